Context: an optimization exercise on an open-source flow, tuned for small area, a short achievable clock period and few clock cycles. The choices shown serve that exercise and are no tape-out recipe.
RTL that was checked went through simulation tests only; none was proved equivalent to the original.
Runs are listed by start time; runs that overlapped did not see each other's results, and the first one shown may already differ from the original design.
The series may have gaps, and a smaller design here may also do less where the tests do not look.
The RTL of runs 2, 3 and 7 to 13 was laid out without a check of its function.
Power figures rest on the tool's default switching activity, not on a simulated workload.

File: flow/config.mk
export PLATFORM = sky130hd
export DESIGN_NAME = RNN
export DESIGN_NICKNAME = RNN
export VERILOG_FILES = /design/flow/design.v
export SDC_FILE = /design/flow/constraint.sdc
export NUM_CORES = 4
export LEC_CHECK = 0
export CAP_MARGIN = 20
export CORE_MARGIN = 2
export CORE_UTILIZATION = 40
export SLEW_MARGIN = 20
File: flow/run.sh
#!/bin/bash
# synth_recipe.tcl (not shown) runs the flow's synth.tcl, then flattens the netlist and writes it again
# the make line also repeats each setting of config.mk as NAME=value (left out here)
make -C /OpenROAD-flow-scripts/flow DESIGN_CONFIG=/design/flow/config.mk WORK_HOME=/design/flow/orfs CLKGATE_MAP_FILE= SYNTH_SCRIPT=/design/flow/synth_recipe.tcl finish
File: flow/constraint.sdc
create_clock -name core_clock -period 5.0 [get_ports {clk}]
set_input_delay 1.0000 -clock core_clock [delete_from_list [all_inputs] [get_ports {clk}]]
set_output_delay 1.0000 -clock core_clock [all_outputs]
set_load 0.01 [all_outputs]
File: flow/design.v
module RNN(clk,reset,busy,ready,i_en,idata,mdata_w,mce,mdata_r,maddr,msel);
input           clk, reset;
input           ready;
input    [31:0] idata;
input    [19:0] mdata_r;
output          busy;
output          i_en;
output          mce;
output   [16:0] maddr;
output   [19:0] mdata_w;
output    [2:0] msel;
integer i;
reg signed [18-1:0] h_old[0:63];
reg signed [18-1:0] h_tmp[0:62];
reg signed [43-1:0] h_new;
reg signed [20:0] adder_d[0:8];
reg signed [23:0] adder_00, adder_01, adder_02, adder_03;
reg signed [20:0] adder_04;
reg signed [28:0] adder_10;
reg signed [28:0] adder_11;
reg signed [20:0] adder_12;
reg signed [37:0] adder_20;
reg signed [20:0] adder_21;
reg signed [38:0] adder_30;
reg signed [39:0] adder_40;
reg signed [19:0] add_data;
reg signed [43-1-16:0] h_round;
reg signed [37-1:0] mul_tmp, mul_tmp1, mul_tmp2, mul_tmp3;
reg mul_on;
reg [8:0] single;
reg [8:0] double;
reg [8:0] neg;
reg signed [19:0] mul_data0,mul_data2;
reg signed [17:0] mul_data1;
reg [31:0] x_data;
reg busy_sig;
reg reset_sig;
reg i_en_sig;
reg [19:0] mdata_w_sig;
reg [2:0] msel_sig;
reg [16:0] maddr_sig;
reg [5:0] address, last_address;
reg [10:0] t_offset;
reg [5:0] h_offset;
reg inited;
reg [2:0] last_stage;
reg [2:0] stage;
reg [10:0] t_count;
reg has_t_count;
reg can_mul;
reg carry_bit;
assign busy = busy_sig;
assign i_en = i_en_sig;
assign mce = busy_sig;
assign mdata_w = mdata_w_sig;
assign msel = msel_sig;
assign maddr = maddr_sig;
always @(posedge clk ) begin
    if (busy_sig&&!has_t_count) begin
        has_t_count <= 1;
        t_count <= mdata_r;
    end
    reset_sig <= reset;
    busy_sig <= inited & !reset_sig & (ready | busy_sig);
    h_new <= h_new + adder_40;
    if ((|h_round[43-2-16:16])&!h_round[43-1-16]) begin
        mdata_w_sig <= 20'h10000;
    end else if ((|(~h_round[43-2-16:16]))&h_round[43-1-16]) begin
        mdata_w_sig <= 20'hf0000;
    end else begin
        mdata_w_sig <= h_round[19:0];
    end
    h_round <= $signed(h_new[43-1:16]) + $signed(adder_40[39:16]) + $signed(add_data) + $signed({1'd0,carry_bit});
    adder_40 <= adder_30 + $signed({add_data,16'd0});
    if (can_mul) begin
        adder_30 <= adder_20 + $signed({adder_21,16'd0});
    end else begin
        adder_30 <=0;
    end
    adder_20 <= adder_10 + $signed({adder_11,8'd0});
    adder_21 <= adder_12;
    adder_10 <= adder_00 + $signed({adder_01,4'd0});
    adder_11 <= adder_02 + $signed({adder_03,4'd0});
    adder_12 <= adder_04;
    adder_00 <= adder_d[0] + $signed({adder_d[1],2'd0});
    adder_01 <= adder_d[2] + $signed({adder_d[3],2'd0});
    adder_02 <= adder_d[4] + $signed({adder_d[5],2'd0});
    adder_03 <= adder_d[6] + $signed({adder_d[7],2'd0});
    adder_04 <= adder_d[8];
    for (i = 0; i < 9; i = i + 1) begin
        adder_d[i] <= (single[i] ? $signed({(neg[i]?-mul_data2:mul_data2)     }) : double[i] ? $signed({(neg[i]?-mul_data2:mul_data2),1'd0}) : $signed(0) );
    end
    neg[0] <= mul_data1[1];
    neg[1] <= mul_data1[3];
    neg[2] <= mul_data1[5];
    neg[3] <= mul_data1[7];
    neg[4] <= mul_data1[9];
    neg[5] <= mul_data1[11];
    neg[6] <= mul_data1[13];
    neg[7] <= mul_data1[15];
    neg[8] <= mul_data1[17];
    single[0] <= 0 ^ mul_data1[0];
    single[1] <= mul_data1[1] ^ mul_data1[2];
    single[2] <= mul_data1[3] ^ mul_data1[4];
    single[3] <= mul_data1[5] ^ mul_data1[6];
    single[4] <= mul_data1[7] ^ mul_data1[8];
    single[5] <= mul_data1[9] ^ mul_data1[10];
    single[6] <= mul_data1[11] ^ mul_data1[12];
    single[7] <= mul_data1[13] ^ mul_data1[14];
    single[8] <= mul_data1[15] ^ mul_data1[16];
    double[0] <= (0 == mul_data1[0]) & (mul_data1[0] ^ mul_data1[1]);
    double[1] <= (mul_data1[1] == mul_data1[2]) & (mul_data1[2] ^ mul_data1[3]);
    double[2] <= (mul_data1[3] == mul_data1[4]) & (mul_data1[4] ^ mul_data1[5]);
    double[3] <= (mul_data1[5] == mul_data1[6]) & (mul_data1[6] ^ mul_data1[7]);
    double[4] <= (mul_data1[7] == mul_data1[8]) & (mul_data1[8] ^ mul_data1[9]);
    double[5] <= (mul_data1[9] == mul_data1[10]) & (mul_data1[10] ^ mul_data1[11]);
    double[6] <= (mul_data1[11] == mul_data1[12]) & (mul_data1[12] ^ mul_data1[13]);
    double[7] <= (mul_data1[13] == mul_data1[14]) & (mul_data1[14] ^ mul_data1[15]);
    double[8] <= (mul_data1[15] == mul_data1[16]) & (mul_data1[16] ^ mul_data1[17]);
    mul_data2 <= mul_data0;
    if (mul_on) begin
        mul_data1 <= h_old[last_address];
    end else begin
        mul_data1 <= 0;
    end
    mul_data0 <= mdata_r;
    add_data <= 0;
    carry_bit <= h_new[15];
    x_data <= idata;
    if(t_count==t_offset) begin
        inited <= 0;
    end
    last_address <= address;
    if (stage == 0) begin
        address <= address + 1;
    end else if(stage == 2) begin
        address <= 32 | (address + 1);
    end else begin
        address <= 0;
    end
    case (last_stage)
        0 : begin
        end
        1 : begin
            add_data <= $signed(mdata_r);
        end
        2 : begin
            if (x_data[last_address[4:0]]) begin
                add_data <= $signed(mdata_r);
            end
        end
        3 : begin
            add_data <= $signed(mdata_r);
        end
        4,5,6 : begin
        end
        7 : begin
            if(h_offset==0) begin
                for (i = 0; i < 63; i = i + 1) begin
                    h_old[i] <= h_tmp[i];
                end
            end
            h_new <= 0;
        end
    endcase
    i_en_sig <= 0;
    case (stage)
        0 : begin
            can_mul <= 1;
            mul_on <= 1;
            msel_sig <= 3'b010;
            maddr_sig <= {h_offset,address};
        end
        1 : begin
            mul_on <= 0;
            if (busy_sig) begin
                msel_sig <= 3'b001;
                maddr_sig <= h_offset;
                if(h_offset == 0) begin
                    i_en_sig <= 1;
                end
            end
        end
        2 : begin
            msel_sig <= 3'b000;
            maddr_sig <= {h_offset,address[4:0]};
        end
        3 : begin
            msel_sig <= 3'b011;
            maddr_sig <= h_offset;
        end
        4,5,6 : begin
        end
        7 : begin
            msel_sig <= 3'b101;
            maddr_sig <= {t_offset,h_offset};
            if((&h_offset)) begin
                t_offset <= t_offset + 1;
                h_old[63] <= mdata_w_sig;
            end else begin
                h_tmp[h_offset] <= mdata_w_sig;
            end
            h_offset <= h_offset + 1;
        end
    endcase
    if (busy_sig) begin
        last_stage <= stage;
        if (stage == 7 && t_offset == 0 && !(&h_offset) ) begin
            stage <= 1;
        end else if (stage[0] || stage[2] || &address[5:0]) begin
            stage <= stage + 1;
        end
    end
    if (reset_sig) begin
        inited <= 1;
        has_t_count <= 0;
        t_count <= -1;
        last_stage <= 0;
        stage <= 1;
        address <= 0;
        msel_sig <= 3'b100;
        maddr_sig <= 0;
        t_offset <= 0;
        h_offset <= 0;
        h_new <= 0;
        mul_on <= 0;
        can_mul <= 0;
        adder_40 <= 0;
    end
end
endmodule
==> results.ini, run 1 <==
[status]
outcome=finished clean

[clocking]
cts-buffers-inserted=318
hold_buffers=0
cts_tree=done
clock_latency_ns=0.92
post-cts-setup-buffers=0
cts.clk_slew.worst_paths_ns=0.06
cts-root-buf=clkbuf_16
cts_max_level=5
clk_path_buf_depth=4
cts_resized=0
cts_sinks=3110

[critical_path]
required_ns=5.62
crit_arrival_ns=5.00
cp_cell_sequence=or2_2 -> nor2_2 -> buf_4 -> a22o_1 -> a221oi_1 -> nand4_1 -> nor3_1 -> a21oi_1
cp_slowest_stage_delay_ns=0.93
critPathKind=reg -> reg
endpoint_kind=flip-flop
worst_path_max_delay_cell=nor3_1
crit_path_max_fanout=17
cp-start-kind=flip-flop

[drt]
via_per_inst=5.83
ant_nets=0
maxUsedRoutingLayer=met5
route.met3.wl_mm=46.1
drt_wl_total_mm=369
drc_errors=0
wl_per_cell_um=32.2
via_count=66900
drt_iter0_markers=9970
wl_met1_mm=142
routed-wl-met2_mm=165
drt-pass1-iter-count=9

[global_route]
grt_usage_pct=25.4
grt_pass1_vias=63000
grt_max_degree=66
overflow=0
antenna_found_initial=43
grt_pass1_wl_mm=503

[floorplanning]
num_io_pins=98
die_x_um=532
start_util_pct=40.3
rows=193
die_h_um=532
core_area_mm2=0.277
dieArea_mm2=0.283

[synth]
synth-edff-count=2286
ys.flop_type=edfxtp_1
post-synth-top-count-cell=edfxtp_1
synthCells=7005
ys_types=73
synth_largest_area_cell=edfxtp_1
yosys.area.top_type_share_pct=61.5
synth_common_cells=2286 x edfxtp_1, 824 x dfxtp_1, 417 x nor2_1, 333 x a22oi_1, 295 x nand2_1
yosysSeqAreaShare_pct=76.3
ys_warn_count=3
synthTopCellsByArea=edfxtp_1 62%, dfxtp_1 15%, ha_1 3.2%
async_flop_share_pct=0
syn_area_per_cell_um2=15.9
syn-num-nets=7383
syn-cell-area_mm2=0.112
ys_ff_latch=3110

[run]
cap_violations=0

[final_layout]
drive_above_1_share_pct=12.4
nNetsFinal=7879
syn_to_final_growth_pct=16.5

[timing]
setup_slack_ns=0.628
skew_ns=0.0994
worst_pin_slew_ns=1.28
clock.fmax_ghz=0.229
relSlewSlack_pct=14.3
drv_slew=0
setup_tns_ns=0
min_period_over_period_pct=87.4
hold_violations=0
setup_viol=0
rsz0062_at_grt=no
min_period_ns=4.37

[placed_design]
gp_congestion=0.926
dp_hpwl_mm=245
pre_cts_ws_ns=0.670
port_buffers=97

[power]
irDropWorstVdd_mv=0.295
power_density_mw_per_mm2=480
leakagePower_nw=45.1

[hold_path]
hp-class=reg -> reg

## kinds of logic (layout without fill, tap and decap cells)
| kind of cell | count (synthesis) | in the layout | share of synthesized area, % |
|---|---|---|---|
| mux | 41 | 41 | 0.485 |
| flops | 3110 | 3110 | 76.3 |
| simple gates | 1373 | 1373 | 5.95 |
| xor+xnor | 409 | 409 | 3.22 |
| fa+ha+maj | 323 | 323 | 3.87 |
| buf+inv | 300 | 1045 | 1.03 |
| other cells | 0 | 10 | 0 |
| compound gates | 1449 | 1449 | 9.11 |
## registers in the layout, indices dropped and copies added, names as in the netlist, 29 cells and up
| name | cells |
|---|---|
| adder_10 | 29 |
| adder_11 | 29 |
| adder_20 | 38 |
| adder_30 | 39 |
| adder_40 | 40 |
| adder_d | 189 |
| h_new | 43 |
| h_old | 1152 |
| h_tmp | 1134 |
| x_data | 32 |
## path summary, 6_finish.rpt
path / startpoint / endpoint / slack, ns / cells past startpoint
max reg2reg: last_address[4] / mul_data1[16] / 0.63 / 8
max: last_address[4] / mul_data1[16] / 0.63 / 8
min reg2reg: adder_12[3] / adder_21[3] / 0.30 / 0
min: adder_12[3] / adder_21[3] / 0.30 / 0
## cells in the final DEF, fill, tap and decap left out, types with 28 or more instances in the layout
cell type        instances
a21o_1                  94
a21oi_1                244
a221oi_1               123
a22o_1                 120
a22oi_1                333
and2_1                  62
buf_12                  35
buf_4                  271
clkbuf_1                61
clkbuf_16              331
clkbuf_8                28
clkdlybuf4s50_1         97
clkinv_1                45
clkinv_2                52
dfxtp_1                805
edfxtp_1              2286
fa_1                    37
ha_1                   286
inv_1                   72
nand2_1                295
nand2b_1                45
nand3_1                104
nand4_1                118
nor2_1                 290
nor2_2                  99
nor2_4                  28
nor2b_1                110
nor3_1                  86
o21a_1                  37
o21ai_0                136
o21bai_1                29
o22ai_1                164
or3_1                   38
xnor2_1                166
xor2_1                 242
## power breakdown
part           leakage [nW]  internal, mW  total (mW)  switching, mW
logic                  12.6          2.83        7.92           5.09
clock network          5.06          13.6        23.6           9.95
registers              27.5          29.6        30.9           1.26
## area by class of cell
type / instances / area [µm²]
Clock buffer: 420 / 8900
Antenna cell: 10 / 25.0
Fill cell: 23500 / 147000
Clock inverter: 149 / 1420
Inverter: 73 / 274
Sequential cell: 3110 / 85200
Timing Repair Buffer: 403 / 3710
Multi-Input combinational cell: 3595 / 25700
Tap cell: 3705 / 4640
## per-layer routing
| layer | GRT usage, % | up-vias |
|---|---|---|
| li1 | - | 28000 |
| met3 | 6.59 | 781 |
| met2 | 38.9 | 4317 |
| met5 | 0 | - |
| met1 | 34.5 | 33800 |
| met4 | 9.72 | 16 |
## through the flow
| stage | util (%) | instances | instance area (µm²) | total power, mW | hold WS (ns) |
|---|---|---|---|---|---|
| 4_1_cts | 46.9 | 11500 | 130000 | 62.6 | 0.297 |
| 3_3_place_gp | 43.2 | 10900 | 120000 | 39.1 | 0.310 |
| 6_report | 46.9 | 11500 | 130000 | 62.4 | 0.301 |
| 5_1_grt | 46.9 | 11500 | 130000 | 64.4 | 0.311 |
| 2_1_floorplan | - | 7005 | 112000 | 35.7 | 0.310 |
| 3_5_place_dp | 43.2 | 10900 | 120000 | 39.2 | 0.312 |
## worst max-delay path: cells and delay by family, from the launching register on
family	cells	cell delay (ns)
buffers and inverters	1	0.30
flip-flops	1	0.63
AO/OA/AOI/OAI	3	0.94
AND/OR/NAND/NOR	4	2.26
Testbench counts, summed over its fixed seeds: cycles 531,888.
==> run 2: changes to the inputs <==
==> flow/design.v (replaced) <==
module RNN(clk,reset,busy,ready,i_en,idata,mdata_w,mce,mdata_r,maddr,msel);
input           clk, reset;
input           ready;
input    [31:0] idata;
input    [19:0] mdata_r;
output          busy;
output          i_en;
output          mce;
output   [16:0] maddr;
output   [19:0] mdata_w;
output    [2:0] msel;
localparam AW = 43;
localparam OP_NONE = 3'd0, OP_WS = 3'd1, OP_BIH = 3'd2, OP_BHH = 3'd3,
           OP_WIH = 3'd4, OP_WHH = 3'd5, OP_PAD = 3'd6;
localparam ST_IDLE = 3'd0, ST_START = 3'd1, ST_RUN = 3'd2, ST_DRAIN = 3'd3,
           ST_DONE = 3'd4;
reg  [2:0]  st;
reg  [2:0]  op;           
reg         last_r;       
reg  [5:0]  ph;           
reg  [5:0]  j;            
reg  [5:0]  n;            
reg  [5:0]  kcnt;         
reg  [1:0]  scnt;
reg  [31:0] mask;         
reg  [10:0] tcnt, tlast;
reg         tpos;         
reg         busy_r, ien_r, mce_r;
reg  [2:0]  msel_r;
reg  [16:0] maddr_r;
reg  [3:0]  pc0, pc1, pc2, pc3;
reg  [5:0]  pop;
wire [5:0]  kp = pop + 6'd9;      
reg  [17:0] H;
reg  [5:0]  jH;
reg         hv, hnew;
reg l0, l1, l2, la, lf1;
reg f0, f1, f2;
wire wr_now = mce_r & (msel_r == 3'b101);
wire wpend  = lf1 | (hv & ~wr_now);
wire [5:0] ph1 = ph + 6'd1;
wire [5:0] wj  = lf1 ? ph1 : jH;
wire inflight = l0 | l1 | l2 | la | lf1;
reg  [4:0] ctz;
integer b;
always @* begin
    ctz = 5'd0;
    for (b = 31; b >= 0; b = b - 1)
        if (mask[b]) ctz = b;
end
wire [31:0] mask_nx = mask & (mask - 32'd1);
wire        mask_nz = |mask;
wire        mask_nx_nz = |mask_nx;
reg  [2:0]  n_st, n_op;
reg         n_last, n_busy, n_ien, n_mce, n_tpos;
reg  [2:0]  n_msel;
reg  [16:0] n_maddr;
reg  [5:0]  n_j, n_n, n_k;
reg  [1:0]  n_scnt;
reg  [31:0] n_mask;
reg  [10:0] n_tcnt;
always @* begin
    n_st = st; n_op = OP_NONE; n_last = 1'b0; n_busy = busy_r; n_ien = 1'b0;
    n_mce = 1'b0; n_msel = 3'b110; n_maddr = maddr_r; n_tpos = tpos;
    n_j = j; n_n = n; n_k = kcnt; n_scnt = scnt; n_mask = mask; n_tcnt = tcnt;
    if (op == OP_WS) n_mask = idata;
    case (st)
    ST_IDLE: begin
        n_mce = 1'b1; n_msel = 3'b100;
        if (ready) begin
            n_busy = 1'b1; n_ien = 1'b1; n_st = ST_START; n_scnt = 2'd0;
            n_mce = 1'b1; n_msel = 3'b100;
        end
    end
    ST_START: begin
        n_scnt = scnt + 2'd1;
        if (scnt == 2'd2) begin
            n_st = ST_RUN; n_op = OP_WS; n_j = ph + kp; n_n = 6'd0;
        end
    end
    ST_RUN: begin
        if (last_r || op == OP_PAD) begin
            if (op != OP_PAD && n == 6'd63) begin
                n_st = ST_DRAIN;
                if (wpend) begin
                    n_mce = 1'b1; n_msel = 3'b101; n_maddr = {tcnt, wj};
                end
            end else if (op != OP_PAD && pop[0]) begin
                n_op = OP_PAD;
            end else begin
                n_op = OP_WS; n_j = ph + kp; n_n = n + 6'd1;
                if (wpend) begin
                    n_mce = 1'b1; n_msel = 3'b101; n_maddr = {tcnt, wj};
                end
            end
        end else begin
            case (op)
            OP_WS: begin
                n_op = OP_BIH; n_mce = 1'b1; n_msel = 3'b001; n_maddr = {11'd0, j};
                if (n == 6'd63 && tcnt != tlast) n_ien = 1'b1;
            end
            OP_BIH: begin
                n_op = OP_BHH; n_mce = 1'b1; n_msel = 3'b011; n_maddr = {11'd0, j};
                n_last = ~tpos & ~mask_nz;
            end
            default: begin  
                n_mce = 1'b1;
                if (mask_nz) begin
                    n_op = OP_WIH; n_msel = 3'b000; n_maddr = {6'd0, j, ctz};
                    n_mask = mask_nx; n_last = ~tpos & ~mask_nx_nz;
                end else begin
                    n_op = OP_WHH; n_msel = 3'b010; n_maddr = {5'd0, j, ph1};
                    n_k = (op == OP_WHH) ? kcnt + 6'd1 : 6'd0;
                    n_last = (op == OP_WHH) && (kcnt == 6'd62);
                end
            end
            endcase
        end
    end
    ST_DRAIN: begin
        if (wpend) begin
            n_mce = 1'b1; n_msel = 3'b101; n_maddr = {tcnt, wj};
        end
        if (!inflight && !(hv && !wr_now)) begin
            if (tcnt == tlast) begin
                n_st = ST_DONE; n_busy = 1'b0;
            end else begin
                n_st = ST_RUN; n_tcnt = tcnt + 11'd1; n_tpos = 1'b1;
                n_op = OP_WS; n_j = ph + kp; n_n = 6'd0;
            end
        end
    end
    default: begin  
        n_busy = 1'b0;
    end
    endcase
end
always @(posedge clk) begin
    ph <= ph1;
    pc0 <= idata[0]+idata[1]+idata[2]+idata[3]+idata[4]+idata[5]+idata[6]+idata[7];
    pc1 <= idata[8]+idata[9]+idata[10]+idata[11]+idata[12]+idata[13]+idata[14]+idata[15];
    pc2 <= idata[16]+idata[17]+idata[18]+idata[19]+idata[20]+idata[21]+idata[22]+idata[23];
    pc3 <= idata[24]+idata[25]+idata[26]+idata[27]+idata[28]+idata[29]+idata[30]+idata[31];
    pop <= pc0 + pc1 + pc2 + pc3;
    if (st == ST_START && scnt == 2'd0) tlast <= mdata_r[10:0] - 11'd1;
    st <= n_st; op <= n_op; last_r <= n_last; busy_r <= n_busy; ien_r <= n_ien;
    mce_r <= n_mce; msel_r <= n_msel; maddr_r <= n_maddr; tpos <= n_tpos;
    j <= n_j; n <= n_n; kcnt <= n_k; scnt <= n_scnt; mask <= n_mask; tcnt <= n_tcnt;
    if (reset) begin
        ph <= 6'd0;
        st <= ST_IDLE; op <= OP_NONE; last_r <= 1'b0; busy_r <= 1'b0; ien_r <= 1'b0;
        mce_r <= 1'b1; msel_r <= 3'b100; tpos <= 1'b0; tcnt <= 11'd0;
    end
end
reg  [18*64-1:0] ra, rb;
wire [17:0] hsel = tcnt[0] ? ra[17:0] : rb[17:0];
always @(posedge clk) begin
    ra <= {(hnew & ~tcnt[0]) ? H : ra[17:0], ra[18*64-1:18]};
    rb <= {(hnew &  tcnt[0]) ? H : rb[17:0], rb[18*64-1:18]};
end
wire [17:0] hval = (op == OP_WHH) ? hsel :
                   (op == OP_BIH || op == OP_BHH || op == OP_WIH) ? 18'h10000 : 18'd0;
wire [18:0] hx = {hval, 1'b0};
reg  [26:0] bth_n;
integer d;
always @* begin
    for (d = 0; d < 9; d = d + 1) begin
        bth_n[3*d]   = hx[2*d+1] ^ hx[2*d];                                    
        bth_n[3*d+1] = hx[2*d+2] ? (~hx[2*d+1] & ~hx[2*d]) : (hx[2*d+1] & hx[2*d]);  
        bth_n[3*d+2] = hx[2*d+2];                                              
    end
end
reg [19:0] md;
reg [26:0] bth;
always @(posedge clk) begin
    md <= mdata_r;
    bth <= bth_n;
    l0 <= last_r & ~reset;
    f0 <= (op == OP_BIH);
end
wire [AW-1:0] pp [0:9];
genvar gi;
generate
for (gi = 0; gi < 9; gi = gi + 1) begin : G_PP
    wire one = bth[3*gi], two = bth[3*gi+1], ng = bth[3*gi+2];
    wire [20:0] sel = one ? {md[19], md} : two ? {md, 1'b0} : 21'd0;
    wire [20:0] v = sel ^ {21{ng}};
    wire [AW-1:0] row = {{(AW-21){1'b0}}, ~v[20], v[19:0]} << (2*gi);
    if (gi == 0) begin : G0
        assign pp[gi] = row;
    end else begin : GN
        assign pp[gi] = row | ({{(AW-1){1'b0}}, bth[3*(gi-1)+2]} << (2*gi-2));
    end
end
endgenerate
localparam [AW-1:0] CK = 43'h7eaaab00000;
assign pp[9] = CK | ({{(AW-1){1'b0}}, bth[26]} << 16);
wire [AW-1:0] a0 = ((pp[0])^(pp[1])^(pp[2])), a1 = ((((pp[0])&(pp[1]))|((pp[0])&(pp[2]))|((pp[1])&(pp[2]))) << 1);
wire [AW-1:0] a2 = ((pp[3])^(pp[4])^(pp[5])), a3 = ((((pp[3])&(pp[4]))|((pp[3])&(pp[5]))|((pp[4])&(pp[5]))) << 1);
wire [AW-1:0] a4 = ((pp[6])^(pp[7])^(pp[8])), a5 = ((((pp[6])&(pp[7]))|((pp[6])&(pp[8]))|((pp[7])&(pp[8]))) << 1);
wire [AW-1:0] a6 = pp[9];
wire [AW-1:0] b0 = ((a0)^(a1)^(a2)), b1 = ((((a0)&(a1))|((a0)&(a2))|((a1)&(a2))) << 1);
wire [AW-1:0] b2 = ((a3)^(a4)^(a5)), b3 = ((((a3)&(a4))|((a3)&(a5))|((a4)&(a5))) << 1);
wire [AW-1:0] b4 = a6;
reg [AW-1:0] q0, q1, q2, q3, q4;
always @(posedge clk) begin
    q0 <= b0; q1 <= b1; q2 <= b2; q3 <= b3; q4 <= b4;
    l1 <= l0 & ~reset; f1 <= f0;
end
wire [AW-1:0] c0 = ((q0)^(q1)^(q2)), c1 = ((((q0)&(q1))|((q0)&(q2))|((q1)&(q2))) << 1);
wire [AW-1:0] c2 = q3, c3 = q4;
wire [AW-1:0] d0 = ((c0)^(c1)^(c2)), d1 = ((((c0)&(c1))|((c0)&(c2))|((c1)&(c2))) << 1);
wire [AW-1:0] d2 = c3;
wire [AW-1:0] e0 = ((d0)^(d1)^(d2)), e1 = ((((d0)&(d1))|((d0)&(d2))|((d1)&(d2))) << 1);
reg [AW-1:0] ps, pcy;
always @(posedge clk) begin
    ps <= e0; pcy <= e1;
    l2 <= l1 & ~reset; f2 <= f1;
end
reg  [AW-1:0] as, ac;
wire [AW-1:0] ai0 = f2 ? 43'h8000 : as;
wire [AW-1:0] ai1 = f2 ? 43'd0 : ac;
wire [AW-1:0] x0 = ((ai0)^(ai1)^(ps)), x1 = ((((ai0)&(ai1))|((ai0)&(ps))|((ai1)&(ps))) << 1);
wire [AW-1:0] y0 = ((x0)^(x1)^(pcy)), y1 = ((((x0)&(x1))|((x0)&(pcy))|((x1)&(pcy))) << 1);
always @(posedge clk) begin
    as <= y0; ac <= y1;
    la <= l2 & ~reset;
end
wire [22:0] lo = as[21:0] + ac[21:0];
reg  [6:0]  lo_r;
reg  [20:0] hs, hc;
always @(posedge clk) begin
    lo_r <= lo[22:16];
    hs <= as[42:22]; hc <= ac[42:22];
    lf1 <= la & ~reset;
end
wire [20:0] hi = hs + hc + {20'd0, lo_r[6]};
wire [26:0] r  = {hi, lo_r[5:0]};
wire sat_hi = ~r[26] & ((|r[25:17]) | (r[16] & (|r[15:0])));
wire sat_lo =  r[26] & ~(&r[25:16]);
wire [17:0] hres = sat_hi ? 18'h10000 : sat_lo ? 18'h30000 : r[17:0];
always @(posedge clk) begin
    if (lf1) begin
        H <= hres;
        jH <= ph1;
    end
    hnew <= lf1 & ~reset;
    hv <= reset ? 1'b0 : lf1 ? 1'b1 : wr_now ? 1'b0 : hv;
end
assign busy = busy_r;
assign i_en = ien_r;
assign mce = mce_r;
assign msel = msel_r;
assign maddr = maddr_r;
assign mdata_w = {{2{H[17]}}, H};
endmodule
==> run 2 against run 1 <==
  * Sequential share of layout area is 0.40 points lower
  * Clock-buffer cell count shrank 34
  * Register-to-register slack improved by 0.17 ns
  * Wire length down 67%
  * Synthesized cell count down 26%
==> results.ini, run 2 <==
[drt]
ant_nets=0  ; unchanged
drt_wl_total_mm=121  ; -67%
drt-pass1-iter-count=7  ; -2
via_per_inst=4.20  ; -28%
drt_iter0_markers=2061  ; -79%
via_count=34300  ; -49%
drc_errors=0  ; unchanged
wl_per_cell_um=14.8  ; -54%

[timing]
drv_slew=0  ; unchanged
rsz0062_at_grt=no
relSlewSlack_pct=23.8  ; +9.4 points
min_period_over_period_pct=83.9  ; -3.5 points
worst_pin_slew_ns=1.14  ; -0.140 ns
clock.fmax_ghz=0.238  ; +4.2%
whs_ns=0.279  ; -0.0216 ns
setup_tns_ns=0  ; unchanged
hold_violations=0  ; unchanged
setup_viol=0  ; unchanged
min_period_ns=4.20  ; -0.175 ns
setup_slack_ns=0.803  ; +0.175 ns
skew_ns=0.0473  ; -0.0521 ns

[global_route]
grt_max_degree=84  ; +27%
antenna_found_initial=1  ; -98%
grt_pass1_vias=35000  ; -44%
grt_usage_pct=12.7  ; -13 points
overflow=0  ; unchanged
grt_pass1_wl_mm=193  ; -62%

[synth]
yosys.area_share.simple_pct=4.09  ; -1.9 points
post-synth-top-count-cell=dfxtp_1
synth_compound_area_share_pct=3.92  ; -5.2 points
synth_common_cells=2765 x dfxtp_1, 336 x inv_1, 280 x nand2_1, 221 x fa_1, 181 x ha_1
yosysSeqAreaShare_pct=76.2  ; -0.11 points
syn-cell-area_mm2=0.0752  ; -33%
synth_largest_area_cell=dfxtp_1
synth_xor_area_share_pct=3.03  ; -0.19 points
synth_mux_area_share_pct=1.23  ; +0.75 points
synth_adder_area_share_pct=8.93  ; +5.1 points
syn-num-nets=5657  ; -23%
synthCells=5200  ; -26%
synthTopCellsByArea=dfxtp_1 74%, fa_1 5.9%, ha_1 3.0%
synth_top_family_by_area=adder cells
syn_area_per_cell_um2=14.5  ; -9.2%
ys_warn_count=1  ; -2
yosys.area.top_type_share_pct=73.6  ; +12 points
ys.flop_type=dfxtp_1
async_flop_share_pct=0  ; unchanged
ys_ff_latch=2831  ; -9.0%
ys_types=80  ; +9.6%
synth-edff-count=66  ; -97%

[run]
cap_violations=0  ; unchanged

[final_layout]
final_common_cell=dfxtp_1
largestRegisters=ra (1152), rb (1152), as (43)
multi_input_area_mm2=0.0160  ; -38%
design_area_mm2=0.0880  ; -32%
diodes=0  ; -10
register_area_mm2=0.0573  ; -33%
mostFrequentLayoutCells=2762 x dfxtp_1, 336 x inv_1, 287 x clkbuf_16
syn_to_final_growth_pct=16.9
nNetsFinal=5911  ; -25%
nFillCells=16200  ; -31%
drive_above_1_share_pct=9.96  ; -2.5 points

[critical_path]
endpoint_kind=flip-flop
critPathKind=reg -> reg
required_ns=5.63  ; about the same
cp-start-kind=flip-flop
crit_path_max_fanout=17  ; unchanged
crit_arrival_ns=4.82  ; -0.18 ns

[placed_design]
placed_area_mm2=0.0790  ; -34%
pre_cts_ws_ns=0.778  ; +0.108 ns
gp_congestion=0.825  ; -11%
port_buffers=97  ; unchanged
dp_hpwl_mm=75.0  ; -69%

[floorplanning]
die_x_um=438  ; -18%
core_area_mm2=0.187  ; -32%
die_h_um=438  ; -18%
dieArea_mm2=0.192  ; -32%
rows=159  ; -18%
num_io_pins=98  ; unchanged
start_util_pct=40.1  ; -0.13 points

[clocking]
cts-root-buf=clkbuf_16
cts_max_level=5  ; unchanged
clock_latency_ns=0.88  ; -0.04 ns
hold_buffers=0  ; unchanged
clk_path_buf_depth=4  ; unchanged
cts_tree=done
post-cts-setup-buffers=0  ; unchanged
cts.clk_slew.worst_paths_ns=0.06  ; about the same
cts-buffers-inserted=281  ; -12%
cts_resized=0  ; unchanged
cts_sinks=2831  ; -9.0%

[power]
pwr-share-clk_pct=40.7  ; +2.9 points
switching_share_pct=23.6  ; -2.6 points
leakagePower_nw=36.4  ; -19%
seq_power_share_pct=49.0  ; -0.5 points
switchingPower_mw=11.6  ; -29%
power_density_mw_per_mm2=561  ; +17%
p_int_mw=37.7  ; -18%
irDropWorstVdd_mv=0.343  ; +16%
combPwrFrac_pct=10.2  ; -2.5 points

[hold_path]
hp-class=reg -> reg

[status]
outcome=finished clean

## run 2: changes by cell type after synthesis, sizes merged, moves of 155 or more
cell,change
edfxtp,-2220
nor2,-293
inv,+263
a22oi,-252
o22ai,-155
dfxtp,+1941
fa,+184
a21oi,-172
## run 2: path summary, 6_finish.rpt
kind,start,endpoint,slack (ns),cells past startpoint
setup / recovery,lo_r[6],H[16],0.80,14
hold / removal,rb[1048],rb[1030],0.28,0
setup reg to reg,lo_r[6],H[16],0.80,14
hold reg to reg,rb[1048],rb[1030],0.28,0
## run 2: kinds of logic after synthesis
logic type,count (synthesis)
muxes,85
buffers and inverters,503
and+or+nand+nor,656
DFF,2831
adders and majority gates,405
AOI/OAI and AO/OA,460
xor gates and xnor gates,260
## run 2: stage by stage
stage | instances | util [%] | total power, mW
global route | 8147 | 46.9 | 51.7
detailed placement | 7665 | 42.1 | 29.7
CTS | 8146 | 46.9 | 50.0
global placement | 7665 | 42.1 | 29.6
finish | 8147 | 46.9 | 49.4
floorplan | 5200 | - | 28.2
## run 2: layout make-up
| type | count | area share, % |
|---|---|---|
| multi-input cells | 1866 | 18.1 |
| clock buffers | 386 | 9.15 |
| repair buffers | 137 | 1.45 |
| well taps | 2495 | 3.55 |
| clock inverters | 95 | 1.09 |
| flip-flops and latches | 2831 | 65.2 |
| inverters | 337 | 1.44 |
## run 2: critical path, stage by stage, from the launching register on
cell and delay, ns:
dfxtp_1 0.30, inv_1 0.07, fa_1 0.19, inv_1 0.05, fa_1 0.41, a211oi_2 0.33, o21ai_2 0.13, a31oi_2 0.32
mux2_4 0.35, a2111oi_4 0.37, nand2_1 0.09, or4_1 0.41, or4b_1 0.53, buf_4 0.22, a21bo_2 0.20
## run 2: power by group through the flow
stage / logic (mW) / registers [mW] / clock network, mW
3_5_place_dp: 5.01 / 24.7 / 0
5_1_grt: 5.74 / 24.3 / 21.7
6_report: 5.04 / 24.2 / 20.1
2_1_floorplan: 3.80 / 24.4 / 0
4_1_cts: 5.07 / 24.2 / 20.8
3_3_place_gp: 4.92 / 24.7 / 0
## run 2: layer usage
layer	global-route usage, %	vias up	wire length, µm
li1	-	17100	-
met1	17.7	16200	59400
met2	18.9	711	51400
met3	3.21	251	6420
met4	4.91	2	3450
met5	0	-	8
==> run 3: changes to the inputs <==
--- a/flow/config.mk
+++ b/flow/config.mk
@@ -5,7 +5,9 @@
 export SDC_FILE = /design/flow/constraint.sdc
 export NUM_CORES = 4
 export LEC_CHECK = 0
+export ABC_CLOCK_PERIOD_IN_PS = 2000
 export CAP_MARGIN = 20
 export CORE_MARGIN = 2
 export CORE_UTILIZATION = 40
+export SETUP_SLACK_MARGIN = 3.0
 export SLEW_MARGIN = 20
==> run 3 against run 2 <==
  * Synthesized area unchanged
  * Via count increased by 4.9%
  * First-iteration DRC count decreased by 2.9%
  * Maximum frequency increased by 14%
  * Hold slack improved by 0.011 ns
  * Total power increased by 4.1%
  * Core utilization increased by 2.9 points
  * Clock power increased by 2%
  * Cell count increased by 3.2%
  * Non-clock buffer count increased by 255
==> results.ini, run 3 <==
[global_route]
antenna_found_initial=2  ; +1
grt_max_degree=42  ; -50%
overflow=0  ; unchanged
grt_pass1_vias=36600  ; +4.7%
grt_usage_pct=13.5  ; +0.84 points
grt_pass1_wl_mm=204  ; +6.0%

[timing]
worst_pin_slew_ns=0.827  ; -0.315 ns
relSlewSlack_pct=43.3  ; +20 points
hold_violations=0  ; unchanged
setup_viol=0  ; unchanged
rsz0062_at_grt=yes
whs_ns=0.290  ; +0.0105 ns
setup_tns_ns=0  ; unchanged
skew_ns=0.0485  ; +0.00118 ns
min_period_ns=3.67  ; -0.528 ns
clock.fmax_ghz=0.273  ; +14%
min_period_over_period_pct=73.4  ; -11 points
setup_slack_ns=1.33  ; +0.528 ns
drv_slew=0  ; unchanged

[drt]
via_per_inst=4.27  ; +1.6%
drt_wl_total_mm=130  ; +7.5%
ant_nets=0  ; unchanged
wl_per_cell_um=15.4  ; +4.1%
via_count=35900  ; +4.9%
drt-pass1-iter-count=5  ; -2
drc_errors=0  ; unchanged
drt_iter0_markers=2002  ; -2.9%

[clocking]
cts_tree=done
cts_sinks=2831  ; unchanged
hold_buffers=0  ; unchanged
cts.clk_slew.worst_paths_ns=0.06  ; about the same
clock_latency_ns=0.89  ; about the same
cts-root-buf=clkbuf_16
cts_max_level=5  ; unchanged
cts-buffers-inserted=278  ; -1.1%
clk_path_buf_depth=4  ; unchanged

[floorplanning]
rows=159  ; unchanged
start_util_pct=40.1  ; unchanged
dieArea_mm2=0.192  ; unchanged
core_area_mm2=0.187  ; unchanged
die_h_um=438  ; unchanged
num_io_pins=98  ; unchanged
die_x_um=438  ; unchanged

[placed_design]
pre_cts_ws_ns=0.842  ; +0.0641 ns
dpl.cell_count=7650  ; -0.20%
gp_congestion=0.838  ; +1.6%
dp_hpwl_mm=74.7  ; -0.37%
placed_area_mm2=0.0793  ; +0.50%
port_buffers=97  ; unchanged

[synth]
ys_types=80  ; unchanged
syn-cell-area_mm2=0.0752  ; unchanged
yosys.area.top_type_share_pct=73.6  ; unchanged
ys_warn_count=1  ; unchanged
ys.flop_type=dfxtp_1
ys_ff_latch=2831  ; unchanged
post-synth-top-count-cell=dfxtp_1
syn_area_per_cell_um2=14.5  ; unchanged
synthTopCellsByArea=dfxtp_1 74%, fa_1 5.9%, ha_1 3.0%
syn-num-nets=5657  ; unchanged
synth_common_cells=2765 x dfxtp_1, 336 x inv_1, 280 x nand2_1, 221 x fa_1, 181 x ha_1
yosysSeqAreaShare_pct=76.2  ; unchanged
synth-edff-count=66  ; unchanged
synth_largest_area_cell=dfxtp_1
synthCells=5200  ; unchanged
async_flop_share_pct=0  ; unchanged

[status]
outcome=finished clean

[critical_path]
critPathBufInv=2  ; -1
worst_path_max_delay_cell=or4b_4
cp_cell_sequence=inv_2 -> fa_2 -> inv_2 -> fa_2 -> a211oi_4 -> o21ai_2 -> a31oi_4 -> mux2_4 -> a2111oi_4 -> nand2_1 -> or4_1 -> or4b_4 -> a21bo_2
reg2regPathDepth=13  ; -1
critPathKind=reg -> reg
critPathTopFamily=compound AO/OA/AOI/OAI gates
required_ns=5.61  ; -0.02 ns
r2r_end=H[16]
rrSetupSlack_ns=1.33  ; +0.53 ns
endpoint_kind=flip-flop
r2r_start=hc[0]
cp_slowest_stage_delay_ns=0.56  ; +0.03 ns
cp-start-kind=flip-flop
crit_path_max_fanout=3  ; -14
crit_arrival_ns=4.28  ; -0.54 ns

[final_layout]
final_util_pct=49.9  ; +2.9 points
nNetsFinal=6170  ; +4.4%
multi_input_area_mm2=0.0181  ; +13%
mostFrequentLayoutCells=2676 x dfxtp_1, 297 x inv_1, 289 x clkbuf_16
final_common_cell=dfxtp_1
design_area_mm2=0.0935  ; +6.3%
syn_to_final_growth_pct=24.3
nFillCells=15800  ; -2.1%
largestRegisters=ra (1152), rb (1152), as (43)
finalNonFillerCells=8411  ; +3.2%
drive_above_1_share_pct=23.0  ; +13 points
register_area_mm2=0.0576  ; +0.41%

[power]
seq_power_share_pct=47.3  ; -1.7 points
pwr-share-clk_pct=40.0  ; -0.7 points
combPwrFrac_pct=12.8  ; +2.6 points
power_density_mw_per_mm2=550  ; -2.0%
switching_share_pct=24.3  ; +0.69 points
p_int_mw=38.9  ; +3.1%
total_power_mw=51.4  ; +4.1%
leakagePower_nw=38.7  ; +6.3%
irDropWorstVdd_mv=0.394  ; +15%
switchingPower_mw=12.5  ; +7.1%

[hold_path]
hold_start=rb[1115]
whs_path_depth=0  ; unchanged
hp-class=reg -> reg
min_to=rb[1097]

[run]
cap_violations=0  ; unchanged

==> run 3: cell count changes in the layout (fill, tap and decap cells not counted), sizes merged, moves of 2 or more <==
cell	delta
clkdlybuf4s50	-59
diode	+2
nand2	+6
inv	+3
bufinv	+10
buf	+307
clkbuf	-11
dlygate4sd2	+4
==> run 3: worst max-delay path by stage <==
stage / start / to / slack (ns) / cells after the start
final: hc[0] / H[16] / 1.33 / 13
after detailed placement: lo_r[6] / H[16] / 0.84 / 13
after floorplan: lo_r[6] / H[16] / 1.44 / 14
after global placement: lo_r[6] / H[16] / 0.81 / 13
after global routing: hc[0] / H[4] / 1.18 / 15
after CTS: hc[0] / H[16] / 1.23 / 12
==> run 3: cell families after synthesis <==
group,after synthesis,share of synthesized area (%)
mux,85,1.23
xor+xnor,260,3.03
compound gates,460,3.92
simple gates,656,4.09
flops,2831,76.2
buf+inv,503,2.58
fa+ha+maj,405,8.93
==> run 3: power groups by stage <==
| stage | Clock, mW | Combinational [mW] | Sequential (mW) |
|---|---|---|---|
| 2_1_floorplan | 0 | 4.01 | 24.4 |
| 3_3_place_gp | 0 | 5.12 | 24.7 |
| 3_5_place_dp | 0 | 5.20 | 24.7 |
| 4_1_cts | 21.2 | 6.05 | 24.2 |
| 5_1_grt | 22.1 | 7.32 | 24.4 |
| 6_report | 20.5 | 6.55 | 24.3 |
==> run 3: area by class of cell <==
cell class                      count  share of cell area, %
Sequential cell                  2831                   61.6
Clock buffer                      373                   8.44
Multi-Input combinational cell   1873                   19.3
Timing Repair Buffer              392                   4.54
Antenna cell                        2                0.00535
Inverter                          337                   1.37
Clock inverter                    108                   1.39
Tap cell                         2495                   3.34
==> run 3: what timing repair did <==
item                                    4_1_cts  5_1_grt
resized for setup                           702      276
endpoints found under the setup margin      342      286
pin swaps                                   164      158
cloned                                       16        3
setup buffers                               173       86
==> run 3: worst reg2reg max path: cells and delay by family (launching register included) <==
kind | cells | cell delay [ns]
AND/OR/NAND/NOR | 3 | 1.05
flip-flops | 1 | 0.31
multiplexers | 1 | 0.34
buffers and inverters | 2 | 0.09
adder cells (fa/ha/maj) | 2 | 0.59
AO/OA/AOI/OAI | 5 | 1.07
==> run 3: layer usage <==
metal  up-vias  routed length [µm]  global-route usage (%)
met5         -                   0                       0
met1     17200               62900                    19.0
li1      17600                   -                       -
met2       828               56200                    20.4
met4         0                3880                    5.01
met3       281                6680                    3.08
==> run 4: changes to the inputs <==
--- a/flow/design.v
+++ b/flow/design.v
@@ -19,6 +19,7 @@
 reg         last_r;       
 reg  [5:0]  ph;           
 reg  [5:0]  j;            
+reg  [5:0]  jb;           
 reg  [5:0]  n;            
 reg  [5:0]  kcnt;         
 reg  [1:0]  scnt;
@@ -28,19 +29,20 @@
 reg         busy_r, ien_r, mce_r;
 reg  [2:0]  msel_r;
 reg  [16:0] maddr_r;
-reg  [3:0]  pc0, pc1, pc2, pc3;
+reg  [23:0] pq;
+reg  [4:0]  pr0, pr1;
 reg  [5:0]  pop;
-wire [5:0]  kp = pop + 6'd9;      
+wire [5:0]  kp = pop + 6'd8;      
 reg  [17:0] H;
 reg  [5:0]  jH;
 reg         hv, hnew;
-reg l0, l1, l2, la, lf1;
-reg f0, f1, f2;
+reg l1, la, lf1, lf2;
+reg f1;
 wire wr_now = mce_r & (msel_r == 3'b101);
-wire wpend  = lf1 | (hv & ~wr_now);
+wire wpend  = lf2 | (hv & ~wr_now);
 wire [5:0] ph1 = ph + 6'd1;
-wire [5:0] wj  = lf1 ? ph1 : jH;
-wire inflight = l0 | l1 | l2 | la | lf1;
+wire [5:0] wj  = lf2 ? ph1 : jH;
+wire inflight = l1 | la | lf1 | lf2;
 reg  [4:0] ctz;
 integer b;
 always @* begin
@@ -55,14 +57,15 @@
 reg         n_last, n_busy, n_ien, n_mce, n_tpos;
 reg  [2:0]  n_msel;
 reg  [16:0] n_maddr;
-reg  [5:0]  n_j, n_n, n_k;
+reg  [5:0]  n_j, n_jb, n_n, n_k;
+wire [5:0]  cand = ph + kp;
 reg  [1:0]  n_scnt;
 reg  [31:0] n_mask;
 reg  [10:0] n_tcnt;
 always @* begin
     n_st = st; n_op = OP_NONE; n_last = 1'b0; n_busy = busy_r; n_ien = 1'b0;
     n_mce = 1'b0; n_msel = 3'b110; n_maddr = maddr_r; n_tpos = tpos;
-    n_j = j; n_n = n; n_k = kcnt; n_scnt = scnt; n_mask = mask; n_tcnt = tcnt;
+    n_j = j; n_jb = jb; n_n = n; n_k = kcnt; n_scnt = scnt; n_mask = mask; n_tcnt = tcnt;
     if (op == OP_WS) n_mask = idata;
     case (st)
     ST_IDLE: begin
@@ -74,8 +77,8 @@
     end
     ST_START: begin
         n_scnt = scnt + 2'd1;
-        if (scnt == 2'd2) begin
-            n_st = ST_RUN; n_op = OP_WS; n_j = ph + kp; n_n = 6'd0;
+        if (scnt == 2'd3) begin
+            n_st = ST_RUN; n_op = OP_WS; n_j = cand; n_jb = cand; n_n = 6'd0;
         end
     end
     ST_RUN: begin
@@ -85,10 +88,14 @@
                 if (wpend) begin
                     n_mce = 1'b1; n_msel = 3'b101; n_maddr = {tcnt, wj};
                 end
-            end else if (op != OP_PAD && pop[0]) begin
+            end else if (op != OP_PAD && cand == jb) begin
                 n_op = OP_PAD;
+                if (wpend) begin
+                    n_mce = 1'b1; n_msel = 3'b101; n_maddr = {tcnt, wj};
+                end
             end else begin
-                n_op = OP_WS; n_j = ph + kp; n_n = n + 6'd1;
+                n_op = OP_WS; n_j = cand; n_n = n + 6'd1;
+                if (op == OP_PAD) n_jb = cand;
                 if (wpend) begin
                     n_mce = 1'b1; n_msel = 3'b101; n_maddr = {tcnt, wj};
                 end
@@ -126,7 +133,7 @@
                 n_st = ST_DONE; n_busy = 1'b0;
             end else begin
                 n_st = ST_RUN; n_tcnt = tcnt + 11'd1; n_tpos = 1'b1;
-                n_op = OP_WS; n_j = ph + kp; n_n = 6'd0;
+                n_op = OP_WS; n_j = cand; n_jb = cand; n_n = 6'd0;
             end
         end
     end
@@ -137,15 +144,15 @@
 end
 always @(posedge clk) begin
     ph <= ph1;
-    pc0 <= idata[0]+idata[1]+idata[2]+idata[3]+idata[4]+idata[5]+idata[6]+idata[7];
-    pc1 <= idata[8]+idata[9]+idata[10]+idata[11]+idata[12]+idata[13]+idata[14]+idata[15];
-    pc2 <= idata[16]+idata[17]+idata[18]+idata[19]+idata[20]+idata[21]+idata[22]+idata[23];
-    pc3 <= idata[24]+idata[25]+idata[26]+idata[27]+idata[28]+idata[29]+idata[30]+idata[31];
-    pop <= pc0 + pc1 + pc2 + pc3;
+    for (b = 0; b < 8; b = b + 1)
+        pq[3*b +: 3] <= idata[4*b] + idata[4*b+1] + idata[4*b+2] + idata[4*b+3];
+    pr0 <= pq[2:0] + pq[5:3] + pq[8:6] + pq[11:9];
+    pr1 <= pq[14:12] + pq[17:15] + pq[20:18] + pq[23:21];
+    pop <= pr0 + pr1;
     if (st == ST_START && scnt == 2'd0) tlast <= mdata_r[10:0] - 11'd1;
     st <= n_st; op <= n_op; last_r <= n_last; busy_r <= n_busy; ien_r <= n_ien;
     mce_r <= n_mce; msel_r <= n_msel; maddr_r <= n_maddr; tpos <= n_tpos;
-    j <= n_j; n <= n_n; kcnt <= n_k; scnt <= n_scnt; mask <= n_mask; tcnt <= n_tcnt;
+    j <= n_j; jb <= n_jb; n <= n_n; kcnt <= n_k; scnt <= n_scnt; mask <= n_mask; tcnt <= n_tcnt;
     if (reset) begin
         ph <= 6'd0;
         st <= ST_IDLE; op <= OP_NONE; last_r <= 1'b0; busy_r <= 1'b0; ien_r <= 1'b0;
@@ -153,13 +160,12 @@
     end
 end
 reg  [18*64-1:0] ra, rb;
-wire [17:0] hsel = tcnt[0] ? ra[17:0] : rb[17:0];
+wire [17:0] hnext = tcnt[0] ? ra[35:18] : rb[35:18];
 always @(posedge clk) begin
     ra <= {(hnew & ~tcnt[0]) ? H : ra[17:0], ra[18*64-1:18]};
     rb <= {(hnew &  tcnt[0]) ? H : rb[17:0], rb[18*64-1:18]};
 end
-wire [17:0] hval = (op == OP_WHH) ? hsel :
-                   (op == OP_BIH || op == OP_BHH || op == OP_WIH) ? 18'h10000 : 18'd0;
+wire [17:0] hval = (n_op == OP_WHH) ? hnext : 18'h10000;
 wire [18:0] hx = {hval, 1'b0};
 reg  [26:0] bth_n;
 integer d;
@@ -170,14 +176,9 @@
         bth_n[3*d+2] = hx[2*d+2];                                              
     end
 end
-reg [19:0] md;
 reg [26:0] bth;
-always @(posedge clk) begin
-    md <= mdata_r;
-    bth <= bth_n;
-    l0 <= last_r & ~reset;
-    f0 <= (op == OP_BIH);
-end
+always @(posedge clk) bth <= bth_n;
+wire [19:0] md = mdata_r;
 wire [AW-1:0] pp [0:9];
 genvar gi;
 generate
@@ -202,29 +203,23 @@
 wire [AW-1:0] b0 = ((a0)^(a1)^(a2)), b1 = ((((a0)&(a1))|((a0)&(a2))|((a1)&(a2))) << 1);
 wire [AW-1:0] b2 = ((a3)^(a4)^(a5)), b3 = ((((a3)&(a4))|((a3)&(a5))|((a4)&(a5))) << 1);
 wire [AW-1:0] b4 = a6;
-reg [AW-1:0] q0, q1, q2, q3, q4;
-always @(posedge clk) begin
-    q0 <= b0; q1 <= b1; q2 <= b2; q3 <= b3; q4 <= b4;
-    l1 <= l0 & ~reset; f1 <= f0;
-end
-wire [AW-1:0] c0 = ((q0)^(q1)^(q2)), c1 = ((((q0)&(q1))|((q0)&(q2))|((q1)&(q2))) << 1);
-wire [AW-1:0] c2 = q3, c3 = q4;
-wire [AW-1:0] d0 = ((c0)^(c1)^(c2)), d1 = ((((c0)&(c1))|((c0)&(c2))|((c1)&(c2))) << 1);
-wire [AW-1:0] d2 = c3;
-wire [AW-1:0] e0 = ((d0)^(d1)^(d2)), e1 = ((((d0)&(d1))|((d0)&(d2))|((d1)&(d2))) << 1);
-reg [AW-1:0] ps, pcy;
-always @(posedge clk) begin
-    ps <= e0; pcy <= e1;
-    l2 <= l1 & ~reset; f2 <= f1;
+wire [AW-1:0] c0 = ((b0)^(b1)^(b2)), c1 = ((((b0)&(b1))|((b0)&(b2))|((b1)&(b2))) << 1);
+wire [AW-1:0] c2 = ((b3)^(b4)^(43'd0)), c3 = ((((b3)&(b4))|((b3)&(43'd0))|((b4)&(43'd0))) << 1);
+reg [AW-1:0] q0, q1, q2, q3;
+always @(posedge clk) begin
+    q0 <= c0; q1 <= c1; q2 <= c2; q3 <= c3;
+    l1 <= last_r & ~reset; f1 <= (op == OP_BIH);
 end
 reg  [AW-1:0] as, ac;
-wire [AW-1:0] ai0 = f2 ? 43'h8000 : as;
-wire [AW-1:0] ai1 = f2 ? 43'd0 : ac;
-wire [AW-1:0] x0 = ((ai0)^(ai1)^(ps)), x1 = ((((ai0)&(ai1))|((ai0)&(ps))|((ai1)&(ps))) << 1);
-wire [AW-1:0] y0 = ((x0)^(x1)^(pcy)), y1 = ((((x0)&(x1))|((x0)&(pcy))|((x1)&(pcy))) << 1);
-always @(posedge clk) begin
-    as <= y0; ac <= y1;
-    la <= l2 & ~reset;
+wire [AW-1:0] ai0 = f1 ? 43'h8000 : as;
+wire [AW-1:0] ai1 = f1 ? 43'd0 : ac;
+wire [AW-1:0] x0 = ((q0)^(q1)^(q2)), x1 = ((((q0)&(q1))|((q0)&(q2))|((q1)&(q2))) << 1);
+wire [AW-1:0] x2 = ((q3)^(ai0)^(ai1)), x3 = ((((q3)&(ai0))|((q3)&(ai1))|((ai0)&(ai1))) << 1);
+wire [AW-1:0] y0 = ((x0)^(x1)^(x2)), y1 = ((((x0)&(x1))|((x0)&(x2))|((x1)&(x2))) << 1);
+wire [AW-1:0] z0 = ((y0)^(y1)^(x3)), z1 = ((((y0)&(y1))|((y0)&(x3))|((y1)&(x3))) << 1);
+always @(posedge clk) begin
+    as <= z0; ac <= z1;
+    la <= l1 & ~reset;
 end
 wire [22:0] lo = as[21:0] + ac[21:0];
 reg  [6:0]  lo_r;
@@ -235,17 +230,21 @@
     lf1 <= la & ~reset;
 end
 wire [20:0] hi = hs + hc + {20'd0, lo_r[6]};
-wire [26:0] r  = {hi, lo_r[5:0]};
+reg  [26:0] r;
+always @(posedge clk) begin
+    r <= {hi, lo_r[5:0]};
+    lf2 <= lf1 & ~reset;
+end
 wire sat_hi = ~r[26] & ((|r[25:17]) | (r[16] & (|r[15:0])));
 wire sat_lo =  r[26] & ~(&r[25:16]);
 wire [17:0] hres = sat_hi ? 18'h10000 : sat_lo ? 18'h30000 : r[17:0];
 always @(posedge clk) begin
-    if (lf1) begin
+    if (lf2) begin
         H <= hres;
         jH <= ph1;
     end
-    hnew <= lf1 & ~reset;
-    hv <= reset ? 1'b0 : lf1 ? 1'b1 : wr_now ? 1'b0 : hv;
+    hnew <= lf2 & ~reset;
+    hv <= reset ? 1'b0 : lf2 ? 1'b1 : wr_now ? 1'b0 : hv;
 end
 assign busy = busy_r;
 assign i_en = ien_r;
==> flow/config.mk (replaced) <==
export PLATFORM = sky130hd
export DESIGN_NAME = RNN
export DESIGN_NICKNAME = RNN
export VERILOG_FILES = /design/flow/design.v
export SDC_FILE = /design/flow/constraint.sdc
export NUM_CORES = 4
export LEC_CHECK = 0
export ABC_CLOCK_PERIOD_IN_PS = 2400
export CAP_MARGIN = 20
export CORE_MARGIN = 2
export CORE_UTILIZATION = 40
export SETUP_SLACK_MARGIN = 2.6
export SLEW_MARGIN = 20
==> run 4 against run 3 <==
  * Core utilization rose by 0.11 points
  * Synthesized cell count fell by 0.88%
  * Global-route usage rose by 0.34 points
  * Via count fell by 0.97%
  * Cell count fell by 1.0%
  * Register-to-register slack improved by 0.70 ns
  * Critical path type unchanged
  * Clock-buffer cell count rose by 29
  * Critical path depth fell by 4
  * Setup slack improved by 0.70 ns
  * Still clean on timing, DRC and antenna
  * First-iteration DRC count fell by 8.6%
  * Highest routed layer unchanged
  * Sequential power barely moved
==> results.ini, run 4 <==
[final_layout]
drive_above_1_share_pct=21.2  ; -1.8 points
syn_to_final_growth_pct=24.3  ; about the same
nFillCells=15500  ; -2.0%
final_common_cell=dfxtp_1
finalNonFillerCells=8326  ; -1.0%
largestRegisters=ra (1152), rb (1152), as (43)
final_util_pct=50.0  ; +0.11 points
nNetsFinal=6124  ; -0.75%
mostFrequentLayoutCells=2656 x dfxtp_1, 297 x clkbuf_16, 288 x nand2_1

[synth]
post-synth-top-count-cell=dfxtp_1
synth_mux_area_share_pct=1.18  ; -0.052 points
synth_top_family_by_area=adder cells
synthCells=5154  ; -0.88%
ys_warn_count=1  ; unchanged
syn_area_per_cell_um2=14.4  ; -0.22%
synth_common_cells=2707 x dfxtp_1, 316 x inv_1, 316 x nand2_1, 229 x fa_1, 187 x ha_1
synth_largest_area_cell=dfxtp_1
yosys.area_share.simple_pct=4.53  ; +0.43 points
ys.flop_type=dfxtp_1
ys_types=79  ; -1.3%
synth_xor_area_share_pct=3.18  ; +0.15 points
synthTopCellsByArea=dfxtp_1 73%, fa_1 6.2%, ha_1 3.1%
syn-cell-area_mm2=0.0744  ; -1.1%
async_flop_share_pct=0  ; unchanged
synth-edff-count=72  ; +9.1%
syn-num-nets=5625  ; -0.57%
synth_adder_area_share_pct=9.33  ; +0.40 points
yosysSeqAreaShare_pct=75.8  ; -0.47 points
synth_compound_area_share_pct=3.55  ; -0.37 points
yosys.area.top_type_share_pct=72.8  ; -0.74 points
ys_ff_latch=2779  ; -1.8%

[timing]
setup_viol=0  ; unchanged
min_period_ns=2.97  ; -0.697 ns
setup_slack_ns=2.03  ; +0.697 ns
clock.fmax_ghz=0.336  ; +23%
setup_tns_ns=0  ; unchanged
min_period_over_period_pct=59.5  ; -14 points
skew_ns=0.0706  ; +0.0221 ns
whs_ns=0.258  ; -0.0313 ns
rsz0062_at_grt=yes
hold_violations=0  ; unchanged
worst_pin_slew_ns=1.01  ; +0.178 ns
relSlewSlack_pct=33.0  ; -10 points
drv_slew=0  ; unchanged

[power]
pwr-share-clk_pct=40.6  ; +0.6 points
leakagePower_nw=38.4  ; -0.77%
irDropWorstVdd_mv=0.316  ; -20%
power_density_mw_per_mm2=546  ; -0.64%
seq_power_share_pct=47.5  ; +0.2 points
switching_share_pct=23.2  ; -1.0 points
p_int_mw=38.8  ; -0.34%
switchingPower_mw=11.7  ; -5.8%
combPwrFrac_pct=11.9  ; -0.9 points

[critical_path]
reg2regPathDepth=9  ; -4
crit_arrival_ns=3.73  ; -0.55 ns
crit_path_max_fanout=12  ; +9
endpoint_kind=flip-flop
cp-start-kind=flip-flop
critPathKind=reg -> reg
required_ns=5.76  ; +0.15 ns

[clocking]
cts-root-buf=clkbuf_16
cts-buffers-inserted=279  ; +0.36%
cts_tree=done
cts_sinks=2779  ; -1.8%
cts_max_level=5  ; unchanged
clk_path_buf_depth=4  ; unchanged
clock_latency_ns=0.89  ; about the same
cts.clk_slew.worst_paths_ns=0.06  ; about the same
hold_buffers=0  ; unchanged

[placed_design]
port_buffers=97  ; unchanged
pre_cts_ws_ns=0.673  ; -0.169 ns
dp_hpwl_mm=75.9  ; +1.6%
dpl.cell_count=7622  ; -0.37%
gp_congestion=0.827  ; -1.3%

[floorplanning]
core_area_mm2=0.185  ; -1.3%
die_x_um=435  ; -0.55%
dieArea_mm2=0.189  ; -1.1%
die_h_um=435  ; -0.55%
start_util_pct=40.2  ; +0.064 points
num_io_pins=98  ; unchanged
rows=158  ; -0.63%

[status]
outcome=finished clean

[drt]
via_count=35600  ; -0.97%
drt_iter0_markers=1830  ; -8.6%
drt-pass1-iter-count=6  ; +1
ant_nets=0  ; unchanged
drt_wl_total_mm=134  ; +3.5%
drc_errors=0  ; unchanged
wl_per_cell_um=16.1  ; +4.5%
via_per_inst=4.27  ; about the same

[global_route]
grt_pass1_wl_mm=207  ; +1.3%
grt_max_degree=36  ; -14%
antenna_found_initial=1  ; -1
grt_pass1_vias=36300  ; -0.94%
overflow=0  ; unchanged
grt_usage_pct=13.9  ; +0.34 points

[run]
cap_violations=0  ; unchanged

[hold_path]
hp-class=reg -> reg
whs_path_depth=0  ; unchanged

-- run 4: cell count changes after synthesis, sizes merged, moves of 10 or more --
cell,delta
a21oi,-17
and2,+16
nand2,+37
xnor2,-35
dfxtp,-58
nor2b,+76
nand2b,-66
inv,-20
xor2,+45
a22oi,-10
-- run 4: layout make-up --
cell class	count	area, µm²	area share [%]
multi-input combinational	1897	18200	19.7
clock inverter	68	937	1.01
sequential	2779	56500	61.1
tap	2480	3100	3.35
inverter	317	1220	1.32
antenna	4	10.0	0.0108
timing repair buffer	379	4230	4.57
clock buffer	402	8290	8.96
-- run 4: path summary, 6_finish.rpt --
kind / startpoint / slack, ns / end
worst max-delay path: st[2] / 2.03 / last_r
worst min-delay path: rb[1144] / 0.26 / rb[1126]
worst max register to register: st[2] / 2.03 / last_r
worst min register to register: rb[1144] / 0.26 / rb[1126]
-- run 4: repair_timing --
item | CTS | global route
gates cloned | 12 | 12
setup endpoints to repair | 312 | 241
setup buffers | 116 | 90
resized for setup | 543 | 330
pin swaps | 58 | 158
-- run 4: cells by family after synthesis --
logic type	count (synthesis)
AND/OR/NAND/NOR	704
adder cells (fa/ha/maj)	418
buffers and inverters	482
multiplexers	81
flip-flops	2779
XOR/XNOR	270
AO/OA/AOI/OAI	420
-- run 4: worst max-delay path, stage by stage (launching register included) --
cell       delay (ns)
dfxtp_1          0.46
or3b_4           0.56
or3_1            0.37
a2111o_1         0.33
a221o_1          0.32
a2111oi_4        0.22
o2111ai_2        0.23
inv_1            0.12
a21oi_2          0.06
o311ai_2         0.22
-- run 4: metrics by stage --
| step | cell area (µm²) | power, mW |
|---|---|---|
| 6_report | 92500 | 50.5 |
| 5_1_grt | 92500 | 52.9 |
| 4_1_cts | 90300 | 50.6 |
| 3_5_place_dp | 78900 | 29.3 |
| 3_3_place_gp | 78900 | 29.2 |
| 2_1_floorplan | 75600 | 28.0 |
-- run 4: metal layers --
metal | up-vias | global-route usage (%) | wire length [µm]
met1 | 17100 | 19.4 | 64500
met4 | 0 | 5.38 | 4340
met5 | - | 0 | 0
met2 | 764 | 21.0 | 58700
li1 | 17400 | - | -
met3 | 280 | 3.04 | 6550
-- run 4: power groups by stage --
stage                     combinational, mW  clock [mW]  sequential, mW
after floorplan                        3.78           0            24.2
after global placement                 4.77           0            24.4
after detailed placement               4.83           0            24.4
after CTS                              5.49        21.1            24.0
after global routing                   6.75        22.0            24.1
final                                  5.99        20.5            24.0
Testbench counts for the RTL of run 4, summed over its fixed seeds: cycles 424,831.
==> run 5: changes to the inputs <==
--- a/flow/config.mk
+++ b/flow/config.mk
@@ -9,5 +9,8 @@
 export CAP_MARGIN = 20
 export CORE_MARGIN = 2
 export CORE_UTILIZATION = 40
+export CTS_BUF_LIST = sky130_fd_sc_hd__clkbuf_8 sky130_fd_sc_hd__clkbuf_16
+export CTS_CLUSTER_DIAMETER = 60
+export CTS_CLUSTER_SIZE = 40
 export SETUP_SLACK_MARGIN = 2.6
 export SLEW_MARGIN = 20
==> run 5 against run 4 <==
  * Still clean on timing, DRC and antenna
  * Synthesized cell count is the same
  * Wire length shrank 3.8%
  * Final area shrank 4.4%
  * Via count shrank 2.9%
  * Maximum frequency grew 0.30%
  * Non-clock buffer count shrank 5
  * Clock-buffer cell count shrank 261
  * Sequential share of layout area grew 2.8 points
  * Critical endpoint is now bth[7]
==> results.ini, run 5 <==
[status]
outcome=finished clean

[power]
seq_power_share_pct=55.1  ; +7.6 points
power_density_mw_per_mm2=492  ; -9.9%
p_int_mw=32.0  ; -17%
irDropWorstVdd_mv=0.322  ; +1.8%
switching_share_pct=26.4  ; +3.2 points
switchingPower_mw=11.5  ; -2.1%
pwr-share-clk_pct=31.4  ; -9.2 points
combPwrFrac_pct=13.5  ; +1.6 points
leakagePower_nw=36.2  ; -5.6%

[final_layout]
nNetsFinal=5976  ; -2.4%
nFillCells=16000  ; +2.9%
multi_input_area_mm2=0.0183  ; +0.52%
mostFrequentLayoutCells=2651 x dfxtp_1, 272 x inv_1, 270 x nand2_1
register_area_mm2=0.0565  ; about the same
drive_above_1_share_pct=19.4  ; -1.8 points
final_common_cell=dfxtp_1
largestRegisters=ra (1152), rb (1152), as (43)
design_area_mm2=0.0884  ; -4.4%
syn_to_final_growth_pct=18.8

[critical_path]
crit_path_max_fanout=7  ; -5
cp-start-kind=flip-flop
cp_cell_sequence=or4_4 -> nor4_4 -> buf_6 -> nand3_4 -> a21oi_2 -> o21a_1 -> nand2b_4 -> nand2_8 -> nor2_4 -> inv_2 -> ha_4 -> mux2_4
critPathKind=reg -> reg
endpoint_kind=flip-flop
critPathTopFamily=simple AND/OR/NAND/NOR gates
cp_slowest_stage_delay_ns=0.57  ; about the same
crit_arrival_ns=3.67  ; -0.06 ns
critPathBufInv=2  ; +1
required_ns=5.71  ; -0.05 ns
worst_path_max_delay_cell=or4_4

[global_route]
grt_max_degree=41  ; +14%
antenna_found_initial=3  ; +2
grt_pass1_vias=34600  ; -4.6%
overflow=0  ; unchanged
grt_usage_pct=13.6  ; -0.25 points
grt_pass1_wl_mm=202  ; -2.2%

[placed_design]
port_buffers=97  ; unchanged
placed_area_mm2=0.0789  ; unchanged
dp_hpwl_mm=75.9  ; unchanged
gp_congestion=0.827  ; unchanged

[timing]
hold_violations=0  ; unchanged
rsz0062_at_grt=yes
whs_ns=0.296  ; +0.0372 ns
setup_tns_ns=0  ; unchanged
setup_viol=0  ; unchanged
worst_pin_slew_ns=1.00  ; -0.00457 ns
relSlewSlack_pct=33.3  ; +0.30 points
skew_ns=0.0662  ; -0.00439 ns
clock.fmax_ghz=0.337  ; +0.30%
min_period_over_period_pct=59.3  ; -0.18 points
drv_slew=0  ; unchanged
min_period_ns=2.96  ; -0.00886 ns

[synth]
synth_common_cells=2707 x dfxtp_1, 316 x inv_1, 316 x nand2_1, 229 x fa_1, 187 x ha_1
yosys.area.top_type_share_pct=72.8  ; unchanged
synthCells=5154  ; unchanged
post-synth-top-count-cell=dfxtp_1
syn-cell-area_mm2=0.0744  ; unchanged
ys.flop_type=dfxtp_1
synth_largest_area_cell=dfxtp_1
yosysSeqAreaShare_pct=75.8  ; unchanged
syn_area_per_cell_um2=14.4  ; unchanged
async_flop_share_pct=0  ; unchanged
syn-num-nets=5625  ; unchanged
synth-edff-count=72  ; unchanged
synthTopCellsByArea=dfxtp_1 73%, fa_1 6.2%, ha_1 3.1%
ys_ff_latch=2779  ; unchanged
ys_types=79  ; unchanged
ys_warn_count=1  ; unchanged

[drt]
drt_iter0_markers=2117  ; +16%
drc_errors=0  ; unchanged
via_per_inst=4.27  ; -0.17%
drt_wl_total_mm=129  ; -3.8%
via_count=34500  ; -2.9%
ant_nets=0  ; unchanged
wl_per_cell_um=15.9  ; -1.0%
drt-pass1-iter-count=5  ; -1

[floorplanning]
dieArea_mm2=0.189  ; unchanged
die_x_um=435  ; unchanged
core_area_mm2=0.185  ; unchanged
num_io_pins=98  ; unchanged
start_util_pct=40.2  ; unchanged
rows=158  ; unchanged
die_h_um=435  ; unchanged

[clocking]
cts_max_level=4  ; -1
cts-root-buf=clkbuf_16
cts_tree=done
clock_latency_ns=0.82  ; -0.07 ns
cts.clk_slew.worst_paths_ns=0.12  ; +0.06 ns
clk_path_buf_depth=3  ; -1
cts_sinks=2779  ; unchanged
cts-buffers-inserted=135  ; -52%

[hold_path]
hp-class=reg -> reg

[run]
cap_violations=0  ; unchanged

[run 5: cell counts after synthesis]
No cell type changed its count.
[run 5: power by group through the flow]
stage                     logic (mW)  registers, mW  clock network (mW)
after floorplan                 3.78           24.2                   0
after CTS                       5.51           24.0                14.1
final                           5.86           24.0                13.7
after global placement          4.77           24.4                   0
after global routing            6.62           24.1                14.9
after detailed placement        4.83           24.4                   0
[run 5: what timing repair did]
item                       in CTS  in global routing
hold buffers                    0                  0
setup endpoints to repair     318                233
gates cloned                   17                  6
pin swaps                     164                111
setup buffers                 151                 52
resized for setup             700                199
[run 5: logic make-up after synthesis]
group                    after synthesis  share of synthesized area (%)
AO/OA/AOI/OAI                        420                           3.55
XOR/XNOR                             270                           3.18
adder cells (fa/ha/maj)              418                           9.33
buffers and inverters                482                           2.47
flip-flops                          2779                           75.8
multiplexers                          81                           1.18
AND/OR/NAND/NOR                      704                           4.53
[run 5: through the flow]
| step | std cells | util (%) | total power [mW] | setup slack (ns) |
|---|---|---|---|---|
| CTS | 8035 | 47.1 | 43.6 | 2.04 |
| global route | 8093 | 47.8 | 45.6 | 1.95 |
| floorplan | 5154 | - | 28.0 | 1.77 |
| finish | 8095 | 47.8 | 43.5 | 2.04 |
| detailed placement | 7622 | 42.7 | 29.3 | 0.673 |
| global placement | 7622 | 42.7 | 29.2 | 0.694 |
[run 5: path summary, 6_finish.rpt]
check / start / to / slack, ns / depth (start not counted)
worst max register to register: mask[6] / bth[7] / 2.04 / 12
worst min-delay path: ra[520] / ra[502] / 0.30 / 0
worst max-delay path: mask[6] / bth[7] / 2.04 / 12
worst min register to register: ra[520] / ra[502] / 0.30 / 0
[run 5: per-layer routing]
metal	part of all wire, %	global-route usage (%)
met1	49	19.6
met2	43	20.4
met3	4.3	2.40
met4	3.4	5.24
met5	0	0
[run 5: cell type report]
cell class                 instances  area share (%)
antenna                            2         0.00566
clock buffer                     141            3.94
clock inverter                   104            1.84
inverter                         317            1.38
multi-input combinational       1897            20.7
sequential                      2779            63.9
tap                             2480            3.51
timing repair buffer             374            4.67
timing repair inverter             1          0.0184
==> run 6: changes to the inputs <==
--- a/flow/config.mk
+++ b/flow/config.mk
@@ -10,7 +10,7 @@
 export CORE_MARGIN = 2
 export CORE_UTILIZATION = 40
 export CTS_BUF_LIST = sky130_fd_sc_hd__clkbuf_8 sky130_fd_sc_hd__clkbuf_16
-export CTS_CLUSTER_DIAMETER = 60
-export CTS_CLUSTER_SIZE = 40
+export CTS_CLUSTER_DIAMETER = 50
+export CTS_CLUSTER_SIZE = 30
 export SETUP_SLACK_MARGIN = 2.6
 export SLEW_MARGIN = 20
==> run 6 against run 5 <==
  * Still clean
  * Clock power is 12% higher
  * Register-to-register slack worse by 0.07 ns
  * Combinational power is 1% lower
  * Synthesized area stayed put
  * Sequential power hardly changed
  * Sequential cell count stayed put
  * Core utilization is 0.65 points higher
  * Cell count is 0.95% higher
  * Sequential share of layout area is 0.87 points lower
  * Critical path type unchanged
  * Highest routed layer unchanged
==> results.ini, run 6 <==
[synth]
synth_adder_area_share_pct=9.33  ; unchanged
post-synth-top-count-cell=dfxtp_1
ys_ff_latch=2779  ; unchanged
synth_common_cells=2707 x dfxtp_1, 316 x inv_1, 316 x nand2_1, 229 x fa_1, 187 x ha_1
yosys.area.top_type_share_pct=72.8  ; unchanged
async_flop_share_pct=0  ; unchanged
syn-num-nets=5625  ; unchanged
synth_mux_area_share_pct=1.18  ; unchanged
synth_xor_area_share_pct=3.18  ; unchanged
synth_compound_area_share_pct=3.55  ; unchanged
synthTopCellsByArea=dfxtp_1 73%, fa_1 6.2%, ha_1 3.1%
ys_warn_count=1  ; unchanged
synthCells=5154  ; unchanged
synth_top_family_by_area=adder cells
ys.flop_type=dfxtp_1
synth_largest_area_cell=dfxtp_1
synth-edff-count=72  ; unchanged
yosys.area_share.simple_pct=4.53  ; unchanged
syn-cell-area_mm2=0.0744  ; unchanged
yosysSeqAreaShare_pct=75.8  ; unchanged
syn_area_per_cell_um2=14.4  ; unchanged
ys_types=79  ; unchanged

[timing]
drv_slew=0  ; unchanged
setup_viol=0  ; unchanged
setup_tns_ns=0  ; unchanged
hold_violations=0  ; unchanged
min_period_over_period_pct=60.6  ; +1.3 points
clock.fmax_ghz=0.330  ; -2.2%
relSlewSlack_pct=33.0  ; -0.24 points
setup_slack_ns=1.97  ; -0.0656 ns
rsz0062_at_grt=yes
min_period_ns=3.03  ; +0.0656 ns
worst_pin_slew_ns=1.00  ; +0.00358 ns
skew_ns=0.0572  ; -0.00899 ns

[critical_path]
required_ns=5.69  ; -0.02 ns
crit_arrival_ns=3.72  ; +0.05 ns
crit_path_max_fanout=6  ; -1
endpoint_kind=flip-flop
cp-start-kind=flip-flop
critPathKind=reg -> reg

[placed_design]
dp_hpwl_mm=75.9  ; unchanged
pre_cts_ws_ns=0.673  ; unchanged
dpl.cell_count=7622  ; unchanged
port_buffers=97  ; unchanged
gp_congestion=0.827  ; unchanged

[final_layout]
register_area_mm2=0.0565  ; about the same
drive_above_1_share_pct=20.7  ; +1.2 points
largestRegisters=ra (1152), rb (1152), as (43)
nNetsFinal=6022  ; +0.77%
multi_input_area_mm2=0.0183  ; -0.33%
mostFrequentLayoutCells=2653 x dfxtp_1, 276 x nand2_1, 272 x inv_1
final_common_cell=dfxtp_1
final_util_pct=48.4  ; +0.65 points
finalNonFillerCells=8172  ; +0.95%
syn_to_final_growth_pct=20.5
nFillCells=15900  ; -0.46%

[global_route]
grt_pass1_vias=35300  ; +1.8%
antenna_found_initial=3  ; unchanged
grt_usage_pct=13.7  ; +0.12 points
grt_max_degree=36  ; -12%
overflow=0  ; unchanged
grt_pass1_wl_mm=204  ; +1.0%

[drt]
ant_nets=0  ; unchanged
via_count=34900  ; +1.2%
drt_wl_total_mm=131  ; +1.3%
drt_iter0_markers=1946  ; -8.1%
wl_per_cell_um=16.0  ; +0.34%
drc_errors=0  ; unchanged
via_per_inst=4.28  ; +0.24%
drt-pass1-iter-count=6  ; +1

[power]
power_density_mw_per_mm2=503  ; +2.3%
leakagePower_nw=36.9  ; +1.9%
irDropWorstVdd_mv=0.314  ; -2.6%

[floorplanning]
die_x_um=435  ; unchanged
core_area_mm2=0.185  ; unchanged
dieArea_mm2=0.189  ; unchanged
die_h_um=435  ; unchanged
start_util_pct=40.2  ; unchanged
rows=158  ; unchanged
num_io_pins=98  ; unchanged

[status]
outcome=finished clean

[clocking]
cts-root-buf=clkbuf_16
cts_tree=done
clock_latency_ns=0.81  ; about the same
clk_path_buf_depth=3  ; unchanged
cts_sinks=2779  ; unchanged
hold_buffers=0  ; unchanged
cts.clk_slew.worst_paths_ns=0.09  ; -0.03 ns
cts-buffers-inserted=169  ; +25%
cts_max_level=4  ; unchanged

[hold_path]
hp-class=reg -> reg

[run]
cap_violations=0  ; unchanged

run 6: cell counts after synthesis:
Identical to the previous run, type by type.
run 6: power breakdown:
part / leakage (nW) / internal (mW) / switching, mW
clock network: 2.99 / 7.26 / 8.11
registers: 22.6 / 23.3 / 0.635
logic: 11.4 / 2.70 / 3.09
run 6: routing by layer:
metal	vias up	global-route usage, %	part of all wire [%]
li1	17200	-	-
met1	16900	19.5	49
met2	613	20.8	44
met3	242	2.59	4.2
met4	0	5.03	3.2
met5	-	0	0
run 6: cell families after synthesis:
family                     Yosys count
AOI/OAI and AO/OA                  420
xor gates and xnor gates           270
muxes                               81
buffers and inverters              482
adders and majority gates          418
and+or+nand+nor                    704
DFF                               2779
run 6: worst paths after layout:
path                               from      end  slack, ns  cells past startpoint
worst max register to register  mask[6]  bth[16]       1.97                     13
worst min register to register  rb[663]  rb[645]       0.29                      0
worst max-delay path            mask[6]  bth[16]       1.97                     13
worst min-delay path            rb[663]  rb[645]       0.29                      0
run 6: timing repair:
| item | 4_1_cts | 5_1_grt |
|---|---|---|
| setup buffers | 154 | 61 |
| gates resized for setup | 695 | 205 |
| gates cloned | 18 | 5 |
| pin swaps | 157 | 120 |
| setup endpoints to repair | 318 | 237 |
run 6: stage by stage:
| step | power, mW | hold slack, ns | instance area [µm²] |
|---|---|---|---|
| after floorplan | 28.0 | 0.310 | 75600 |
| after global placement | 29.2 | 0.309 | 78900 |
| after detailed placement | 29.3 | 0.312 | 78900 |
| after CTS | 45.2 | 0.292 | 88100 |
| after global routing | 47.3 | 0.299 | 89600 |
| final | 45.1 | 0.293 | 89600 |
run 6: worst max-delay path: stages (launching register included):
cell and delay, ns:
dfxtp_4 0.37, or4_4 0.57, nor4_4 0.29, buf_6 0.17, nand3_4 0.11, a21oi_2 0.19
o21a_1 0.18, nand2b_4 0.16, nand2_8 0.08, buf_12 0.17, nor2_4 0.16, inv_2 0.06
ha_4 0.14, mux2_4 0.24
run 6: final cells by class:
cell class              count  area share [%]
repair buffers            387            4.84
diodes                      2         0.00559
clock buffers             174            4.82
clock inverters           136            2.08
flip-flops and latches   2779            63.0
multi-input cells        1896            20.4
repair inverters            1          0.0182
inverters                 317            1.36
well taps                2480            3.46
==> run 7: changes to the inputs <==
==> flow/design.v (replaced) <==
module RNN(clk,reset,busy,ready,i_en,idata,mdata_w,mce,mdata_r,maddr,msel);
input           clk, reset;
input           ready;
input    [31:0] idata;
input    [19:0] mdata_r;
output          busy;
output          i_en;
output          mce;
output   [16:0] maddr;
output   [19:0] mdata_w;
output    [2:0] msel;
localparam AW = 43;
localparam OP_NONE = 3'd0, OP_WS = 3'd1, OP_BIH = 3'd2, OP_BHH = 3'd3,
           OP_WIH = 3'd4, OP_WHH = 3'd5, OP_PAD = 3'd6, OP_T = 3'd7;
localparam ST_IDLE = 3'd0, ST_START = 3'd1, ST_RUN = 3'd2, ST_DRAIN = 3'd3,
           ST_DONE = 3'd4;
reg  [2:0]  st;
reg  [2:0]  opA;          
reg         lastA;        
reg  [4:0]  widxA;        
reg         busyA;
reg  [5:0]  ph;           
reg  [5:0]  j;            
reg  [5:0]  jb;           
reg  [5:0]  n;            
reg  [5:0]  kcnt;         
reg  [1:0]  scnt;
reg  [31:0] mask;         
reg  [10:0] tcnt, tlast;
reg         tpos;         
reg  [2:0]  op;           
reg         last_r;
reg         busy_r, ien_r, mce_r, wr_r;
reg  [2:0]  msel_r;
reg  [16:0] maddr_r;
reg  [17:0] wd;
reg  [23:0] pq;
reg  [4:0]  pr0, pr1;
reg  [5:0]  pop;
wire [5:0]  cand = ph + pop + 6'd9;
reg  [17:0] H;
reg  [5:0]  jH;
reg         hv, hnew;
wire [17:0] hres;
reg l1, l2, la, lf1;
reg f1, f2;
wire [5:0] ph1 = ph + 6'd1;
wire wpend  = lf1 | (hv & ~wr_r);
wire [5:0] wj  = lf1 ? ph1 : jH;
wire inflight = last_r | l1 | l2 | la | lf1;
reg  [4:0] ctz;
integer b;
always @* begin
    ctz = 5'd0;
    for (b = 31; b >= 0; b = b - 1)
        if (mask[b]) ctz = b;
end
wire [31:0] mask_nx = mask & (mask - 32'd1);
wire        mask_nz = |mask;
wire        mask_nx_nz = |mask_nx;
reg  [2:0]  n_st, n_op;
reg         n_last, n_busy, n_tpos;
reg  [4:0]  n_widx;
reg  [5:0]  n_j, n_jb, n_n, n_k;
reg  [1:0]  n_scnt;
reg  [31:0] n_mask;
reg  [10:0] n_tcnt;
always @* begin
    n_st = st; n_op = OP_NONE; n_last = 1'b0; n_busy = busyA; n_tpos = tpos;
    n_widx = widxA; n_j = j; n_jb = jb; n_n = n; n_k = kcnt; n_scnt = scnt;
    n_mask = mask; n_tcnt = tcnt;
    if (opA == OP_WS) n_mask = idata;
    case (st)
    ST_IDLE: begin
        n_op = OP_T;
        if (ready) begin
            n_busy = 1'b1; n_st = ST_START; n_scnt = 2'd0; n_op = OP_NONE;
        end
    end
    ST_START: begin
        n_scnt = scnt + 2'd1;
        if (scnt == 2'd3) begin
            n_st = ST_RUN; n_op = OP_WS; n_j = cand; n_jb = cand; n_n = 6'd0;
        end
    end
    ST_RUN: begin
        if (lastA || opA == OP_PAD) begin
            if (opA != OP_PAD && n == 6'd63) begin
                n_st = ST_DRAIN; n_op = OP_PAD;
            end else if (opA != OP_PAD && cand == jb) begin
                n_op = OP_PAD;
            end else begin
                n_op = OP_WS; n_j = cand; n_n = n + 6'd1;
                if (opA == OP_PAD) n_jb = cand;
            end
        end else begin
            case (opA)
            OP_WS: n_op = OP_BIH;
            OP_BIH: begin
                n_op = OP_BHH; n_last = ~tpos & (pop == 6'd0);
            end
            default: begin  
                if (mask_nz) begin
                    n_op = OP_WIH; n_widx = ctz;
                    n_mask = mask_nx; n_last = ~tpos & ~mask_nx_nz;
                end else begin
                    n_op = OP_WHH;
                    n_k = (opA == OP_WHH) ? kcnt + 6'd1 : 6'd0;
                    n_last = (opA == OP_WHH) && (kcnt == 6'd62);
                end
            end
            endcase
        end
    end
    ST_DRAIN: begin
        n_op = OP_PAD;
        if (!inflight) begin
            if (tcnt == tlast) begin
                n_st = ST_DONE; n_op = OP_NONE; n_busy = 1'b0;
            end else begin
                n_st = ST_RUN; n_tcnt = tcnt + 11'd1; n_tpos = 1'b1;
                n_op = OP_WS; n_j = cand; n_jb = cand; n_n = 6'd0;
            end
        end
    end
    default: begin  
        n_busy = 1'b0;
    end
    endcase
end
wire slot = (opA == OP_WS) | (opA == OP_PAD);
wire wr_next = slot & wpend;
reg  [2:0]  p_msel;
reg  [16:0] p_maddr;
reg         p_mce;
always @* begin
    p_mce = 1'b1; p_msel = 3'b110; p_maddr = {11'd0, j};
    case (opA)
    OP_BIH: p_msel = 3'b001;
    OP_BHH: p_msel = 3'b011;
    OP_WIH: begin p_msel = 3'b000; p_maddr = {6'd0, j, widxA}; end
    OP_WHH: begin p_msel = 3'b010; p_maddr = {5'd0, j, ph1}; end
    OP_T:   p_msel = 3'b100;
    default: p_mce = 1'b0;
    endcase
    if (wr_next) begin
        p_mce = 1'b1; p_msel = 3'b101; p_maddr = {tcnt, wj};
    end
end
always @(posedge clk) begin
    ph <= ph1;
    for (b = 0; b < 8; b = b + 1)
        pq[3*b +: 3] <= idata[4*b] + idata[4*b+1] + idata[4*b+2] + idata[4*b+3];
    pr0 <= pq[2:0] + pq[5:3] + pq[8:6] + pq[11:9];
    pr1 <= pq[14:12] + pq[17:15] + pq[20:18] + pq[23:21];
    pop <= pr0 + pr1;
    if (st == ST_START && scnt == 2'd0) tlast <= mdata_r[10:0] - 11'd1;
    st <= n_st; opA <= n_op; lastA <= n_last; widxA <= n_widx; busyA <= n_busy;
    tpos <= n_tpos; j <= n_j; jb <= n_jb; n <= n_n; kcnt <= n_k; scnt <= n_scnt;
    mask <= n_mask; tcnt <= n_tcnt;
    op <= opA; last_r <= lastA;
    mce_r <= p_mce; msel_r <= p_msel; maddr_r <= p_maddr; wr_r <= wr_next;
    if (wr_next) wd <= lf1 ? hres : H;
    busy_r <= (st == ST_IDLE) ? ready : busyA;
    ien_r <= (st == ST_IDLE) ? ready : (opA == OP_BIH && n == 6'd63 && tcnt != tlast);
    if (reset) begin
        ph <= 6'd0;
        st <= ST_IDLE; opA <= OP_T; lastA <= 1'b0; busyA <= 1'b0;
        tpos <= 1'b0; tcnt <= 11'd0;
        op <= OP_NONE; last_r <= 1'b0;
        mce_r <= 1'b1; msel_r <= 3'b100; wr_r <= 1'b0;
        busy_r <= 1'b0; ien_r <= 1'b0;
    end
end
reg  [18*64-1:0] ra, rb;
wire [17:0] hnext = tcnt[0] ? ra[35:18] : rb[35:18];
always @(posedge clk) begin
    ra <= {(hnew & ~tcnt[0]) ? H : ra[17:0], ra[18*64-1:18]};
    rb <= {(hnew &  tcnt[0]) ? H : rb[17:0], rb[18*64-1:18]};
end
wire [17:0] hval = (opA == OP_WHH) ? hnext : 18'h10000;
wire [18:0] hx = {hval, 1'b0};
reg  [26:0] bth_n;
integer d;
always @* begin
    for (d = 0; d < 9; d = d + 1) begin
        bth_n[3*d]   = hx[2*d+1] ^ hx[2*d];                                    
        bth_n[3*d+1] = hx[2*d+2] ? (~hx[2*d+1] & ~hx[2*d]) : (hx[2*d+1] & hx[2*d]);  
        bth_n[3*d+2] = hx[2*d+2];                                              
    end
end
reg [26:0] bth;
always @(posedge clk) bth <= bth_n;
wire [19:0] md = mdata_r;
wire [AW-1:0] pp [0:9];
genvar gi;
generate
for (gi = 0; gi < 9; gi = gi + 1) begin : G_PP
    wire one = bth[3*gi], two = bth[3*gi+1], ng = bth[3*gi+2];
    wire [20:0] sel = one ? {md[19], md} : two ? {md, 1'b0} : 21'd0;
    wire [20:0] v = sel ^ {21{ng}};
    wire [AW-1:0] row = {{(AW-21){1'b0}}, ~v[20], v[19:0]} << (2*gi);
    if (gi == 0) begin : G0
        assign pp[gi] = row;
    end else begin : GN
        assign pp[gi] = row | ({{(AW-1){1'b0}}, bth[3*(gi-1)+2]} << (2*gi-2));
    end
end
endgenerate
localparam [AW-1:0] CK = 43'h7eaaab00000;
assign pp[9] = CK | ({{(AW-1){1'b0}}, bth[26]} << 16);
wire [AW-1:0] a0 = ((pp[0])^(pp[1])^(pp[2])), a1 = ((((pp[0])&(pp[1]))|((pp[0])&(pp[2]))|((pp[1])&(pp[2]))) << 1);
wire [AW-1:0] a2 = ((pp[3])^(pp[4])^(pp[5])), a3 = ((((pp[3])&(pp[4]))|((pp[3])&(pp[5]))|((pp[4])&(pp[5]))) << 1);
wire [AW-1:0] a4 = ((pp[6])^(pp[7])^(pp[8])), a5 = ((((pp[6])&(pp[7]))|((pp[6])&(pp[8]))|((pp[7])&(pp[8]))) << 1);
wire [AW-1:0] a6 = pp[9];
wire [AW-1:0] b0 = ((a0)^(a1)^(a2)), b1 = ((((a0)&(a1))|((a0)&(a2))|((a1)&(a2))) << 1);
wire [AW-1:0] b2 = ((a3)^(a4)^(a5)), b3 = ((((a3)&(a4))|((a3)&(a5))|((a4)&(a5))) << 1);
wire [AW-1:0] b4 = a6;
reg [AW-1:0] q0, q1, q2, q3, q4;
always @(posedge clk) begin
    q0 <= b0; q1 <= b1; q2 <= b2; q3 <= b3; q4 <= b4;
    l1 <= last_r & ~reset; f1 <= (op == OP_BIH);
end
wire [AW-1:0] c0 = ((q0)^(q1)^(q2)), c1 = ((((q0)&(q1))|((q0)&(q2))|((q1)&(q2))) << 1);
wire [AW-1:0] c2 = q3, c3 = q4;
wire [AW-1:0] d0 = ((c0)^(c1)^(c2)), d1 = ((((c0)&(c1))|((c0)&(c2))|((c1)&(c2))) << 1);
wire [AW-1:0] d2 = c3;
wire [AW-1:0] e0 = ((d0)^(d1)^(d2)), e1 = ((((d0)&(d1))|((d0)&(d2))|((d1)&(d2))) << 1);
reg [AW-1:0] ps, pcy;
always @(posedge clk) begin
    ps <= e0; pcy <= e1;
    l2 <= l1 & ~reset; f2 <= f1;
end
reg  [AW-1:0] as, ac;
wire [AW-1:0] ai0 = f2 ? 43'h8000 : as;
wire [AW-1:0] ai1 = f2 ? 43'd0 : ac;
wire [AW-1:0] x0 = ((ai0)^(ai1)^(ps)), x1 = ((((ai0)&(ai1))|((ai0)&(ps))|((ai1)&(ps))) << 1);
wire [AW-1:0] y0 = ((x0)^(x1)^(pcy)), y1 = ((((x0)&(x1))|((x0)&(pcy))|((x1)&(pcy))) << 1);
always @(posedge clk) begin
    as <= y0; ac <= y1;
    la <= l2 & ~reset;
end
wire [22:0] lo  = as[21:0] + ac[21:0];
wire [21:0] hi0 = as[42:22] + ac[42:22];
wire [21:0] hi1 = {as[42:22], 1'b1} + {ac[42:22], 1'b1};
reg  [6:0]  lo_r;
reg  [20:0] h0, h1;
always @(posedge clk) begin
    lo_r <= lo[22:16];
    h0 <= hi0[20:0]; h1 <= hi1[21:1];
    lf1 <= la & ~reset;
end
wire [26:0] r  = {lo_r[6] ? h1 : h0, lo_r[5:0]};
wire sat_hi = ~r[26] & ((|r[25:17]) | (r[16] & (|r[15:0])));
wire sat_lo =  r[26] & ~(&r[25:16]);
assign hres = sat_hi ? 18'h10000 : sat_lo ? 18'h30000 : r[17:0];
always @(posedge clk) begin
    if (lf1) begin
        H <= hres;
        jH <= ph1;
    end
    hnew <= lf1 & ~reset;
    hv <= reset ? 1'b0 : lf1 ? 1'b1 : wr_r ? 1'b0 : hv;
end
assign busy = busy_r;
assign i_en = ien_r;
assign mce = mce_r;
assign msel = msel_r;
assign maddr = maddr_r;
assign mdata_w = {{2{wd[17]}}, wd};
endmodule
==> run 7 against run 6 <==
  * Synthesized area increased by 2.8%
  * Maximum frequency grew 11%
  * Die area increased by 2.7%
  * Wire length down 5.1%
  * Sequential share of layout area up 2.4 points
  * Register-to-register slack better by 0.30 ns
  * Non-clock buffer count shrank 171
  * Total power rose by 3.0%
  * Via count grew 0.62%
  * Hold slack gained 0.011 ns
  * Combinational power increased by 3%
  * Final area down 1.2%
==> results.ini, run 7 <==
[synth]
yosys.area.top_type_share_pct=73.4  ; +0.52 points
synth_top_family_by_area=adder cells
syn-cell-area_mm2=0.0765  ; +2.8%
ys_warn_count=1  ; unchanged
ys.flop_type=dfxtp_1
synth_adder_area_share_pct=8.93  ; -0.41 points
syn_area_per_cell_um2=14.2  ; -1.9%
yosys.area_share.simple_pct=4.36  ; -0.16 points
synth_xor_area_share_pct=3.35  ; +0.17 points
synthTopCellsByArea=dfxtp_1 73%, fa_1 5.7%, ha_1 3.2%
synth_common_cells=2802 x dfxtp_1, 376 x inv_1, 310 x nand2_1, 218 x fa_1, 214 x o21ai_0
synth_mux_area_share_pct=0.736  ; -0.44 points
synthCells=5401  ; +4.8%
post-synth-top-count-cell=dfxtp_1
yosysSeqAreaShare_pct=75.7  ; about the same
synth-edff-count=60  ; -17%
async_flop_share_pct=0  ; unchanged
syn-num-nets=5869  ; +4.3%
ys_ff_latch=2862  ; +3.0%
synth_largest_area_cell=dfxtp_1
synth_compound_area_share_pct=4.08  ; +0.53 points
ys_types=76  ; -3.8%

[placed_design]
placed_area_mm2=0.0805  ; +2.0%
dp_hpwl_mm=77.6  ; +2.3%
pre_cts_ws_ns=1.08  ; +0.412 ns
gp_congestion=0.825  ; -0.29%
port_buffers=97  ; unchanged

[clocking]
cts.clk_slew.worst_paths_ns=0.10  ; about the same
clock_latency_ns=0.83  ; +0.02 ns
cts_sinks=2862  ; +3.0%
cts-root-buf=clkbuf_16
cts_max_level=4  ; unchanged
hold_buffers=0  ; unchanged
cts-buffers-inserted=167  ; -1.2%
clk_path_buf_depth=3  ; unchanged
cts_tree=done

[final_layout]
design_area_mm2=0.0886  ; -1.2%
largestRegisters=ra (1152), rb (1152), as (43)
final_common_cell=dfxtp_1
syn_to_final_growth_pct=15.8
mostFrequentLayoutCells=2764 x dfxtp_1, 375 x inv_1, 300 x nand2_1
drive_above_1_share_pct=13.0  ; -7.7 points
nNetsFinal=6071  ; +0.81%

[critical_path]
critPathTopFamily=adder cells
critPathKind=reg -> reg
crit_path_max_fanout=6  ; unchanged
worst_path_max_delay_cell=fa_2
cp_slowest_stage_delay_ns=0.41  ; -0.16 ns
crit_path_frequent_cell=ha_4
cp_cell_sequence=ha_4 -> ha_4 -> inv_2 -> fa_2 -> nor2b_2 -> o21ai_1 -> nand2b_1 -> xor3_1 -> a31oi_4 -> o21ai_4 -> nor2_4 -> clkbuf_16
cp-start-kind=flip-flop
required_ns=5.53  ; -0.16 ns
endpoint_kind=flip-flop
crit_arrival_ns=3.26  ; -0.46 ns
critPathBufInv=2  ; -1

[floorplanning]
num_io_pins=98  ; unchanged
core_area_mm2=0.190  ; +2.7%
rows=160  ; +1.3%
die_h_um=441  ; +1.4%
die_x_um=441  ; +1.4%
dieArea_mm2=0.195  ; +2.7%
start_util_pct=40.2  ; about the same

[timing]
relSlewSlack_pct=38.6  ; +5.6 points
setup_tns_ns=0  ; unchanged
skew_ns=0.0334  ; -0.0238 ns
worst_pin_slew_ns=0.921  ; -0.0835 ns
min_period_over_period_pct=54.5  ; -6.1 points
hold_violations=0  ; unchanged
drv_slew=0  ; unchanged
rsz0062_at_grt=yes
setup_viol=0  ; unchanged
setup_slack_ns=2.27  ; +0.305 ns
clock.fmax_ghz=0.367  ; +11%
min_period_ns=2.73  ; -0.305 ns

[power]
leakagePower_nw=36.6  ; -0.86%
irDropWorstVdd_mv=0.304  ; -3.2%
total_power_mw=46.4  ; +3.0%
power_density_mw_per_mm2=524  ; +4.2%

[drt]
drt_wl_total_mm=124  ; -5.1%
drt_iter0_markers=1943  ; -0.15%
drc_errors=0  ; unchanged
via_per_inst=4.26  ; -0.34%
drt-pass1-iter-count=6  ; unchanged
via_count=35200  ; +0.62%
wl_per_cell_um=15.0  ; -6.0%
ant_nets=0  ; unchanged

[global_route]
antenna_found_initial=3  ; unchanged
grt_max_degree=84  ; +130%
grt_usage_pct=12.8  ; -0.89 points
overflow=0  ; unchanged
grt_pass1_wl_mm=196  ; -3.9%
grt_pass1_vias=35300  ; +0.16%

[status]
outcome=finished clean

[run]
cap_violations=0  ; unchanged

[hold_path]
hp-class=reg -> reg

run 7: changes by cell type in the layout (fill, tap and decap cells not counted), moves of 53 or more:
cell	delta
dfxtp_1	+111
inv_1	+103
xnor2_1	+59
buf_4	-75
buf_6	-86
o21ai_0	+94
nor2b_1	-53
nand2b_1	+75
run 7: cell type report:
class	instances	area [µm²]
multi-input cells	1978	17500
flip-flops and latches	2862	58000
inverters	377	1430
fillers	16400	101000
well taps	2511	3140
clock buffers	175	4310
diodes	4	10.0
clock inverters	127	2070
repair inverters	1	7.51
repair buffers	216	2130
run 7: what timing repair did:
item / CTS / global route
gates resized for setup: 353 / 114
cloned: 7 / 7
pin swaps: 22 / 62
setup endpoints to repair: 336 / 171
buffers inserted: 32 / 36
run 7: path summary, 6_finish.rpt:
path	start	to	slack [ns]	cells after the start
min reg2reg	ra[309]	ra[291]	0.30	0
min	ra[309]	ra[291]	0.30	0
max	pop[1]	j[5]	2.27	12
max reg2reg	pop[1]	j[5]	2.27	12
run 7: cell families (layout without fill, tap and decap cells):
logic type,after synthesis,count (layout)
flip-flops,2862,2862
other,0,4
buffers and inverters,563,896
XOR/XNOR,291,291
AND/OR/NAND/NOR,709,711
AO/OA/AOI/OAI,508,508
multiplexers,53,53
adder cells (fa/ha/maj),415,415
run 7: power by group:
| group | leakage, nW | internal (mW) | switching, mW |
|---|---|---|---|
| Combinational | 10.3 | 2.59 | 3.35 |
| Clock | 3.05 | 7.39 | 8.36 |
| Sequential | 23.3 | 24.0 | 0.769 |
run 7: metal layers:
layer / vias up / part of all wire, % / track usage [%]
met4: 0 / 3.6 / 5.57
met1: 16800 / 49 / 18.1
met5: - / 0 / 0
met3: 251 / 4.1 / 2.31
li1: 17500 / - / -
met2: 592 / 43 / 19.3
run 7: metrics by stage:
step	util, %	instances	hold slack [ns]
detailed placement	42.4	7863	0.312
CTS	46.2	8204	0.293
floorplan	-	5401	0.310
global route	46.6	8247	0.296
global placement	42.4	7863	0.310
finish	46.6	8251	0.304
==> run 8: changes to the inputs <==
--- a/flow/design.v
+++ b/flow/design.v
@@ -24,7 +24,7 @@
 reg  [5:0]  jb;           
 reg  [5:0]  n;            
 reg  [5:0]  kcnt;         
-reg  [1:0]  scnt;
+reg  [2:0]  scnt;
 reg  [31:0] mask;         
 reg  [10:0] tcnt, tlast;
 reg         tpos;         
@@ -37,7 +37,9 @@
 reg  [23:0] pq;
 reg  [4:0]  pr0, pr1;
 reg  [5:0]  pop;
-wire [5:0]  cand = ph + pop + 6'd9;
+reg  [5:0]  kq;           
+reg  [5:0]  cand;         
+reg  [5:0]  wcnt;         
 reg  [17:0] H;
 reg  [5:0]  jH;
 reg         hv, hnew;
@@ -56,30 +58,30 @@
         if (mask[b]) ctz = b;
 end
 wire [31:0] mask_nx = mask & (mask - 32'd1);
-wire        mask_nz = |mask;
-wire        mask_nx_nz = |mask_nx;
 reg  [2:0]  n_st, n_op;
 reg         n_last, n_busy, n_tpos;
 reg  [4:0]  n_widx;
-reg  [5:0]  n_j, n_jb, n_n, n_k;
-reg  [1:0]  n_scnt;
+reg  [5:0]  n_j, n_jb, n_n, n_k, n_wcnt;
+reg  [2:0]  n_scnt;
 reg  [31:0] n_mask;
 reg  [10:0] n_tcnt;
 always @* begin
     n_st = st; n_op = OP_NONE; n_last = 1'b0; n_busy = busyA; n_tpos = tpos;
     n_widx = widxA; n_j = j; n_jb = jb; n_n = n; n_k = kcnt; n_scnt = scnt;
-    n_mask = mask; n_tcnt = tcnt;
-    if (opA == OP_WS) n_mask = idata;
+    n_mask = mask; n_tcnt = tcnt; n_wcnt = wcnt;
+    if (opA == OP_WS) begin
+        n_mask = idata; n_wcnt = pop;
+    end
     case (st)
     ST_IDLE: begin
         n_op = OP_T;
         if (ready) begin
-            n_busy = 1'b1; n_st = ST_START; n_scnt = 2'd0; n_op = OP_NONE;
+            n_busy = 1'b1; n_st = ST_START; n_scnt = 3'd0; n_op = OP_NONE;
         end
     end
     ST_START: begin
-        n_scnt = scnt + 2'd1;
-        if (scnt == 2'd3) begin
+        n_scnt = scnt + 3'd1;
+        if (scnt == 3'd5) begin
             n_st = ST_RUN; n_op = OP_WS; n_j = cand; n_jb = cand; n_n = 6'd0;
         end
     end
@@ -100,9 +102,9 @@
                 n_op = OP_BHH; n_last = ~tpos & (pop == 6'd0);
             end
             default: begin  
-                if (mask_nz) begin
-                    n_op = OP_WIH; n_widx = ctz;
-                    n_mask = mask_nx; n_last = ~tpos & ~mask_nx_nz;
+                if (wcnt != 6'd0) begin
+                    n_op = OP_WIH; n_widx = ctz; n_wcnt = wcnt - 6'd1;
+                    n_mask = mask_nx; n_last = ~tpos & (wcnt == 6'd1);
                 end else begin
                     n_op = OP_WHH;
                     n_k = (opA == OP_WHH) ? kcnt + 6'd1 : 6'd0;
@@ -154,15 +156,17 @@
     pr0 <= pq[2:0] + pq[5:3] + pq[8:6] + pq[11:9];
     pr1 <= pq[14:12] + pq[17:15] + pq[20:18] + pq[23:21];
     pop <= pr0 + pr1;
-    if (st == ST_START && scnt == 2'd0) tlast <= mdata_r[10:0] - 11'd1;
+    kq <= pop + 6'd9;
+    cand <= ph1 + kq;
+    if (st == ST_START && scnt == 3'd0) tlast <= mdata_r[10:0] - 11'd1;
     st <= n_st; opA <= n_op; lastA <= n_last; widxA <= n_widx; busyA <= n_busy;
     tpos <= n_tpos; j <= n_j; jb <= n_jb; n <= n_n; kcnt <= n_k; scnt <= n_scnt;
-    mask <= n_mask; tcnt <= n_tcnt;
+    mask <= n_mask; tcnt <= n_tcnt; wcnt <= n_wcnt;
     op <= opA; last_r <= lastA;
     mce_r <= p_mce; msel_r <= p_msel; maddr_r <= p_maddr; wr_r <= wr_next;
-    if (wr_next) wd <= lf1 ? hres : H;
+    wd <= wr_next ? (lf1 ? hres : H) : 18'd0;
     busy_r <= (st == ST_IDLE) ? ready : busyA;
-    ien_r <= (st == ST_IDLE) ? ready : (opA == OP_BIH && n == 6'd63 && tcnt != tlast);
+    ien_r <= (st == ST_IDLE) ? ready : (opA == OP_WS && n == 6'd63 && tcnt != tlast);
     if (reset) begin
         ph <= 6'd0;
         st <= ST_IDLE; opA <= OP_T; lastA <= 1'b0; busyA <= 1'b0;
==> run 8 against run 7 <==
  * Still clean
  * Total power fell by 0.30%
  * Core utilization fell by 0.13 points
  * First-iteration DRC count rose by 3.5%
  * Maximum frequency rose by 13%
  * Sequential power barely moved
  * Final area rose by 0.76%
  * Sequential cell count rose by 19
  * Clock-buffer cell count rose by 18
  * Clock skew rose by 0.021 ns
  * Via count rose by 2.7%
  * Largest cell class unchanged
==> results.ini, run 8 <==
[floorplanning]
start_util_pct=40.2  ; -0.085 points
rows=161  ; +0.63%
dieArea_mm2=0.196  ; +0.83%
die_x_um=443  ; +0.41%
num_io_pins=98  ; unchanged
die_h_um=443  ; +0.41%
core_area_mm2=0.192  ; +1.0%

[synth]
synth_common_cells=2838 x dfxtp_1, 376 x inv_1, 328 x nand2_1, 218 x fa_1, 202 x o21ai_0
ys_types=75  ; -1.3%
syn_area_per_cell_um2=14.1  ; -0.51%
synthTopCellsByArea=dfxtp_1 74%, fa_1 5.7%, ha_1 3.2%
ys_warn_count=1  ; unchanged
post-synth-top-count-cell=dfxtp_1
syn-num-nets=5945  ; +1.3%
synth_largest_area_cell=dfxtp_1
syn-cell-area_mm2=0.0771  ; +0.83%
ys_ff_latch=2881  ; +0.66%
synthCells=5474  ; +1.4%
yosys.area.top_type_share_pct=73.7  ; +0.33 points
ys.flop_type=dfxtp_1
synth-edff-count=43  ; -28%
yosysSeqAreaShare_pct=75.4  ; -0.35 points
async_flop_share_pct=0  ; unchanged

[global_route]
grt_max_degree=84  ; unchanged
grt_pass1_wl_mm=204  ; +3.7%
antenna_found_initial=4  ; +1
overflow=0  ; unchanged
grt_usage_pct=13.1  ; +0.26 points
grt_pass1_vias=36000  ; +2.0%

[timing]
setup_viol=0  ; unchanged
drv_slew=0  ; unchanged
min_period_over_period_pct=48.1  ; -6.4 points
hold_violations=0  ; unchanged
setup_tns_ns=0  ; unchanged
skew_ns=0.0545  ; +0.0211 ns
rsz0062_at_grt=yes
clock.fmax_ghz=0.416  ; +13%
min_period_ns=2.40  ; -0.321 ns
worst_pin_slew_ns=0.907  ; -0.0143 ns
relSlewSlack_pct=38.9  ; +0.31 points

[final_layout]
drive_above_1_share_pct=11.9  ; -1.1 points
finalNonFillerCells=8352  ; +1.2%
nFillCells=16700  ; +2.2%
final_util_pct=46.5  ; -0.13 points
nNetsFinal=6133  ; +1.0%
mostFrequentLayoutCells=2805 x dfxtp_1, 385 x inv_1, 315 x nand2_1
largestRegisters=ra (1152), rb (1152), as (43)
final_common_cell=dfxtp_1
syn_to_final_growth_pct=15.7  ; about the same

[hold_path]
hp-class=reg -> reg

[critical_path]
endpoint_kind=flip-flop
cp_cell_sequence=or4_4 -> nor2_4 -> a21oi_2 -> o21bai_1 -> a2111o_1 -> a21oi_4
startpoint=la
required_ns=5.52  ; about the same
worst_path_max_delay_cell=or4_4
r2r_end=jb[5]
r2r_start=la
rrSetupSlack_ns=2.60  ; +0.32 ns
cp-endpoint=jb[5]
cp-start-kind=flip-flop
reg2regPathDepth=6  ; -6
critPathKind=reg -> reg
cp_slowest_stage_delay_ns=0.57  ; +0.16 ns
crit_path_max_fanout=6  ; unchanged
crit_arrival_ns=2.92  ; -0.34 ns

[clocking]
cts-root-buf=clkbuf_16
clk_path_buf_depth=3  ; unchanged
cts.clk_slew.worst_paths_ns=0.09  ; about the same
cts-buffers-inserted=185  ; +11%
cts_tree=done
hold_buffers=0  ; unchanged
cts_max_level=4  ; unchanged
cts_sinks=2881  ; +0.66%
clock_latency_ns=0.83  ; about the same

[drt]
via_per_inst=4.32  ; +1.5%
drt-pass1-iter-count=7  ; +1
ant_nets=0  ; unchanged
drc_errors=0  ; unchanged
via_count=36100  ; +2.7%
drt_wl_total_mm=129  ; +3.7%
drt_iter0_markers=2011  ; +3.5%
wl_per_cell_um=15.4  ; +2.5%

[placed_design]
dpl.cell_count=7959  ; +1.2%
gp_congestion=0.805  ; -2.4%
dp_hpwl_mm=81.3  ; +4.8%
port_buffers=97  ; unchanged

[power]
power_density_mw_per_mm2=519  ; -1.1%
irDropWorstVdd_mv=0.412  ; +36%
leakagePower_nw=36.9  ; +0.75%
total_power_mw=46.3  ; -0.30%

[run]
cap_violations=0  ; unchanged

[status]
outcome=finished clean

[run 8: how the worst min path moves through the flow]
stage               depth (start not counted)  startpoint  endpoint
floorplan                                   0          f1        f2
global placement                            0    ra[1135]  ra[1117]
detailed placement                          0     ra[148]   ra[130]
CTS                                         0     rb[324]   rb[306]
global route                                0     rb[324]   rb[306]
finish                                      0     rb[324]   rb[306]
[run 8: cell type report]
type                            count  area [µm²]  area share (%)
Tap cell                         2526        3160            3.54
Clock buffer                      193        4770            5.35
Sequential cell                  2881       58200            65.2
Clock inverter                    153        2330            2.61
Antenna cell                        5        12.5          0.0140
Timing Repair Buffer              189        1870            2.09
Inverter                          377        1420            1.59
Timing Repair inverter              1        7.51         0.00841
Multi-Input combinational cell   2027       17500            19.6
[run 8: metrics by stage]
step           hold slack, ns  setup slack, ns  area (µm²)
2_1_floorplan           0.310             2.31       77900
6_report                0.284             2.60       89200
3_5_place_dp            0.312             1.00       81200
5_1_grt                 0.283             2.52       89200
3_3_place_gp            0.310            0.958       81200
4_1_cts                 0.275             2.59       88700
[run 8: layer usage]
metal	vias to the layer above	part of all wire [%]	GRT usage [%]
li1	17900	-	-
met5	-	0	0
met1	17400	50	18.8
met3	223	4.5	2.46
met2	654	43	19.9
met4	0	2.6	4.30
[run 8: power by group]
group	internal, mW	switching, mW
Sequential	23.9	0.635
Clock	8.29	8.75
Combinational	1.91	2.82
[run 8: repair_timing]
item	4_1_cts	5_1_grt
endpoints found under the hold margin	0	0
resized for setup	311	97
setup buffers	22	9
cloned	4	7
pin swaps	8	20
endpoints found under the setup margin	269	113
[run 8: kinds of logic (layout without fill, tap and decap cells)]
kind of cell    after synthesis  in the layout  synth area share (%)
fa+ha+maj                   416            416                  8.87
xor+xnor                    295            295                  3.35
flops                      2881           2881                  75.4
mux                          50             50                 0.690
compound gates              536            537                  4.43
other cells                   0              5                     0
simple gates                729            729                  4.46
buf+inv                     567            913                  2.82
[run 8: critical path, delay by kind of cell, from the launching register on]
family,cells,cell delay (ns)
AOI/OAI and AO/OA,4,1.05
DFF,1,0.31
and+or+nand+nor,2,0.72
==> run 9: changes to the inputs <==
==> flow/flow/run.sh (new file) <==
#!/bin/bash
# The standard layout, except that the input and output ports are
# buffered with plain buffers (buf_4) rather than the delay-cell buffers
# buffer_ports picks by default.  make's full output goes to standard_flow.log;
# each ORFS step keeps its own log under orfs/logs.
set -euo pipefail
bash standard.sh "BUFFER_PORTS_ARGS=-buffer_cell sky130_fd_sc_hd__buf_4" finish > standard_flow.log 2>&1
==> flow/standard.sh (new file) <==
#!/bin/bash
# synth_recipe.tcl (not shown) runs the flow's synth.tcl, then flattens the netlist and writes it again
# the make line also repeats each setting of config.mk as NAME=value (left out here)
make -C /OpenROAD-flow-scripts/flow DESIGN_CONFIG=/design/flow/config.mk WORK_HOME=/design/flow/orfs CLKGATE_MAP_FILE= SYNTH_SCRIPT=/design/flow/synth_recipe.tcl "${@:-finish}"
removed: flow/run.sh
==> run 9 against run 8 <==
  * Still clean
  * Core utilization down 0.46 points
  * Synthesized area unchanged
  * Die area unchanged
  * Sequential power about the same
  * Setup slack worse by 0.024 ns
  * Cell count down 0.55%
  * Final area down 0.98%
  * Register-to-register slack worse by 0.02 ns
  * Hold slack better by 0.015 ns
  * First-iteration DRC count down 4.7%
  * Combinational power down 3%
  * Critical endpoint is now j[1]
  * Largest cell class unchanged
==> results.ini, run 9 <==
[clocking]
cts-root-buf=clkbuf_16
cts.clk_slew.worst_paths_ns=0.10  ; about the same
cts_max_level=4  ; unchanged
cts_sinks=2881  ; unchanged
cts-buffers-inserted=178  ; -3.8%
cts_tree=done
hold_buffers=0  ; unchanged
clk_path_buf_depth=3  ; unchanged
clock_latency_ns=0.85  ; +0.02 ns

[critical_path]
cp_slowest_stage_delay_ns=0.51  ; -0.06 ns
crit_arrival_ns=2.96  ; +0.04 ns
cp_cell_sequence=nor2b_4 -> nand2_1 -> nand2_1 -> nor2_1 -> a2111o_1 -> nor2_4 -> buf_4
critPathBufInv=1  ; +1
critPathTopFamily=simple AND/OR/NAND/NOR gates
crit_path_max_fanout=9  ; +3
crit_path_frequent_cell=nand2_1
cp-start-kind=flip-flop
required_ns=5.53  ; about the same
endpoint_kind=flip-flop
critPathKind=reg -> reg
worst_path_max_delay_cell=a2111o_1

[power]
pwr-share-clk_pct=36.0  ; -0.8 points
leakagePower_nw=36.5  ; -0.98%
total_power_mw=45.5  ; -1.7%
switchingPower_mw=12.0  ; -1.3%
seq_power_share_pct=53.9  ; +0.9 points
power_density_mw_per_mm2=515  ; -0.76%
switching_share_pct=26.5  ; +0.11 points
irDropWorstVdd_mv=0.310  ; -25%
combPwrFrac_pct=10.0  ; -0.2 points
p_int_mw=33.5  ; -1.9%

[floorplanning]
rows=161  ; unchanged
die_h_um=443  ; unchanged
dieArea_mm2=0.196  ; unchanged
start_util_pct=40.2  ; unchanged
num_io_pins=98  ; unchanged
die_x_um=443  ; unchanged
core_area_mm2=0.192  ; unchanged

[global_route]
antenna_found_initial=2  ; -2
grt_pass1_vias=35700  ; -1.0%
grt_pass1_wl_mm=199  ; -2.1%
grt_max_degree=54  ; -36%
overflow=0  ; unchanged
grt_usage_pct=12.8  ; -0.31 points

[timing]
hold_violations=0  ; unchanged
setup_viol=0  ; unchanged
min_period_over_period_pct=48.6  ; +0.49 points
skew_ns=0.0377  ; -0.0168 ns
setup_tns_ns=0  ; unchanged
relSlewSlack_pct=55.0  ; +16 points
worst_pin_slew_ns=0.671  ; -0.235 ns
clock.fmax_ghz=0.412  ; -1.0%
min_period_ns=2.43  ; +0.0243 ns
drv_slew=0  ; unchanged
rsz0062_at_grt=yes

[drt]
drc_errors=0  ; unchanged
via_count=35700  ; -1.1%
drt_iter0_markers=1917  ; -4.7%
via_per_inst=4.30  ; -0.56%
wl_per_cell_um=15.1  ; -2.1%
ant_nets=0  ; unchanged
drt-pass1-iter-count=5  ; -2
drt_wl_total_mm=125  ; -2.6%

[synth]
post-synth-top-count-cell=dfxtp_1
syn_area_per_cell_um2=14.1  ; unchanged
synthCells=5474  ; unchanged
synth-edff-count=43  ; unchanged
ys_types=75  ; unchanged
yosysSeqAreaShare_pct=75.4  ; unchanged
ys.flop_type=dfxtp_1
ys_warn_count=1  ; unchanged
yosys.area.top_type_share_pct=73.7  ; unchanged
ys_ff_latch=2881  ; unchanged
async_flop_share_pct=0  ; unchanged
synth_common_cells=2838 x dfxtp_1, 376 x inv_1, 328 x nand2_1, 218 x fa_1, 202 x o21ai_0
synthTopCellsByArea=dfxtp_1 74%, fa_1 5.7%, ha_1 3.2%
syn-cell-area_mm2=0.0771  ; unchanged
synth_largest_area_cell=dfxtp_1
syn-num-nets=5945  ; unchanged

[final_layout]
finalNonFillerCells=8306  ; -0.55%
nNetsFinal=6099  ; -0.55%
drive_above_1_share_pct=11.8  ; -0.048 points
syn_to_final_growth_pct=14.6
final_common_cell=dfxtp_1
mostFrequentLayoutCells=2805 x dfxtp_1, 380 x inv_1, 317 x nand2_1
largestRegisters=ra (1152), rb (1152), as (43)

[placed_design]
gp_congestion=0.812  ; +0.94%
dp_hpwl_mm=80.5  ; -1.1%
port_buffers=97  ; unchanged
dpl.cell_count=7940  ; -0.24%

[hold_path]
hp-class=reg -> reg

[run]
cap_violations=0  ; unchanged

[status]
outcome=finished clean

[run 9: cell types whose count changed in the layout (fill, tap and decap cells not counted), sizes merged, moves of 5 or more]
cell / before / now
clkdlybuf4s50: 36 / 0
buf: 131 / 160
clkbuf: 204 / 185
clkdlybuf4s15: 8 / 0
bufinv: 12 / 7
[run 9: final timing paths]
kind / start / endpoint / slack, ns / cells after the start
setup / recovery: opA[1] / j[1] / 2.57 / 7
setup reg to reg: opA[1] / j[1] / 2.57 / 7
hold / removal: rb[563] / rb[545] / 0.30 / 0
hold reg to reg: rb[563] / rb[545] / 0.30 / 0
[run 9: timing repair]
action                                  4_1_cts  5_1_grt
pin swaps                                     2        9
resized for setup                            79       58
cloned                                        0        4
buffers inserted                              9       21
endpoints found under the setup margin      222      120
[run 9: per-layer routing]
metal	up-vias	share of wire, %	GRT usage (%)
met4	4	3.1	4.56
met3	257	4.8	2.68
met1	17100	50	18.3
li1	17700	-	-
met5	-	0.027	0
met2	657	42	19.1
[run 9: layout make-up]
type                            instances  area, µm²
Multi-Input combinational cell       2026      17400
Clock buffer                          181       4510
Clock inverter                        148       2200
Timing Repair Buffer                  164       1520
Tap cell                             2526       3160
Fill cell                           16800     104000
Sequential cell                      2881      58200
Inverter                              377       1420
Antenna cell                            3       7.51
[run 9: power groups by stage]
stage	Combinational [mW]	Clock, mW	Sequential [mW]
3_5_place_dp	4.50	0	25.1
5_1_grt	5.22	17.8	24.7
3_3_place_gp	4.40	0	25.1
4_1_cts	4.55	16.9	24.6
2_1_floorplan	3.38	0	24.8
6_report	4.57	16.4	24.5
[run 9: cell families after synthesis]
family	after synthesis	share of synthesized area (%)
buffers and inverters	567	2.82
XOR/XNOR	295	3.35
adder cells (fa/ha/maj)	416	8.87
AO/OA/AOI/OAI	536	4.43
multiplexers	50	0.690
flip-flops	2881	75.4
AND/OR/NAND/NOR	729	4.46
[run 9: worst register-to-register path: stages (launching register included)]
cell      delay [ns]
dfxtp_2         0.46
nor2b_4         0.30
nand2_1         0.22
nand2_1         0.22
nor2_1          0.12
a2111o_1        0.51
nor2_4          0.13
buf_4           0.17
[run 9: metrics by stage]
step	hold slack [ns]	instance area [µm²]	setup slack, ns	util [%]
4_1_cts	0.299	87900	2.45	45.8
5_1_grt	0.293	88400	2.42	46.0
3_5_place_dp	0.312	80800	1.89	42.1
3_3_place_gp	0.310	80800	1.89	42.1
6_report	0.299	88400	2.57	46.0
2_1_floorplan	0.310	77900	2.31	-
==> run 10: changes to the inputs <==
==> flow/run.sh (new file) <==
#!/bin/bash
# synth_recipe.tcl (not shown) runs the flow's synth.tcl, then flattens the netlist and writes it again
# the make line also repeats each setting of config.mk as NAME=value (left out here)
make -C /OpenROAD-flow-scripts/flow DESIGN_CONFIG=/design/flow/config.mk WORK_HOME=/design/flow/orfs CLKGATE_MAP_FILE= SYNTH_SCRIPT=/design/flow/synth_recipe.tcl finish
--- a/flow/config.mk
+++ b/flow/config.mk
@@ -8,9 +8,10 @@
 export ABC_CLOCK_PERIOD_IN_PS = 2400
 export CAP_MARGIN = 20
 export CORE_MARGIN = 2
-export CORE_UTILIZATION = 40
+export CORE_UTILIZATION = 60
 export CTS_BUF_LIST = sky130_fd_sc_hd__clkbuf_8 sky130_fd_sc_hd__clkbuf_16
 export CTS_CLUSTER_DIAMETER = 50
 export CTS_CLUSTER_SIZE = 30
+export PLACE_DENSITY = 0.75
 export SETUP_SLACK_MARGIN = 2.6
 export SLEW_MARGIN = 20
removed: flow/flow/run.sh
removed: flow/standard.sh
==> run 10 against run 9 <==
  * Highest routed layer unchanged
  * Cell count is 11% lower
  * Die area is 33% lower
  * Sequential cell count unchanged
  * Global-route usage is 7.2 points higher
  * Still clean on timing, DRC and antenna
  * Critical path type is now in -> reg
  * Sequential power about the same
==> results.ini, run 10 <==
[status]
outcome=finished clean

[timing]
clock.fmax_ghz=0.421  ; +2.3%
min_period_ns=2.37  ; -0.0540 ns
worst_pin_slew_ns=1.10  ; +0.426 ns
skew_ns=0.0403  ; +0.00255 ns
drv_slew=0  ; unchanged
hold_violations=0  ; unchanged
rsz0062_at_grt=yes
relSlewSlack_pct=26.3  ; -29 points
setup_viol=0  ; unchanged
min_period_over_period_pct=47.5  ; -1.1 points
setup_tns_ns=0  ; unchanged

[synth]
ys_warn_count=1  ; unchanged
synthTopCellsByArea=dfxtp_1 74%, fa_1 5.7%, ha_1 3.2%
synth_common_cells=2838 x dfxtp_1, 376 x inv_1, 328 x nand2_1, 218 x fa_1, 202 x o21ai_0
ys_types=75  ; unchanged
ys_ff_latch=2881  ; unchanged
yosys.area.top_type_share_pct=73.7  ; unchanged
synth_largest_area_cell=dfxtp_1
syn-num-nets=5945  ; unchanged
synth-edff-count=43  ; unchanged
synthCells=5474  ; unchanged
post-synth-top-count-cell=dfxtp_1
async_flop_share_pct=0  ; unchanged
ys.flop_type=dfxtp_1
yosysSeqAreaShare_pct=75.4  ; unchanged
syn_area_per_cell_um2=14.1  ; unchanged
syn-cell-area_mm2=0.0771  ; unchanged

[global_route]
grt_max_degree=84  ; +56%
grt_pass1_wl_mm=205  ; +2.8%
grt_pass1_vias=36900  ; +3.5%
grt_usage_pct=20.0  ; +7.2 points
antenna_found_initial=7  ; +5
overflow=0  ; unchanged

[final_layout]
drive_above_1_share_pct=10.6  ; -1.2 points
mostFrequentLayoutCells=2807 x dfxtp_1, 380 x inv_1, 314 x nand2_1
nNetsFinal=6091  ; -0.13%
syn_to_final_growth_pct=12.4
final_common_cell=dfxtp_1
nFillCells=8658  ; -49%
final_util_pct=68.0  ; +22 points
design_area_mm2=0.0867  ; -1.9%
largestRegisters=ra (1152), rb (1152), as (43)

[critical_path]
crit_arrival_ns=3.09  ; +0.13 ns
cp_cell_sequence=clkdlybuf4s15_2 -> a22oi_1 -> xnor2_1 -> fa_1 -> fa_2
crit_path_max_fanout=21  ; +12
endpoint_kind=flip-flop
critPathTopFamily=adder cells
cp-start-kind=input port
cp_slowest_stage_delay_ns=0.59  ; +0.08 ns
critPathKind=in -> reg
critPathBufInv=1  ; unchanged
worst_path_max_delay_cell=fa_2
required_ns=5.72  ; +0.19 ns

[drt]
drc_errors=0  ; unchanged
drt_iter0_markers=2302  ; +20%
via_count=36100  ; +1.2%
ant_nets=0  ; unchanged
via_per_inst=4.87  ; +13%
drt-pass1-iter-count=5  ; unchanged
wl_per_cell_um=17.6  ; +17%
drt_wl_total_mm=130  ; +4.1%

[power]
power_density_mw_per_mm2=511  ; -0.73%
irDropWorstVdd_mv=0.406  ; +31%
total_power_mw=44.3  ; -2.6%
leakagePower_nw=36.1  ; -1.1%

[clocking]
cts.clk_slew.worst_paths_ns=0.10  ; about the same
clk_path_buf_depth=3  ; unchanged
cts_max_level=4  ; unchanged
hold_buffers=0  ; unchanged
clock_latency_ns=0.81  ; -0.04 ns
cts_tree=done
cts-buffers-inserted=164  ; -7.9%
cts_sinks=2881  ; unchanged
cts-root-buf=clkbuf_16

[floorplanning]
start_util_pct=60.5  ; +20 points
num_io_pins=98  ; unchanged
die_h_um=362  ; -18%
core_area_mm2=0.128  ; -34%
die_x_um=362  ; -18%
dieArea_mm2=0.131  ; -33%
rows=131  ; -19%

[placed_design]
dp_hpwl_mm=78.0  ; -3.1%
placed_area_mm2=0.0800  ; -1.0%
gp_congestion=0.860  ; +5.9%
port_buffers=97  ; unchanged

[hold_path]
hp-class=reg -> reg

[run]
cap_violations=0  ; unchanged

[run 10: cell counts after synthesis]
No cell type changed its count.
[run 10: path summary, 6_finish.rpt]
kind	start	end	slack, ns	cells past startpoint
worst max-delay path	mdata_r[8]	q0[13]	2.63	5
worst min-delay path	ra[749]	ra[731]	0.31	0
worst max register to register	l1	jb[5]	2.63	6
worst min register to register	ra[749]	ra[731]	0.31	0
[run 10: kinds of logic (layout without fill, tap and decap cells)]
logic type | after synthesis | after routing | share of synthesized area, %
multiplexers | 50 | 50 | 0.690
adder cells (fa/ha/maj) | 416 | 416 | 8.87
AND/OR/NAND/NOR | 729 | 729 | 4.46
flip-flops | 2881 | 2881 | 75.4
buffers and inverters | 567 | 841 | 2.82
AO/OA/AOI/OAI | 536 | 536 | 4.43
XOR/XNOR | 295 | 295 | 3.35
other | 0 | 4 | 0
[run 10: timing repair]
item	4_1_cts	5_1_grt
cloned	1	6
pin swaps	5	19
setup endpoints to repair	244	113
gates resized for setup	289	88
buffers inserted	12	17
[run 10: report_power, final]
group	internal, mW	switching (mW)	total, mW
Combinational	1.90	2.69	4.59
Clock	6.98	8.21	15.2
Sequential	23.9	0.629	24.5
Total	32.8	11.5	44.3
[run 10: area by class of cell]
| cell class | instances | area (µm²) | share of cell area (%) |
|---|---|---|---|
| antenna | 4 | 10.0 | 0.0115 |
| clock buffer | 168 | 4160 | 4.80 |
| clock inverter | 126 | 1700 | 1.96 |
| inverter | 377 | 1420 | 1.64 |
| multi-input combinational | 2026 | 17500 | 20.2 |
| sequential | 2881 | 58200 | 67.1 |
| tap | 1662 | 2080 | 2.40 |
| timing repair buffer | 170 | 1650 | 1.91 |
[run 10: through the flow]
stage                     hold WS (ns)  cells  setup slack (ns)
final                            0.308   7414              2.63
after global routing             0.315   7413              2.56
after CTS                        0.309   7387              2.57
after detailed placement         0.312   7080              1.09
after global placement           0.310   7080              1.13
after floorplan                  0.310   5474              2.31
[run 10: metal layers]
metal  GRT usage (%)  vias up  wire length [µm]  share of wire, %
met3            3.42      232              6360               4.9
met5               0        -                23             0.018
met4            6.57        4              3320               2.5
li1                -    17700                 -                 -
met1            29.1    17400             63100                48
met2            30.5      824             57600                44
==> run 11: changes to the inputs <==
--- a/flow/design.v
+++ b/flow/design.v
@@ -24,7 +24,6 @@
 reg  [5:0]  jb;           
 reg  [5:0]  n;            
 reg  [5:0]  kcnt;         
-reg  [2:0]  scnt;
 reg  [31:0] mask;         
 reg  [10:0] tcnt, tlast;
 reg         tpos;         
@@ -34,12 +33,17 @@
 reg  [2:0]  msel_r;
 reg  [16:0] maddr_r;
 reg  [17:0] wd;
-reg  [23:0] pq;
-reg  [4:0]  pr0, pr1;
+reg  [3:0]  pcnt;
 reg  [5:0]  pop;
+wire        pvalid = (pcnt >= 4'd10);    
+wire [3:0]  xg = idata[4*pcnt[2:0] +: 4];
+wire [2:0]  xg_n = xg[0] + xg[1] + xg[2] + xg[3];
 reg  [5:0]  kq;           
 reg  [5:0]  cand;         
 reg  [5:0]  wcnt;         
+reg         candeq;       
+reg         n63;          
+reg         slotA;        
 reg  [17:0] H;
 reg  [5:0]  jH;
 reg         hv, hnew;
@@ -62,12 +66,11 @@
 reg         n_last, n_busy, n_tpos;
 reg  [4:0]  n_widx;
 reg  [5:0]  n_j, n_jb, n_n, n_k, n_wcnt;
-reg  [2:0]  n_scnt;
 reg  [31:0] n_mask;
 reg  [10:0] n_tcnt;
 always @* begin
     n_st = st; n_op = OP_NONE; n_last = 1'b0; n_busy = busyA; n_tpos = tpos;
-    n_widx = widxA; n_j = j; n_jb = jb; n_n = n; n_k = kcnt; n_scnt = scnt;
+    n_widx = widxA; n_j = j; n_jb = jb; n_n = n; n_k = kcnt;
     n_mask = mask; n_tcnt = tcnt; n_wcnt = wcnt;
     if (opA == OP_WS) begin
         n_mask = idata; n_wcnt = pop;
@@ -76,20 +79,19 @@
     ST_IDLE: begin
         n_op = OP_T;
         if (ready) begin
-            n_busy = 1'b1; n_st = ST_START; n_scnt = 3'd0; n_op = OP_NONE;
+            n_busy = 1'b1; n_st = ST_START; n_op = OP_NONE;
         end
     end
     ST_START: begin
-        n_scnt = scnt + 3'd1;
-        if (scnt == 3'd5) begin
+        if (pvalid && !ien_r) begin
             n_st = ST_RUN; n_op = OP_WS; n_j = cand; n_jb = cand; n_n = 6'd0;
         end
     end
     ST_RUN: begin
         if (lastA || opA == OP_PAD) begin
-            if (opA != OP_PAD && n == 6'd63) begin
+            if (opA != OP_PAD && n63) begin
                 n_st = ST_DRAIN; n_op = OP_PAD;
-            end else if (opA != OP_PAD && cand == jb) begin
+            end else if (opA != OP_PAD && candeq) begin
                 n_op = OP_PAD;
             end else begin
                 n_op = OP_WS; n_j = cand; n_n = n + 6'd1;
@@ -116,7 +118,7 @@
     end
     ST_DRAIN: begin
         n_op = OP_PAD;
-        if (!inflight) begin
+        if (!inflight && pvalid) begin
             if (tcnt == tlast) begin
                 n_st = ST_DONE; n_op = OP_NONE; n_busy = 1'b0;
             end else begin
@@ -130,8 +132,7 @@
     end
     endcase
 end
-wire slot = (opA == OP_WS) | (opA == OP_PAD);
-wire wr_next = slot & wpend;
+wire wr_next = slotA & wpend;
 reg  [2:0]  p_msel;
 reg  [16:0] p_maddr;
 reg         p_mce;
@@ -151,25 +152,27 @@
 end
 always @(posedge clk) begin
     ph <= ph1;
-    for (b = 0; b < 8; b = b + 1)
-        pq[3*b +: 3] <= idata[4*b] + idata[4*b+1] + idata[4*b+2] + idata[4*b+3];
-    pr0 <= pq[2:0] + pq[5:3] + pq[8:6] + pq[11:9];
-    pr1 <= pq[14:12] + pq[17:15] + pq[20:18] + pq[23:21];
-    pop <= pr0 + pr1;
+    if (ien_r) pcnt <= 4'd0;
+    else if (pcnt != 4'd15) pcnt <= pcnt + 4'd1;
+    if (pcnt == 4'd0) pop <= {3'd0, xg_n};
+    else if (pcnt < 4'd8) pop <= pop + {3'd0, xg_n};
     kq <= pop + 6'd9;
     cand <= ph1 + kq;
-    if (st == ST_START && scnt == 3'd0) tlast <= mdata_r[10:0] - 11'd1;
+    candeq <= (ph1 + kq == jb);
+    n63 <= (n_n == 6'd63);
+    slotA <= (n_op == OP_WS) | (n_op == OP_PAD);
+    if (st == ST_START && ien_r) tlast <= mdata_r[10:0] - 11'd1;
     st <= n_st; opA <= n_op; lastA <= n_last; widxA <= n_widx; busyA <= n_busy;
-    tpos <= n_tpos; j <= n_j; jb <= n_jb; n <= n_n; kcnt <= n_k; scnt <= n_scnt;
+    tpos <= n_tpos; j <= n_j; jb <= n_jb; n <= n_n; kcnt <= n_k;
     mask <= n_mask; tcnt <= n_tcnt; wcnt <= n_wcnt;
     op <= opA; last_r <= lastA;
     mce_r <= p_mce; msel_r <= p_msel; maddr_r <= p_maddr; wr_r <= wr_next;
     wd <= wr_next ? (lf1 ? hres : H) : 18'd0;
     busy_r <= (st == ST_IDLE) ? ready : busyA;
-    ien_r <= (st == ST_IDLE) ? ready : (opA == OP_WS && n == 6'd63 && tcnt != tlast);
+    ien_r <= (st == ST_IDLE) ? ready : (opA == OP_WS && n63 && tcnt != tlast);
     if (reset) begin
         ph <= 6'd0;
-        st <= ST_IDLE; opA <= OP_T; lastA <= 1'b0; busyA <= 1'b0;
+        st <= ST_IDLE; opA <= OP_T; slotA <= 1'b0; lastA <= 1'b0; busyA <= 1'b0;
         tpos <= 1'b0; tcnt <= 11'd0;
         op <= OP_NONE; last_r <= 1'b0;
         mce_r <= 1'b1; msel_r <= 3'b100; wr_r <= 1'b0;
@@ -201,7 +204,7 @@
 generate
 for (gi = 0; gi < 9; gi = gi + 1) begin : G_PP
     wire one = bth[3*gi], two = bth[3*gi+1], ng = bth[3*gi+2];
-    wire [20:0] sel = one ? {md[19], md} : two ? {md, 1'b0} : 21'd0;
+    wire [20:0] sel = ({21{one}} & {md[19], md}) | ({21{two}} & {md, 1'b0});
     wire [20:0] v = sel ^ {21{ng}};
     wire [AW-1:0] row = {{(AW-21){1'b0}}, ~v[20], v[19:0]} << (2*gi);
     if (gi == 0) begin : G0
==> run 11 against run 10 <==
  * Clock-buffer cell count unchanged
  * Hold slack better by 0.0075 ns
  * Clock skew up 0.0026 ns
  * Total power up 2.0%
  * Final area down 1.4%
  * Sequential power about the same
==> results.ini, run 11 <==
[status]
outcome=finished clean

[drt]
wl_per_cell_um=18.0  ; +2.4%
via_per_inst=4.93  ; +1.1%
via_count=34800  ; -3.6%
drt_wl_total_mm=127  ; -2.4%
drc_errors=0  ; unchanged
drt-pass1-iter-count=6  ; +1
ant_nets=0  ; unchanged
drt_iter0_markers=2303  ; +0.043%

[clocking]
clock_latency_ns=0.82  ; about the same
cts-buffers-inserted=158  ; -3.7%
clk_path_buf_depth=3  ; unchanged
cts_tree=done
hold_buffers=0  ; unchanged
cts.clk_slew.worst_paths_ns=0.10  ; about the same
cts_max_level=4  ; unchanged
cts_sinks=2851  ; -1.0%
cts-root-buf=clkbuf_16

[timing]
setup_slack_ns=1.66  ; -0.968 ns
rsz0062_at_grt=yes
skew_ns=0.0429  ; +0.00264 ns
drv_slew=0  ; unchanged
setup_viol=0  ; unchanged
whs_ns=0.316  ; +0.00750 ns
min_period_over_period_pct=66.9  ; +19 points
min_period_ns=3.34  ; +0.968 ns
clock.fmax_ghz=0.299  ; -29%
setup_tns_ns=0  ; unchanged
hold_violations=0  ; unchanged
worst_pin_slew_ns=1.05  ; -0.0499 ns
relSlewSlack_pct=30.0  ; +3.7 points

[critical_path]
reg2regPathDepth=12  ; +6
r2r_end=pop[3]
critPathTopFamily=adder cells
critPathBufInv=2  ; +1
required_ns=5.66  ; -0.06 ns
critPathKind=in -> reg
cp-start-kind=input port
cp_slowest_stage_delay_ns=0.57  ; -0.02 ns
r2r_start=pcnt[0]
worst_path_max_delay_cell=fa_2
crit_path_frequent_cell=ha_4
endpoint_kind=flip-flop
crit_arrival_ns=4.00  ; +0.91 ns
rrSetupSlack_ns=1.70  ; -0.93 ns
cp_cell_sequence=clkdlybuf4s50_1 -> mux4_2 -> mux2_4 -> fa_2 -> ha_4 -> ha_4 -> ha_4 -> a21o_1 -> a21oi_2 -> nor2_2 -> buf_4 -> xnor2_1 -> nor2_1
crit_path_max_fanout=3  ; -86%

[global_route]
grt_usage_pct=20.1  ; +0.11 points
grt_pass1_wl_mm=199  ; -2.9%
grt_max_degree=79  ; -6.0%
overflow=0  ; unchanged
antenna_found_initial=5  ; -2
grt_pass1_vias=35900  ; -2.9%

[final_layout]
nFillCells=8193  ; -5.4%
syn_to_final_growth_pct=13.4
mostFrequentLayoutCells=2776 x dfxtp_1, 297 x inv_1, 166 x ha_1
design_area_mm2=0.0854  ; -1.4%
largestRegisters=ra (1152), rb (1152), as (43)
final_common_cell=dfxtp_1
final_util_pct=68.3  ; +0.33 points
nNetsFinal=5727  ; -6.0%
drive_above_1_share_pct=14.9  ; +4.3 points
finalNonFillerCells=7066  ; -4.7%

[floorplanning]
num_io_pins=98  ; unchanged
core_area_mm2=0.125  ; -1.9%
start_util_pct=60.2  ; -0.23 points
die_x_um=358  ; -1.1%
rows=130  ; -0.76%
die_h_um=358  ; -1.1%
dieArea_mm2=0.128  ; -2.3%

[synth]
async_flop_share_pct=0  ; unchanged
synth_common_cells=2814 x dfxtp_1, 299 x inv_1, 199 x fa_1, 182 x a22oi_1, 174 x ha_1
post-synth-top-count-cell=dfxtp_1
syn-num-nets=5550  ; -6.6%
ys.flop_type=dfxtp_1
synth-edff-count=37  ; -14%
synthTopCellsByArea=dfxtp_1 75%, fa_1 5.3%, ha_1 2.9%
synthCells=5122  ; -6.4%
syn-cell-area_mm2=0.0753  ; -2.3%
ys_ff_latch=2851  ; -1.0%
yosysSeqAreaShare_pct=76.3  ; +0.88 points
syn_area_per_cell_um2=14.7  ; +4.4%
ys_warn_count=1  ; unchanged
ys_types=74  ; -1.3%
yosys.area.top_type_share_pct=74.8  ; +1.1 points
synth_largest_area_cell=dfxtp_1

[power]
total_power_mw=45.2  ; +2.0%
leakagePower_nw=34.9  ; -3.3%
irDropWorstVdd_mv=0.432  ; +6.2%
power_density_mw_per_mm2=529  ; +3.5%

[hold_path]
hold_start=rb[374]
min_to=rb[356]
hp-class=reg -> reg
whs_path_depth=0  ; unchanged

[run]
cap_violations=0  ; unchanged

[placed_design]
dpl.cell_count=6743  ; -4.8%
gp_congestion=0.847  ; -1.5%
dp_hpwl_mm=75.8  ; -2.8%
placed_area_mm2=0.0788  ; -1.5%
port_buffers=97  ; unchanged
pre_cts_ws_ns=0.715  ; -0.377 ns

## run 11: changes by cell type after synthesis, moves of 52 or more
| cell | change |
|---|---|
| nand2_1 | -210 |
| o21ai_0 | -127 |
| a22oi_1 | +98 |
| inv_1 | -77 |
| mux2_2 | +52 |
## run 11: layout make-up
| type | instances | area, µm² | share of cell area [%] |
|---|---|---|---|
| diodes | 2 | 5.00 | 0.00586 |
| clock buffers | 168 | 4140 | 4.84 |
| clock inverters | 107 | 1590 | 1.86 |
| inverters | 301 | 1130 | 1.33 |
| multi-input cells | 1796 | 17300 | 20.3 |
| flip-flops and latches | 2851 | 57500 | 67.3 |
| well taps | 1650 | 2060 | 2.42 |
| repair buffers | 190 | 1620 | 1.90 |
| repair inverters | 1 | 7.51 | 0.00879 |
## run 11: what timing repair did
item | in CTS | in global routing
pin swaps | 18 | 40
buffers inserted | 19 | 23
resized for setup | 304 | 132
cloned | 3 | 1
setup endpoints to repair | 289 | 126
## run 11: worst max path at each step
stage	startpoint	end	cells after the start
final	idata[25]	pop[3]	13
after global routing	pcnt[0]	pop[5]	12
after CTS	pcnt[0]	pop[5]	12
after detailed placement	idata[12]	pop[5]	13
after global placement	idata[12]	pop[5]	13
after floorplan	idata[12]	pop[5]	12
## run 11: cell families (layout without fill, tap and decap cells)
kind of cell,count (synthesis),count (layout),synth area share [%]
AOI/OAI and AO/OA,492,492,4.49
xor gates and xnor gates,286,286,3.34
adders and majority gates,373,373,8.18
buffers and inverters,476,767,2.39
DFF,2851,2851,76.3
muxes,103,103,1.63
other,0,2,0
and+or+nand+nor,541,542,3.71
## run 11: worst register-to-register path: cells and delay by family (launching register included)
kind,cells,cell delay (ns)
XOR/XNOR,1,0.16
buffers and inverters,1,0.14
adder cells (fa/ha/maj),4,1.18
AND/OR/NAND/NOR,2,0.13
AO/OA/AOI/OAI,2,0.29
flip-flops,1,0.45
multiplexers,2,0.85
## run 11: layer usage
layer	GRT usage (%)	part of all wire, %	vias to the layer above
met1	28.2	47	17000
met2	31.5	46	775
met4	7.36	2.9	0
met3	3.45	4.5	241
met5	0	0	-
li1	-	-	16800
## run 11: power by group
group	internal, mW	switching, mW
Sequential	23.8	0.784
Clock	6.87	7.99
Combinational	2.63	3.18
==> run 12: changes to the inputs <==
--- a/flow/config.mk
+++ b/flow/config.mk
@@ -5,7 +5,7 @@
 export SDC_FILE = /design/flow/constraint.sdc
 export NUM_CORES = 4
 export LEC_CHECK = 0
-export ABC_CLOCK_PERIOD_IN_PS = 2400
+export ABC_CLOCK_PERIOD_IN_PS = 2000
 export CAP_MARGIN = 20
 export CORE_MARGIN = 2
 export CORE_UTILIZATION = 60
@@ -13,5 +13,5 @@
 export CTS_CLUSTER_DIAMETER = 50
 export CTS_CLUSTER_SIZE = 30
 export PLACE_DENSITY = 0.75
-export SETUP_SLACK_MARGIN = 2.6
+export SETUP_SLACK_MARGIN = 3.0
 export SLEW_MARGIN = 20
==> run 12 against run 11 <==
  * Total power increased by 3.1%
  * Maximum frequency rose by 0.77%
  * Sequential cell count unchanged
  * Synthesized area unchanged
  * Sequential power about the same
  * Combinational power increased by 21%
  * Non-clock buffer count increased by 150
  * Clock-buffer cell count is 2 higher
  * Clock power barely moved
  * Critical path depth did not move
  * Die area unchanged
==> results.ini, run 12 <==
[critical_path]
required_ns=5.69  ; +0.03 ns
crit_arrival_ns=4.01  ; about the same
cp-start-kind=input port
endpoint_kind=flip-flop
crit_path_max_fanout=3  ; unchanged
critPathKind=in -> reg

[synth]
ys_ff_latch=2851  ; unchanged
synth_adder_area_share_pct=8.18  ; unchanged
syn_area_per_cell_um2=14.7  ; unchanged
synth_largest_area_cell=dfxtp_1
async_flop_share_pct=0  ; unchanged
synth_compound_area_share_pct=4.49  ; unchanged
syn-cell-area_mm2=0.0753  ; unchanged
synth_top_family_by_area=adder cells
yosys.area.top_type_share_pct=74.8  ; unchanged
yosys.area_share.simple_pct=3.71  ; unchanged
ys_types=74  ; unchanged
yosysSeqAreaShare_pct=76.3  ; unchanged
synth_common_cells=2814 x dfxtp_1, 299 x inv_1, 199 x fa_1, 182 x a22oi_1, 174 x ha_1
synth_mux_area_share_pct=1.63  ; unchanged
syn-num-nets=5550  ; unchanged
synthTopCellsByArea=dfxtp_1 75%, fa_1 5.3%, ha_1 2.9%
synth_xor_area_share_pct=3.34  ; unchanged
post-synth-top-count-cell=dfxtp_1
ys.flop_type=dfxtp_1
ys_warn_count=1  ; unchanged
synthCells=5122  ; unchanged
synth-edff-count=37  ; unchanged

[timing]
clock.fmax_ghz=0.301  ; +0.77%
min_period_ns=3.32  ; -0.0255 ns
relSlewSlack_pct=38.2  ; +8.2 points
setup_viol=0  ; unchanged
min_period_over_period_pct=66.3  ; -0.51 points
setup_tns_ns=0  ; unchanged
rsz0062_at_grt=yes
setup_slack_ns=1.68  ; +0.0255 ns
whs_ns=0.298  ; -0.0177 ns
worst_pin_slew_ns=0.928  ; -0.120 ns
drv_slew=0  ; unchanged
skew_ns=0.0583  ; +0.0154 ns
hold_violations=0  ; unchanged

[drt]
routed-wl-met2_mm=63.4  ; +9.3%
ant_nets=0  ; unchanged
drt-pass1-iter-count=5  ; -1
drc_errors=0  ; unchanged
wl_met1_mm=64.9  ; +8.2%
drt_iter0_markers=2445  ; +6.2%
via_count=36100  ; +3.6%
maxUsedRoutingLayer=met5
drt_wl_total_mm=141  ; +11%
via_per_inst=4.99  ; +1.2%
wl_per_cell_um=19.5  ; +8.0%
route.met3.wl_mm=7.65  ; +33%

[placed_design]
dp_hpwl_mm=78.9  ; +4.1%
port_buffers=97  ; unchanged
dpl.cell_count=6745  ; +0.030%
placed_area_mm2=0.0790  ; +0.32%
pre_cts_ws_ns=0.714  ; -0.00131 ns
gp_congestion=0.867  ; +2.4%

[clocking]
cts-buffers-inserted=161  ; +1.9%
clk_path_buf_depth=3  ; unchanged
cts_sinks=2851  ; unchanged
cts-root-buf=clkbuf_16
cts_max_level=4  ; unchanged
clock_latency_ns=0.84  ; +0.02 ns
cts_tree=done
hold_buffers=0  ; unchanged
cts.clk_slew.worst_paths_ns=0.10  ; about the same

[floorplanning]
rows=130  ; unchanged
num_io_pins=98  ; unchanged
die_x_um=358  ; unchanged
start_util_pct=60.2  ; unchanged
dieArea_mm2=0.128  ; unchanged
core_area_mm2=0.125  ; unchanged
die_h_um=358  ; unchanged

[final_layout]
largestRegisters=ra (1152), rb (1152), as (43)
final_util_pct=71.4  ; +3.1 points
mostFrequentLayoutCells=2721 x dfxtp_1, 281 x inv_1, 164 x clkbuf_16
design_area_mm2=0.0893  ; +4.5%
nNetsFinal=5883  ; +2.7%
finalNonFillerCells=7231  ; +2.3%
syn_to_final_growth_pct=18.5
drive_above_1_share_pct=23.1  ; +8.3 points
final_common_cell=dfxtp_1

[global_route]
grt_pass1_vias=37800  ; +5.3%
grt_pass1_wl_mm=217  ; +9.0%
grt_usage_pct=22.2  ; +2.1 points
overflow=0  ; unchanged
antenna_found_initial=9  ; +4
grt_max_degree=84  ; +6.3%

[power]
leakagePower_nw=36.4  ; +4.2%
total_power_mw=46.6  ; +3.1%
irDropWorstVdd_mv=0.422  ; -2.3%
power_density_mw_per_mm2=522  ; -1.3%

[run]
cap_violations=0  ; unchanged

[hold_path]
hp-class=reg -> reg

[status]
outcome=finished clean

==> run 12: cell families (layout without fill, tap and decap cells) <==
family	Yosys count	after routing
AO/OA/AOI/OAI	492	492
XOR/XNOR	286	286
adder cells (fa/ha/maj)	373	373
buffers and inverters	476	931
flip-flops	2851	2851
multiplexers	103	103
other	0	2
AND/OR/NAND/NOR	541	543
==> run 12: critical path: stages <==
cell	delay (ns)
clkdlybuf4s50_1	0.42
mux4_2	0.47
mux2_4	0.28
fa_2	0.56
ha_4	0.14
ha_4	0.21
ha_4	0.21
a21o_1	0.18
a21oi_2	0.14
nor2_2	0.06
nand3_1	0.10
xor2_1	0.16
nor2_1	0.06
==> run 12: final timing paths <==
check | endpoint | depth (start not counted) | from | slack, ns
worst max-delay path | pop[5] | 13 | idata[16] | 1.68
worst min-delay path | ra[81] | 0 | ra[99] | 0.30
worst max register to register | pop[5] | 12 | pcnt[0] | 1.75
worst min register to register | ra[81] | 0 | ra[99] | 0.30
==> run 12: per-layer routing <==
metal | GRT usage, % | vias up
met1 | 31.1 | 17700
met3 | 4.63 | 325
met4 | 8.08 | 4
met2 | 34.4 | 894
met5 | 0 | -
li1 | - | 17200
==> run 12: what timing repair did <==
item                       in CTS  in global routing
hold endpoints to repair        0                  0
gates resized for setup       839                197
setup endpoints to repair     400                269
setup buffers                 145                 34
gates cloned                   17                  1
pin swaps                     238                151
==> run 12: power breakdown <==
group | switching (mW) | total (mW) | internal [mW] | leakage [nW]
Clock | 8.05 | 14.9 | 6.87 | 2.80
Sequential | 0.869 | 24.6 | 23.8 | 23.1
Combinational | 3.78 | 7.06 | 3.28 | 10.5
==> run 12: cell type report <==
cell class              count  area, µm²
flip-flops and latches   2851      57600
fillers                  7767      35800
multi-input cells        1797      19000
clock buffers             170       4180
repair buffers            340       3710
well taps                1650       2060
clock inverters           117       1540
inverters                 301       1160
repair inverters            3       43.8
diodes                      2       5.00
==> run 13: changes to the inputs <==
--- a/flow/design.v
+++ b/flow/design.v
@@ -35,8 +35,9 @@
 reg  [17:0] wd;
 reg  [3:0]  pcnt;
 reg  [5:0]  pop;
-wire        pvalid = (pcnt >= 4'd10);    
-wire [3:0]  xg = idata[4*pcnt[2:0] +: 4];
+reg         pvalid;       
+reg         tlq;          
+reg  [3:0]  xg;           
 wire [2:0]  xg_n = xg[0] + xg[1] + xg[2] + xg[3];
 reg  [5:0]  kq;           
 reg  [5:0]  cand;         
@@ -119,7 +120,7 @@
     ST_DRAIN: begin
         n_op = OP_PAD;
         if (!inflight && pvalid) begin
-            if (tcnt == tlast) begin
+            if (tlq) begin
                 n_st = ST_DONE; n_op = OP_NONE; n_busy = 1'b0;
             end else begin
                 n_st = ST_RUN; n_tcnt = tcnt + 11'd1; n_tpos = 1'b1;
@@ -152,10 +153,13 @@
 end
 always @(posedge clk) begin
     ph <= ph1;
+    pvalid <= ~ien_r & (pcnt >= 4'd10);
+    tlq <= (tcnt == tlast);
     if (ien_r) pcnt <= 4'd0;
     else if (pcnt != 4'd15) pcnt <= pcnt + 4'd1;
-    if (pcnt == 4'd0) pop <= {3'd0, xg_n};
-    else if (pcnt < 4'd8) pop <= pop + {3'd0, xg_n};
+    xg <= idata[4*pcnt[2:0] +: 4];
+    if (pcnt == 4'd1) pop <= {3'd0, xg_n};
+    else if (pcnt >= 4'd2 && pcnt <= 4'd8) pop <= pop + {3'd0, xg_n};
     kq <= pop + 6'd9;
     cand <= ph1 + kq;
     candeq <= (ph1 + kq == jb);
@@ -169,7 +173,7 @@
     mce_r <= p_mce; msel_r <= p_msel; maddr_r <= p_maddr; wr_r <= wr_next;
     wd <= wr_next ? (lf1 ? hres : H) : 18'd0;
     busy_r <= (st == ST_IDLE) ? ready : busyA;
-    ien_r <= (st == ST_IDLE) ? ready : (opA == OP_WS && n63 && tcnt != tlast);
+    ien_r <= (st == ST_IDLE) ? ready : (opA == OP_WS && n63 && ~tlq);
     if (reset) begin
         ph <= 6'd0;
         st <= ST_IDLE; opA <= OP_T; slotA <= 1'b0; lastA <= 1'b0; busyA <= 1'b0;
--- a/flow/config.mk
+++ b/flow/config.mk
@@ -5,7 +5,7 @@
 export SDC_FILE = /design/flow/constraint.sdc
 export NUM_CORES = 4
 export LEC_CHECK = 0
-export ABC_CLOCK_PERIOD_IN_PS = 2000
+export ABC_CLOCK_PERIOD_IN_PS = 2400
 export CAP_MARGIN = 20
 export CORE_MARGIN = 2
 export CORE_UTILIZATION = 60
@@ -13,5 +13,5 @@
 export CTS_CLUSTER_DIAMETER = 50
 export CTS_CLUSTER_SIZE = 30
 export PLACE_DENSITY = 0.75
-export SETUP_SLACK_MARGIN = 3.0
+export SETUP_SLACK_MARGIN = 2.6
 export SLEW_MARGIN = 20
==> run 13 against run 12 <==
  * Non-clock buffer count shrank 202
  * Hold slack lost 0.0026 ns
  * Maximum frequency grew 39%
  * Clock skew shrank 0.0086 ns
  * Sequential power is essentially flat
  * First-iteration DRC count shrank 10%
  * Critical path type unchanged
  * Critical endpoint is now q0[20]
  * Largest cell class unchanged
==> results.ini, run 13 <==
[synth]
ys_warn_count=1  ; unchanged
post-synth-top-count-cell=dfxtp_1
synthCells=5204  ; +1.6%
yosys.area.top_type_share_pct=74.5  ; -0.29 points
ys.flop_type=dfxtp_1
ys_ff_latch=2857  ; +0.21%
yosysSeqAreaShare_pct=76.0  ; -0.30 points
synth-edff-count=37  ; unchanged
synth_largest_area_cell=dfxtp_1
ys_types=76  ; +2.7%
synthTopCellsByArea=dfxtp_1 74%, fa_1 5.3%, ha_1 2.9%
syn_area_per_cell_um2=14.6  ; -0.99%
syn-cell-area_mm2=0.0758  ; +0.60%
syn-num-nets=5632  ; +1.5%
synth_common_cells=2820 x dfxtp_1, 303 x inv_1, 199 x fa_1, 182 x a22oi_1, 174 x ha_1
async_flop_share_pct=0  ; unchanged

[critical_path]
endpoint_kind=flip-flop
critPathBufInv=2  ; +1
cp_slowest_stage_delay_ns=0.61  ; +0.05 ns
cp_cell_sequence=dlygate4sd2_1 -> o21ai_0 -> xnor2_1 -> fa_1 -> inv_1 -> fa_1
critPathKind=in -> reg
cp-start-kind=input port
required_ns=5.65  ; -0.04 ns
crit_arrival_ns=3.04  ; -0.97 ns
crit_path_max_fanout=13  ; +10
critPathTopFamily=adder cells
worst_path_max_delay_cell=dlygate4sd2_1
crit_path_frequent_cell=fa_1

[drt]
via_count=34700  ; -3.8%
drc_errors=0  ; unchanged
drt_wl_total_mm=127  ; -9.4%
via_per_inst=4.89  ; -1.9%
drt-pass1-iter-count=5  ; unchanged
wl_per_cell_um=18.0  ; -7.7%
ant_nets=0  ; unchanged
drt_iter0_markers=2201  ; -10%

[timing]
relSlewSlack_pct=44.2  ; +6.1 points
setup_viol=0  ; unchanged
rsz0062_at_grt=yes
skew_ns=0.0497  ; -0.00862 ns
drv_slew=0  ; unchanged
min_period_over_period_pct=47.8  ; -19 points
clock.fmax_ghz=0.418  ; +39%
worst_pin_slew_ns=0.837  ; -0.0912 ns
hold_violations=0  ; unchanged
setup_tns_ns=0  ; unchanged
min_period_ns=2.39  ; -0.926 ns

[clocking]
cts_sinks=2857  ; +0.21%
cts_max_level=4  ; unchanged
cts.clk_slew.worst_paths_ns=0.10  ; about the same
clk_path_buf_depth=3  ; unchanged
hold_buffers=0  ; unchanged
cts_tree=done
cts-root-buf=clkbuf_16
cts-buffers-inserted=160  ; -0.62%
clock_latency_ns=0.82  ; -0.02 ns

[power]
total_power_mw=45.3  ; -2.8%
power_density_mw_per_mm2=534  ; +2.3%
leakagePower_nw=35.0  ; -4.0%
irDropWorstVdd_mv=0.385  ; -8.7%

[floorplanning]
num_io_pins=98  ; unchanged
die_h_um=359  ; +0.30%
core_area_mm2=0.125  ; +0.26%
start_util_pct=60.4  ; +0.20 points
rows=130  ; unchanged
die_x_um=359  ; +0.30%
dieArea_mm2=0.129  ; +0.59%

[run]
cap_violations=0  ; unchanged

[placed_design]
placed_area_mm2=0.0788  ; -0.30%
gp_congestion=0.834  ; -3.8%
port_buffers=97  ; unchanged
dp_hpwl_mm=77.7  ; -1.6%

[global_route]
grt_pass1_vias=36000  ; -4.7%
antenna_found_initial=10  ; +1
overflow=0  ; unchanged
grt_pass1_wl_mm=202  ; -6.9%
grt_max_degree=84  ; unchanged
grt_usage_pct=19.9  ; -2.3 points

[final_layout]
drive_above_1_share_pct=12.5  ; -11 points
multi_input_area_mm2=0.0170  ; -10%
syn_to_final_growth_pct=11.9
nFillCells=8341  ; +7.4%
largestRegisters=ra (1152), rb (1152), as (43)
mostFrequentLayoutCells=2772 x dfxtp_1, 309 x inv_1, 180 x fa_1
design_area_mm2=0.0848  ; -5.0%
nNetsFinal=5751  ; -2.2%
final_common_cell=dfxtp_1
register_area_mm2=0.0576  ; about the same

[hold_path]
hp-class=reg -> reg

[status]
outcome=finished clean

## run 13: cell types whose count changed in the layout (fill, tap and decap cells not counted), moves of 39 or more
| cell | previous run | this run |
|---|---|---|
| o21ai_0 | 30 | 93 |
| dfxtp_1 | 2721 | 2772 |
| a22oi_2 | 143 | 76 |
| a22oi_1 | 39 | 106 |
| buf_6 | 84 | 6 |
| ha_1 | 130 | 169 |
| buf_4 | 137 | 38 |
| nand2_1 | 98 | 138 |
## run 13: final cells by class
type                       count  area share (%)
multi-input combinational   1861            20.1
tap                         1650            2.43
clock inverter               116            1.95
clock buffer                 168            4.90
antenna                        1         0.00295
timing repair buffer         138            1.29
sequential                  2857            68.0
inverter                     305            1.36
## run 13: logic make-up after synthesis
group	share of synthesized area [%]
adders and majority gates	8.13
buffers and inverters	2.48
muxes	1.62
xor gates and xnor gates	3.35
and+or+nand+nor	4.09
AOI/OAI and AO/OA	4.37
DFF	76.0
## run 13: power breakdown
| group | leakage (nW) | switching (mW) | internal (mW) |
|---|---|---|---|
| logic | 9.02 | 3.23 | 2.38 |
| registers | 23.1 | 0.781 | 23.9 |
| clock network | 2.79 | 8.16 | 6.88 |
| total | 35.0 | 12.2 | 33.1 |
## run 13: final timing paths
path,start,end,slack (ns),cells past startpoint
setup reg to reg,ph[0],candeq,2.66,10
setup / recovery,mdata_r[19],q0[20],2.61,6
hold / removal,rb[331],rb[313],0.30,0
hold reg to reg,rb[331],rb[313],0.30,0
## run 13: stage by stage
stage / setup WS (ns) / util, % / std cells / hold WS, ns
global placement: 1.08 / 62.8 / 6800 / 0.309
finish: 2.61 / 67.6 / 7096 / 0.295
floorplan: 2.34 / - / 5204 / 0.310
CTS: 2.60 / 67.5 / 7088 / 0.304
detailed placement: 1.04 / 62.8 / 6800 / 0.312
global route: 2.48 / 67.6 / 7095 / 0.299
## run 13: worst reg2reg max path, stage by stage (launching register included)
cell	delay [ns]
dfxtp_2	0.38
ha_2	0.22
nand3_1	0.12
xor2_2	0.29
inv_1	0.08
ha_1	0.33
a21oi_1	0.14
o21a_1	0.18
xor2_2	0.22
xor2_1	0.11
nor4_2	0.19
## run 13: what timing repair did
action | 4_1_cts | 5_1_grt
setup buffers | 3 | 7
resized for setup | 306 | 58
setup endpoints to repair | 248 | 78
cloned | 1 | 0
pin swaps | 2 | 11
## run 13: routing by layer
| metal | track usage [%] | wire length, µm | vias to the layer above |
|---|---|---|---|
| met1 | 27.7 | 59600 | 16800 |
| met2 | 32.2 | 59600 | 721 |
| met3 | 3.20 | 5300 | 240 |
| met5 | 0 | 0 | - |
| li1 | - | - | 17000 |
| met4 | 6.47 | 2980 | 0 |
==> run 14: changes to the inputs <==
--- a/flow/design.v
+++ b/flow/design.v
@@ -35,8 +35,7 @@
 reg  [17:0] wd;
 reg  [3:0]  pcnt;
 reg  [5:0]  pop;
-reg         pvalid;       
-reg         tlq;          
+wire        pvalid = (pcnt >= 4'd11);    
 reg  [3:0]  xg;           
 wire [2:0]  xg_n = xg[0] + xg[1] + xg[2] + xg[3];
 reg  [5:0]  kq;           
@@ -120,7 +119,7 @@
     ST_DRAIN: begin
         n_op = OP_PAD;
         if (!inflight && pvalid) begin
-            if (tlq) begin
+            if (tcnt == tlast) begin
                 n_st = ST_DONE; n_op = OP_NONE; n_busy = 1'b0;
             end else begin
                 n_st = ST_RUN; n_tcnt = tcnt + 11'd1; n_tpos = 1'b1;
@@ -153,8 +152,6 @@
 end
 always @(posedge clk) begin
     ph <= ph1;
-    pvalid <= ~ien_r & (pcnt >= 4'd10);
-    tlq <= (tcnt == tlast);
     if (ien_r) pcnt <= 4'd0;
     else if (pcnt != 4'd15) pcnt <= pcnt + 4'd1;
     xg <= idata[4*pcnt[2:0] +: 4];
@@ -173,7 +170,7 @@
     mce_r <= p_mce; msel_r <= p_msel; maddr_r <= p_maddr; wr_r <= wr_next;
     wd <= wr_next ? (lf1 ? hres : H) : 18'd0;
     busy_r <= (st == ST_IDLE) ? ready : busyA;
-    ien_r <= (st == ST_IDLE) ? ready : (opA == OP_WS && n63 && ~tlq);
+    ien_r <= (st == ST_IDLE) ? ready : (opA == OP_WS && n63 && tcnt != tlast);
     if (reset) begin
         ph <= 6'd0;
         st <= ST_IDLE; opA <= OP_T; slotA <= 1'b0; lastA <= 1'b0; busyA <= 1'b0;
==> run 14 against run 13 <==
  * Die area decreased by 0.65%
  * Hold slack improved by 0.0074 ns
  * Sequential power about the same
  * Non-clock buffer count increased by 33
  * Clock skew increased by 0.00074 ns
  * Sequential share of layout area decreased by 0.43 points
  * Critical path type is now reg -> reg
==> results.ini, run 14 <==
[timing]
hold_violations=0  ; unchanged
clock.fmax_ghz=0.423  ; +1.1%
setup_tns_ns=0  ; unchanged
drv_slew=0  ; unchanged
min_period_over_period_pct=47.3  ; -0.54 points
skew_ns=0.0504  ; +0.000736 ns
setup_viol=0  ; unchanged
rsz0062_at_grt=yes
relSlewSlack_pct=32.9  ; -11 points
worst_pin_slew_ns=0.996  ; +0.159 ns
min_period_ns=2.36  ; -0.0269 ns

[critical_path]
required_ns=5.72  ; +0.07 ns
critPathKind=reg -> reg
crit_path_max_fanout=12  ; -1
cp-start-kind=flip-flop
endpoint_kind=flip-flop
crit_arrival_ns=3.09  ; +0.05 ns
rrSetupSlack_ns=2.64  ; -0.02 ns

[final_layout]
largestRegisters=ra (1152), rb (1152), as (43)
drive_above_1_share_pct=14.1  ; +1.5 points
nFillCells=7967  ; -4.5%
nNetsFinal=5743  ; -0.14%
mostFrequentLayoutCells=2767 x dfxtp_1, 295 x inv_1, 177 x fa_1
final_common_cell=dfxtp_1
syn_to_final_growth_pct=13.4
final_util_pct=68.8  ; +1.1 points
finalNonFillerCells=7077  ; -0.27%

[global_route]
grt_usage_pct=20.5  ; +0.52 points
grt_max_degree=84  ; unchanged
antenna_found_initial=6  ; -4
overflow=0  ; unchanged
grt_pass1_vias=36000  ; unchanged
grt_pass1_wl_mm=203  ; +0.76%

[synth]
synth_common_cells=2818 x dfxtp_1, 296 x inv_1, 199 x fa_1, 180 x a22oi_1, 178 x xnor2_1
synth-edff-count=37  ; unchanged
ys_types=68  ; -11%
post-synth-top-count-cell=dfxtp_1
syn_area_per_cell_um2=14.6  ; +0.28%
ys.flop_type=dfxtp_1
syn-num-nets=5583  ; -0.87%
async_flop_share_pct=0  ; unchanged
synth_largest_area_cell=dfxtp_1
yosys.area.top_type_share_pct=74.9  ; +0.44 points
synthTopCellsByArea=dfxtp_1 75%, fa_1 5.3%, ha_1 2.9%
yosysSeqAreaShare_pct=76.4  ; +0.45 points
ys_ff_latch=2855  ; -0.070%
ys_warn_count=1  ; unchanged
synthCells=5155  ; -0.94%
syn-cell-area_mm2=0.0753  ; -0.66%

[floorplanning]
dieArea_mm2=0.128  ; -0.65%
num_io_pins=98  ; unchanged
die_x_um=358  ; -0.33%
rows=129  ; -0.77%
core_area_mm2=0.124  ; -1.0%
die_h_um=358  ; -0.33%
start_util_pct=60.7  ; +0.22 points

[clocking]
cts-root-buf=clkbuf_16
clk_path_buf_depth=3  ; unchanged
clock_latency_ns=0.83  ; about the same
cts.clk_slew.worst_paths_ns=0.10  ; about the same
cts-buffers-inserted=162  ; +1.3%
cts_tree=done
cts_max_level=4  ; unchanged
cts_sinks=2855  ; -0.070%

[drt]
drt-pass1-iter-count=5  ; unchanged
via_per_inst=4.89  ; about the same
ant_nets=0  ; unchanged
drt_iter0_markers=2395  ; +8.8%
drt_wl_total_mm=129  ; +1.6%
drc_errors=0  ; unchanged
via_count=34600  ; -0.36%
wl_per_cell_um=18.3  ; +1.8%

[placed_design]
port_buffers=97  ; unchanged
gp_congestion=0.837  ; +0.30%
dpl.cell_count=6759  ; -0.60%
dp_hpwl_mm=76.4  ; -1.6%

[run]
cap_violations=0  ; unchanged

[status]
outcome=finished clean

[power]
power_density_mw_per_mm2=534  ; about the same
leakagePower_nw=35.1  ; +0.29%
total_power_mw=45.6  ; +0.57%
irDropWorstVdd_mv=0.358  ; -7.2%

[hold_path]
hp-class=reg -> reg

## run 14: through the flow
| step | setup slack (ns) | hold slack, ns | area [µm²] |
|---|---|---|---|
| floorplan | 2.32 | 0.310 | 76400 |
| global placement | 1.15 | 0.310 | 78500 |
| detailed placement | 1.11 | 0.312 | 78500 |
| CTS | 2.56 | 0.302 | 84800 |
| global route | 2.44 | 0.307 | 85300 |
| finish | 2.64 | 0.303 | 85300 |
## run 14: metal layers
layer | wire, µm | vias up | track usage, %
met1 | 60100 | 16800 | 28.4
met4 | 3420 | 0 | 6.60
li1 | - | 16900 | -
met3 | 5730 | 228 | 3.41
met2 | 60200 | 701 | 33.0
met5 | 0 | - | 0
## run 14: cells by family (layout without fill, tap and decap cells)
logic type	count (synthesis)	count (layout)	synth area share, %
xor gates and xnor gates	291	291	3.39
AOI/OAI and AO/OA	489	489	4.33
and+or+nand+nor	581	581	3.81
other	0	1	0
adders and majority gates	373	373	8.18
DFF	2855	2855	76.4
muxes	94	94	1.50
buffers and inverters	472	756	2.37
## run 14: what timing repair did
| action | in CTS | in global routing |
|---|---|---|
| hold buffers | 0 | 0 |
| pin swaps | 14 | 38 |
| endpoints found under the setup margin | 306 | 114 |
| gates resized for setup | 347 | 101 |
| setup buffers | 12 | 10 |
| cloned | 3 | 4 |
| hold endpoints to repair | 0 | 0 |
## run 14: final timing paths
check,startpoint,end,depth (start not counted)
max reg2reg,lo_r[6],wd[4],9
min reg2reg,rb[233],rb[215],0
max,lo_r[6],wd[4],9
min,rb[233],rb[215],0
## run 14: cell type report
class / count / area (µm²) / share of cell area, %
antenna: 1 / 2.50 / 0.00293
clock buffer: 176 / 4300 / 5.04
clock inverter: 112 / 1590 / 1.86
inverter: 297 / 1120 / 1.31
multi-input combinational: 1828 / 17100 / 20.0
sequential: 2855 / 57600 / 67.5
tap: 1637 / 2050 / 2.40
timing repair buffer: 171 / 1540 / 1.81
## run 14: worst max-delay path, cell delays in order, from the launching register on
cell	delay, ns
dfxtp_4	0.37
buf_12	0.13
or4b_2	0.60
nor4_2	0.15
a31oi_1	0.11
o31ai_2	0.20
buf_4	0.17
buf_6	0.13
nand2_1	0.16
a21oi_4	0.27
## run 14: where the power goes
part / internal [mW] / switching, mW
registers: 23.9 / 0.728
logic: 2.55 / 3.24
clock network: 6.98 / 8.17
total: 33.4 / 12.1
Testbench counts for the RTL of run 14, summed over its fixed seeds: cycles 425,040.
==> run 15: changes to the inputs <==
--- a/flow/design.v
+++ b/flow/design.v
@@ -35,13 +35,16 @@
 reg  [17:0] wd;
 reg  [3:0]  pcnt;
 reg  [5:0]  pop;
-wire        pvalid = (pcnt >= 4'd11);    
+reg         pvalid;       
+reg         tlq;          
 reg  [3:0]  xg;           
 wire [2:0]  xg_n = xg[0] + xg[1] + xg[2] + xg[3];
 reg  [5:0]  kq;           
 reg  [5:0]  cand;         
 reg  [5:0]  wcnt;         
 reg         candeq;       
+reg  [5:0]  dk;           
+reg         whhA;         
 reg         n63;          
 reg         slotA;        
 reg  [17:0] H;
@@ -119,7 +122,7 @@
     ST_DRAIN: begin
         n_op = OP_PAD;
         if (!inflight && pvalid) begin
-            if (tcnt == tlast) begin
+            if (tlq) begin
                 n_st = ST_DONE; n_op = OP_NONE; n_busy = 1'b0;
             end else begin
                 n_st = ST_RUN; n_tcnt = tcnt + 11'd1; n_tpos = 1'b1;
@@ -152,6 +155,8 @@
 end
 always @(posedge clk) begin
     ph <= ph1;
+    pvalid <= ~ien_r & (pcnt >= 4'd10);
+    tlq <= (tcnt == tlast);
     if (ien_r) pcnt <= 4'd0;
     else if (pcnt != 4'd15) pcnt <= pcnt + 4'd1;
     xg <= idata[4*pcnt[2:0] +: 4];
@@ -159,7 +164,9 @@
     else if (pcnt >= 4'd2 && pcnt <= 4'd8) pop <= pop + {3'd0, xg_n};
     kq <= pop + 6'd9;
     cand <= ph1 + kq;
-    candeq <= (ph1 + kq == jb);
+    dk <= jb - kq - 6'd1;
+    candeq <= (ph == dk);
+    whhA <= (n_op == OP_WHH);
     n63 <= (n_n == 6'd63);
     slotA <= (n_op == OP_WS) | (n_op == OP_PAD);
     if (st == ST_START && ien_r) tlast <= mdata_r[10:0] - 11'd1;
@@ -170,10 +177,10 @@
     mce_r <= p_mce; msel_r <= p_msel; maddr_r <= p_maddr; wr_r <= wr_next;
     wd <= wr_next ? (lf1 ? hres : H) : 18'd0;
     busy_r <= (st == ST_IDLE) ? ready : busyA;
-    ien_r <= (st == ST_IDLE) ? ready : (opA == OP_WS && n63 && tcnt != tlast);
+    ien_r <= (st == ST_IDLE) ? ready : (opA == OP_WS && n63 && ~tlq);
     if (reset) begin
         ph <= 6'd0;
-        st <= ST_IDLE; opA <= OP_T; slotA <= 1'b0; lastA <= 1'b0; busyA <= 1'b0;
+        st <= ST_IDLE; opA <= OP_T; slotA <= 1'b0; whhA <= 1'b0; lastA <= 1'b0; busyA <= 1'b0;
         tpos <= 1'b0; tcnt <= 11'd0;
         op <= OP_NONE; last_r <= 1'b0;
         mce_r <= 1'b1; msel_r <= 3'b100; wr_r <= 1'b0;
@@ -186,7 +193,7 @@
     ra <= {(hnew & ~tcnt[0]) ? H : ra[17:0], ra[18*64-1:18]};
     rb <= {(hnew &  tcnt[0]) ? H : rb[17:0], rb[18*64-1:18]};
 end
-wire [17:0] hval = (opA == OP_WHH) ? hnext : 18'h10000;
+wire [17:0] hval = whhA ? hnext : 18'h10000;
 wire [18:0] hx = {hval, 1'b0};
 reg  [26:0] bth_n;
 integer d;
==> flow/flow/run.sh (new file) <==
#!/bin/bash
# The standard layout, except that the input and output ports are
# buffered with plain buffers (buf_4) rather than the delay-cell buffers
# buffer_ports picks by default.  make's full output goes to standard_flow.log;
# each ORFS step keeps its own log under orfs/logs.
set -euo pipefail
bash standard.sh "BUFFER_PORTS_ARGS=-buffer_cell sky130_fd_sc_hd__buf_4" finish > standard_flow.log 2>&1
==> flow/standard.sh (new file) <==
#!/bin/bash
# synth_recipe.tcl (not shown) runs the flow's synth.tcl, then flattens the netlist and writes it again
# the make line also repeats each setting of config.mk as NAME=value (left out here)
make -C /OpenROAD-flow-scripts/flow DESIGN_CONFIG=/design/flow/config.mk WORK_HOME=/design/flow/orfs CLKGATE_MAP_FILE= SYNTH_SCRIPT=/design/flow/synth_recipe.tcl "${@:-finish}"
--- a/flow/config.mk
+++ b/flow/config.mk
@@ -13,5 +13,5 @@
 export CTS_CLUSTER_DIAMETER = 50
 export CTS_CLUSTER_SIZE = 30
 export PLACE_DENSITY = 0.75
-export SETUP_SLACK_MARGIN = 2.6
+export SETUP_SLACK_MARGIN = 2.85
 export SLEW_MARGIN = 20
removed: flow/run.sh
==> run 15 against run 14 <==
  * Critical path depth fell by 8
  * Total power increased by 0.42%
  * Final area rose by 1.8%
  * Hold slack got worse by 0.0032 ns
  * Sequential cell count grew 9
  * Via count is 3.5% higher
  * Critical endpoint is now mdata_w[5]
==> results.ini, run 15 <==
[synth]
synth_mux_area_share_pct=1.11  ; -0.39 points
syn-cell-area_mm2=0.0759  ; +0.87%
ys_ff_latch=2864  ; +0.32%
syn-num-nets=5694  ; +2.0%
synthCells=5260  ; +2.0%
yosys.area.top_type_share_pct=74.5  ; -0.41 points
synthTopCellsByArea=dfxtp_1 75%, fa_1 5.3%, ha_1 2.9%
syn_area_per_cell_um2=14.4  ; -1.1%
synth_compound_area_share_pct=4.63  ; +0.30 points
yosys.area_share.simple_pct=4.08  ; +0.27 points
yosysSeqAreaShare_pct=76.0  ; -0.42 points
synth_top_family_by_area=adder cells
async_flop_share_pct=0  ; unchanged
ys.flop_type=dfxtp_1
synth_common_cells=2827 x dfxtp_1, 319 x inv_1, 200 x fa_1, 179 x ha_1, 177 x a22oi_1
ys_warn_count=1  ; unchanged
synth-edff-count=37  ; unchanged
synth_largest_area_cell=dfxtp_1
synth_xor_area_share_pct=3.39  ; +0.0053 points
ys_types=84  ; +24%
synth_adder_area_share_pct=8.22  ; +0.038 points
post-synth-top-count-cell=dfxtp_1

[clocking]
cts.clk_slew.worst_paths_ns=0.10  ; about the same
clk_path_buf_depth=3  ; unchanged
cts_sinks=2864  ; +0.32%
cts_tree=done
cts-root-buf=clkbuf_16
cts-buffers-inserted=160  ; -1.2%
cts_max_level=4  ; unchanged
clock_latency_ns=0.82  ; about the same

[critical_path]
endpoint_kind=primary output
critPathKind=reg -> out
crit_arrival_ns=1.38  ; -1.71 ns
reg2regPathDepth=8  ; -1
rrSetupSlack_ns=2.74  ; +0.10 ns
r2r_end=st[0]
crit_path_max_fanout=1  ; -11
r2r_start=l2
cp_cell_sequence=buf_6
cp_slowest_stage_delay_ns=0.43  ; -0.17 ns
worst_path_max_delay_cell=dfxtp_4
required_ns=4.00  ; -1.72 ns
critPathBufInv=1  ; -2
critPathTopFamily=flip-flops
cp-start-kind=flip-flop

[placed_design]
dp_hpwl_mm=77.6  ; +1.5%
gp_congestion=0.833  ; -0.44%
port_buffers=97  ; unchanged
dpl.cell_count=6842  ; +1.2%

[global_route]
grt_usage_pct=20.7  ; +0.28 points
grt_pass1_vias=36700  ; +2.0%
antenna_found_initial=1  ; -5
grtUsageMet1_pct=30.5  ; +2.1 points
grt_max_degree=84  ; unchanged
grt-busiest-layer=met2
use_met3_pct=3.42  ; +0.0097 points
grt_pass1_wl_mm=210  ; +3.4%
grtUsageMet2_pct=31.6  ; -1.4 points
overflow=0  ; unchanged

[power]
total_power_mw=45.7  ; +0.42%
switching_share_pct=27.0  ; +0.34 points
p_int_mw=33.4  ; about the same
pwr-share-clk_pct=32.7  ; -0.6 points
switchingPower_mw=12.4  ; +1.7%
power_density_mw_per_mm2=526  ; -1.4%
seq_power_share_pct=54.2  ; +0.2 points
combPwrFrac_pct=13.1  ; +0.4 points
irDropWorstVdd_mv=0.384  ; +7.3%
leakagePower_nw=35.7  ; +1.7%

[drt]
via_count=35800  ; +3.5%
ant_nets=0  ; unchanged
wl_per_cell_um=18.9  ; +3.3%
drt_wl_total_mm=136  ; +5.3%
drt-pass1-iter-count=5  ; unchanged
drt_iter0_markers=2539  ; +6.0%
via_per_inst=4.96  ; +1.5%
drc_errors=0  ; unchanged

[timing]
whs_ns=0.300  ; -0.00316 ns
min_period_over_period_pct=47.5  ; +0.26 points
skew_ns=0.0710  ; +0.0206 ns
worst_pin_slew_ns=0.746  ; -0.249 ns
hold_violations=0  ; unchanged
setup_viol=0  ; unchanged
rsz0062_at_grt=yes
min_period_ns=2.38  ; +0.0129 ns
setup_tns_ns=0  ; unchanged
clock.fmax_ghz=0.421  ; -0.54%
relSlewSlack_pct=49.8  ; +17 points
drv_slew=0  ; unchanged

[hold_path]
hold_start=rb[1112]
whs_path_depth=0  ; unchanged
min_to=rb[1094]
hp-class=reg -> reg

[final_layout]
mostFrequentLayoutCells=2740 x dfxtp_1, 324 x inv_1, 176 x fa_1
nNetsFinal=5880  ; +2.4%
drive_above_1_share_pct=16.3  ; +2.2 points
finalNonFillerCells=7218  ; +2.0%
syn_to_final_growth_pct=14.4
final_common_cell=dfxtp_1
largestRegisters=ra (1152), rb (1152), as (43)
diodes=0  ; -1

[floorplanning]
core_area_mm2=0.126  ; +1.2%
die_x_um=360  ; +0.43%
num_io_pins=98  ; unchanged
die_h_um=360  ; +0.43%
dieArea_mm2=0.129  ; +0.86%
rows=130  ; +0.78%
start_util_pct=60.5  ; -0.18 points

[run]
cap_violations=0  ; unchanged

[status]
outcome=finished clean

## run 15: cell types whose count changed in the layout (fill, tap and decap cells not counted), moves of 23 or more
cell	previous run	this run
buf_2	39	0
dfxtp_4	18	47
clkdlybuf4s50_1	34	0
dfxtp_1	2767	2740
buf_6	6	64
a22oi_2	82	105
inv_1	295	324
a22oi_1	98	72
mux2_2	72	44
buf_4	57	126
## run 15: repair_timing
item	4_1_cts	5_1_grt
hold buffers	0	0
gates resized for setup	256	147
gates cloned	2	3
buffers inserted	41	46
setup endpoints to repair	319	213
pin swaps	35	48
## run 15: kinds of logic (layout without fill, tap and decap cells)
logic type                 count (synthesis)  in the layout
DFF                                     2864           2864
xor gates and xnor gates                 294            294
buffers and inverters                    515            822
adders and majority gates                379            379
muxes                                     69             69
and+or+nand+nor                          619            620
AOI/OAI and AO/OA                        520            520
## run 15: final cells by class
| cell class | count | area [µm²] |
|---|---|---|
| Inverter | 322 | 1230 |
| Clock inverter | 117 | 1550 |
| Timing Repair Buffer | 216 | 2190 |
| Fill cell | 8103 | 38700 |
| Clock buffer | 167 | 4100 |
| Multi-Input combinational cell | 1882 | 17800 |
| Tap cell | 1650 | 2060 |
| Sequential cell | 2864 | 57900 |
## run 15: through the flow
| stage | worst slack (ns) | instance area, µm² | utilization, % |
|---|---|---|---|
| CTS | 2.57 | 85700 | 68.3 |
| global route | 2.58 | 86900 | 69.2 |
| finish | 2.62 | 86900 | 69.2 |
| floorplan | 2.34 | 77200 | - |
| global placement | 1.95 | 78900 | 62.8 |
| detailed placement | 1.87 | 78900 | 62.8 |
## run 15: routing by layer
metal  routed length (µm)  share of wire [%]
met3                 6470                4.7
met1                65700                 48
met4                 3520                2.6
met5                    0                  0
met2                60700                 44
## run 15: worst max path at each step
| stage | cells past startpoint | slack, ns | startpoint | to |
|---|---|---|---|---|
| after detailed placement | 7 | 1.87 | st[1] | mask[27] |
| final | 1 | 2.62 | wd[5] | mdata_w[5] |
| after global placement | 7 | 1.95 | st[1] | wcnt[4] |
| after floorplan | 7 | 2.34 | mdata_r[13] | q2[29] |
| after global routing | 1 | 2.58 | wd[5] | mdata_w[5] |
| after CTS | 1 | 2.57 | maddr_r[6] | maddr[6] |
## run 15: power groups by stage
| stage | registers, mW | clock network, mW | logic [mW] |
|---|---|---|---|
| floorplan | 24.9 | 0 | 4.20 |
| global placement | 25.2 | 0 | 5.10 |
| detailed placement | 25.3 | 0 | 5.24 |
| CTS | 24.8 | 15.2 | 5.59 |
| global route | 24.9 | 16.0 | 6.70 |
| finish | 24.8 | 15.0 | 5.99 |
Testbench counts for the RTL of run 15, summed over its fixed seeds: cycles 425,040.
==> run 16: changes to the inputs <==
--- a/flow/config.mk
+++ b/flow/config.mk
@@ -13,5 +13,5 @@
 export CTS_CLUSTER_DIAMETER = 50
 export CTS_CLUSTER_SIZE = 30
 export PLACE_DENSITY = 0.75
-export SETUP_SLACK_MARGIN = 2.85
+export SETUP_SLACK_MARGIN = 2.6
 export SLEW_MARGIN = 20
==> run 16 against run 15 <==
  * Largest power group unchanged
  * Global-route usage fell by 0.38 points
  * Combinational power decreased by about 10%
  * Sequential share of layout area grew 1.4 points
  * Critical path depth up 4
  * Setup slack improved by 0.022 ns
  * Die area stayed put
  * Synthesized cell count unchanged
  * Still clean
==> results.ini, run 16 <==
[synth]
synth-edff-count=37  ; unchanged
yosys.area_share.simple_pct=4.08  ; unchanged
synthTopCellsByArea=dfxtp_1 75%, fa_1 5.3%, ha_1 2.9%
syn_area_per_cell_um2=14.4  ; unchanged
synth_largest_area_cell=dfxtp_1
synthCells=5260  ; unchanged
yosysSeqAreaShare_pct=76.0  ; unchanged
post-synth-top-count-cell=dfxtp_1
synth_common_cells=2827 x dfxtp_1, 319 x inv_1, 200 x fa_1, 179 x ha_1, 177 x a22oi_1
synth_adder_area_share_pct=8.22  ; unchanged
synth_mux_area_share_pct=1.11  ; unchanged
ys_ff_latch=2864  ; unchanged
ys_types=84  ; unchanged
syn-cell-area_mm2=0.0759  ; unchanged
syn-num-nets=5694  ; unchanged
synth_xor_area_share_pct=3.39  ; unchanged
async_flop_share_pct=0  ; unchanged
yosys.area.top_type_share_pct=74.5  ; unchanged
ys_warn_count=1  ; unchanged
synth_top_family_by_area=adder cells
ys.flop_type=dfxtp_1
synth_compound_area_share_pct=4.63  ; unchanged

[global_route]
grt_pass1_vias=36500  ; -0.52%
antenna_found_initial=9  ; +8
overflow=0  ; unchanged
grt_pass1_wl_mm=206  ; -2.3%
grt_usage_pct=20.4  ; -0.38 points
grt_max_degree=84  ; unchanged

[drt]
drc_errors=0  ; unchanged
drt-pass1-iter-count=6  ; +1
routed-wl-met2_mm=57.0  ; -6.0%
ant_nets=0  ; unchanged
route.met3.wl_mm=6.35  ; -1.9%
maxUsedRoutingLayer=met5
wl_per_cell_um=18.2  ; -3.4%
wl_met1_mm=62.9  ; -4.3%
via_per_inst=4.94  ; -0.41%
via_count=35300  ; -1.5%
drt_iter0_markers=2373  ; -6.5%
drt_wl_total_mm=130  ; -4.5%

[placed_design]
port_buffers=97  ; unchanged
gp_congestion=0.823  ; -1.2%
dp_hpwl_mm=77.6  ; about the same

[run]
cap_violations=0  ; unchanged

[final_layout]
final_common_cell=dfxtp_1
drive_above_1_share_pct=12.2  ; -4.0 points
syn_to_final_growth_pct=11.9
mostFrequentLayoutCells=2779 x dfxtp_1, 328 x inv_1, 180 x fa_1
nFillCells=8329  ; +2.8%
diodes=0  ; unchanged
nNetsFinal=5797  ; -1.4%
largestRegisters=ra (1152), rb (1152), as (43)

[floorplanning]
num_io_pins=98  ; unchanged
die_x_um=360  ; unchanged
rows=130  ; unchanged
dieArea_mm2=0.129  ; unchanged
die_h_um=360  ; unchanged
start_util_pct=60.5  ; unchanged
core_area_mm2=0.126  ; unchanged

[clocking]
cts-buffers-inserted=162  ; +1.3%
cts_sinks=2864  ; unchanged
cts_tree=done
clk_path_buf_depth=3  ; unchanged
clock_latency_ns=0.82  ; about the same
cts-root-buf=clkbuf_16
cts_max_level=4  ; unchanged
cts.clk_slew.worst_paths_ns=0.11  ; about the same

[timing]
hold_violations=0  ; unchanged
rsz0062_at_grt=yes
clock.fmax_ghz=0.425  ; +0.93%
skew_ns=0.0480  ; -0.0231 ns
whs_ns=0.304  ; +0.00440 ns
min_period_ns=2.36  ; -0.0219 ns
relSlewSlack_pct=37.7  ; -12 points
drv_slew=0  ; unchanged
worst_pin_slew_ns=0.932  ; +0.186 ns
setup_tns_ns=0  ; unchanged
setup_viol=0  ; unchanged
min_period_over_period_pct=47.1  ; -0.44 points

[critical_path]
crit_arrival_ns=3.07  ; +1.69 ns
cp-start-kind=flip-flop
endpoint_kind=flip-flop
critPathKind=reg -> reg
cp_slowest_stage_delay_ns=0.78  ; +0.35 ns
cp_cell_sequence=a22oi_1 -> xor2_1 -> fa_1 -> inv_1 -> fa_2
worst_path_max_delay_cell=dfxtp_2
required_ns=5.72  ; +1.72 ns
crit_path_max_fanout=20  ; +19

[power]
seq_power_share_pct=54.8  ; +0.6 points
irDropWorstVdd_mv=0.331  ; -14%
combPwrFrac_pct=12.0  ; -1.1 points
p_int_mw=33.2  ; -0.56%
power_density_mw_per_mm2=531  ; +0.81%
leakagePower_nw=35.0  ; -1.8%
pwr-share-clk_pct=33.2  ; +0.5 points
switchingPower_mw=11.9  ; -3.8%
switching_share_pct=26.4  ; -0.65 points

[hold_path]
hp-class=reg -> reg

[status]
outcome=finished clean

[run 16: cell types whose count changed in the layout (fill, tap and decap cells not counted), sizes merged]
cell      before  now
buf          213  131
clkinv        36   41
inv          383  381
o21ai        113  114
clkinvlp      13    7
clkbuf       170  175
bufinv         7    6
nand2        173  172
[run 16: logic make-up after synthesis]
logic type      after synthesis
buf+inv                     515
mux                          69
xor+xnor                    294
simple gates                619
compound gates              520
fa+ha+maj                   379
flops                      2864
[run 16: layout make-up]
class | instances | area (µm²) | area share, %
Sequential cell | 2864 | 57800 | 68.1
Multi-Input combinational cell | 1882 | 17100 | 20.1
Clock buffer | 175 | 4310 | 5.07
Tap cell | 1650 | 2060 | 2.43
Clock inverter | 113 | 1430 | 1.69
Inverter | 322 | 1220 | 1.43
Timing Repair Buffer | 131 | 1050 | 1.23
[run 16: per-stage QoR]
stage	setup WS, ns	utilization [%]	power, mW	std cells	cell area, µm²
3_5_place_dp	1.73	62.7	30.4	6841	78700
2_1_floorplan	2.34	-	28.9	5260	77000
4_1_cts	2.57	67.5	45.3	7135	84800
6_report	2.64	67.7	45.1	7137	85000
5_1_grt	2.56	67.7	47.0	7137	85000
3_3_place_gp	1.91	62.7	30.2	6841	78700
[run 16: repair_timing]
item	4_1_cts	5_1_grt
cloned	1	0
resized for setup	84	46
pin swaps	6	12
hold buffers	0	0
hold endpoints to repair	0	0
endpoints found under the setup margin	192	75
buffers inserted	5	2
[run 16: power by group through the flow]
stage | registers, mW | logic, mW | clock network, mW
after global routing | 24.8 | 6.06 | 16.1
after global placement | 25.2 | 5.01 | 0
after floorplan | 24.9 | 4.09 | 0
after CTS | 24.7 | 5.29 | 15.3
final | 24.7 | 5.39 | 15.0
after detailed placement | 25.2 | 5.16 | 0
[run 16: worst paths after layout]
path	start	endpoint	slack, ns	depth (start not counted)
setup / recovery	bth[10]	q0[10]	2.64	5
hold / removal	ra[855]	ra[837]	0.30	0
setup reg to reg	bth[10]	q0[10]	2.64	5
hold reg to reg	ra[855]	ra[837]	0.30	0
[run 16: worst max-delay path, delay by kind of cell, from the launching register on]
family	cells	cell delay [ns]
fa+ha+maj	2	1.07
buf+inv	1	0.06
compound gates	1	0.16
xor+xnor	1	0.20
flops	1	0.78
[run 16: layer usage]
metal,up-vias,track usage [%]
met5,-,0
met4,8,7.65
met3,262,3.99
met2,735,30.5
met1,17100,29.5
li1,17100,-
==> run 17: changes to the inputs <==
--- a/flow/config.mk
+++ b/flow/config.mk
@@ -5,7 +5,7 @@
 export SDC_FILE = /design/flow/constraint.sdc
 export NUM_CORES = 4
 export LEC_CHECK = 0
-export ABC_CLOCK_PERIOD_IN_PS = 2400
+export ABC_AREA = 1
 export CAP_MARGIN = 20
 export CORE_MARGIN = 2
 export CORE_UTILIZATION = 60
@@ -13,5 +13,5 @@
 export CTS_CLUSTER_DIAMETER = 50
 export CTS_CLUSTER_SIZE = 30
 export PLACE_DENSITY = 0.75
-export SETUP_SLACK_MARGIN = 2.6
+export SETUP_SLACK_MARGIN = 2.7
 export SLEW_MARGIN = 20
==> run 17 against run 16 <==
  * Combinational power increased by 24%
  * Critical path depth increased by 5
  * Die area fell by 0.70%
  * Sequential cell count unchanged
  * Synthesized area shrank 0.71%
  * Setup slack got worse by 0.071 ns
  * Critical endpoint is now wd[11]
  * Global-route usage up 0.94 points
  * Via count rose by 3.5%
  * Sequential share of layout area down 1.0 points
  * Still clean on timing, DRC and antenna
  * Critical path type unchanged
  * Non-clock buffer count is 48 higher
  * Final area grew 1.5%
==> results.ini, run 17 <==
[clocking]
clock_latency_ns=0.82  ; about the same
cts_tree=done
cts-buffers-inserted=160  ; -1.2%
cts_max_level=4  ; unchanged
cts_sinks=2864  ; unchanged
cts-root-buf=clkbuf_16
hold_buffers=0  ; unchanged
cts.clk_slew.worst_paths_ns=0.10  ; about the same
clk_path_buf_depth=3  ; unchanged

[final_layout]
final_common_cell=dfxtp_1
largestRegisters=ra (1152), rb (1152), as (43)
nNetsFinal=6168  ; +6.4%
final_util_pct=68.9  ; +1.2 points
drive_above_1_share_pct=13.7  ; +1.4 points
syn_to_final_growth_pct=14.4
finalNonFillerCells=7502  ; +5.1%
mostFrequentLayoutCells=2766 x dfxtp_1, 502 x inv_1, 379 x nand2_1

[global_route]
grt_pass1_vias=37600  ; +3.0%
overflow=0  ; unchanged
grt_usage_pct=21.3  ; +0.94 points
antenna_found_initial=2  ; -7
grt_pass1_wl_mm=210  ; +2.2%
grt_max_degree=44  ; -48%

[power]
pwr-share-clk_pct=32.1  ; -1.1 points
seq_power_share_pct=53.5  ; -1.3 points
combPwrFrac_pct=14.4  ; +2.4 points
irDropWorstVdd_mv=0.367  ; +11%
total_power_mw=46.4  ; +2.9%
p_int_mw=33.5  ; +0.77%
switchingPower_mw=12.9  ; +8.8%
leakagePower_nw=36.9  ; +5.5%
switching_share_pct=27.9  ; +1.5 points
power_density_mw_per_mm2=538  ; +1.4%

[synth]
syn-num-nets=5943  ; +4.4%
yosysSeqAreaShare_pct=76.5  ; +0.54 points
async_flop_share_pct=0  ; unchanged
synth_largest_area_cell=dfxtp_1
ys_ff_latch=2864  ; unchanged
post-synth-top-count-cell=dfxtp_1
synthCells=5509  ; +4.7%
syn_area_per_cell_um2=13.7  ; -5.2%
yosys.area.top_type_share_pct=75.1  ; +0.53 points
synthTopCellsByArea=dfxtp_1 75%, fa_1 5.3%, xor2_1 3.0%
syn-cell-area_mm2=0.0754  ; -0.71%
ys.flop_type=dfxtp_1
synth-edff-count=37  ; unchanged
ys_warn_count=1  ; unchanged
ys_types=59  ; -30%
synth_common_cells=2827 x dfxtp_1, 514 x inv_1, 387 x nand2_1, 261 x xor2_1, 208 x nor2_1

[floorplanning]
core_area_mm2=0.125  ; -0.26%
start_util_pct=60.2  ; -0.27 points
num_io_pins=98  ; unchanged
die_x_um=359  ; -0.35%
dieArea_mm2=0.129  ; -0.70%
rows=130  ; unchanged
die_h_um=359  ; -0.35%

[critical_path]
rrSetupSlack_ns=2.57  ; -0.07 ns
required_ns=5.72  ; about the same
cp-start-kind=flip-flop
r2r_end=wd[11]
endpoint_kind=flip-flop
r2r_start=lo_r[6]
critPathKind=reg -> reg
crit_path_max_fanout=8  ; -60%
crit_arrival_ns=3.15  ; +0.08 ns
reg2regPathDepth=10  ; +5
startpoint=lo_r[6]

[timing]
hold_violations=0  ; unchanged
worst_pin_slew_ns=0.996  ; +0.0634 ns
min_period_ns=2.43  ; +0.0715 ns
drv_slew=0  ; unchanged
rsz0062_at_grt=yes
min_period_over_period_pct=48.5  ; +1.4 points
whs_ns=0.297  ; -0.00713 ns
setup_viol=0  ; unchanged
setup_tns_ns=0  ; unchanged
clock.fmax_ghz=0.412  ; -2.9%
relSlewSlack_pct=31.9  ; -5.8 points
skew_ns=0.0500  ; +0.00201 ns

[drt]
via_count=36500  ; +3.5%
drt-pass1-iter-count=6  ; unchanged
drt_iter0_markers=2679  ; +13%
via_per_inst=4.87  ; -1.5%
drt_wl_total_mm=137  ; +5.2%
ant_nets=0  ; unchanged
drc_errors=0  ; unchanged
wl_per_cell_um=18.3  ; about the same

[run]
cap_violations=0  ; unchanged

[hold_path]
hold_start=rb[1151]
min_to=rb[1133]
whs_path_depth=0  ; unchanged
hp-class=reg -> reg

[placed_design]
gp_congestion=0.899  ; +9.1%
dp_hpwl_mm=82.8  ; +6.7%
port_buffers=97  ; unchanged
dpl.cell_count=7154  ; +4.6%

[status]
outcome=finished clean

run 17: changes by cell type after synthesis, sizes merged, moves of 33 or more:
cell	before	now
xor2	125	261
a21oi	78	111
nor2	137	210
o22ai	17	196
mux2	44	1
clkinv	1	38
clkbuf	165	97
a22oi	177	3
inv	321	521
o21ai	113	168
xnor2	169	15
nand2b	90	0
nand2	172	387
run 17: metrics by stage:
stage                     area (µm²)  worst slack (ns)
after floorplan                76600              2.33
after global placement         78700              1.88
after detailed placement       78700              1.84
after CTS                      85300              2.48
after global routing           86200              2.39
final                          86200              2.57
run 17: area by class of cell:
class	instances	area [µm²]
flip-flops and latches	2864	57800
repair buffers	179	1700
clock inverters	111	1560
clock buffers	167	4150
inverters	559	2540
diodes	2	5.00
well taps	1650	2060
fillers	8347	39000
multi-input cells	1965	16400
repair inverters	5	35.0
run 17: worst max-delay path by stage:
stage | to | cells after the start
6_report | wd[11] | 10
5_1_grt | lo_r[5] | 16
4_1_cts | lo_r[6] | 15
3_5_place_dp | wd[3] | 11
3_3_place_gp | maddr_r[0] | 5
2_1_floorplan | q2[17] | 8
run 17: layer usage:
layer / track usage [%] / up-vias / share of wire, %
met5: 0 / - / 0
met4: 7.75 / 0 / 3.1
met3: 4.25 / 271 / 5.8
met2: 33.8 / 949 / 46
met1: 29.3 / 17500 / 46
li1: - / 17800 / -
run 17: kinds of logic after synthesis:
group,Yosys count,synth area share [%]
AO/OA/AOI/OAI,542,4.26
multiplexers,14,0.192
AND/OR/NAND/NOR,754,4.11
XOR/XNOR,276,3.21
buffers and inverters,680,3.42
flip-flops,2864,76.5
adder cells (fa/ha/maj),379,8.28
run 17: timing repair:
item,4_1_cts,5_1_grt
buffers inserted,15,45
setup endpoints to repair,323,157
resized for setup,216,125
gates cloned,3,5
pin swaps,22,32
run 17: power by group through the flow:
stage / clock (mW) / combinational [mW] / sequential (mW)
floorplan: 0 / 4.31 / 25.0
global placement: 0 / 5.75 / 25.2
detailed placement: 0 / 5.92 / 25.3
CTS: 15.2 / 6.26 / 24.8
global route: 16.0 / 7.57 / 25.0
finish: 14.9 / 6.66 / 24.8
run 17: worst max-delay path, cell delays in order, from the launching register on:
cell and delay [ns]:
dfxtp_4 0.38, buf_12 0.16, mux2i_4 0.31, nand4_1 0.22, o41ai_4 0.38, a21oi_2 0.12, nor3_4 0.18, bufinv_8 0.27
o22ai_4 0.12, inv_1 0.07, nor2_1 0.14
==> run 18: changes to the inputs <==
==> flow/config.mk (replaced) <==
export PLATFORM = sky130hd
export DESIGN_NAME = RNN
export DESIGN_NICKNAME = RNN
export VERILOG_FILES = /design/flow/design.v
export SDC_FILE = /design/flow/constraint.sdc
export NUM_CORES = 4
export LEC_CHECK = 0
export ABC_CLOCK_PERIOD_IN_PS = 2400
export CAP_MARGIN = 20
export CORE_MARGIN = 2
export CORE_UTILIZATION = 60
export CTS_BUF_LIST = sky130_fd_sc_hd__clkbuf_16
export CTS_CLUSTER_DIAMETER = 55
export CTS_CLUSTER_SIZE = 34
export PLACE_DENSITY = 0.75
export SETUP_SLACK_MARGIN = 2.7
export SLEW_MARGIN = 20
==> run 18 against run 17 <==
  * Setup slack better by 0.039 ns
  * Critical path type unchanged
  * Critical endpoint is now n63
  * Highest routed layer is now met5
  * Sequential cell count did not move
  * Clock power is 5% lower
  * Hold slack lost 0.0025 ns
  * Synthesized cell count fell by 4.5%
  * Non-clock buffer count fell by 34
  * Global-route usage fell by 1.0 points
  * Still clean
  * First-iteration DRC count down 11%
==> results.ini, run 18 <==
[critical_path]
cp_slowest_stage_delay_ns=0.59  ; +0.21 ns
r2r_start=last_r
crit_path_max_fanout=4  ; -4
critPathKind=reg -> reg
crit_arrival_ns=3.07  ; -0.08 ns
rrSetupSlack_ns=2.61  ; +0.04 ns
startpoint=last_r
endpoint_kind=flip-flop
cp_cell_sequence=or4_4 -> or2_4 -> a311o_2 -> a221oi_2 -> a311oi_1 -> and4b_1
required_ns=5.68  ; -0.04 ns
cp-start-kind=flip-flop
worst_path_max_delay_cell=or4_4

[final_layout]
drive_above_1_share_pct=12.6  ; -1.1 points
nNetsFinal=5793  ; -6.1%
final_util_pct=67.6  ; -1.2 points
mostFrequentLayoutCells=2773 x dfxtp_1, 324 x inv_1, 178 x fa_1
largestRegisters=ra (1152), rb (1152), as (43)
finalNonFillerCells=7121  ; -5.1%
syn_to_final_growth_pct=11.8
design_area_mm2=0.0849  ; -1.5%
final_common_cell=dfxtp_1

[power]
switchingPower_mw=11.9  ; -7.9%
combPwrFrac_pct=12.7  ; -1.7 points
p_int_mw=32.7  ; -2.4%
power_density_mw_per_mm2=525  ; -2.5%
leakagePower_nw=34.9  ; -5.6%
seq_power_share_pct=55.4  ; +1.9 points
switching_share_pct=26.7  ; -1.2 points
pwr-share-clk_pct=31.9  ; -0.2 points
irDropWorstVdd_mv=0.436  ; +19%
total_power_mw=44.6  ; -3.9%

[drt]
via_per_inst=4.92  ; +1.1%
via_count=35000  ; -4.0%
drt_wl_total_mm=130  ; -4.8%
drc_errors=0  ; unchanged
drt-pass1-iter-count=7  ; +1
ant_nets=0  ; unchanged
drt_iter0_markers=2397  ; -11%
wl_per_cell_um=18.3  ; +0.27%

[status]
outcome=finished clean

[timing]
hold_violations=0  ; unchanged
drv_slew=0  ; unchanged
skew_ns=0.0419  ; -0.00813 ns
clock.fmax_ghz=0.419  ; +1.6%
setup_viol=0  ; unchanged
worst_pin_slew_ns=1.04  ; +0.0410 ns
setup_slack_ns=2.61  ; +0.0392 ns
setup_tns_ns=0  ; unchanged
min_period_ns=2.39  ; -0.0392 ns
relSlewSlack_pct=30.7  ; -1.2 points
min_period_over_period_pct=47.7  ; -0.78 points
whs_ns=0.294  ; -0.00253 ns
rsz0062_at_grt=yes

[placed_design]
pre_cts_ws_ns=1.83  ; -0.00187 ns
dp_hpwl_mm=77.6  ; -6.3%
placed_area_mm2=0.0788  ; about the same
port_buffers=97  ; unchanged
gp_congestion=0.866  ; -3.6%
dpl.cell_count=6845  ; -4.3%

[clocking]
hold_buffers=0  ; unchanged
clock_latency_ns=0.81  ; about the same
cts.clk_slew.worst_paths_ns=0.12  ; +0.02 ns
cts-buffers-inserted=145  ; -9.4%
clk_path_buf_depth=3  ; unchanged
cts_tree=done
cts_sinks=2864  ; unchanged
cts-root-buf=clkbuf_16
cts_max_level=4  ; unchanged

[synth]
yosysSeqAreaShare_pct=76.0  ; -0.54 points
ys.flop_type=dfxtp_1
synthCells=5260  ; -4.5%
synthTopCellsByArea=dfxtp_1 75%, fa_1 5.3%, ha_1 2.9%
synth_common_cells=2827 x dfxtp_1, 319 x inv_1, 200 x fa_1, 179 x ha_1, 177 x a22oi_1
post-synth-top-count-cell=dfxtp_1
synth_largest_area_cell=dfxtp_1
async_flop_share_pct=0  ; unchanged
ys_warn_count=1  ; unchanged
ys_ff_latch=2864  ; unchanged
syn-num-nets=5694  ; -4.2%
syn_area_per_cell_um2=14.4  ; +5.5%
synth-edff-count=37  ; unchanged
yosys.area.top_type_share_pct=74.5  ; -0.53 points
ys_types=84  ; +42%
syn-cell-area_mm2=0.0759  ; +0.72%

[global_route]
grt_pass1_wl_mm=204  ; -2.7%
grt_max_degree=84  ; +91%
overflow=0  ; unchanged
grt_usage_pct=20.3  ; -1.0 points
antenna_found_initial=4  ; +2
grt_pass1_vias=35900  ; -4.5%

[hold_path]
hp-class=reg -> reg
hold_start=ra[77]

[floorplanning]
rows=130  ; unchanged
start_util_pct=60.5  ; +0.27 points
dieArea_mm2=0.129  ; +0.71%
die_x_um=360  ; +0.35%
num_io_pins=98  ; unchanged
die_h_um=360  ; +0.35%
core_area_mm2=0.126  ; +0.26%

[run]
cap_violations=0  ; unchanged

-- run 18: cell families after synthesis --
logic type / count (synthesis) / share of synthesized area, %
compound gates: 520 / 4.63
flops: 2864 / 76.0
buf+inv: 515 / 2.57
xor+xnor: 294 / 3.39
simple gates: 619 / 4.08
fa+ha+maj: 379 / 8.22
mux: 69 / 1.11
-- run 18: worst max-delay path: cells and delay by family (launching register included) --
family / cells / cell delay, ns
AND/OR/NAND/NOR: 3 / 1.08
AO/OA/AOI/OAI: 3 / 0.89
flip-flops: 1 / 0.32
-- run 18: area by class of cell --
class | instances | area (µm²)
clock inverters | 107 | 1540
flip-flops and latches | 2864 | 57900
multi-input cells | 1881 | 17200
diodes | 4 | 10.0
fillers | 8348 | 40600
repair buffers | 145 | 1290
clock buffers | 148 | 3700
inverters | 322 | 1220
well taps | 1650 | 2060
-- run 18: power by group through the flow --
stage | clock network (mW) | logic [mW] | registers [mW]
floorplan | 0 | 4.09 | 24.9
global placement | 0 | 5.11 | 25.1
detailed placement | 0 | 5.25 | 25.2
CTS | 14.5 | 5.43 | 24.6
global route | 15.3 | 6.35 | 24.8
finish | 14.2 | 5.67 | 24.7
-- run 18: path summary, 6_finish.rpt --
check | end | depth (start not counted)
setup / recovery | n63 | 6
hold / removal | ra[59] | 0
setup reg to reg | n63 | 6
hold reg to reg | ra[59] | 0
-- run 18: repair_timing --
action | CTS | global route
buffers inserted | 6 | 8
pin swaps | 12 | 30
gates cloned | 0 | 3
setup endpoints to repair | 202 | 139
resized for setup | 132 | 77
hold endpoints to repair | 0 | 0
-- run 18: layer usage --
layer  part of all wire [%]  global-route usage (%)  vias up
li1                       -                       -    17100
met1                     49                    29.7    17000
met2                     44                    31.0      716
met3                    4.3                    3.39      229
met4                    2.3                    6.43        2
met5                 0.0061                       0        -
==> run 19: changes to the inputs <==
--- a/flow/design.v
+++ b/flow/design.v
@@ -39,7 +39,6 @@
 reg         tlq;          
 reg  [3:0]  xg;           
 wire [2:0]  xg_n = xg[0] + xg[1] + xg[2] + xg[3];
-reg  [5:0]  kq;           
 reg  [5:0]  cand;         
 reg  [5:0]  wcnt;         
 reg         candeq;       
@@ -155,16 +154,15 @@
 end
 always @(posedge clk) begin
     ph <= ph1;
-    pvalid <= ~ien_r & (pcnt >= 4'd10);
+    pvalid <= ~ien_r & (pcnt >= 4'd9);
     tlq <= (tcnt == tlast);
     if (ien_r) pcnt <= 4'd0;
     else if (pcnt != 4'd15) pcnt <= pcnt + 4'd1;
     xg <= idata[4*pcnt[2:0] +: 4];
     if (pcnt == 4'd1) pop <= {3'd0, xg_n};
     else if (pcnt >= 4'd2 && pcnt <= 4'd8) pop <= pop + {3'd0, xg_n};
-    kq <= pop + 6'd9;
-    cand <= ph1 + kq;
-    dk <= jb - kq - 6'd1;
+    cand <= ph + pop + 6'd10;
+    dk <= jb - pop - 6'd10;
     candeq <= (ph == dk);
     whhA <= (n_op == OP_WHH);
     n63 <= (n_n == 6'd63);
--- a/flow/config.mk
+++ b/flow/config.mk
@@ -10,8 +10,8 @@
 export CORE_MARGIN = 2
 export CORE_UTILIZATION = 60
 export CTS_BUF_LIST = sky130_fd_sc_hd__clkbuf_16
-export CTS_CLUSTER_DIAMETER = 55
-export CTS_CLUSTER_SIZE = 34
+export CTS_CLUSTER_DIAMETER = 100
+export CTS_CLUSTER_SIZE = 30
 export PLACE_DENSITY = 0.75
 export SETUP_SLACK_MARGIN = 2.7
 export SLEW_MARGIN = 20
==> run 19 against run 18 <==
  * Largest power group unchanged
  * Sequential share of layout area up 2.2 points
  * Clock power shrank 26%
  * Via count down 1.9%
  * Critical path type unchanged
  * Die area is 0.46% lower
  * Non-clock buffer count shrank 7
  * Global-route usage is 0.10 points lower
  * Setup slack better by 0.047 ns
  * Core utilization decreased by 2.1 points
==> results.ini, run 19 <==
[placed_design]
dp_hpwl_mm=79.7  ; +2.8%
dpl.cell_count=6806  ; -0.57%
port_buffers=97  ; unchanged
gp_congestion=0.845  ; -2.5%
pre_cts_ws_ns=2.08  ; +0.248 ns
placed_area_mm2=0.0785  ; -0.37%

[synth]
async_flop_share_pct=0  ; unchanged
ys.flop_type=dfxtp_1
synth_common_cells=2821 x dfxtp_1, 340 x inv_1, 200 x fa_1, 186 x ha_1, 179 x a22oi_1
syn_area_per_cell_um2=14.5  ; +0.39%
syn-cell-area_mm2=0.0756  ; -0.46%
yosys.area.top_type_share_pct=74.7  ; +0.19 points
post-synth-top-count-cell=dfxtp_1
yosysSeqAreaShare_pct=76.2  ; +0.20 points
ys_types=77  ; -8.3%
ys_ff_latch=2858  ; -0.21%
ys_warn_count=1  ; unchanged
synthCells=5215  ; -0.86%
synthTopCellsByArea=dfxtp_1 75%, fa_1 5.3%, ha_1 3.1%
synth_largest_area_cell=dfxtp_1
synth-edff-count=37  ; unchanged
syn-num-nets=5656  ; -0.67%

[critical_path]
critPathKind=reg -> reg
cp-start-kind=flip-flop
endpoint_kind=flip-flop
required_ns=5.65  ; -0.03 ns
crit_arrival_ns=3.00  ; -0.07 ns
crit_path_max_fanout=3  ; -1
startpoint=xg[0]
r2r_start=xg[0]

[floorplanning]
num_io_pins=98  ; unchanged
core_area_mm2=0.125  ; -0.26%
die_h_um=359  ; -0.23%
rows=130  ; unchanged
start_util_pct=60.4  ; -0.12 points
die_x_um=359  ; -0.23%
dieArea_mm2=0.129  ; -0.46%

[timing]
worst_pin_slew_ns=0.753  ; -0.284 ns
min_period_over_period_pct=46.8  ; -0.93 points
setup_slack_ns=2.66  ; +0.0466 ns
skew_ns=0.0544  ; +0.0126 ns
drv_slew=0  ; unchanged
min_period_ns=2.34  ; -0.0466 ns
hold_violations=0  ; unchanged
relSlewSlack_pct=49.7  ; +19 points
clock.fmax_ghz=0.427  ; +2.0%
rsz0062_at_grt=yes
setup_viol=0  ; unchanged
setup_tns_ns=0  ; unchanged

[clocking]
clock_latency_ns=0.77  ; -0.04 ns
cts-buffers-inserted=107  ; -26%
cts_max_level=3  ; -1
cts_tree=done
cts-root-buf=clkbuf_16
cts.clk_slew.worst_paths_ns=0.12  ; about the same
hold_buffers=0  ; unchanged
clk_path_buf_depth=3  ; unchanged
cts_sinks=2858  ; -0.21%

[global_route]
grtUsageMet1_pct=29.8  ; +0.13 points
grt_usage_pct=20.2  ; -0.10 points
use_met3_pct=3.63  ; +0.25 points
antenna_found_initial=3  ; -1
overflow=0  ; unchanged
grt_pass1_vias=35500  ; -1.3%
grt_pass1_wl_mm=203  ; -0.52%
grt-busiest-layer=met2
grtUsageMet2_pct=30.7  ; -0.31 points
grt_max_degree=84  ; unchanged

[power]
power_density_mw_per_mm2=490  ; -6.6%
leakagePower_nw=33.7  ; -3.3%
irDropWorstVdd_mv=0.392  ; -10%
total_power_mw=40.2  ; -9.7%

[drt]
drc_errors=0  ; unchanged
wl_per_cell_um=18.5  ; +1.2%
ant_nets=0  ; unchanged
drt_iter0_markers=2481  ; +3.5%
via_per_inst=4.95  ; +0.48%
drt-pass1-iter-count=5  ; -2
drt_wl_total_mm=129  ; -1.2%
via_count=34400  ; -1.9%

[final_layout]
largestRegisters=ra (1152), rb (1152), as (43)
drive_above_1_share_pct=9.96  ; -2.6 points
finalNonFillerCells=6951  ; -2.4%
mostFrequentLayoutCells=2765 x dfxtp_1, 344 x inv_1, 174 x ha_1
nNetsFinal=5723  ; -1.2%
syn_to_final_growth_pct=8.60
final_common_cell=dfxtp_1
design_area_mm2=0.0821  ; -3.3%

[status]
outcome=finished clean

[hold_path]
hold_start=rb[740]
hp-class=reg -> reg

[run]
cap_violations=0  ; unchanged

[run 19: cell types whose count changed after synthesis, sizes merged, moves of 8 or more]
| cell | change |
|---|---|
| nor3 | -9 |
| nor2 | -19 |
| a211oi | +8 |
| clkbuf | -16 |
| o22ai | -13 |
| or3 | -8 |
| and2 | +16 |
| o32ai | +17 |
| xor2 | -8 |
| inv | +19 |
| mux2 | -14 |
[run 19: logic make-up (layout without fill, tap and decap cells)]
group | count (synthesis) | in the layout | synth area share (%)
AO/OA/AOI/OAI | 523 | 523 | 4.65
XOR/XNOR | 287 | 287 | 3.33
adder cells (fa/ha/maj) | 386 | 386 | 8.38
buffers and inverters | 521 | 606 | 2.60
flip-flops | 2858 | 2858 | 76.2
multiplexers | 59 | 59 | 0.963
other | 0 | 1 | 0
AND/OR/NAND/NOR | 581 | 581 | 3.90
[run 19: worst max-delay path, cell delays in order, from the launching register on]
cell and delay [ns]:
dfxtp_2 0.34, fa_1 0.52, ha_4 0.19, ha_4 0.30, ha_4 0.20, a21o_1 0.17
a21oi_2 0.13, nor2_2 0.06, nand3_1 0.11, xor2_1 0.15, nor2_1 0.05
[run 19: cell type report]
type / instances / area, µm²
sequential: 2858 / 57700
tap: 1650 / 2060
clock buffer: 109 / 2730
clock inverter: 18 / 251
inverter: 341 / 1280
timing repair buffer: 138 / 1200
fill: 8514 / 43200
antenna: 1 / 2.50
multi-input combinational: 1836 / 16800
[run 19: repair_timing]
action,in CTS,in global routing
pin swaps,10,9
endpoints found under the hold margin,0,0
setup buffers,10,7
resized for setup,116,44
setup endpoints to repair,254,101
[run 19: path summary, 6_finish.rpt]
check / endpoint / slack [ns] / cells after the start
hold / removal: rb[722] / 0.29 / 0
setup reg to reg: pop[5] / 2.66 / 10
hold reg to reg: rb[722] / 0.29 / 0
setup / recovery: pop[5] / 2.66 / 10
[run 19: metrics by stage]
stage	utilization (%)	hold slack [ns]
2_1_floorplan	-	0.310
3_3_place_gp	62.6	0.310
3_5_place_dp	62.7	0.312
4_1_cts	65.4	0.267
5_1_grt	65.5	0.288
6_report	65.5	0.289
[run 19: layer usage]
layer	share of wire, %	wire length, µm	up-vias
met5	0	0	-
met4	2.1	2730	0
met3	4.8	6230	164
met2	44	56700	687
met1	49	63100	16800
li1	-	-	16700
[run 19: power breakdown]
group / leakage, nW / internal [mW] / switching (mW)
clock: 1.47 / 4.02 / 6.51
combinational: 9.07 / 2.29 / 2.92
sequential: 23.2 / 23.7 / 0.739
total: 33.7 / 30.1 / 10.2
Testbench counts for the RTL of run 19, summed over its fixed seeds: cycles 425,028.
==> run 20: changes to the inputs <==
--- a/flow/config.mk
+++ b/flow/config.mk
@@ -5,7 +5,7 @@
 export SDC_FILE = /design/flow/constraint.sdc
 export NUM_CORES = 4
 export LEC_CHECK = 0
-export ABC_CLOCK_PERIOD_IN_PS = 2400
+export ABC_CLOCK_PERIOD_IN_PS = 2300
 export CAP_MARGIN = 20
 export CORE_MARGIN = 2
 export CORE_UTILIZATION = 60
@@ -13,5 +13,5 @@
 export CTS_CLUSTER_DIAMETER = 100
 export CTS_CLUSTER_SIZE = 30
 export PLACE_DENSITY = 0.75
-export SETUP_SLACK_MARGIN = 2.7
+export SETUP_SLACK_MARGIN = 2.8
 export SLEW_MARGIN = 20
==> run 20 against run 19 <==
  * Maximum frequency rose by 0.58%
  * Critical endpoint is now maddr[8]
  * Synthesized area unchanged
  * Final area is 0.93% higher
  * Non-clock buffer count up 26
  * Highest routed layer is now met5
  * Wire length up 0.85%
  * Register-to-register slack gained 0.06 ns
  * Total power rose by 0.21%
  * Critical path depth is 9 lower
  * Core utilization grew 0.61 points
  * Cell count is 0.42% higher
  * Clock skew fell by 0.0094 ns
==> results.ini, run 20 <==
[final_layout]
final_common_cell=dfxtp_1
mostFrequentLayoutCells=2749 x dfxtp_1, 345 x inv_1, 170 x xnor2_1, 170 x fa_1, 168 x ha_1
nFillCells=8597  ; +0.97%
largestRegisters=ra (1152), rb (1152), as (43)
nNetsFinal=5751  ; +0.49%
syn_to_final_growth_pct=9.61
drive_above_1_share_pct=11.5  ; +1.5 points

[synth]
synthCells=5215  ; unchanged
synth-edff-count=37  ; unchanged
ys_ff_latch=2858  ; unchanged
synth_largest_area_cell=dfxtp_1
ys.flop_type=dfxtp_1
yosys.area_share.simple_pct=3.90  ; unchanged
syn_area_per_cell_um2=14.5  ; unchanged
ys_types=77  ; unchanged
synth_adder_area_share_pct=8.38  ; unchanged
synth_xor_area_share_pct=3.33  ; unchanged
yosys.area.top_type_share_pct=74.7  ; unchanged
synth_common_cells=2821 x dfxtp_1, 340 x inv_1, 200 x fa_1, 186 x ha_1, 179 x a22oi_1
synth_top_family_by_area=adder cells
syn-num-nets=5656  ; unchanged
post-synth-top-count-cell=dfxtp_1
synth_compound_area_share_pct=4.65  ; unchanged
syn-cell-area_mm2=0.0756  ; unchanged
synth_mux_area_share_pct=0.963  ; unchanged
synthTopCellsByArea=dfxtp_1 75%, fa_1 5.3%, ha_1 3.1%
async_flop_share_pct=0  ; unchanged
ys_warn_count=1  ; unchanged
yosysSeqAreaShare_pct=76.2  ; unchanged

[critical_path]
critPathKind=reg -> out
critPathBufInv=1  ; +1
cp_slowest_stage_delay_ns=0.44  ; -0.08 ns
critPathTopFamily=flip-flops
worst_path_max_delay_cell=dfxtp_4
cp-start-kind=flip-flop
endpoint_kind=primary output
required_ns=4.00  ; -1.65 ns
crit_path_max_fanout=1  ; -2
crit_arrival_ns=1.33  ; -1.67 ns
cp_cell_sequence=buf_6

[timing]
clock.fmax_ghz=0.430  ; +0.58%
rsz0062_at_grt=yes
min_period_over_period_pct=46.5  ; -0.27 points
relSlewSlack_pct=36.9  ; -13 points
drv_slew=0  ; unchanged
setup_viol=0  ; unchanged
hold_violations=0  ; unchanged
min_period_ns=2.33  ; -0.0134 ns
worst_pin_slew_ns=0.942  ; +0.189 ns
setup_tns_ns=0  ; unchanged
skew_ns=0.0450  ; -0.00942 ns

[power]
switching_share_pct=25.4  ; +0.080 points
switchingPower_mw=10.2  ; +0.52%
seq_power_share_pct=60.9  ; about the same
total_power_mw=40.3  ; +0.21%
irDropWorstVdd_mv=0.315  ; -20%
pwr-share-clk_pct=25.8  ; -0.4 points
power_density_mw_per_mm2=487  ; -0.72%
leakagePower_nw=33.9  ; +0.70%
p_int_mw=30.1  ; about the same
combPwrFrac_pct=13.3  ; +0.3 points

[drt]
via_count=34600  ; +0.80%
drt_iter0_markers=2455  ; -1.0%
ant_nets=0  ; unchanged
wl_per_cell_um=18.6  ; +0.43%
via_per_inst=4.96  ; +0.38%
drt_wl_total_mm=130  ; +0.85%
drt-pass1-iter-count=5  ; unchanged
drc_errors=0  ; unchanged

[clocking]
cts_max_level=3  ; unchanged
cts_sinks=2858  ; unchanged
cts-buffers-inserted=106  ; -0.93%
cts.clk_slew.worst_paths_ns=0.11  ; about the same
clock_latency_ns=0.78  ; about the same
cts_tree=done
clk_path_buf_depth=3  ; unchanged
cts-root-buf=clkbuf_16

[global_route]
grt_pass1_vias=34900  ; -1.5%
antenna_found_initial=9  ; +6
grt_pass1_wl_mm=199  ; -2.0%
overflow=0  ; unchanged
grt_max_degree=84  ; unchanged
grt_usage_pct=19.8  ; -0.35 points

[floorplanning]
die_h_um=359  ; unchanged
num_io_pins=98  ; unchanged
rows=130  ; unchanged
die_x_um=359  ; unchanged
dieArea_mm2=0.129  ; unchanged
start_util_pct=60.4  ; unchanged
core_area_mm2=0.125  ; unchanged

[run]
cap_violations=0  ; unchanged

[placed_design]
gp_congestion=0.861  ; +2.0%
port_buffers=97  ; unchanged
dp_hpwl_mm=80.9  ; +1.5%

[hold_path]
hp-class=reg -> reg

[status]
outcome=finished clean

-- run 20: through the flow --
stage	util, %	hold WS (ns)	std cells	instance area (µm²)	setup slack (ns)
2_1_floorplan	-	0.310	5215	76800	2.32
3_3_place_gp	62.7	0.310	6804	78500	2.08
3_5_place_dp	62.7	0.312	6804	78500	2.03
4_1_cts	65.6	0.291	6946	82200	2.64
5_1_grt	66.2	0.294	6978	82900	2.61
6_report	66.2	0.301	6980	82900	2.67
-- run 20: what timing repair did --
item,in CTS,in global routing
hold buffers,0,0
buffers inserted,15,28
resized for setup,197,88
endpoints found under the setup margin,267,176
gates cloned,2,3
pin swaps,9,26
-- run 20: cell type report --
| class | instances | area (µm²) | area share, % |
|---|---|---|---|
| antenna | 3 | 7.51 | 0.00906 |
| clock buffer | 107 | 2680 | 3.23 |
| clock inverter | 18 | 256 | 0.310 |
| inverter | 341 | 1290 | 1.56 |
| multi-input combinational | 1838 | 17100 | 20.7 |
| sequential | 2858 | 57800 | 69.8 |
| tap | 1650 | 2060 | 2.49 |
| timing repair buffer | 164 | 1630 | 1.96 |
| timing repair inverter | 1 | 7.51 | 0.00906 |
-- run 20: power by group through the flow --
stage	registers (mW)	clock network, mW	logic (mW)
6_report	24.5	10.4	5.36
2_1_floorplan	24.7	0	3.85
3_3_place_gp	25.0	0	4.77
5_1_grt	24.6	11.4	6.02
4_1_cts	24.5	10.7	5.13
3_5_place_dp	25.0	0	4.90
-- run 20: worst paths after layout --
check                           cells after the start  startpoint  endpoint  slack [ns]
worst max-delay path                                1  maddr_r[8]  maddr[8]        2.67
worst min-delay path                                0    ra[1105]  ra[1087]        0.30
worst max register to register                     10       xg[0]    pop[5]        2.72
worst min register to register                      0    ra[1105]  ra[1087]        0.30
-- run 20: logic make-up (layout without fill, tap and decap cells) --
family | Yosys count | in the layout
buffers and inverters | 521 | 631
xor gates and xnor gates | 287 | 287
DFF | 2858 | 2858
other | 0 | 3
AOI/OAI and AO/OA | 523 | 523
and+or+nand+nor | 581 | 583
adders and majority gates | 386 | 386
muxes | 59 | 59
-- run 20: per-layer routing --
layer / routed length [µm] / GRT usage, % / up-vias
li1: - / - / 16800
met1: 63200 / 29.7 / 16800
met2: 55800 / 29.3 / 804
met3: 7230 / 3.82 / 209
met4: 3580 / 5.98 / 8
met5: 46 / 0 / -
==> run 21: changes to the inputs <==
--- a/flow/design.v
+++ b/flow/design.v
@@ -37,8 +37,8 @@
 reg  [5:0]  pop;
 reg         pvalid;       
 reg         tlq;          
-reg  [3:0]  xg;           
-wire [2:0]  xg_n = xg[0] + xg[1] + xg[2] + xg[3];
+wire [3:0]  xg = idata[4*pcnt[2:0] +: 4];
+reg  [2:0]  xg_n;         
 reg  [5:0]  cand;         
 reg  [5:0]  wcnt;         
 reg         candeq;       
@@ -158,7 +158,7 @@
     tlq <= (tcnt == tlast);
     if (ien_r) pcnt <= 4'd0;
     else if (pcnt != 4'd15) pcnt <= pcnt + 4'd1;
-    xg <= idata[4*pcnt[2:0] +: 4];
+    xg_n <= {2'd0, xg[0]} + {2'd0, xg[1]} + {2'd0, xg[2]} + {2'd0, xg[3]};
     if (pcnt == 4'd1) pop <= {3'd0, xg_n};
     else if (pcnt >= 4'd2 && pcnt <= 4'd8) pop <= pop + {3'd0, xg_n};
     cand <= ph + pop + 6'd10;
--- a/flow/config.mk
+++ b/flow/config.mk
@@ -5,7 +5,7 @@
 export SDC_FILE = /design/flow/constraint.sdc
 export NUM_CORES = 4
 export LEC_CHECK = 0
-export ABC_CLOCK_PERIOD_IN_PS = 2300
+export ABC_CLOCK_PERIOD_IN_PS = 2400
 export CAP_MARGIN = 20
 export CORE_MARGIN = 2
 export CORE_UTILIZATION = 60
@@ -13,5 +13,5 @@
 export CTS_CLUSTER_DIAMETER = 100
 export CTS_CLUSTER_SIZE = 30
 export PLACE_DENSITY = 0.75
-export SETUP_SLACK_MARGIN = 2.8
+export SETUP_SLACK_MARGIN = 2.7
 export SLEW_MARGIN = 20
==> run 21 against run 20 <==
  * Still clean on timing, DRC and antenna
  * Clock power about the same
  * Register-to-register slack better by 0.04 ns
  * Final area down 0.74%
  * Critical endpoint is now maddr[1]
==> results.ini, run 21 <==
[timing]
clock.fmax_ghz=0.432  ; +0.49%
drv_slew=0  ; unchanged
worst_pin_slew_ns=1.03  ; +0.0858 ns
min_period_over_period_pct=46.3  ; -0.22 points
rsz0062_at_grt=yes
setup_viol=0  ; unchanged
setup_slack_ns=2.68  ; +0.0112 ns
setup_tns_ns=0  ; unchanged
min_period_ns=2.32  ; -0.0112 ns
skew_ns=0.0529  ; +0.00789 ns
hold_violations=0  ; unchanged
relSlewSlack_pct=31.2  ; -5.7 points

[drt]
drt_iter0_markers=2247  ; -8.5%
wl_per_cell_um=18.0  ; -3.4%
via_per_inst=4.93  ; -0.68%
drt_wl_total_mm=125  ; -3.6%
drt-pass1-iter-count=6  ; +1
drc_errors=0  ; unchanged
ant_nets=0  ; unchanged
via_count=34300  ; -0.93%

[global_route]
antenna_found_initial=10  ; +1
overflow=0  ; unchanged
grt_max_degree=84  ; unchanged
grt_usage_pct=19.4  ; -0.40 points
grt_pass1_wl_mm=197  ; -1.2%
grt_pass1_vias=35100  ; +0.47%

[synth]
synthTopCellsByArea=dfxtp_1 74%, fa_1 5.3%, ha_1 3.1%
synth_top_family_by_area=adder cells
syn-num-nets=5672  ; +0.28%
syn-cell-area_mm2=0.0760  ; +0.49%
ys_types=82  ; +6.5%
yosys.area_share.simple_pct=4.13  ; +0.23 points
synth_common_cells=2820 x dfxtp_1, 323 x inv_1, 200 x fa_1, 186 x ha_1, 180 x a22oi_1
yosysSeqAreaShare_pct=75.8  ; -0.40 points
yosys.area.top_type_share_pct=74.3  ; -0.39 points
ys_warn_count=1  ; unchanged
synth_mux_area_share_pct=1.42  ; +0.46 points
async_flop_share_pct=0  ; unchanged
synth_compound_area_share_pct=4.44  ; -0.21 points
synth_xor_area_share_pct=3.33  ; +0.0069 points
ys_ff_latch=2857  ; -0.035%
ys.flop_type=dfxtp_1
synth-edff-count=37  ; unchanged
synth_adder_area_share_pct=8.33  ; -0.041 points
synthCells=5231  ; +0.31%
synth_largest_area_cell=dfxtp_1
syn_area_per_cell_um2=14.5  ; +0.18%
post-synth-top-count-cell=dfxtp_1

[clocking]
clock_latency_ns=0.76  ; -0.02 ns
clk_path_buf_depth=3  ; unchanged
cts_sinks=2857  ; -0.035%
cts_tree=done
cts_max_level=3  ; unchanged
cts-root-buf=clkbuf_16
cts-buffers-inserted=107  ; +0.94%
cts.clk_slew.worst_paths_ns=0.11  ; about the same
hold_buffers=0  ; unchanged

[critical_path]
critPathKind=reg -> out
cp_slowest_stage_delay_ns=0.43  ; about the same
critPathBufInv=1  ; unchanged
crit_arrival_ns=1.32  ; about the same
worst_path_max_delay_cell=dfxtp_4
crit_path_max_fanout=1  ; unchanged
critPathTopFamily=flip-flops
required_ns=4.00  ; about the same
cp_cell_sequence=buf_6
endpoint_kind=primary output
cp-start-kind=flip-flop

[placed_design]
dp_hpwl_mm=80.3  ; -0.76%
pre_cts_ws_ns=2.10  ; +0.0751 ns
port_buffers=97  ; unchanged
gp_congestion=0.834  ; -3.2%

[run]
cap_violations=0  ; unchanged

[floorplanning]
num_io_pins=98  ; unchanged
start_util_pct=60.5  ; +0.14 points
die_x_um=360  ; +0.24%
core_area_mm2=0.126  ; +0.26%
dieArea_mm2=0.129  ; +0.48%
rows=130  ; unchanged
die_h_um=360  ; +0.24%

[final_layout]
final_common_cell=dfxtp_1
largestRegisters=ra (1152), rb (1152), as (43)
nNetsFinal=5733  ; -0.31%
final_util_pct=65.5  ; -0.66 points
mostFrequentLayoutCells=2768 x dfxtp_1, 328 x inv_1, 181 x ha_1
syn_to_final_growth_pct=8.27
nFillCells=8819  ; +2.6%
drive_above_1_share_pct=10.1  ; -1.4 points

[power]
leakagePower_nw=33.8  ; -0.52%
power_density_mw_per_mm2=491  ; +0.95%
irDropWorstVdd_mv=0.341  ; +8.5%

[status]
outcome=finished clean

[hold_path]
hp-class=reg -> reg

[run 21: changes by cell type in the layout (fill, tap and decap cells not counted), moves of 19 or more]
cell     previous run  this run
buf_6              49        30
mux2_2             30        56
o21ai_0           105        84
dfxtp_1          2749      2768
nand2_1           166       145
nor2_1            115       135
[run 21: worst paths after layout]
path                    to  cells past startpoint  slack, ns        from
setup / recovery  maddr[1]                      1       2.68  maddr_r[1]
hold / removal      ra[21]                      0       0.30      ra[39]
setup reg to reg    h0[20]                      7       2.76      as[31]
hold reg to reg     ra[21]                      0       0.30      ra[39]
[run 21: logic make-up (layout without fill, tap and decap cells)]
family	after synthesis	after routing
DFF	2857	2857
muxes	91	91
AOI/OAI and AO/OA	497	497
and+or+nand+nor	607	607
other	0	2
xor gates and xnor gates	289	289
buffers and inverters	504	584
adders and majority gates	386	386
[run 21: cell type report]
class	instances	area, µm²	share of cell area, %
timing repair buffer	132	1180	1.43
sequential	2857	57700	70.2
tap	1650	2060	2.51
multi-input combinational	1870	17100	20.8
clock inverter	21	309	0.376
clock buffer	107	2680	3.26
inverter	324	1220	1.49
antenna	2	5.00	0.00609
[run 21: metal layers]
metal | vias to the layer above | share of wire, % | track usage (%)
li1 | 16800 | - | -
met1 | 16600 | 49 | 28.7
met2 | 740 | 43 | 29.0
met3 | 193 | 6.0 | 4.43
met4 | 4 | 2.2 | 4.95
met5 | - | 0.015 | 0
[run 21: timing repair]
item	CTS	global route
gates resized for setup	118	31
endpoints found under the setup margin	239	116
gates cloned	0	1
buffers inserted	12	4
pin swaps	1	3
[run 21: metrics by stage]
stage | power, mW | cells | area (µm²) | hold slack (ns)
4_1_cts | 40.6 | 6956 | 82100 | 0.291
6_report | 40.4 | 6963 | 82200 | 0.298
2_1_floorplan | 28.7 | 5231 | 77000 | 0.310
3_3_place_gp | 30.0 | 6815 | 78600 | 0.310
5_1_grt | 42.3 | 6962 | 82200 | 0.300
3_5_place_dp | 30.2 | 6816 | 78700 | 0.312
[run 21: report_power, final]
| part | total [mW] | leakage [nW] | internal, mW | switching (mW) |
|---|---|---|---|---|
| combinational | 5.26 | 9.13 | 2.25 | 3.01 |
| sequential | 24.6 | 23.2 | 23.8 | 0.833 |
| clock | 10.5 | 1.48 | 4.06 | 6.44 |
Testbench counts for the RTL of run 21, summed over its fixed seeds: cycles 425,028.
==> run 22: changes to the inputs <==
--- a/flow/config.mk
+++ b/flow/config.mk
@@ -5,7 +5,7 @@
 export SDC_FILE = /design/flow/constraint.sdc
 export NUM_CORES = 4
 export LEC_CHECK = 0
-export ABC_CLOCK_PERIOD_IN_PS = 2400
+export ABC_CLOCK_PERIOD_IN_PS = 2300
 export CAP_MARGIN = 20
 export CORE_MARGIN = 2
 export CORE_UTILIZATION = 60
@@ -13,5 +13,5 @@
 export CTS_CLUSTER_DIAMETER = 100
 export CTS_CLUSTER_SIZE = 30
 export PLACE_DENSITY = 0.75
-export SETUP_SLACK_MARGIN = 2.7
+export SETUP_SLACK_MARGIN = 2.8
 export SLEW_MARGIN = 20
==> run 22 against run 21 <==
  * Highest routed layer is now met4
  * Largest power group unchanged
  * Still clean on timing, DRC and antenna
  * Die area is the same
  * Combinational power grew 4.8%
  * Final area grew 0.41%
  * Sequential share of layout area shrank 0.27 points
  * Sequential power is essentially flat
==> results.ini, run 22 <==
[drt]
ant_nets=0  ; unchanged
drt-pass1-iter-count=5  ; -1
drt_iter0_markers=2324  ; +3.4%
via_per_inst=4.92  ; -0.11%
via_count=34400  ; +0.14%
wl_per_cell_um=17.9  ; -0.29%
drt_wl_total_mm=125  ; about the same
drc_errors=0  ; unchanged

[clocking]
cts_sinks=2857  ; unchanged
cts-root-buf=clkbuf_16
clk_path_buf_depth=3  ; unchanged
hold_buffers=0  ; unchanged
cts_tree=done
cts-buffers-inserted=106  ; -0.93%
cts_max_level=3  ; unchanged
cts.clk_slew.worst_paths_ns=0.10  ; about the same
clock_latency_ns=0.77  ; about the same

[timing]
worst_pin_slew_ns=1.10  ; +0.0761 ns
skew_ns=0.0447  ; -0.00821 ns
hold_violations=0  ; unchanged
drv_slew=0  ; unchanged
setup_viol=0  ; unchanged
clock.fmax_ghz=0.434  ; +0.57%
min_period_over_period_pct=46.1  ; -0.26 points
relSlewSlack_pct=26.2  ; -4.9 points
min_period_ns=2.30  ; -0.0131 ns
setup_slack_ns=2.70  ; +0.0131 ns
setup_tns_ns=0  ; unchanged
whs_ns=0.305  ; +0.00699 ns
rsz0062_at_grt=yes

[floorplanning]
dieArea_mm2=0.129  ; unchanged
core_area_mm2=0.126  ; unchanged
rows=130  ; unchanged
die_x_um=360  ; unchanged
start_util_pct=60.5  ; unchanged
die_h_um=360  ; unchanged
num_io_pins=98  ; unchanged

[synth]
yosys.area.top_type_share_pct=74.3  ; unchanged
syn-num-nets=5672  ; unchanged
ys_types=82  ; unchanged
post-synth-top-count-cell=dfxtp_1
ys.flop_type=dfxtp_1
syn-cell-area_mm2=0.0760  ; unchanged
yosysSeqAreaShare_pct=75.8  ; unchanged
synthTopCellsByArea=dfxtp_1 74%, fa_1 5.3%, ha_1 3.1%
syn_area_per_cell_um2=14.5  ; unchanged
synthCells=5231  ; unchanged
synth-edff-count=37  ; unchanged
synth_common_cells=2820 x dfxtp_1, 323 x inv_1, 200 x fa_1, 186 x ha_1, 180 x a22oi_1
ys_warn_count=1  ; unchanged
ys_ff_latch=2857  ; unchanged
async_flop_share_pct=0  ; unchanged
synth_largest_area_cell=dfxtp_1

[critical_path]
endpoint_kind=primary output
critPathBufInv=1  ; unchanged
critPathTopFamily=flip-flops
worst_path_max_delay_cell=dfxtp_4
crit_arrival_ns=1.30  ; -0.02 ns
required_ns=4.00  ; about the same
cp-start-kind=flip-flop
cp_cell_sequence=buf_6
cp_slowest_stage_delay_ns=0.42  ; about the same
crit_path_max_fanout=1  ; unchanged
critPathKind=reg -> out

[hold_path]
hp-class=reg -> reg

[power]
switching_share_pct=25.5  ; +0.035 points
switchingPower_mw=10.3  ; +0.38%
leakagePower_nw=33.9  ; +0.33%
irDropWorstVdd_mv=0.318  ; -6.8%
power_density_mw_per_mm2=490  ; -0.16%
p_int_mw=30.2  ; +0.19%
combPwrFrac_pct=13.6  ; +0.6 points
seq_power_share_pct=60.8  ; -0.2 points
pwr-share-clk_pct=25.6  ; -0.4 points

[placed_design]
gp_congestion=0.838  ; +0.50%
pre_cts_ws_ns=1.95  ; -0.149 ns
dp_hpwl_mm=78.6  ; -2.1%
port_buffers=97  ; unchanged

[final_layout]
nFillCells=8712  ; -1.2%
final_util_pct=65.8  ; +0.27 points
largestRegisters=ra (1152), rb (1152), as (43)
final_common_cell=dfxtp_1
mostFrequentLayoutCells=2752 x dfxtp_1, 327 x inv_1, 176 x fa_1
drive_above_1_share_pct=11.2  ; +1.1 points
syn_to_final_growth_pct=8.71
nNetsFinal=5752  ; +0.33%

[run]
cap_violations=0  ; unchanged

[global_route]
grt_pass1_vias=35000  ; -0.41%
grt_pass1_wl_mm=197  ; +0.17%
grt_usage_pct=19.4  ; about the same
overflow=0  ; unchanged
grt_max_degree=84  ; unchanged
antenna_found_initial=12  ; +2

[status]
outcome=finished clean

==> run 22: metrics by stage <==
stage          instances  area (µm²)  power (mW)
2_1_floorplan       5231       77000        28.7
3_3_place_gp        6822       78700        30.0
3_5_place_dp        6822       78700        30.1
4_1_cts             6966       82200        40.5
5_1_grt             6979       82600        42.3
6_report            6980       82600        40.5
==> run 22: area by class of cell <==
class	instances	area [µm²]	share of cell area, %
Sequential cell	2857	57700	69.9
Multi-Input combinational cell	1870	17200	20.9
Timing Repair Buffer	152	1440	1.74
Inverter	324	1220	1.48
Clock inverter	19	244	0.295
Antenna cell	2	5.00	0.00606
Tap cell	1650	2060	2.50
Clock buffer	106	2650	3.21
==> run 22: repair_timing <==
action,in CTS,in global routing
buffers inserted,18,12
setup endpoints to repair,291,174
pin swaps,5,11
gates cloned,1,0
gates resized for setup,172,70
==> run 22: cell families (layout without fill, tap and decap cells) <==
| logic type | after synthesis | count (layout) | synth area share, % |
|---|---|---|---|
| AOI/OAI and AO/OA | 497 | 497 | 4.44 |
| buffers and inverters | 504 | 601 | 2.55 |
| xor gates and xnor gates | 289 | 289 | 3.33 |
| DFF | 2857 | 2857 | 75.8 |
| and+or+nand+nor | 607 | 607 | 4.13 |
| adders and majority gates | 386 | 386 | 8.33 |
| other | 0 | 2 | 0 |
| muxes | 91 | 91 | 1.42 |
==> run 22: worst paths after layout <==
| path | startpoint | end | slack [ns] | depth (start not counted) |
|---|---|---|---|---|
| worst max register to register | pcnt[0] | xg_n[1] | 2.80 | 6 |
| worst max-delay path | wd[1] | mdata_w[1] | 2.70 | 1 |
| worst min-delay path | rb[1147] | rb[1129] | 0.30 | 0 |
| worst min register to register | rb[1147] | rb[1129] | 0.30 | 0 |
==> run 22: layer usage <==
metal | vias up | global-route usage, % | share of wire [%]
met5 | - | 0 | 0
met4 | 0 | 5.63 | 2.3
met3 | 185 | 2.97 | 4.9
met2 | 742 | 28.8 | 43
met1 | 16600 | 29.6 | 50
li1 | 16800 | - | -
==> run 22: power groups by stage <==
stage / Sequential (mW) / Clock, mW / Combinational, mW
final: 24.6 / 10.3 / 5.51
after global routing: 24.7 / 11.4 / 6.23
after CTS: 24.6 / 10.6 / 5.26
after detailed placement: 25.1 / 0 / 5.02
after global placement: 25.1 / 0 / 4.88
after floorplan: 24.8 / 0 / 3.96
==> run 23: changes to the inputs <==
==> flow/flow/run.sh (replaced) <==
#!/bin/bash
# The standard layout, except that the input and output ports are
# buffered with plain buffers (buf_2) rather than the delay-cell buffers
# buffer_ports picks by default.  make's full output goes to standard_flow.log;
# each ORFS step keeps its own log under orfs/logs.
set -euo pipefail
bash standard.sh "BUFFER_PORTS_ARGS=-buffer_cell sky130_fd_sc_hd__buf_2" finish > standard_flow.log 2>&1
==> run 23 against run 22 <==
  * Sequential share of layout area down 0.11 points
  * Die area unchanged
  * Non-clock buffer count rose by 4
  * Total power increased by 0.43%
  * Synthesized area unchanged
  * Clock-buffer cell count increased by 2
  * Maximum frequency is 0.85% higher
  * Combinational power is 0.9% higher
  * Clock skew rose by 0.016 ns
  * Largest cell class unchanged
==> results.ini, run 23 <==
[final_layout]
final_common_cell=dfxtp_1
final_util_pct=65.8  ; +0.091 points
nNetsFinal=5757  ; +0.087%
largestRegisters=ra (1152), rb (1152), as (43)
nFillCells=8773  ; +0.70%
mostFrequentLayoutCells=2762 x dfxtp_1, 329 x inv_1, 176 x ha_1
drive_above_1_share_pct=11.2  ; -0.054 points
syn_to_final_growth_pct=8.86

[drt]
wl_per_cell_um=18.2  ; +1.6%
drc_errors=0  ; unchanged
route.met3.wl_mm=6.07  ; -1.7%
routed-wl-met2_mm=54.0  ; +0.99%
via_per_inst=4.94  ; +0.35%
via_count=34500  ; +0.48%
drt_iter0_markers=2573  ; +11%
drt-pass1-iter-count=8  ; +3
drt_wl_total_mm=127  ; +1.7%
ant_nets=0  ; unchanged
maxUsedRoutingLayer=met4
wl_met1_mm=64.0  ; +2.3%

[power]
power_density_mw_per_mm2=492  ; +0.29%
irDropWorstVdd_mv=0.379  ; +19%
leakagePower_nw=33.9  ; +0.15%

[critical_path]
r2r_start=pcnt[0]
startpoint=msel_r[1]
critPathTopFamily=flip-flops
critPathBufInv=1  ; unchanged
r2r_end=xg_n[1]
critPathKind=reg -> out
worst_path_max_delay_cell=dfxtp_2
crit_path_max_fanout=1  ; unchanged
endpoint_kind=primary output
required_ns=4.00  ; about the same
cp_cell_sequence=buf_6
cp.depth=1  ; unchanged
crit_arrival_ns=1.28  ; -0.02 ns
cp_slowest_stage_delay_ns=0.38  ; -0.04 ns
reg2regPathDepth=7  ; +1
cp-endpoint=msel[1]
rrSetupSlack_ns=2.78  ; -0.02 ns
cp-start-kind=flip-flop

[timing]
setup_tns_ns=0  ; unchanged
skew_ns=0.0603  ; +0.0156 ns
min_period_over_period_pct=45.7  ; -0.39 points
drv_slew=0  ; unchanged
whs_ns=0.284  ; -0.0208 ns
relSlewSlack_pct=32.1  ; +5.9 points
setup_slack_ns=2.72  ; +0.0195 ns
rsz0062_at_grt=yes
hold_violations=0  ; unchanged
clock.fmax_ghz=0.438  ; +0.85%
min_period_ns=2.28  ; -0.0195 ns
worst_pin_slew_ns=1.01  ; -0.0900 ns
setup_viol=0  ; unchanged

[floorplanning]
start_util_pct=60.5  ; unchanged
rows=130  ; unchanged
num_io_pins=98  ; unchanged
die_x_um=360  ; unchanged
die_h_um=360  ; unchanged
core_area_mm2=0.126  ; unchanged
dieArea_mm2=0.129  ; unchanged

[synth]
synth_common_cells=2820 x dfxtp_1, 323 x inv_1, 200 x fa_1, 186 x ha_1, 180 x a22oi_1
ys_types=82  ; unchanged
ys.flop_type=dfxtp_1
async_flop_share_pct=0  ; unchanged
syn-cell-area_mm2=0.0760  ; unchanged
synthCells=5231  ; unchanged
post-synth-top-count-cell=dfxtp_1
syn_area_per_cell_um2=14.5  ; unchanged
yosys.area.top_type_share_pct=74.3  ; unchanged
synth_largest_area_cell=dfxtp_1
yosys.area_share.simple_pct=4.13  ; unchanged
yosysSeqAreaShare_pct=75.8  ; unchanged
synth_mux_area_share_pct=1.42  ; unchanged
synth-edff-count=37  ; unchanged
synth_adder_area_share_pct=8.33  ; unchanged
synth_xor_area_share_pct=3.33  ; unchanged
syn-num-nets=5672  ; unchanged
ys_warn_count=1  ; unchanged
synth_top_family_by_area=adder cells
ys_ff_latch=2857  ; unchanged
synthTopCellsByArea=dfxtp_1 74%, fa_1 5.3%, ha_1 3.1%
synth_compound_area_share_pct=4.44  ; unchanged

[global_route]
grt_max_degree=84  ; unchanged
grt_pass1_vias=35300  ; +1.0%
grt_usage_pct=19.6  ; +0.20 points
antenna_found_initial=9  ; -3
grt_pass1_wl_mm=200  ; +1.2%
overflow=0  ; unchanged

[placed_design]
pre_cts_ws_ns=1.89  ; -0.0629 ns
dp_hpwl_mm=78.2  ; -0.43%
gp_congestion=0.826  ; -1.4%
port_buffers=97  ; unchanged

[clocking]
clk_path_buf_depth=3  ; unchanged
cts_max_level=3  ; unchanged
cts.clk_slew.worst_paths_ns=0.12  ; +0.02 ns
hold_buffers=0  ; unchanged
cts-buffers-inserted=107  ; +0.94%
clock_latency_ns=0.79  ; +0.02 ns
cts_sinks=2857  ; unchanged
cts_tree=done
cts-root-buf=clkbuf_16

[run]
cap_violations=0  ; unchanged

[status]
outcome=finished clean

[hold_path]
whs_path_depth=0  ; unchanged
hp-class=reg -> reg

-- run 23: final cells by class --
type                            count  area [µm²]  share of cell area (%)
Multi-Input combinational cell   1870       17300                    20.9
Clock buffer                      108        2700                    3.27
Sequential cell                  2857       57700                    69.8
Timing Repair Buffer              156        1390                    1.69
Tap cell                         1650        2060                    2.50
Clock inverter                     21         290                   0.351
Inverter                          324        1220                    1.48
Antenna cell                        3        7.51                 0.00908
-- run 23: power breakdown --
part | internal, mW | switching, mW | leakage [nW]
sequential | 23.8 | 0.771 | 23.2
combinational | 2.41 | 3.15 | 9.29
clock | 4.00 | 6.53 | 1.48
total | 30.2 | 10.5 | 33.9
-- run 23: worst min-delay path by stage --
| stage | from | end | slack, ns |
|---|---|---|---|
| 2_1_floorplan | f1 | f2 | 0.31 |
| 3_3_place_gp | ra[1148] | ra[1130] | 0.31 |
| 3_5_place_dp | ra[242] | ra[224] | 0.31 |
| 4_1_cts | rb[65] | rb[47] | 0.28 |
| 5_1_grt | rb[65] | rb[47] | 0.29 |
| 6_report | rb[65] | rb[47] | 0.28 |
-- run 23: cell families after synthesis --
| logic type | Yosys count |
|---|---|
| simple gates | 607 |
| compound gates | 497 |
| mux | 91 |
| flops | 2857 |
| xor+xnor | 289 |
| buf+inv | 504 |
| fa+ha+maj | 386 |
-- run 23: metrics by stage --
step	instances	total power [mW]	cell area, µm²
global placement	6820	30.0	78400
global route	6987	42.5	82700
detailed placement	6820	30.1	78500
floorplan	5231	28.7	77000
finish	6989	40.7	82700
CTS	6968	40.7	82200
-- run 23: repair_timing --
item | in CTS | in global routing
gates resized for setup | 166 | 92
setup endpoints to repair | 288 | 200
setup buffers | 17 | 18
gates cloned | 2 | 0
pin swaps | 10 | 9
-- run 23: routing by layer --
metal / vias to the layer above / global-route usage, %
li1: 16900 / -
met1: 16700 / 29.7
met2: 752 / 29.4
met3: 206 / 3.16
met4: 0 / 5.30
met5: - / 0

[re-timing with driven ports]
Ports are ideal in the flow. The routed layouts listed here were re-timed in OpenROAD.
Step 1, drivers: a clkbuf_16 drives clk and a buf_2 each remaining input, both assumed.
Step 2 times the ports against the registers' clock, not the clock port: input delays grow and output delays shrink by t, the midpoint of the rising clock arrivals with the driver on.
a / b / c = ideal ports / drivers / drivers and shift; a / b = the first two.
run	shift t [ns]	setup slack, ns	cell pins on the clock port's net
run 1	0.970	0.628 / 0.628 / 0.628	1
run 2	0.938	0.803 / 0.803 / 0.803	1
run 3	0.952	1.330 / 1.330 / 1.330	1
run 4	0.934	2.027 / 2.027 / 1.268	1
run 5	0.865	2.036 / 2.036 / 1.283	1
run 6	0.869	1.970 / 1.970 / 1.249	1
run 7	0.895	2.275 / 2.275 / 1.732	1
run 8	0.890	2.596 / 2.594 / 1.704	1
run 9	0.913	2.572 / 2.572 / 1.989	1
run 10	0.873	2.626 / 2.586 / 1.775	1
run 11	0.867	1.657 / 1.696 / 0.840	1
run 12	0.889	1.683 / 1.736 / 0.847	1
run 13	0.865	2.609 / 2.599 / 1.756	1
run 14	0.874	2.636 / 2.595 / 1.783	1
run 15	0.867	2.623 / 2.550 / 1.999	1
run 16	0.867	2.645 / 2.574 / 2.025	1
run 17	0.878	2.573 / 2.508 / 1.949	1
run 18	0.863	2.613 / 2.575 / 1.989	1
run 19	0.819	2.659 / 2.625 / 2.042	1
run 20	0.829	2.673 / 2.598 / 2.093	1
run 21	0.812	2.684 / 2.611 / 2.097	1
run 22	0.818	2.697 / 2.623 / 2.106	1
run 23	0.832	2.716 / 2.645 / 1.978	1
After both steps setup and hold are still met in every run listed. The setup slack of run 8, which loses most, moves by -0.002 ns with the drivers and by -0.892 ns with both steps.
